From an optimization exercise on the open Yosys and OpenROAD flow, aimed at small area, a short achievable clock period and few clock cycles; shortcuts taken in it are not production practice.
RTL that was checked went through simulation tests only; none was proved equivalent to the original.
The runs stand in the order in which they began. Some may have run side by side, so a run need not build on the results above it, and the first need not be the original design.
Not every run is shown, and edits may drop behaviour that the tests do not exercise.
Only the layout flow was run in runs 2 to 9, 11, 12, 19 to 22, 29 and 30; the RTL was not checked for function there.

==> design/flow/design.v <==
module Register_Unit (data_out, data_in, load, clk, rst);
  parameter 		word_size = 8;
  output [word_size-1: 0] 	data_out	;
  input 	[word_size-1: 0] 	data_in	;
  input 							load		;
  input 							clk, rst	;
  reg 	[word_size-1: 0]	data_out	;
  always @ (posedge clk or negedge rst)
    if (rst == 0) 
		data_out <= 0			; 
	 else if (load) 
		data_out <= data_in	;
endmodule 
module D_flop (data_out, data_in, load, clk, rst);
  output 		data_out;
  input 		data_in;
  input 		load;
  input 		clk, rst;
  reg 		data_out;
  always @ (posedge clk or negedge rst)
	if (rst == 0) 
		data_out <= 0			; 
	else if (load == 1)
		data_out <= data_in	;
endmodule 
module Address_Register (data_out, data_in, load, clk, rst);
  parameter word_size = 8;
  output [word_size-1: 0] 	data_out			;
  input 	[word_size-1: 0] 	data_in			;
  input 							load, clk, rst	;
  reg 	[word_size-1: 0]	data_out			;
  always @ (posedge clk or negedge rst)
   if (rst == 0) 
		data_out <= 0			; 
	else if (load) 
		data_out <= data_in	;
endmodule 
module Instruction_Register (data_out, data_in, load, clk, rst);
  parameter word_size = 8;
  output [word_size-1: 0] 	data_out		;
  input 	[word_size-1: 0] 	data_in		;
  input 							load			;
  input 							clk, rst		;
  reg 	[word_size-1: 0]	data_out		;
  always @ (posedge clk or negedge rst)
   if (rst == 0) 
		data_out <= 0			; 
	else if (load) 
		data_out <= data_in	; 
endmodule 
module Program_Counter (count, data_in, Load_PC, Inc_PC, clk, rst);
  parameter word_size = 8;
  output [word_size-1: 0] 	count					;
  input 	[word_size-1: 0] 	data_in				;
  input 							Load_PC, Inc_PC	;
  input 							clk, rst				;
  reg 	[word_size-1: 0]	count					;
  always @ (posedge clk or negedge rst)
    if (rst == 0) 
		count <= 0; 
	else if (Load_PC) 
		count <= data_in; 
	else if  (Inc_PC) 
		count <= count +1;
endmodule 
module Multiplexer_5ch (mux_out, data_a, data_b, data_c, data_d, data_e, sel);
  parameter word_size = 8;
  output [word_size-1: 0] 	mux_out											;
  input 	[word_size-1: 0] 	data_a, data_b, data_c, data_d, data_e	;
  input 	[2: 0] 				sel												;
  assign  mux_out = (sel == 0) 	? data_a: (sel == 1) 
? data_b : (sel == 2) 
? data_c: (sel == 3) 
? data_d : (sel == 4) 
? data_e : data_a; 
endmodule
module MultControl 
	(
		input Clock, rst, Reset, Q0, C0,           
		output Start, Add,sub, Shift, Halt			 
	);  
	reg [5:0] state;                					 
	parameter StartS=6'b000001, TestS=6'b000010, AddS=6'b000100, ShiftS=6'b001000, HaltS=6'b010000,subS=6'b100000	;
	always @(posedge Clock, negedge rst)
	if (rst==0)
		state <= HaltS		;
	else if (Reset==1) 
		state <= StartS		; 				 
	else 											 
	case (state)          
	StartS:  
			state <= TestS		;       		 
	TestS:   
		if (Q0 == 1 && C0 == 1) 
			state <= subS		;
		else if(Q0 == 1)
			state <= AddS		; 				 
		else 
			state <= ShiftS	; 				 
	AddS:  
			state <= ShiftS	;          	 
	subS:
			state <= ShiftS	;          	 
	ShiftS:   
		if (C0) 
			state <= HaltS		;  			 
		else 
			state <= TestS		; 				 
	HaltS:  
			state <= HaltS		; 				 
	endcase
	assign Start 	= state[0]	;       
	assign Add  	= state[2]	;       
	assign Shift 	= state[3]	;       
	assign Halt  	= state[4]	;       
	assign sub	 	= state[5] 	;
endmodule
module Eight_Bit_Multiplier_RISC 
	(
		input 				Clock										, 
		input 				rst											,
		input 				Reset										,		
		input  	[7:0] 		Multiplicand								,
		input  	[7:0] 		Multiplier									,        
		output 	[15:0] 		Product										,
		output 				mul_done										
	);
	reg 	[7:0]  	RegQ   												;       
	reg 	[16:0]	RegA												;       
	reg 	[16:0] 	RegM												;       
	reg 	[2:0] 	Count												;       
	wire 	C0, Start, Add, Shift, sub, sub_flag						;
	assign 	Product = {RegA[7:0],RegQ}									;		
	always @(posedge Clock)
	if (Start == 1) 
		Count <= 3'b00													;        
	else if (Shift == 1) 
		Count <= Count + 1												;  		 
	assign C0 			= Count[2] & Count[1] & Count[0]				;      	 
	always @(posedge Clock)
		if (Start == 1) 
				RegM <= {{8{Multiplicand[7]}},Multiplicand}				;
	always @(posedge Clock)
	if (Start == 1)  
			RegQ <= Multiplier											;      
	else if (Shift == 1) 
		RegQ <= {RegA[0],RegQ[7:1]}										;  	 
	always @(posedge Clock)
	if (Start == 1)
			RegA	<=	16'd0											;
	else if(sub == 1)
		RegA	<=	RegA - RegM											;		 
	else if (Add == 1)  
		RegA <= RegA + RegM												;    	 
	else if(Shift == 1)							 								 
		RegA	<= RegA >> 1											;
	MultControl Ctrl
	(
		 .Clock(Clock)													,
		 .rst(rst)														,
		 .Reset(Reset)													,
		 .Q0(RegQ[0])													,                             
		 .C0(C0)														, 
		 .Start(Start)													,
		 .Add(Add)														,
		 .sub(sub)														,
		 .Shift(Shift)													,
		 .Halt(mul_done)										
	);  
endmodule 
module Alu_RISC (alu_mul_done_flag,alu_overflow_flag,alu_zero_flag, alu_out,mul_LSB_byte,mul_MSB_byte, data_1, data_2, sel, mul_start, clk, rst);
  parameter word_size = 8;
  parameter op_size = 4;
  parameter NOP 	= 4'b0000							;
  parameter ADD 	= 4'b0001							;
  parameter SUB 	= 4'b0010							;
  parameter AND 	= 4'b0011							;
  parameter NOT 	= 4'b0100							;
  parameter RD  	= 4'b0101							;
  parameter WR		= 4'b0110							;
  parameter BR		= 4'b0111							;
  parameter BRZ 	= 4'b1000							;
  parameter BRO 	= 4'b1001							;
  parameter MUL 	= 4'b1010							;
  output 						alu_overflow_flag		;
  output 						alu_zero_flag			;
  output 						alu_mul_done_flag		;
  output 	[word_size-1: 0] 	alu_out					;
  output 	[word_size-1: 0] 	mul_LSB_byte			;
  output 	[word_size-1: 0] 	mul_MSB_byte			;
  input 	[word_size-1: 0] 	data_1, data_2			;
  input 	[op_size-1: 0] 		sel						;
  input     					mul_start				;
  input     					clk, rst				;
  reg 		[word_size-1: 0]	alu_out					;
  wire							Reset					;
  wire							mul_done				;
  wire          [(2*word_size)-1: 0]    		Product					;
  assign  alu_zero_flag = ~|alu_out;
 assign  alu_overflow_flag	=	(data_1[word_size - 1] & data_2[word_size - 1] & ~alu_out[word_size - 1])|(~data_1[word_size - 1] & ~data_2[word_size - 1] & alu_out[word_size - 1])	;
 assign alu_mul_done_flag	=	mul_done	;
	always @ (sel or data_1 or data_2) 
	begin  
		 case  (sel)
		  NOP:	alu_out = 0;
		  ADD:	alu_out = data_1 + data_2;   
		  SUB:	alu_out = data_2 - data_1;
		  AND:	alu_out = data_1 & data_2;
		  NOT:	alu_out = ~ data_2;	  
		  default: 	alu_out = 0	;
		endcase 
	end	 
	assign Reset	=	mul_start	;
	assign mul_LSB_byte	=	Product[7:0]	;
	assign mul_MSB_byte	=	Product[15:8]	;
	Eight_Bit_Multiplier_RISC MULTIPLIER
	(
		 .Clock(clk)													,
		 .rst(rst)														,
		 .Reset(Reset)													,
		 .Multiplicand(data_1)											,                             
		 .Multiplier(data_2)											, 
		 .Product(Product)												,
		 .mul_done(mul_done)														
	);  
endmodule
module Processing_Unit (instruction, Zflag,ovflag, mdflag,address, Bus_1, mem_word, Load_R0, Load_R1, Load_R2, 
  Load_R3, Load_PC, Inc_PC, Sel_Bus_1_Mux, Load_IR, Load_Add_R, Load_Reg_Y, Load_Reg_Z, Load_Reg_ov,Load_Reg_md,
  Start_mul, Sel_Bus_2_Mux, clk, rst);
  parameter word_size = 8;
  parameter op_size = 4;
  parameter Sel1_size = 3;
  parameter Sel2_size = 3;
  output [word_size-1: 0] 	instruction, address, Bus_1															;
  output 					mdflag																				;
  output 					ovflag																				;
  output 					Zflag																				;
  input [word_size-1: 0]  	mem_word																			;
  input 					Load_R0, Load_R1, Load_R2, Load_R3, Load_PC, Inc_PC									;
  input [Sel1_size-1: 0] 	Sel_Bus_1_Mux																		;
  input [Sel2_size-1: 0] 	Sel_Bus_2_Mux																		;
  input 					Load_IR, Load_Add_R, Load_Reg_Y, Load_Reg_Z	,Load_Reg_ov,Load_Reg_md				;
  input 					Start_mul																			;
  input 					clk, rst																			;
  wire						Load_R0, Load_R1, Load_R2, Load_R3													;
  wire [word_size-1: 0] 	Bus_2																				;
  wire [word_size-1: 0] 	R0_out, R1_out, R2_out, R3_out														;
  wire [word_size-1: 0] 	PC_count, Y_value, alu_out,mul_LSB_byte,mul_MSB_byte								;
  wire 						alu_zero_flag																		;
  wire 						alu_overflow_flag																	;
  wire 						alu_mul_done_flag																	;
  wire [op_size-1 : 0] 		opcode = instruction [word_size-1: word_size-op_size]								;
  Register_Unit 		R0 	(R0_out, Bus_2, Load_R0, clk, rst)													;
  Register_Unit 		R1 	(R1_out, Bus_2, Load_R1, clk, rst)													;
  Register_Unit 		R2 	(R2_out, Bus_2, Load_R2, clk, rst)													;
  Register_Unit 		R3 	(R3_out, Bus_2, Load_R3, clk, rst)													;
  Register_Unit 		Reg_Y (Y_value, Bus_2, Load_Reg_Y, clk, rst)											;
  D_flop 				Reg_md 	(mdflag, alu_mul_done_flag, Load_Reg_md, clk, rst)								;
  D_flop 				Reg_ov 	(ovflag, alu_overflow_flag, Load_Reg_ov, clk, rst)								;
  D_flop 				Reg_Z 	(Zflag, alu_zero_flag, Load_Reg_Z, clk, rst)									;
  Address_Register 		Add_R	(address, Bus_2, Load_Add_R, clk, rst)											;
  Instruction_Register	IR		(instruction, Bus_2, Load_IR, clk, rst)											;
  Program_Counter 		PC		(PC_count, Bus_2, Load_PC, Inc_PC, clk, rst)									;
  Multiplexer_5ch 		Mux_1 (Bus_1, R0_out, R1_out, R2_out, R3_out, PC_count, Sel_Bus_1_Mux)					;
  Multiplexer_5ch 		Mux_2	(Bus_2, alu_out, Bus_1, mem_word,mul_LSB_byte,mul_MSB_byte, Sel_Bus_2_Mux)		;
  Alu_RISC 				ALU	(alu_mul_done_flag,alu_overflow_flag,alu_zero_flag, alu_out,mul_LSB_byte,mul_MSB_byte, Y_value, Bus_1, opcode, Start_mul, clk, rst)			;
endmodule 
module Control_Unit (
  Load_R0, Load_R1, 
  Load_R2, Load_R3, 
  Load_PC, Inc_PC, 
  Sel_Bus_1_Mux, Sel_Bus_2_Mux,
  Load_IR, Load_Add_R, Load_Reg_Y, Load_Reg_Z, Load_Reg_ov,Load_Reg_md,
  Start_mul, write, instruction, zero,over_flow,mul_done, clk, rst);
  parameter word_size = 8, op_size = 4, state_size = 4;
  parameter src_size = 2, dest_size = 2, Sel1_size = 3, Sel2_size = 3;
  parameter S_idle = 0, S_fet1 = 1, S_fet2 = 2, S_dec = 3;
  parameter  S_ex1 = 4, S_rd1 = 5, S_rd2 = 6,S_ex2 = 12,mul_done_wait = 13,LD_MUL_MSB=14;  
  parameter S_wr1 = 7, S_wr2 = 8, S_br1 = 9, S_br2 = 10, S_halt = 11;  
  parameter NOP = 0, ADD = 1, SUB = 2, AND = 3, NOT = 4	,MUL = 10;
  parameter RD  = 5, WR =  6,  BR =  7, BRZ = 8,BRO = 9	;  
  parameter R0 = 0, R1 = 1, R2 = 2, R3 = 3;  
  output Load_R0, Load_R1, Load_R2, Load_R3;
  output Load_PC, Inc_PC;
  output [Sel1_size-1:0] Sel_Bus_1_Mux;
  output Load_IR, Load_Add_R;
  output Load_Reg_Y, Load_Reg_Z,Load_Reg_ov,Load_Reg_md;
  output [Sel2_size-1: 0] Sel_Bus_2_Mux;
  output Start_mul;
  output write;
  input [word_size-1: 0] instruction;
  input zero;
  input over_flow;
  input mul_done;
  input clk, rst;
  reg [state_size-1: 0] state, next_state;
  reg Load_R0, Load_R1, Load_R2, Load_R3, Load_PC, Inc_PC;
  reg Load_IR, Load_Add_R, Load_Reg_Y;
  reg Sel_ALU, Sel_Bus_1, Sel_Mem,Sel_mul_LSB,Sel_mul_MSB;
  reg Sel_R0, Sel_R1, Sel_R2, Sel_R3, Sel_PC;
  reg Load_Reg_Z, write,Load_Reg_ov,Load_Reg_md,Start_mul;
  reg err_flag;
  wire [op_size-1:0] opcode = instruction [word_size-1: word_size - op_size];
  wire [src_size-1: 0] src = instruction [src_size + dest_size -1: dest_size];
  wire [dest_size-1:0] dest = instruction [dest_size -1:0];
  assign  Sel_Bus_1_Mux[Sel1_size-1:0] = Sel_R0 ? 0:
				 Sel_R1 ? 1:
				 Sel_R2 ? 2:
				 Sel_R3 ? 3:
				 Sel_PC ? 4: 3'd0;   
  assign  Sel_Bus_2_Mux[Sel2_size-1:0] = Sel_ALU ? 0:
				 Sel_Bus_1 	 ? 1:
				 Sel_Mem 	 ? 2:
				 Sel_mul_LSB ? 3:
				 Sel_mul_MSB ? 4: 3'd0;
  always @ (posedge clk or negedge rst) begin: State_transitions
    if (rst == 0) state <= S_idle; else state <= next_state; end
  always @ (*) begin: Output_and_next_state 
    Sel_R0 = 0; 	Sel_R1 = 0;     	Sel_R2 = 0;    	Sel_R3 = 0;     	Sel_PC = 0;
    Load_R0 = 0; 	Load_R1 = 0; 	Load_R2 = 0; 	Load_R3 = 0;	Load_PC = 0;
    Load_IR = 0;	Load_Add_R = 0;	Load_Reg_Y = 0;	Load_Reg_Z = 0;Load_Reg_ov = 0;Load_Reg_md=0	;
    Inc_PC 		= 0			; 
    Sel_Bus_1 	= 0			; 
    Sel_ALU 	= 0			; 
    Sel_Mem 	= 0			; 
    Sel_mul_LSB = 0			; 
    Sel_mul_MSB = 0			; 
    write 		= 0			; 
    Start_mul 	= 0			; 
    err_flag 	= 0			;	 
    next_state 	= state		;
     case  (state)	
			S_idle:		
				next_state = S_fet1;      
			S_fet1:	  begin       	  	  	
						next_state = S_fet2; 
						Sel_PC = 1;
						Sel_Bus_1 = 1;
						Load_Add_R = 1; 
    				  end
			S_fet2:	  begin 		
							next_state = S_dec; 
							Sel_Mem = 1;
      	  	  		   Load_IR = 1; 
      	  	  		   Inc_PC = 1;
    				     end
      	S_dec:  	  case  (opcode) 
							  NOP: next_state = S_fet1;
							  ADD, SUB, AND: begin
													  next_state = S_ex1;
													  Sel_Bus_1 = 1;
													  Load_Reg_Y = 1;
													  case  (src)
															R0: 		Sel_R0 = 1; 
															R1: 		Sel_R1 = 1; 
															R2: 		Sel_R2 = 1;
															R3: 		Sel_R3 = 1; 
															default : 	err_flag = 1;
													  endcase   
													end  
							  NOT: begin
									 next_state = S_fet1;
									 Load_Reg_Z = 1;
									 Sel_Bus_1 = 1; 
									 Sel_ALU = 1; 
									 case  (src)
											R0: 		Sel_R0 = 1;			      
											R1: 		Sel_R1 = 1;
											R2: 		Sel_R2 = 1;			      
											R3: 		Sel_R3 = 1; 
											default : 	err_flag = 1;
									 endcase   
									 case  (dest)
											R0: 		Load_R0 = 1; 
											R1: 		Load_R1 = 1;			      
											R2: 		Load_R2 = 1;
											R3: 		Load_R3 = 1;			      
											default: 	err_flag = 1;
									 endcase   
									 end  
							RD: begin
									 next_state = S_rd1;
									 Sel_PC = 1; Sel_Bus_1 = 1; Load_Add_R = 1; 
								 end  
							WR: begin
									 next_state = S_wr1;
									 Sel_PC = 1; Sel_Bus_1 = 1; Load_Add_R = 1; 
								 end   
							BR: begin 
									next_state = S_br1;  
									Sel_PC = 1; Sel_Bus_1 = 1; Load_Add_R = 1; 
								 end   
							BRZ: if (zero == 1) 
										begin 
											next_state = S_br1; 
											Sel_PC = 1; Sel_Bus_1 = 1; Load_Add_R = 1; 
										end  
									else 
										begin  
											 next_state = S_fet1; 
											 Inc_PC = 1; 
										end
							BRO: if (over_flow == 1) 
										begin
											next_state = S_br1;  
											Sel_PC = 1; Sel_Bus_1 = 1; Load_Add_R = 1; 
										end  
									else  
										begin 
											 next_state = S_fet1; 
											 Inc_PC = 1; 
										end
							MUL: begin
									  next_state 	= S_ex2	;
									  Start_mul 	= 1		;
									  Sel_Bus_1 	= 1		;
									  Load_Reg_Y 	= 1		;
									  case  (src)
											R0: 		Sel_R0 = 1; 
											R1: 		Sel_R1 = 1; 
											R2: 		Sel_R2 = 1;
											R3: 		Sel_R3 = 1; 
											default : 	err_flag = 1;
									  endcase   
								end  
							default : 
										next_state = S_halt;
							endcase   
				S_ex1:		begin 
								  next_state = S_fet1;
								  Load_Reg_Z = 1;
								  Load_Reg_ov	=	1;	 
								  Sel_ALU = 1; 
									  case  (dest)
										 R0: begin Sel_R0 = 1; Load_R0 = 1; end
										 R1: begin Sel_R1 = 1; Load_R1 = 1; end
										 R2: begin Sel_R2 = 1; Load_R2 = 1; end
										 R3: begin Sel_R3 = 1; Load_R3 = 1; end
										 default : err_flag = 1; 
									  endcase  
								end 
				S_ex2:		begin 
								  next_state 	= mul_done_wait	;
								  Load_Reg_md 	= 1				;
									  case  (dest)
										 R0: Sel_R0 = 1; 
										 R1: Sel_R1 = 1; 
										 R2: Sel_R2 = 1; 
										 R3: Sel_R3 = 1; 
										 default : err_flag = 1; 
									  endcase  
								end 
				mul_done_wait:begin
								if(mul_done == 1) 
								begin
									next_state = LD_MUL_MSB			;
									Load_Reg_Z 	= 	1				;
									Load_Reg_ov	=	1				;
									Sel_mul_LSB = 	1				;
									  case  (src)
										 R0: Load_R0 = 1			; 
										 R1: Load_R1 = 1			; 
										 R2: Load_R2 = 1			; 
										 R3: Load_R3 = 1			; 
										 default : err_flag = 1		;	 
									  endcase 
								end 
							else
								begin
								  next_state 	= state				;
								  Load_Reg_md 	= 1					;
								  case  (dest)
										 R0: Sel_R0 = 1; 
										 R1: Sel_R1 = 1; 
										 R2: Sel_R2 = 1; 
										 R3: Sel_R3 = 1; 
										 default : err_flag = 1; 
									  endcase 
								end
								end
				LD_MUL_MSB:	begin
							next_state = S_fet1;
							Load_Reg_Z 	= 	1				;
							Load_Reg_ov	=	1				;
							Sel_mul_MSB = 	1				;
							case  (dest)
								 R0: Load_R0 = 1			; 
								 R1: Load_R1 = 1			; 
								 R2: Load_R2 = 1			; 
								 R3: Load_R3 = 1			; 
							 default : err_flag = 1		;	 
						  endcase 
						end 
    	      S_rd1:		begin 
								  next_state = S_rd2;
								  Sel_Mem = 1;
								  Load_Add_R = 1; 
								  Inc_PC = 1;
								end
    	      S_wr1: 		begin
								  next_state = S_wr2;
								  Sel_Mem = 1;
								  Load_Add_R = 1; 
								  Inc_PC = 1;
								end 
      		S_rd2:		begin 
								  next_state = S_fet1;
								  Sel_Mem = 1;
									  case  (dest) 
										 R0: 		Load_R0 = 1; 
										 R1: 		Load_R1 = 1; 
										 R2: 		Load_R2 = 1; 
										 R3: 		Load_R3 = 1; 
										 default : 	err_flag = 1;
									  endcase  
								end
    	      S_wr2:		begin 
								  next_state = S_fet1;
								  write = 1;
								  case  (src)
										 R0: 		Sel_R0 = 1;		 	    
										 R1: 		Sel_R1 = 1;		 	    
										 R2: 		Sel_R2 = 1; 		 	    
										 R3: 		Sel_R3 = 1;			    
										 default : 	err_flag = 1;
								  endcase  
								end
				S_br1:		begin next_state = S_br2; Sel_Mem = 1; Load_Add_R = 1; end
				S_br2:		begin next_state = S_fet1; Sel_Mem = 1; Load_PC = 1; end
				S_halt:  		next_state = S_halt;
				default:		next_state = S_idle;
     endcase    
  end
endmodule 
module RISC_SPM (clk, rst, mem_addr, mem_wdata, mem_we, mem_rdata);
  parameter word_size = 8;
  parameter Sel1_size = 3;
  parameter Sel2_size = 3;
  wire [Sel1_size-1: 0] Sel_Bus_1_Mux;
  wire [Sel2_size-1: 0] Sel_Bus_2_Mux;
  input clk, rst;
  output [word_size-1: 0] mem_addr;
  output [word_size-1: 0] mem_wdata;
  output                  mem_we;
  input  [word_size-1: 0] mem_rdata;
  wire zero,over_flow,mul_done;
  wire [word_size-1: 0] instruction, address, Bus_1, mem_word;
  wire Load_R0, Load_R1, Load_R2, Load_R3, Load_PC, Inc_PC, Load_IR;   
  wire Load_Add_R, Load_Reg_Y, Load_Reg_Z,Load_Reg_ov,Load_Reg_md;
  wire Start_mul;
  wire write;
  Processing_Unit M0_Processor (instruction,zero, over_flow,mul_done,address, Bus_1, mem_word, Load_R0, Load_R1,
    Load_R2, Load_R3, Load_PC, Inc_PC, Sel_Bus_1_Mux, Load_IR, Load_Add_R, Load_Reg_Y,
    Load_Reg_Z, Load_Reg_ov, Load_Reg_md, Start_mul, Sel_Bus_2_Mux, clk, rst);
  Control_Unit M1_Controller (Load_R0, Load_R1, Load_R2, Load_R3, Load_PC, Inc_PC, 
    Sel_Bus_1_Mux, Sel_Bus_2_Mux , Load_IR, Load_Add_R, Load_Reg_Y, Load_Reg_Z, Load_Reg_ov,Load_Reg_md,
    Start_mul, write, instruction, zero,over_flow,mul_done, clk, rst);
  assign mem_addr  = address;
  assign mem_wdata = Bus_1;
  assign mem_we    = write;
  assign mem_word  = mem_rdata;
endmodule
==> design/flow/run.sh <==
#!/bin/bash
# synth_recipe.tcl (not shown) runs the flow's synth.tcl, then flattens the netlist and writes it again
# the make line also repeats each setting of config.mk as NAME=value (left out here)
make -C /OpenROAD-flow-scripts/flow DESIGN_CONFIG=/design/flow/config.mk WORK_HOME=/design/flow/orfs CLKGATE_MAP_FILE= SYNTH_SCRIPT=/design/flow/synth_recipe.tcl finish
==> design/flow/config.mk <==
export PLATFORM = sky130hd
export DESIGN_NAME = RISC_SPM
export DESIGN_NICKNAME = RISC_SPM
export VERILOG_FILES = /design/flow/design.v
export SDC_FILE = /design/flow/constraint.sdc
export NUM_CORES = 4
export LEC_CHECK = 0
export CAP_MARGIN = 20
export CORE_MARGIN = 2
export CORE_UTILIZATION = 40
export SLEW_MARGIN = 20
==> design/flow/constraint.sdc <==
create_clock -name core_clock -period 6.0 [get_ports {clk}]
set_input_delay 1.2000 -clock core_clock [delete_from_list [all_inputs] [get_ports {clk}]]
set_output_delay 1.2000 -clock core_clock [all_outputs]
set_load 0.01 [all_outputs]
==> impl_metrics.env, run 1 <==
export IMPL_num_io_pins=27
export IMPL_cp_start_kind="register"
export IMPL_drc=0
export IMPL_crit_fanout=18
export IMPL_clk_pin_slew_ns=0.06
export IMPL_setup_tns_ns=0
export IMPL_first_global_vias=6843
export IMPL_overflow=0
export IMPL_grt_max_degree=64
export IMPL_start_util_pct=40.6
export IMPL_drtIter0Drc=667
export IMPL_globalplace_congestion=0.921
export IMPL_worst_ep_arrival_time_ns=5.53
export IMPL_cts_root_buf="clkbuf_16"
export IMPL_syn_inst=914
export IMPL_drt_pre_antenna_iters=5
export IMPL_end_kind="register"
export IMPL_synthArstFlopShare_pct=68.1
export IMPL_postCtsHoldBufs=0
export IMPL_numPortBuffers=26
export IMPL_tightest_slew_ns=1.04
export IMPL_grt_pass1_wl_um=38200
export IMPL_syn_cell_area_um2=8190
export IMPL_cts_buffer_depth=2
export IMPL_synth_warning_count=9
export IMPL_fin_crit_ns=5.22
export IMPL_fmax_mhz=191
export IMPL_post_cts_setup_buffers=0
export IMPL_fp_dieArea_um2=21600
export IMPL_seq_area_frac_synth_pct=34.3
export IMPL_fp_coreArea_um2=20200
export IMPL_dp_hpwl_um=17000
export IMPL_drv_cap=0
export IMPL_regMostFlops="M0_Processor.ALU.MULTIPLIER.RegA"
export IMPL_cts_resized=0
export IMPL_max_slew_margin_rel_pct=30.9
export IMPL_path_class="register to register"
export IMPL_antenna_found_initial=0
export IMPL_h_tree_depth=4
export IMPL_rsz0062_at_grt="false"
export IMPL_largest_reg_flops=17
export IMPL_wl_per_cell_um=19.9
export IMPL_ys_flop_type="dfrtp_1"
export IMPL_drive_above_1_share_pct=14.1
export IMPL_holdWs_ns=0.477
export IMPL_fin_skew_ns=0.0107
export IMPL_fin_nets=969
export IMPL_ys_types=87
export IMPL_period_share_pct=87.0
export IMPL_avgSynthCellArea_um2=8.96
export IMPL_slew_violations=0
export IMPL_die_h_um=147
export IMPL_worstSkewPairLatency_ns=0.42
export IMPL_worstHoldPathType="register to register"
export IMPL_synth_edff_count=16
export IMPL_syn2layout_area_growth_pct=12.4
export IMPL_finalHoldViolCount=0
export IMPL_cp_required_ns=6.31
export IMPL_syn_num_nets=971
export IMPL_numCtsBuffers=17
export IMPL_status="complete, no violations"
export IMPL_antenna_cells=0
export IMPL_ys_ff_latch=113
export IMPL_antenna_left=0
export IMPL_viasPerCell=5.93
export IMPL_die_w_um=147
export IMPL_vias=7081
export IMPL_post_place_ws_ns=0.873
export IMPL_cts_sinks=113
export IMPL_cts_tree="built"
export IMPL_layout_setup_ws_ns=0.777
export IMPL_finalSetupViolations=0
export IMPL_fillers=1970
export IMPL_seqCellArea_um2=2810
export IMPL_multi_input_area_um2=5000
export IMPL_postRouteWirelength_um=23800
export IMPL_num_rows=52
export IMPL_track_usage_pct=22.3
-- synth_stat cells (8+ instances only) --
cell type	count	area, µm²
nand3_1	23	115
and3_1	8	50.1
dfxtp_1	20	400
a21o_1	19	143
mux2i_1	12	120
nor2_1	89	334
o21bai_1	8	60.1
xnor2_1	11	96.3
a31oi_1	13	81.3
o21ai_0	51	255
edfxtp_1	16	480
dfrtp_1	76	1900
inv_1	41	154
mux2_2	61	687
nor3_1	26	130
a21oi_1	66	330
a221o_1	8	80.1
clkbuf_1	38	143
ha_1	44	551
nand2_1	58	218
a211oi_1	18	135
nand2b_1	16	100
nor2b_1	15	93.8
o22ai_1	10	62.6
-- worst paths after layout --
path	startpoint	depth (start not counted)	endpoint	slack, ns
min in group asynchronous	rst	1	M0_Processor.ALU.MULTIPLIER.Ctrl.state[1]$_DFFE_PN0P_	0.63
max	M1_Controller.state[2]$_DFFE_PN0N_	17	M0_Processor.PC.count[7]$_DFFE_PN0P_	0.78
max reg2reg	M1_Controller.state[2]$_DFFE_PN0N_	17	M0_Processor.PC.count[7]$_DFFE_PN0P_	0.78
min reg2reg	M0_Processor.Add_R.data_out[0]$_DFFE_PN0P_	2	M0_Processor.Add_R.data_out[0]$_DFFE_PN0P_	0.48
min	M0_Processor.Add_R.data_out[0]$_DFFE_PN0P_	2	M0_Processor.Add_R.data_out[0]$_DFFE_PN0P_	0.48
max in group asynchronous	rst	2	M0_Processor.R0.data_out[4]$_DFFE_PN0P_	4.34
-- cells by family after synthesis --
| logic type | Yosys count | synth area share, % |
|---|---|---|
| xor+xnor | 18 | 1.92 |
| flops | 113 | 34.3 |
| simple gates | 281 | 17.1 |
| fa+ha+maj | 47 | 7.45 |
| compound gates | 285 | 24.2 |
| mux | 76 | 10.4 |
| buf+inv | 94 | 4.69 |
-- worst max-delay path, stage by stage (launching register included) --
cell and delay (ns):
dfrtp_1 0.64, nor2b_1 0.26, a21boi_1 0.40, nand2_1 0.15, o2bb2ai_1 0.68, a21o_1 0.19
nor2_1 0.06, nor2_1 0.32, ha_1 0.30, nor2b_1 0.13, o21a_1 0.17, o31a_1 0.25
o41ai_1 0.31, xnor2_1 0.17, a22o_1 0.25, mux2i_1 0.19, o21ai_1 0.23, a221o_1 0.41
-- layout make-up --
class,count,share of cell area (%)
Multi-Input combinational cell,707,54.3
Sequential cell,113,30.5
Clock buffer,18,4.77
Tap cell,270,3.67
Timing Repair Buffer,32,3.29
Clock inverter,14,1.85
Inverter,41,1.67
-- metal layers --
metal | track usage [%] | share of wire (%) | vias up
met5 | 0 | 0 | -
li1 | - | - | 3389
met3 | 5.43 | 5.7 | 34
met1 | 32.4 | 48 | 3449
met4 | 5.67 | 1.7 | 0
met2 | 33.4 | 44 | 209
-- metrics by stage --
stage,instances,area (µm²),util (%)
2_1_floorplan,914,8190,-
3_3_place_gp,1163,8600,42.7
3_5_place_dp,1163,8600,42.7
4_1_cts,1195,9210,45.7
5_1_grt,1195,9210,45.7
6_report,1195,9210,45.7
-- cell usage in the layout (no fill, tap or decap), drive strengths merged, types with 6 or more instances in the layout --
cell type and count:
a21o 19, inv 48, nand3 23, mux2i 12, a21oi 69, buf 7
o211ai 10, o31ai 6, nand2 58, or2 6, clkdlybuf4s50 25, xnor2 11
o21bai 8, o22a 7, nand2b 17, nor3 27, and3 8, mux2 64
a211oi 21, o221ai 7, ha 44, xor2 7, edfxtp 16, o22ai 10
a221o 8, clkbuf 18, a221oi 6, a31oi 13, dfxtp 20, dfrtp 76
o21ai 53, nor3b 6, nor2b 15, nor2 89
Testbench counts, summed over its fixed seeds: cycles 69,472.
Power of run 1 is not shown: the default activity estimate is doubtful for this run.
==> run 2, diff against run 1 <==
==> design/flow/design.v (replaced) <==
module RISC_SPM (clk, rst, mem_addr, mem_wdata, mem_we, mem_rdata);
  input        clk, rst;
  output [7:0] mem_addr;
  output [7:0] mem_wdata;
  output       mem_we;
  input  [7:0] mem_rdata;
  localparam [3:0] S_FETCH = 4'd0, S_EXEC = 4'd1, S_RD2 = 4'd2, S_WR2 = 4'd3, S_BR2 = 4'd4,
                   S_M1 = 4'd5, S_M2 = 4'd6, S_M3 = 4'd7, S_MW = 4'd8, S_HALT = 4'd9;
  reg [7:0] R0, R1, R2, R3;    
  reg [7:0] IR;                
  reg [7:0] AR;                
  reg [7:0] T;                 
  reg       Z, V;
  reg [1:0] pr;                
  reg       qm1;               
  reg [3:0] st;
  wire [3:0] op = IR[7:4];
  wire [1:0] s  = IR[3:2];
  wire [1:0] d  = IR[1:0];
  reg [7:0] a, b;              
  always @* begin
    case (s) 2'd0: a = R0; 2'd1: a = R1; 2'd2: a = R2; default: a = R3; endcase
    case (d) 2'd0: b = R0; 2'd1: b = R1; 2'd2: b = R2; default: b = R3; endcase
  end
  wire exec = (st == S_EXEC);
  wire       is_sub = (op == 4'd2);
  wire [7:0] ax     = a ^ {8{is_sub}};
  wire [4:0] alo    = {1'b0, b[3:0]} + {1'b0, ax[3:0]} + {4'd0, is_sub};
  wire [3:0] ahi0   = b[7:4] + ax[7:4];
  wire [3:0] ahi1   = b[7:4] + ax[7:4] + 4'd1;
  wire [7:0] sum    = {alo[4] ? ahi1 : ahi0, alo[3:0]};
  reg  [7:0] r;
  always @* begin
    case (op[2:0])
      3'd3:    r = a & b;
      3'd4:    r = ~a;
      default: r = sum;
    endcase
  end
  wire alu_v = (a[7] & b[7] & ~r[7]) | (~a[7] & ~b[7] & r[7]);
  wire       same = (s == d);
  wire       one  = pr[0] ^ qm1;
  wire       two  = (pr[1] & ~pr[0] & ~qm1) | (~pr[1] & pr[0] & qm1);
  wire       neg  = pr[1];
  wire [9:0] mb   = two ? {b[7], b, 1'b0} : (one ? {b[7], b[7], b} : 10'd0);
  wire [9:0] my   = mb ^ {10{neg}};
  wire [9:0] mx   = {{2{T[7]}}, T};
  wire [5:0] mlo  = {1'b0, mx[4:0]} + {1'b0, my[4:0]} + {5'd0, neg};
  wire [4:0] mhi0 = mx[9:5] + my[9:5];
  wire [4:0] mhi1 = mx[9:5] + my[9:5] + 5'd1;
  wire [9:0] S    = {mlo[5] ? mhi1 : mhi0, mlo[4:0]};
  reg  [1:0] pnext;
  always @* begin
    if (!same) pnext = a[3:2];
    else case (st)
      S_M1:    pnext = a[5:4];
      S_M2:    pnext = a[7:6];
      default: pnext = a[3:2];
    endcase
  end
  wire is_alu  = (op == 4'd1) | (op == 4'd2) | (op == 4'd3) | (op == 4'd4);
  wire is_mul  = (op == 4'd10);
  wire is_mem  = (op == 4'd5) | (op == 4'd6);
  wire taken   = (op == 4'd7) | ((op == 4'd8) & Z) | ((op == 4'd9) & V);
  wire halt    = op[3] & (op[2] | (op[1] & op[0]));
  wire mul_it  = (exec & is_mul) | (st == S_M1) | (st == S_M2) | (st == S_M3);
  wire use_t   = (exec & (is_mem | taken)) | (st == S_RD2) | (st == S_WR2) | (st == S_BR2);
  assign mem_addr  = use_t ? T : AR;
  assign mem_wdata = a;
  assign mem_we    = (st == S_WR2);
  wire fetch = (st == S_FETCH) | (st == S_MW) |
               (exec & ~is_mul & ~is_mem & ~taken & ~halt);
  wire [3:0] nop   = mem_rdata[7:4];
  wire       nlong = (nop == 4'd5) | (nop == 4'd6) | (nop == 4'd7) | (nop == 4'd8) | (nop == 4'd9);
  wire [7:0] ar1   = AR + 8'd1;
  wire [7:0] ar2   = AR + 8'd2;
  reg       wen;
  reg [7:0] W;
  always @* begin
    wen = 1'b0;
    W   = r;
    if (exec & is_alu)      begin wen = 1'b1; W = r; end
    else if (st == S_RD2)   begin wen = 1'b1; W = mem_rdata; end
    else if (mul_it)        begin wen = ~same; W = {S[1:0], a[7:2]}; end
    else if (st == S_MW)    begin wen = 1'b1; W = T; end
  end
  wire [1:0] widx = mul_it ? s : d;
  wire [1:0] ns = mem_rdata[3:2];
  reg  [1:0] rn;
  always @* begin
    case (ns) 2'd0: rn = R0[1:0]; 2'd1: rn = R1[1:0]; 2'd2: rn = R2[1:0]; default: rn = R3[1:0]; endcase
    if (wen && widx == ns) rn = W[1:0];
  end
  always @(posedge clk or negedge rst) begin
    if (!rst) begin
      R0 <= 8'd0; R1 <= 8'd0; R2 <= 8'd0; R3 <= 8'd0;
      AR <= 8'd0; Z <= 1'b0; V <= 1'b0; st <= S_FETCH;
    end else begin
      if (wen) case (widx)
        2'd0: R0 <= W; 2'd1: R1 <= W; 2'd2: R2 <= W; default: R3 <= W;
      endcase
      if (exec & is_alu) begin
        Z <= (r == 8'd0);
        if (op != 4'd4) V <= alu_v;
      end else if (st == S_M3) begin
        Z <= 1'b1;
        V <= pr[1] & ((s == 2'd0) ? S[1] : R0[7]);
      end
      if (fetch) AR <= nlong ? ar2 : ar1;
      else if (st == S_BR2) AR <= mem_rdata;
      case (st)
        S_FETCH: st <= S_EXEC;
        S_EXEC:
          if (halt)         st <= S_HALT;
          else if (is_mul)  st <= S_M1;
          else if (is_mem | taken)
            st <= (op == 4'd5) ? S_RD2 : (op == 4'd6) ? S_WR2 : S_BR2;
        S_RD2:   st <= S_FETCH;
        S_WR2:   st <= S_FETCH;
        S_BR2:   st <= S_FETCH;
        S_M1:    st <= S_M2;
        S_M2:    st <= S_M3;
        S_M3:    st <= S_MW;
        S_MW:    st <= S_EXEC;
        S_HALT:  st <= S_HALT;
        default: st <= S_FETCH;
      endcase
    end
  end
  always @(posedge clk) begin
    if (fetch) begin
      IR  <= mem_rdata;
      T   <= nlong ? ar1 : 8'd0;
      pr  <= rn;
      qm1 <= 1'b0;
    end else if (mul_it) begin
      T   <= S[9:2];
      pr  <= pnext;
      qm1 <= pr[1];
    end else if (exec & (is_mem | taken)) begin
      T   <= mem_rdata;
    end
  end
endmodule
--- a/design/flow/config.mk
+++ b/design/flow/config.mk
@@ -7,2 +7,3 @@
 export LEC_CHECK = 0
+export ABC_AREA = 1
 export CAP_MARGIN = 20
==> impl_metrics.env, run 2 <==
export IMPL_worstSkewPairLatency_ns=0.34
export IMPL_reg2reg_to="T[7]$_DFFE_PP_"
export IMPL_period_share_pct=71.4
export IMPL_drt_pre_antenna_iters=5
export IMPL_syn2layout_area_growth_pct=14.0
export IMPL_die_w_um=119
export IMPL_yosys_top_cells_count="nand2_1, inv_1, nand3_1, nor2_1"
export IMPL_first_global_vias=5089
export IMPL_drive_above_1_share_pct=7.73
export IMPL_cts_sinks=65
export IMPL_slew_violations=0
export IMPL_worst_r2r_path_depth=16
export IMPL_die_h_um=119
export IMPL_num_io_pins=27
export IMPL_fin_crit_ns=4.28
export IMPL_postRouteWirelength_um=17100
export IMPL_seq_area_frac_synth_pct=32.2
export IMPL_cp_required_ns=4.80
export IMPL_post_cts_setup_buffers=0
export IMPL_numPortBuffers=26
export IMPL_syn_cell_area_um2=5310
export IMPL_synth_top_cell_by_area="dfrtp_1"
export IMPL_reg2reg_slack_ns=2.42
export IMPL_globalplace_congestion=0.925
export IMPL_antenna_left=0
export IMPL_cp_start_kind="register"
export IMPL_ys_flop_type="dfrtp_1"
export IMPL_grt_pass1_wl_um=27500
export IMPL_ys_ff_latch=65
export IMPL_fp_dieArea_um2=14200
export IMPL_hold_path_depth=2
export IMPL_drc=0
export IMPL_worst_ep_arrival_time_ns=3.08
export IMPL_cts_root_buf="clkbuf_16"
export IMPL_numCtsBuffers=9
export IMPL_ys_top_cells_by_area="dfrtp_1, nand2_1, edfxtp_1"
export IMPL_synth_edff_count=18
export IMPL_crit_fanout=9
export IMPL_cts_tree="built"
export IMPL_end_kind="primary output"
export IMPL_wl_per_cell_um=17.5
export IMPL_synthArstFlopShare_pct=70.8
export IMPL_vias=5413
export IMPL_finalSetupViolations=0
export IMPL_hold_path_startpoint="AR[5]$_DFFE_PN0P_"
export IMPL_synth_most_common_cell="nand2_1"
export IMPL_syn_inst=769
export IMPL_num_rows=42
export IMPL_hold_path_end="AR[5]$_DFFE_PN0P_"
export IMPL_finalHoldViolCount=0
export IMPL_clk_pin_slew_ns=0.06
export IMPL_avgSynthCellArea_um2=6.91
export IMPL_drtIter0Drc=588
export IMPL_antenna_found_initial=0
export IMPL_viasPerCell=5.53
export IMPL_ys_types=50
export IMPL_overflow=0
export IMPL_layout_common_cells="nand2_1, inv_1, nand3_1, nor2_1"
export IMPL_tightest_slew_ns=0.962
export IMPL_fin_skew_ns=0.00855
export IMPL_cts_resized=0
export IMPL_syn_num_nets=801
export IMPL_final_common_cell="nand2_1"
export IMPL_fmax_mhz=233
export IMPL_postCtsHoldBufs=0
export IMPL_fin_nets=829
export IMPL_rsz0062_at_grt="false"
export IMPL_max_slew_margin_rel_pct=35.7
export IMPL_r2r_start="IR[0]$_DFFE_PN_"
export IMPL_synth_top_area_share_pct=21.7
export IMPL_dp_hpwl_um=13100
export IMPL_path_class="register to primary output"
export IMPL_cts_buffer_depth=2
export IMPL_grt_max_degree=47
export IMPL_setup_tns_ns=0
export IMPL_fp_coreArea_um2=13100
export IMPL_antenna_cells=0
export IMPL_worstHoldPathType="register to register"
export IMPL_h_tree_depth=3
export IMPL_synth_warning_count=1
export IMPL_track_usage_pct=24.8
export IMPL_drv_cap=0
export IMPL_status="complete, no violations"
export IMPL_start_util_pct=40.6
[run 2: through the flow]
| stage | cells | worst slack (ns) | hold WS (ns) | utilization [%] | cell area, µm² |
|---|---|---|---|---|---|
| 6_report | 978 | 1.72 | 0.480 | 46.3 | 6060 |
| 5_1_grt | 978 | 1.62 | 0.522 | 46.3 | 6060 |
| 4_1_cts | 977 | 1.74 | 0.485 | 46.2 | 6050 |
| 3_5_place_dp | 961 | 2.12 | 0.473 | 43.9 | 5740 |
| 3_3_place_gp | 961 | 2.14 | 0.468 | 43.9 | 5740 |
| 2_1_floorplan | 769 | 3.09 | 0.448 | - | 5310 |
[run 2: area by class of cell]
cell class	count	area, µm²
Fill cell	1320	7030
Sequential cell	65	1710
Tap cell	176	220
Clock buffer	11	253
Inverter	88	330
Multi-Input combinational cell	605	3220
Clock inverter	5	53.8
Timing Repair Buffer	28	273
[run 2: worst max-delay path, stage by stage (launching register included)]
cell and delay (ns):
dfrtp_1 0.44, or2_1 0.31, nor2_2 0.30, inv_1 0.23
o211ai_1 0.37, buf_4 0.27, nor2_1 0.05, a21oi_1 0.19
clkdlybuf4s50_1 0.57
[run 2: cells by family (layout without fill, tap and decap cells)]
logic type	after synthesis	after routing	share of synthesized area, %
and+or+nand+nor	406	406	33.2
AOI/OAI and AO/OA	142	142	15.7
buffers and inverters	99	132	7.25
DFF	65	65	32.2
xor gates and xnor gates	34	34	5.75
adders and majority gates	22	22	5.75
muxes	1	1	0.188
[run 2: worst max-delay path by stage]
stage,endpoint,cells after the start,from
finish,mem_addr[2],8,st[0]$_DFFE_PN0P_
global route,mem_addr[2],8,st[0]$_DFFE_PN0P_
CTS,mem_addr[2],7,st[0]$_DFFE_PN0P_
detailed placement,mem_addr[2],7,st[0]$_DFFE_PN0P_
global placement,mem_addr[2],7,st[0]$_DFFE_PN0P_
floorplan,Z$_DFFE_PN0P_,20,IR[3]$_DFFE_PN_
[run 2: metal layers]
| layer | wire, µm | vias to the layer above | GRT usage, % |
|---|---|---|---|
| li1 | - | 2612 | - |
| met5 | 0 | - | 0 |
| met4 | 359 | 0 | 8.33 |
| met2 | 7760 | 192 | 39.2 |
| met3 | 924 | 24 | 2.63 |
| met1 | 8080 | 2585 | 35.3 |
Power of run 2 is left out: the tool's default activity adds up to more than one toggle a clock period on the data nets, which glitch-free logic cannot reach.
==> run 3, diff against run 2 <==
--- a/design/flow/config.mk
+++ b/design/flow/config.mk
@@ -7,3 +7,2 @@
 export LEC_CHECK = 0
-export ABC_AREA = 1
 export CAP_MARGIN = 20
==> impl_metrics.env, run 3 <==
export IMPL_status="complete, no violations"
export IMPL_post_cts_setup_buffers=0
export IMPL_crit_fanout=14
export IMPL_track_usage_pct=22.7
export IMPL_h_tree_depth=3
export IMPL_cts_root_buf="clkbuf_16"
export IMPL_drv_cap=0
export IMPL_ys_types=76
export IMPL_end_kind="primary output"
export IMPL_drt_pre_antenna_iters=5
export IMPL_fmax_mhz=231
export IMPL_synthArstFlopShare_pct=70.8
export IMPL_seq_area_frac_synth_pct=30.7
export IMPL_fp_dieArea_um2=14900
export IMPL_synth_edff_count=18
export IMPL_worstHoldPathType="register to register"
export IMPL_worstSkewPairLatency_ns=0.34
export IMPL_cts_resized=0
export IMPL_layout_common_cells="nor2_1, dfrtp_1, nand2_1, a21oi_1"
export IMPL_worst_ep_arrival_time_ns=3.13
export IMPL_yosys_top_cells_count="nor2_1, dfrtp_1, nand2_1, a21oi_1, o21ai_0"
export IMPL_finalHoldViolCount=0
export IMPL_syn_cell_area_um2=5570
export IMPL_slew_violations=0
export IMPL_syn_inst=593
export IMPL_num_rows=43
export IMPL_syn_num_nets=625
export IMPL_rsz0062_at_grt="false"
export IMPL_fillers=1328
export IMPL_finalSetupViolations=0
export IMPL_antenna_left=0
export IMPL_wl_per_cell_um=21.1
export IMPL_cts_buffer_depth=2
export IMPL_viasPerCell=6.30
export IMPL_max_slew_margin_rel_pct=44.7
export IMPL_fp_coreArea_um2=13700
export IMPL_grt_max_degree=47
export IMPL_overflow=0
export IMPL_final_common_cell="nor2_1"
export IMPL_synth_warning_count=1
export IMPL_tightest_slew_ns=0.824
export IMPL_dp_hpwl_um=12000
export IMPL_drtIter0Drc=613
export IMPL_numPortBuffers=26
export IMPL_synth_top_cell_by_area="dfrtp_1"
export IMPL_cts_tree="built"
export IMPL_fin_nets=621
export IMPL_startpoint="IR[4]$_DFFE_PN_"
export IMPL_drc=0
export IMPL_num_io_pins=27
export IMPL_grt_pass1_wl_um=26000
export IMPL_ys_top_cells_by_area="dfrtp_1, edfxtp_1, mux4_2"
export IMPL_r2r_start="IR[2]$_DFFE_PN_"
export IMPL_die_w_um=122
export IMPL_antenna_found_initial=0
export IMPL_setup_tns_ns=0
export IMPL_clk_pin_slew_ns=0.06
export IMPL_period_share_pct=72.1
export IMPL_globalplace_congestion=0.867
export IMPL_postCtsHoldBufs=0
export IMPL_syn2layout_area_growth_pct=11.9
export IMPL_hold_path_startpoint="R3[2]$_DFFE_PN0P_"
export IMPL_drive_above_1_share_pct=15.0
export IMPL_path_class="register to primary output"
export IMPL_fin_skew_ns=0.00645
export IMPL_vias=4876
export IMPL_ys_ff_latch=65
export IMPL_die_h_um=122
export IMPL_ys_flop_type="dfrtp_1"
export IMPL_avgSynthCellArea_um2=9.39
export IMPL_start_util_pct=40.6
export IMPL_synth_most_common_cell="nor2_1"
export IMPL_first_global_vias=4561
export IMPL_postRouteWirelength_um=16300
export IMPL_cp_required_ns=4.80
export IMPL_cp_start_kind="register"
export IMPL_cts_sinks=65
export IMPL_antenna_cells=0
export IMPL_numCtsBuffers=9
export IMPL_synth_top_area_share_pct=20.7
export IMPL_fin_crit_ns=4.33
run 3: changes by cell type after synthesis, moves of 12 or more:
| cell | before | now |
|---|---|---|
| inv_1 | 72 | 10 |
| clkbuf_1 | 2 | 23 |
| inv_2 | 15 | 0 |
| a21oi_1 | 26 | 39 |
| o21ai_1 | 25 | 0 |
| nand2_1 | 235 | 41 |
| xnor2_1 | 8 | 22 |
| mux4_2 | 0 | 18 |
| mux2_2 | 0 | 33 |
| nand3_1 | 72 | 15 |
| o21ai_0 | 46 | 34 |
run 3: cell type report:
class	count	area, µm²	share of cell area (%)
Tap cell	180	225	3.61
Multi-Input combinational cell	473	3640	58.4
Clock buffer	11	243	3.90
Clock inverter	5	86.3	1.39
Inverter	10	37.5	0.602
Timing Repair Buffer	30	288	4.62
Sequential cell	65	1710	27.5
run 3: final timing paths:
kind	endpoint	slack (ns)	cells after the start
min in group asynchronous	AR[2]$_DFFE_PN0P_	0.87	1
max	mem_addr[1]	1.67	6
min	R3[2]$_DFFE_PN0P_	0.51	2
max reg2reg	R1[5]$_DFFE_PN0P_	1.80	10
max in group asynchronous	R1[4]$_DFFE_PN0P_	4.68	1
min reg2reg	R3[2]$_DFFE_PN0P_	0.51	2
run 3: kinds of logic after synthesis:
group / after synthesis / synth area share, %
AOI/OAI and AO/OA: 169 / 20.9
and+or+nand+nor: 177 / 15.8
DFF: 65 / 30.7
muxes: 68 / 17.1
xor gates and xnor gates: 37 / 5.82
adders and majority gates: 22 / 5.48
buffers and inverters: 55 / 4.16
run 3: critical path, stage by stage (launching register included):
cell and delay [ns]:
edfxtp_1 0.66, mux2_2 0.40, a32oi_1 0.33, o21ai_0 0.13
nand3b_1 0.38, mux2_2 0.40, clkdlybuf4s50_1 0.48
run 3: routing by layer:
layer / part of all wire, % / vias to the layer above / track usage, %
li1: - / 2247 / -
met1: 45 / 2419 / 33.2
met2: 46 / 189 / 34.3
met3: 6.8 / 21 / 3.75
met4: 1.8 / 0 / 7.47
met5: 0 / - / 0
run 3: metrics by stage:
step	utilization [%]	instance area, µm²	hold slack (ns)	setup WS [ns]	std cells
2_1_floorplan	-	5570	0.460	2.66	593
3_3_place_gp	42.9	5890	0.478	1.94	758
3_5_place_dp	43.0	5890	0.496	1.80	758
4_1_cts	45.4	6220	0.514	1.73	774
5_1_grt	45.4	6230	0.541	1.52	774
6_report	45.4	6230	0.510	1.67	774
Power of run 3 is left out for the same reason.
==> run 4, diff against run 3 <==
==> design/flow/design.v (replaced) <==
module RISC_SPM (clk, rst, mem_addr, mem_wdata, mem_we, mem_rdata);
  input        clk, rst;
  output [7:0] mem_addr;
  output [7:0] mem_wdata;
  output       mem_we;
  input  [7:0] mem_rdata;
  localparam [3:0] S_FETCH = 4'd0, S_EXEC = 4'd1, S_RD2 = 4'd2, S_WR2 = 4'd3, S_BR2 = 4'd4,
                   S_M1 = 4'd5, S_M2 = 4'd6, S_M3 = 4'd7, S_MW = 4'd8, S_HALT = 4'd9;
  reg [7:0] R0, R1, R2, R3;    
  reg [3:0] op;                
  reg [3:0] so, sd;            
  reg       opnd;              
  reg [7:0] AR;                
  reg [7:0] T;                 
  reg       Z, V;
  reg [1:0] pr;                
  reg       qm1;               
  reg [3:0] st;
  wire [7:0] a = ({8{so[0]}} & R0) | ({8{so[1]}} & R1) | ({8{so[2]}} & R2) | ({8{so[3]}} & R3);
  wire [7:0] b = ({8{sd[0]}} & R0) | ({8{sd[1]}} & R1) | ({8{sd[2]}} & R2) | ({8{sd[3]}} & R3);
  wire exec = (st == S_EXEC);
  wire       is_sub = (op == 4'd2);
  wire       is_and = (op == 4'd3);
  wire       is_not = (op == 4'd4);
  wire [7:0] ax     = a ^ {8{is_sub}};
  wire [4:0] alo    = {1'b0, b[3:0]} + {1'b0, ax[3:0]} + {4'd0, is_sub};
  wire [3:0] ahi0   = b[7:4] + ax[7:4];
  wire [3:0] ahi1   = b[7:4] + ax[7:4] + 4'd1;
  wire [7:0] sum    = {alo[4] ? ahi1 : ahi0, alo[3:0]};
  wire [7:0] r      = is_and ? (a & b) : is_not ? ~a : sum;
  wire       alu_v  = (a[7] & b[7] & ~r[7]) | (~a[7] & ~b[7] & r[7]);
  wire [7:0] zc     = {b[6:0] | ax[6:0], is_sub};
  wire       zsum   = ((b ^ ax) == zc);
  wire       alu_z  = is_and ? ((a & b) == 8'd0) : is_not ? (a == 8'hFF) : zsum;
  wire       same = |(so & sd);
  wire       one  = pr[0] ^ qm1;
  wire       two  = (pr[1] & ~pr[0] & ~qm1) | (~pr[1] & pr[0] & qm1);
  wire       neg  = pr[1];
  wire [9:0] mb   = two ? {b[7], b, 1'b0} : (one ? {b[7], b[7], b} : 10'd0);
  wire [9:0] my   = mb ^ {10{neg}};
  wire [9:0] mx   = {{2{T[7]}}, T};
  wire [5:0] mlo  = {1'b0, mx[4:0]} + {1'b0, my[4:0]} + {5'd0, neg};
  wire [4:0] mhi0 = mx[9:5] + my[9:5];
  wire [4:0] mhi1 = mx[9:5] + my[9:5] + 5'd1;
  wire [9:0] S    = {mlo[5] ? mhi1 : mhi0, mlo[4:0]};
  reg  [1:0] pnext;
  always @* begin
    if (!same) pnext = a[3:2];
    else case (st)
      S_M1:    pnext = a[5:4];
      S_M2:    pnext = a[7:6];
      default: pnext = a[3:2];
    endcase
  end
  wire is_alu  = (op == 4'd1) | (op == 4'd2) | is_and | is_not;
  wire is_mul  = (op == 4'd10);
  wire halt    = op[3] & (op[2] | (op[1] & op[0]));
  wire mul_it  = (exec & is_mul) | (st == S_M1) | (st == S_M2) | (st == S_M3);
  assign mem_addr  = AR;
  assign mem_wdata = a;
  assign mem_we    = (st == S_WR2);
  wire fetch = (st == S_FETCH) | (st == S_MW) | (exec & ~is_mul & ~opnd & ~halt);
  wire alu_w  = exec & is_alu;
  wire z_next = alu_w ? alu_z : Z;
  wire v_next = (alu_w & ~is_not) ? alu_v : V;
  wire [3:0] nop    = mem_rdata[7:4];
  wire       nmul   = (nop == 4'd10);
  wire       nbrz   = (nop == 4'd8);
  wire       nbro   = (nop == 4'd9);
  wire       nopnd  = (nop == 4'd5) | (nop == 4'd6) | (nop == 4'd7) |
                      (nbrz & z_next) | (nbro & v_next);
  wire       nskip  = (nbrz | nbro) & ~nopnd;
  wire [7:0] ar1    = AR + 8'd1;
  wire [7:0] ar2    = AR + 8'd2;
  reg       wen;
  reg [7:0] W;
  always @* begin
    wen = 1'b0;
    W   = r;
    if (alu_w)              begin wen = 1'b1; W = r; end
    else if (st == S_RD2)   begin wen = 1'b1; W = mem_rdata; end
    else if (mul_it)        begin wen = ~same; W = {S[1:0], a[7:2]}; end
    else if (st == S_MW)    begin wen = 1'b1; W = T; end
  end
  wire [3:0] wsel = {4{wen}} & (mul_it ? so : sd);
  wire [1:0] ns = mem_rdata[3:2];
  reg  [1:0] rn;
  always @* begin
    case (ns) 2'd0: rn = R0[1:0]; 2'd1: rn = R1[1:0]; 2'd2: rn = R2[1:0]; default: rn = R3[1:0]; endcase
    if (wsel[ns]) rn = W[1:0];
  end
  always @(posedge clk or negedge rst) begin
    if (!rst) begin
      R0 <= 8'd0; R1 <= 8'd0; R2 <= 8'd0; R3 <= 8'd0;
      AR <= 8'd0; Z <= 1'b0; V <= 1'b0; st <= S_FETCH;
    end else begin
      if (wsel[0]) R0 <= W;
      if (wsel[1]) R1 <= W;
      if (wsel[2]) R2 <= W;
      if (wsel[3]) R3 <= W;
      if (alu_w) begin
        Z <= alu_z;
        if (!is_not) V <= alu_v;
      end else if (st == S_M3) begin
        Z <= 1'b1;
        V <= pr[1] & (so[0] ? S[1] : R0[7]);
      end
      if (fetch) AR <= nskip ? ar2 : ar1;
      else if ((exec & opnd) | (st == S_BR2)) AR <= mem_rdata;
      else if ((st == S_RD2) | (st == S_WR2)) AR <= T;
      case (st)
        S_FETCH: st <= S_EXEC;
        S_EXEC:
          if (halt)         st <= S_HALT;
          else if (is_mul)  st <= S_M1;
          else if (opnd)    st <= (op == 4'd5) ? S_RD2 : (op == 4'd6) ? S_WR2 : S_BR2;
        S_RD2:   st <= S_FETCH;
        S_WR2:   st <= S_FETCH;
        S_BR2:   st <= S_FETCH;
        S_M1:    st <= S_M2;
        S_M2:    st <= S_M3;
        S_M3:    st <= S_MW;
        S_MW:    st <= S_EXEC;
        S_HALT:  st <= S_HALT;
        default: st <= S_FETCH;
      endcase
    end
  end
  always @(posedge clk) begin
    if (fetch) begin
      op   <= nop;
      so   <= 4'b0001 << mem_rdata[3:2];
      sd   <= 4'b0001 << mem_rdata[1:0];
      opnd <= nopnd;
      T    <= nmul ? 8'd0 : ar2;
      pr   <= rn;
      qm1  <= 1'b0;
    end else if (mul_it) begin
      T    <= S[9:2];
      pr   <= pnext;
      qm1  <= pr[1];
    end
  end
endmodule
--- a/design/flow/config.mk
+++ b/design/flow/config.mk
@@ -7,2 +7,3 @@
 export LEC_CHECK = 0
+export ABC_AREA = 1
 export CAP_MARGIN = 20
==> impl_metrics.env, run 4 <==
export IMPL_cts_sinks=70
export IMPL_num_rows=44
export IMPL_setup_tns_ns=0
export IMPL_antenna_left=0
export IMPL_ys_types=56
export IMPL_cts_root_buf="clkbuf_16"
export IMPL_cts_buffer_depth=2
export IMPL_cp_required_ns=6.22
export IMPL_cp_start_kind="register"
export IMPL_fin_crit_ns=3.85
export IMPL_synth_edff_count=23
export IMPL_worstSkewPairLatency_ns=0.34
export IMPL_fp_dieArea_um2=15600
export IMPL_grt_pass1_wl_um=28300
export IMPL_num_io_pins=27
export IMPL_hold_path_startpoint="R2[6]$_DFFE_PN0P_"
export IMPL_track_usage_pct=22.7
export IMPL_wl_met1_um=8260
export IMPL_avgSynthCellArea_um2=7.00
export IMPL_drtIter0Drc=488
export IMPL_antenna_found_initial=0
export IMPL_worst_ep_arrival_time_ns=4.07
export IMPL_finalSetupViolations=0
export IMPL_seq_area_frac_synth_pct=31.8
export IMPL_ys_flop_type="dfrtp_1"
export IMPL_syn_num_nets=877
export IMPL_yosys_top_cells_count="nand2_1, inv_1, o21ai_0, nor2_1, dfrtp_1"
export IMPL_globalplace_congestion=0.927
export IMPL_cts_resized=0
export IMPL_cts_tree="built"
export IMPL_wl_per_cell_um=16.6
export IMPL_antenna_cells=0
export IMPL_numCtsBuffers=9
export IMPL_fmax_mhz=260
export IMPL_fin_skew_ns=0.00961
export IMPL_fillers=1480
export IMPL_dr_wl_met3_um=1080
export IMPL_r2r_start="so[0]$_SDFFCE_PP0N_"
export IMPL_tightest_slew_ns=0.831
export IMPL_start_util_pct=40.6
export IMPL_worstHoldPathType="register to register"
export IMPL_final_common_cell="nand2_1"
export IMPL_vias=5595
export IMPL_drive_above_1_share_pct=8.00
export IMPL_max_slew_margin_rel_pct=44.0
export IMPL_grt_max_degree=47
export IMPL_crit_fanout=11
export IMPL_postCtsHoldBufs=0
export IMPL_postRouteWirelength_um=17400
export IMPL_slew_violations=0
export IMPL_clk_pin_slew_ns=0.06
export IMPL_fp_coreArea_um2=14400
export IMPL_first_global_vias=5354
export IMPL_synth_warning_count=1
export IMPL_die_h_um=125
export IMPL_ys_ff_latch=70
export IMPL_synthArstFlopShare_pct=65.7
export IMPL_dp_hpwl_um=13400
export IMPL_startpoint="so[0]$_SDFFCE_PP0N_"
export IMPL_period_share_pct=64.1
export IMPL_syn_cell_area_um2=5860
export IMPL_fin_nets=897
export IMPL_met2_length_um=7570
export IMPL_viasPerCell=5.34
export IMPL_synth_top_area_share_pct=19.6
export IMPL_path_class="register to register"
export IMPL_drt_pre_antenna_iters=5
export IMPL_ys_top_cells_by_area="dfrtp_1, nand2_1, edfxtp_1"
export IMPL_layout_common_cells="nand2_1, inv_1, o21ai_0, nor2_1, dfrtp_1"
export IMPL_rsz0062_at_grt="false"
export IMPL_syn_inst=838
export IMPL_synth_top_cell_by_area="dfrtp_1"
export IMPL_end_kind="register"
export IMPL_drv_cap=0
export IMPL_overflow=0
export IMPL_numPortBuffers=26
export IMPL_top_layer="met4"
export IMPL_post_cts_setup_buffers=0
export IMPL_die_w_um=125
export IMPL_finalHoldViolCount=0
export IMPL_h_tree_depth=3
export IMPL_synth_most_common_cell="nand2_1"
export IMPL_status="complete, no violations"
export IMPL_syn2layout_area_growth_pct=11.5
export IMPL_final_util_pct=45.3
export IMPL_drc=0
-- run 4: cell types whose count changed after synthesis, moves of 13 or more --
cell / before / now
nand2_1: 41 / 235
inv_1: 10 / 108
o21ai_0: 34 / 91
mux2_2: 33 / 1
nand3_1: 15 / 34
mux4_2: 18 / 0
xnor2_1: 22 / 4
clkbuf_1: 23 / 8
xor2_1: 15 / 28
-- run 4: per-layer routing --
| layer | vias to the layer above | global-route usage [%] |
|---|---|---|
| li1 | 2804 | - |
| met1 | 2555 | 32.3 |
| met2 | 198 | 34.8 |
| met3 | 38 | 3.77 |
| met4 | 0 | 8.17 |
| met5 | - | 0 |
-- run 4: final timing paths --
path	to	slack (ns)	cells after the start
setup / recovery	AR[3]$_DFFE_PN0P_	2.15	24
hold / removal	R2[6]$_DFFE_PN0P_	0.49	2
setup reg to reg	AR[3]$_DFFE_PN0P_	2.15	24
hold reg to reg	R2[6]$_DFFE_PN0P_	0.49	2
max in group asynchronous	st[3]$_DFFE_PN0P_	4.60	2
min in group asynchronous	R1[0]$_DFFE_PN0P_	0.98	2
-- run 4: stage by stage --
| step | hold WS (ns) | instance area (µm²) | setup WS, ns | instances |
|---|---|---|---|---|
| 3_5_place_dp | 0.485 | 6240 | 2.16 | 1031 |
| 5_1_grt | 0.531 | 6540 | 1.71 | 1047 |
| 2_1_floorplan | 0.453 | 5860 | 2.77 | 838 |
| 4_1_cts | 0.501 | 6540 | 2.17 | 1047 |
| 3_3_place_gp | 0.470 | 6240 | 2.28 | 1031 |
| 6_report | 0.494 | 6540 | 2.15 | 1047 |
-- run 4: cell type report --
type	count	area [µm²]	area share (%)
clock inverters	6	42.5	0.651
flip-flops and latches	70	1860	28.5
repair buffers	30	285	4.37
well taps	184	230	3.52
clock buffers	10	250	3.83
inverters	119	447	6.84
multi-input cells	628	3420	52.3
-- run 4: worst max-delay path, cell delays in order, from the launching register on --
cell and delay (ns):
edfxtp_1 0.55, nand2_1 0.11, nand4_1 0.34, xor2_1 0.30, ha_1 0.20, inv_1 0.05, fa_1 0.44, inv_1 0.08
nand2_1 0.05, nor2_1 0.17, nand2_1 0.10, nand2_1 0.07, nand2_1 0.05, nand3_1 0.06, nand3_1 0.11, nand3_1 0.10
nand2_1 0.05, clkinv_1 0.04, nand2_1 0.07, nand2_2 0.17, nand3_2 0.27, nand2_1 0.14, nand3_1 0.08, nand2_1 0.07
o21ai_1 0.06
-- run 4: logic make-up after synthesis --
| group | count (synthesis) | synth area share, % |
|---|---|---|
| simple gates | 386 | 28.8 |
| flops | 70 | 31.8 |
| mux | 1 | 0.192 |
| compound gates | 180 | 17.9 |
| buf+inv | 140 | 9.93 |
| fa+ha+maj | 29 | 6.70 |
| xor+xnor | 32 | 4.78 |
Power of run 4 is left out for the same reason.
==> run 5, diff against run 4 <==
--- a/design/flow/config.mk
+++ b/design/flow/config.mk
@@ -7,3 +7,2 @@
 export LEC_CHECK = 0
-export ABC_AREA = 1
 export CAP_MARGIN = 20
==> impl_metrics.env, run 5 <==
export IMPL_multi_input_area_um2=3670
export IMPL_reg2reg_to="AR[7]$_DFFE_PN0P_"
export IMPL_overflow=0
export IMPL_layout_common_cells="nand2_1, dfrtp_1, a22oi_1, a21oi_1, nor2_1"
export IMPL_hold_path_end="R0[4]$_DFFE_PN0P_"
export IMPL_cts_root_buf="clkbuf_16"
export IMPL_numPortBuffers=26
export IMPL_num_io_pins=27
export IMPL_seqCellArea_um2=1860
export IMPL_grt_busiest_layer="met2"
export IMPL_synth_top_area_share_pct=19.6
export IMPL_fillers=1420
export IMPL_syn2layout_area_growth_pct=10.7
export IMPL_cts_resized=0
export IMPL_grtUsageMet1_pct=29.6
export IMPL_cts_buffer_depth=2
export IMPL_ys_types=79
export IMPL_worstSkewPairLatency_ns=0.35
export IMPL_ys_flop_type="dfrtp_1"
export IMPL_die_h_um=125
export IMPL_synthArstFlopShare_pct=65.7
export IMPL_worst_r2r_path_depth=15
export IMPL_fp_coreArea_um2=14400
export IMPL_worst_ep_arrival_time_ns=4.75
export IMPL_cts_tree="built"
export IMPL_hold_path_startpoint="R0[4]$_DFFE_PN0P_"
export IMPL_fin_crit_ns=4.50
export IMPL_worstHoldPathType="register to register"
export IMPL_synth_edff_count=23
export IMPL_syn_num_nets=671
export IMPL_drc=0
export IMPL_cts_sinks=70
export IMPL_met2_usage_pct=36.7
export IMPL_die_w_um=125
export IMPL_slew_violations=0
export IMPL_grt_max_degree=47
export IMPL_end_kind="register"
export IMPL_drive_above_1_share_pct=13.2
export IMPL_synth_top_cell_by_area="dfrtp_1"
export IMPL_tightest_slew_ns=0.942
export IMPL_postCtsHoldBufs=0
export IMPL_grt_pass1_wl_um=27800
export IMPL_post_cts_setup_buffers=0
export IMPL_rsz0062_at_grt="false"
export IMPL_vias=5144
export IMPL_setup_tns_ns=0
export IMPL_drt_pre_antenna_iters=5
export IMPL_start_util_pct=40.7
export IMPL_crit_fanout=16
export IMPL_viasPerCell=6.27
export IMPL_drv_cap=0
export IMPL_path_class="register to register"
export IMPL_status="complete, no violations"
export IMPL_reg2reg_slack_ns=1.50
export IMPL_postRouteWirelength_um=17400
export IMPL_track_usage_pct=22.5
export IMPL_fin_nets=671
export IMPL_antenna_left=0
export IMPL_max_slew_margin_rel_pct=36.7
export IMPL_dp_hpwl_um=12900
export IMPL_synth_most_common_cell="nand2_1"
export IMPL_clk_pin_slew_ns=0.06
export IMPL_antenna_found_initial=0
export IMPL_h_tree_depth=3
export IMPL_antenna_cells=0
export IMPL_first_global_vias=5071
export IMPL_globalplace_congestion=0.903
export IMPL_fp_dieArea_um2=15700
export IMPL_cp_required_ns=6.25
export IMPL_wl_per_cell_um=21.2
export IMPL_fin_skew_ns=0.00843
export IMPL_syn_cell_area_um2=5870
export IMPL_synth_warning_count=1
export IMPL_r2r_start="op[2]$_DFFE_PN_"
export IMPL_numCtsBuffers=9
export IMPL_holdWs_ns=0.541
export IMPL_ys_top_cells_by_area="dfrtp_1, edfxtp_1, mux2_2"
export IMPL_finalSetupViolations=0
export IMPL_final_common_cell="nand2_1"
export IMPL_seq_area_frac_synth_pct=31.7
export IMPL_ys_ff_latch=70
export IMPL_yosys_top_cells_count="nand2_1, dfrtp_1, a22oi_1, a21oi_1, nor2_1"
export IMPL_gr_usage_met3_pct=5.05
export IMPL_finalHoldViolCount=0
export IMPL_avgSynthCellArea_um2=9.29
export IMPL_num_rows=44
export IMPL_period_share_pct=74.9
export IMPL_drtIter0Drc=567
export IMPL_fmax_mhz=222
export IMPL_hold_path_depth=1
export IMPL_cp_start_kind="register"
export IMPL_syn_inst=632
==> run 5: cell types whose count changed after synthesis, moves of 11 or more <==
cell | before | now
mux2i_1 | 0 | 13
and2_1 | 1 | 12
nand2_2 | 12 | 0
nand2_1 | 235 | 64
xnor2_1 | 4 | 18
clkbuf_1 | 8 | 21
nand4_1 | 17 | 4
o21ai_0 | 91 | 20
nand3_1 | 34 | 13
mux2_2 | 1 | 35
nor2_1 | 61 | 36
a22oi_1 | 3 | 41
inv_1 | 108 | 26
==> run 5: cell type report <==
type / instances / share of cell area (%)
inverters: 29 / 1.67
clock inverters: 3 / 0.693
multi-input cells: 491 / 56.4
flip-flops and latches: 70 / 28.6
repair buffers: 31 / 4.54
clock buffers: 13 / 4.50
well taps: 184 / 3.54
==> run 5: critical path, cell delays in order, from the launching register on <==
cell	delay [ns]
edfxtp_1	0.61
nor4b_2	0.32
buf_4	0.25
xor2_1	0.21
ha_1	0.20
inv_1	0.05
fa_1	0.37
xor2_1	0.18
a2111oi_2	0.44
xnor3_1	0.37
o2111a_1	0.32
o31ai_2	0.34
a21oi_4	0.11
a21oi_2	0.26
a2111oi_0	0.14
a311oi_1	0.23
==> run 5: worst max path at each step <==
stage / to / start / cells past startpoint
after floorplan: AR[7]$_DFFE_PN0P_ / so[0]$_SDFFCE_PP0N_ / 16
after global placement: AR[7]$_DFFE_PN0P_ / op[3]$_DFFE_PN_ / 15
after detailed placement: AR[7]$_DFFE_PN0P_ / op[3]$_DFFE_PN_ / 15
after CTS: AR[7]$_DFFE_PN0P_ / op[3]$_DFFE_PN_ / 15
after global routing: AR[7]$_DFFE_PN0P_ / op[3]$_DFFE_PN_ / 15
final: AR[7]$_DFFE_PN0P_ / op[2]$_DFFE_PN_ / 15
==> run 5: through the flow <==
step | util [%] | setup WS [ns] | instances | area, µm²
finish | 45.1 | 1.50 | 821 | 6500
global route | 45.1 | 1.11 | 821 | 6500
CTS | 45.1 | 1.54 | 821 | 6500
detailed placement | 42.7 | 1.53 | 805 | 6160
global placement | 42.7 | 1.64 | 805 | 6160
floorplan | - | 2.04 | 632 | 5870
==> run 5: cell families after synthesis <==
family          Yosys count  synth area share [%]
compound gates          189                  22.8
xor+xnor                 41                  6.58
fa+ha+maj                29                  6.69
buf+inv                  71                  5.84
flops                    70                  31.7
mux                      52                  10.3
simple gates            180                  16.0
==> run 5: layer usage <==
metal / wire, µm / vias to the layer above / part of all wire, %
met5: 0 / - / 0
met4: 415 / 0 / 2.4
met3: 1270 / 41 / 7.3
met2: 8300 / 230 / 48
met1: 7460 / 2520 / 43
li1: - / 2353 / -
Power of run 5 is left out for the same reason.
==> run 6, diff against run 5 <==
--- a/design/flow/design.v
+++ b/design/flow/design.v
@@ -12,2 +12,3 @@
   reg       opnd;              
+  reg       chk;               
   reg [7:0] AR;                
@@ -64,3 +65,2 @@
   wire z_next = alu_w ? alu_z : Z;
-  wire v_next = (alu_w & ~is_not) ? alu_v : V;
   wire [3:0] nop    = mem_rdata[7:4];
@@ -69,5 +69,8 @@
   wire       nbro   = (nop == 4'd9);
+  wire       vlate  = alu_w & ~is_not;
   wire       nopnd  = (nop == 4'd5) | (nop == 4'd6) | (nop == 4'd7) |
-                      (nbrz & z_next) | (nbro & v_next);
+                      (nbrz & z_next) | (nbro & (V | vlate));
+  wire       nchk   = nbro & vlate;
   wire       nskip  = (nbrz | nbro) & ~nopnd;
+  wire       untake = chk & ~V;            
   wire [7:0] ar1    = AR + 8'd1;
@@ -108,2 +111,3 @@
       if (fetch) AR <= nskip ? ar2 : ar1;
+      else if (exec & opnd & untake) AR <= ar1;
       else if ((exec & opnd) | (st == S_BR2)) AR <= mem_rdata;
@@ -115,2 +119,3 @@
           else if (is_mul)  st <= S_M1;
+          else if (opnd & untake) st <= S_FETCH;
           else if (opnd)    st <= (op == 4'd5) ? S_RD2 : (op == 4'd6) ? S_WR2 : S_BR2;
@@ -134,2 +139,3 @@
       opnd <= nopnd;
+      chk  <= nchk;
       T    <= nmul ? 8'd0 : ar2;
--- a/design/flow/config.mk
+++ b/design/flow/config.mk
@@ -7,2 +7,3 @@
 export LEC_CHECK = 0
+export ABC_AREA = 1
 export CAP_MARGIN = 20
==> impl_metrics.env, run 6 <==
export IMPL_antenna_found_initial=0
export IMPL_seqCellArea_um2=1890
export IMPL_critPathBufInv=0
export IMPL_drive_above_1_share_pct=6.19
export IMPL_numPortBuffers=26
export IMPL_first_global_vias=5439
export IMPL_ys_types=47
export IMPL_setup_tns_ns=0
export IMPL_worstHoldPathType="register to register"
export IMPL_drv_cap=0
export IMPL_grt_max_degree=47
export IMPL_syn_inst=861
export IMPL_crit_fanout=11
export IMPL_globalplace_congestion=0.900
export IMPL_layout_common_cells="nand2_1, inv_1, o21ai_0, nor2_1, nand3_1"
export IMPL_synth_compound_area_share_pct=16.7
export IMPL_path_common_cell="o21ai_0"
export IMPL_multi_input_area_um2=3490
export IMPL_crit_path_max_incr_delay_ns=0.57
export IMPL_die_h_um=126
export IMPL_cts_tree="built"
export IMPL_post_cts_setup_buffers=0
export IMPL_synth_simple_gate_area_share_pct=30.6
export IMPL_cts_sinks=71
export IMPL_dp_hpwl_um=14100
export IMPL_postRouteWirelength_um=18500
export IMPL_viasPerCell=5.39
export IMPL_drt_pre_antenna_iters=5
export IMPL_ys_ff_latch=71
export IMPL_grt_pass1_wl_um=30200
export IMPL_antenna_left=0
export IMPL_synthArstFlopShare_pct=64.8
export IMPL_fin_skew_ns=0.00866
export IMPL_wl_per_cell_um=17.3
export IMPL_critPathSlowestCell="edfxtp_1"
export IMPL_worstSkewPairLatency_ns=0.34
export IMPL_cts_buffer_depth=2
export IMPL_post_place_ws_ns=2.30
export IMPL_top_layer="met4"
export IMPL_rsz0062_at_grt="false"
export IMPL_seq_area_frac_synth_pct=31.8
export IMPL_synth_edff_count=24
export IMPL_fmax_mhz=262
export IMPL_fin_nets=922
export IMPL_tightest_slew_ns=0.881
export IMPL_start_util_pct=40.9
export IMPL_numCtsBuffers=9
export IMPL_synth_top_cell_by_area="dfrtp_1"
export IMPL_fin_crit_ns=3.82
export IMPL_synth_warning_count=1
export IMPL_drc=0
export IMPL_die_w_um=126
export IMPL_postCtsHoldBufs=0
export IMPL_syn2layout_area_growth_pct=11.5
export IMPL_syn_num_nets=900
export IMPL_track_usage_pct=24.0
export IMPL_max_slew_margin_rel_pct=41.2
export IMPL_end_kind="register"
export IMPL_synth_top_area_share_pct=19.4
export IMPL_finalHoldViolCount=0
export IMPL_h_tree_depth=3
export IMPL_yosys_area_share_xor_xnor_pct=4.72
export IMPL_layout_setup_ws_ns=2.18
export IMPL_synth_adder_area_share_pct=6.61
export IMPL_final_util_pct=45.6
export IMPL_synth_most_common_cell="nand2_1"
export IMPL_status="complete, no violations"
export IMPL_synthMuxAreaShare_pct=0
export IMPL_fillers=1555
export IMPL_syn_cell_area_um2=5940
export IMPL_dr_wl_met3_um=1160
export IMPL_ys_top_cells_by_area="dfrtp_1, nand2_1, edfxtp_1"
export IMPL_cts_root_buf="clkbuf_16"
export IMPL_fp_dieArea_um2=15800
export IMPL_avgSynthCellArea_um2=6.90
export IMPL_num_rows=44
export IMPL_cts_resized=0
export IMPL_finalSetupViolations=0
export IMPL_fp_coreArea_um2=14500
export IMPL_vias=5774
export IMPL_period_share_pct=63.7
export IMPL_met2_length_um=8140
export IMPL_synth_top_family_by_area="simple AND/OR/NAND/NOR gates"
export IMPL_path_class="register to register"
export IMPL_num_io_pins=27
export IMPL_clk_pin_slew_ns=0.06
export IMPL_cp_required_ns=6.19
export IMPL_ys_flop_type="dfrtp_1"
export IMPL_final_common_cell="nand2_1"
export IMPL_worst_ep_arrival_time_ns=4.01
export IMPL_drtIter0Drc=574
export IMPL_cp_start_kind="register"
export IMPL_antenna_cells=0
export IMPL_yosys_top_cells_count="nand2_1, inv_1, o21ai_0, nor2_1, nand3_1"
export IMPL_overflow=0
export IMPL_cp_top_family="compound AO/OA/AOI/OAI gates"
export IMPL_crit_chain="nand2_1 > nand4_1 > xor2_1 > ha_1 > fa_1 > ha_1 > nand2_1 > o21ai_0 > o21ai_0 > o21ai_0 > o21ai_0 > o221ai_1 > o21ai_0 > o21ai_0"
export IMPL_slew_violations=0
export IMPL_wl_met1_um=8960
-- run 6: kinds of logic (layout without fill, tap and decap cells) --
kind of cell    after synthesis  in the layout
compound gates              174            174
xor+xnor                     32             32
fa+ha+maj                    29             29
buf+inv                     141            168
flops                        71             71
simple gates                414            414
-- run 6: worst reg2reg max path, cell delays in order, from the launching register on --
cell      delay [ns]
edfxtp_1        0.57
nand2_1         0.12
nand4_1         0.37
xor2_1          0.30
ha_1            0.24
fa_1            0.46
ha_1            0.29
nand2_1         0.06
o21ai_0         0.11
o21ai_0         0.18
o21ai_0         0.12
o21ai_0         0.23
o221ai_1        0.15
o21ai_0         0.27
o21ai_0         0.19
-- run 6: path summary, 6_finish.rpt --
path	slack, ns	endpoint	depth (start not counted)	startpoint
max	2.18	R3[5]$_DFFE_PN0P_	14	so[0]$_SDFFCE_PP0N_
min	0.49	R1[2]$_DFFE_PN0P_	2	R1[2]$_DFFE_PN0P_
max reg2reg	2.18	R3[5]$_DFFE_PN0P_	14	so[0]$_SDFFCE_PP0N_
min reg2reg	0.49	R1[2]$_DFFE_PN0P_	2	R1[2]$_DFFE_PN0P_
max in group asynchronous	4.60	Z$_DFFE_PN0P_	2	rst
min in group asynchronous	0.97	R3[0]$_DFFE_PN0P_	2	rst
-- run 6: final cells by class --
type | instances | area share, %
Clock buffer | 13 | 3.95
Sequential cell | 71 | 28.6
Tap cell | 184 | 3.48
Inverter | 124 | 7.03
Clock inverter | 3 | 0.246
Timing Repair Buffer | 28 | 4.08
Multi-Input combinational cell | 649 | 52.7
-- run 6: metrics by stage --
| step | hold slack, ns | area (µm²) | instances |
|---|---|---|---|
| 5_1_grt | 0.540 | 6620 | 1072 |
| 4_1_cts | 0.499 | 6620 | 1072 |
| 2_1_floorplan | 0.453 | 5940 | 861 |
| 3_3_place_gp | 0.482 | 6350 | 1056 |
| 3_5_place_dp | 0.484 | 6350 | 1056 |
| 6_report | 0.494 | 6620 | 1072 |
-- run 6: per-layer routing --
layer	global-route usage, %	vias to the layer above
li1	-	2881
met1	36.3	2666
met2	36.3	205
met3	3.70	22
met4	5.43	0
met5	0	-
Power of run 6 is left out for the same reason.
==> run 7, diff against run 6 <==
--- a/design/flow/config.mk
+++ b/design/flow/config.mk
@@ -11,2 +11,3 @@
 export CORE_UTILIZATION = 40
+export SETUP_SLACK_MARGIN = 2.3
 export SLEW_MARGIN = 20
==> impl_metrics.env, run 7 <==
export IMPL_status="complete, no violations"
export IMPL_worstHoldPathType="register to register"
export IMPL_finalHoldViolCount=0
export IMPL_seq_area_frac_synth_pct=31.8
export IMPL_fillers=1551
export IMPL_vias=5819
export IMPL_cp_required_ns=6.21
export IMPL_syn_num_nets=900
export IMPL_yosys_top_cells_count="nand2_1, inv_1, o21ai_0, nor2_1, nand3_1"
export IMPL_fmax_mhz=289
export IMPL_end_kind="register"
export IMPL_cts_buffer_depth=2
export IMPL_synth_edff_count=24
export IMPL_postRouteWirelength_um=18600
export IMPL_r2r_start="so[0]$_SDFFCE_PP0N_"
export IMPL_globalplace_congestion=0.900
export IMPL_hold_path_startpoint="R1[2]$_DFFE_PN0P_"
export IMPL_ys_ff_latch=71
export IMPL_ys_types=47
export IMPL_yosys_area_share_xor_xnor_pct=4.72
export IMPL_rsz0062_at_grt="true"
export IMPL_drive_above_1_share_pct=7.27
export IMPL_layout_common_cells="nand2_1, inv_1, o21ai_0, nor2_1, nand3_1"
export IMPL_worst_ep_arrival_time_ns=3.66
export IMPL_fp_coreArea_um2=14500
export IMPL_drtIter0Drc=565
export IMPL_wl_per_cell_um=17.3
export IMPL_cts_tree="built"
export IMPL_synth_simple_gate_area_share_pct=30.6
export IMPL_numPortBuffers=26
export IMPL_num_rows=44
export IMPL_antenna_found_initial=0
export IMPL_critPathSlowestCell="edfxtp_1"
export IMPL_fin_skew_ns=0.00805
export IMPL_h_tree_depth=3
export IMPL_clk_pin_slew_ns=0.06
export IMPL_antenna_cells=0
export IMPL_cts_sinks=71
export IMPL_ys_top_cells_by_area="dfrtp_1, nand2_1, edfxtp_1"
export IMPL_avgSynthCellArea_um2=6.90
export IMPL_setup_tns_ns=0
export IMPL_tightest_slew_ns=0.872
export IMPL_cp_start_kind="register"
export IMPL_synth_top_area_share_pct=19.4
export IMPL_synth_top_family_by_area="simple AND/OR/NAND/NOR gates"
export IMPL_synth_warning_count=1
export IMPL_synthArstFlopShare_pct=64.8
export IMPL_antenna_left=0
export IMPL_synth_most_common_cell="nand2_1"
export IMPL_seqCellArea_um2=1890
export IMPL_grt_max_degree=47
export IMPL_synth_adder_area_share_pct=6.61
export IMPL_crit_path_max_incr_delay_ns=0.57
export IMPL_numCtsBuffers=9
export IMPL_max_slew_margin_rel_pct=41.8
export IMPL_track_usage_pct=24.0
export IMPL_reg2reg_to="R1[5]$_DFFE_PN0P_"
export IMPL_worst_r2r_path_depth=13
export IMPL_drc=0
export IMPL_synth_compound_area_share_pct=16.7
export IMPL_fin_nets=928
export IMPL_fin_crit_ns=3.45
export IMPL_ys_flop_type="dfrtp_1"
export IMPL_syn2layout_area_growth_pct=12.5
export IMPL_die_w_um=126
export IMPL_syn_inst=861
export IMPL_die_h_um=126
export IMPL_crit_chain="nand2_1 > nand4_1 > xor2_2 > fa_1 > ha_1 > nand2_1 > o21ai_0 > o21ai_0 > o21ai_0 > o21ai_0 > o221ai_1 > o21ai_2 > o21ai_0"
export IMPL_reg2reg_slack_ns=2.55
export IMPL_drt_pre_antenna_iters=5
export IMPL_period_share_pct=57.6
export IMPL_worstSkewPairLatency_ns=0.34
export IMPL_finalSetupViolations=0
export IMPL_dp_hpwl_um=14100
export IMPL_grt_pass1_wl_um=30200
export IMPL_path_class="register to register"
export IMPL_first_global_vias=5439
export IMPL_viasPerCell=5.40
export IMPL_overflow=0
export IMPL_start_util_pct=40.9
export IMPL_multi_input_area_um2=3500
export IMPL_syn_cell_area_um2=5940
export IMPL_cts_root_buf="clkbuf_16"
export IMPL_num_io_pins=27
export IMPL_hold_path_end="R1[2]$_DFFE_PN0P_"
export IMPL_fp_dieArea_um2=15800
export IMPL_drv_cap=0
export IMPL_path_common_cell="o21ai_0"
export IMPL_crit_fanout=11
export IMPL_slew_violations=0
export IMPL_final_common_cell="nand2_1"
export IMPL_synth_top_cell_by_area="dfrtp_1"
export IMPL_synthMuxAreaShare_pct=0
export IMPL_hold_path_depth=2
run 7: cell families after synthesis:
group / Yosys count
simple gates: 414
compound gates: 174
buf+inv: 141
flops: 71
xor+xnor: 32
fa+ha+maj: 29
run 7: worst max-delay path by stage:
| stage | from | end | cells after the start |
|---|---|---|---|
| after floorplan | so[0]$_SDFFCE_PP0N_ | R0[5]$_DFFE_PN0P_ | 15 |
| after global placement | so[0]$_SDFFCE_PP0N_ | R3[5]$_DFFE_PN0P_ | 14 |
| after detailed placement | so[0]$_SDFFCE_PP0N_ | R1[5]$_DFFE_PN0P_ | 14 |
| after CTS | so[0]$_SDFFCE_PP0N_ | R2[5]$_DFFE_PN0P_ | 14 |
| after global routing | so[0]$_SDFFCE_PP0N_ | R3[5]$_DFFE_PN0P_ | 13 |
| final | so[0]$_SDFFCE_PP0N_ | R1[5]$_DFFE_PN0P_ | 13 |
run 7: metal layers:
| metal | vias to the layer above | track usage, % | share of wire, % |
|---|---|---|---|
| li1 | 2899 | - | - |
| met1 | 2688 | 36.3 | 48 |
| met2 | 208 | 36.3 | 44 |
| met3 | 24 | 3.70 | 6.3 |
| met4 | 0 | 5.43 | 1.7 |
| met5 | - | 0 | 0 |
run 7: critical path: cells and delay by family, from the launching register on:
kind,cells,cell delay (ns)
AND/OR/NAND/NOR,3,0.55
AO/OA/AOI/OAI,7,1.10
flip-flops,1,0.57
XOR/XNOR,1,0.30
adder cells (fa/ha/maj),2,0.79
run 7: area by class of cell:
type                            count  share of cell area (%)
Sequential cell                    71                    28.3
Tap cell                          184                    3.44
Clock inverter                      3                   0.243
Multi-Input combinational cell    649                    52.4
Inverter                          124                    6.96
Clock buffer                       13                    3.91
Timing Repair Buffer               34                    4.72
run 7: repair_timing:
item                       4_1_cts  5_1_grt
setup endpoints to repair        0       15
resized for setup                0        5
setup buffers                    0        6
hold buffers                     0        0
run 7: metrics by stage:
step | hold WS, ns | instance area [µm²] | utilization [%] | cells | setup WS, ns
3_3_place_gp | 0.482 | 6350 | 43.7 | 1056 | 2.36
2_1_floorplan | 0.453 | 5940 | - | 861 | 3.06
4_1_cts | 0.499 | 6620 | 45.6 | 1072 | 2.30
6_report | 0.494 | 6690 | 46.0 | 1078 | 2.55
3_5_place_dp | 0.484 | 6350 | 43.7 | 1056 | 2.30
5_1_grt | 0.540 | 6690 | 46.0 | 1078 | 2.32
Power of run 7 is left out for the same reason.
==> run 8, diff against run 7 <==
--- a/design/flow/config.mk
+++ b/design/flow/config.mk
@@ -11,3 +11,3 @@
 export CORE_UTILIZATION = 40
-export SETUP_SLACK_MARGIN = 2.3
+export SETUP_SLACK_MARGIN = 2.7
 export SLEW_MARGIN = 20
==> impl_metrics.env, run 8 <==
export IMPL_drive_above_1_share_pct=15.0
export IMPL_tightest_slew_ns=0.755
export IMPL_worstSkewPairLatency_ns=0.34
export IMPL_cts_root_buf="clkbuf_16"
export IMPL_critPathSlowestCell="clkdlybuf4s50_1"
export IMPL_ys_top_cells_by_area="dfrtp_1, nand2_1, edfxtp_1"
export IMPL_num_rows=44
export IMPL_grt_pass1_wl_um=30400
export IMPL_synth_compound_area_share_pct=16.7
export IMPL_numCtsBuffers=9
export IMPL_yosys_area_share_xor_xnor_pct=4.72
export IMPL_synth_top_family_by_area="simple AND/OR/NAND/NOR gates"
export IMPL_fin_crit_ns=3.25
export IMPL_hold_path_depth=2
export IMPL_ys_flop_type="dfrtp_1"
export IMPL_critPathBufInv=3
export IMPL_synth_top_area_share_pct=19.4
export IMPL_dp_hpwl_um=14100
export IMPL_fillers=1511
export IMPL_fp_dieArea_um2=15800
export IMPL_crit_chain="buf_4 > nand2_1 > nand2_1 > inv_1 > nand2_1 > clkdlybuf4s50_1"
export IMPL_overflow=0
export IMPL_start_util_pct=40.9
export IMPL_final_common_cell="nand2_1"
export IMPL_crit_path_max_incr_delay_ns=0.59
export IMPL_die_h_um=126
export IMPL_synth_adder_area_share_pct=6.61
export IMPL_cts_sinks=71
export IMPL_synthMuxAreaShare_pct=0
export IMPL_syn_cell_area_um2=5940
export IMPL_syn2layout_area_growth_pct=20.1
export IMPL_drc=0
export IMPL_antenna_cells=0
export IMPL_multi_input_area_um2=3720
export IMPL_ys_ff_latch=71
export IMPL_die_w_um=126
export IMPL_cp_top_family="buffers and inverters"
export IMPL_fmax_mhz=308
export IMPL_vias=6054
export IMPL_end_kind="primary output"
export IMPL_synthArstFlopShare_pct=64.8
export IMPL_wl_per_cell_um=17.3
export IMPL_syn_inst=861
export IMPL_startpoint="so[3]$_SDFFCE_PN0N_"
export IMPL_path_depth=6
export IMPL_layout_common_cells="nand2_1, inv_1, nor2_1, o21ai_0, nand3_1"
export IMPL_clk_pin_slew_ns=0.06
export IMPL_avgSynthCellArea_um2=6.90
export IMPL_drtIter0Drc=678
export IMPL_first_global_vias=5509
export IMPL_viasPerCell=5.45
export IMPL_fin_nets=960
export IMPL_seq_area_frac_synth_pct=31.8
export IMPL_slew_violations=0
export IMPL_worst_r2r_path_depth=15
export IMPL_track_usage_pct=24.3
export IMPL_postRouteWirelength_um=19200
export IMPL_setup_tns_ns=0
export IMPL_synth_top_cell_by_area="dfrtp_1"
export IMPL_synth_simple_gate_area_share_pct=30.6
export IMPL_period_share_pct=54.2
export IMPL_globalplace_congestion=0.900
export IMPL_reg2reg_slack_ns=2.77
export IMPL_rsz0062_at_grt="true"
export IMPL_cts_tree="built"
export IMPL_synth_warning_count=1
export IMPL_fp_coreArea_um2=14500
export IMPL_fin_skew_ns=0.00776
export IMPL_path_class="register to primary output"
export IMPL_reg2reg_to="R1[6]$_DFFE_PN0P_"
export IMPL_path_common_cell="nand2_1"
export IMPL_cp_required_ns=4.80
export IMPL_r2r_start="so[3]$_SDFFCE_PN0N_"
export IMPL_status="complete, no violations"
export IMPL_antenna_found_initial=0
export IMPL_drt_pre_antenna_iters=5
export IMPL_yosys_top_cells_count="nand2_1, inv_1, o21ai_0, nor2_1, nand3_1"
export IMPL_numPortBuffers=26
export IMPL_drv_cap=0
export IMPL_finalHoldViolCount=0
export IMPL_worst_ep_arrival_time_ns=2.05
export IMPL_synth_most_common_cell="nand2_1"
export IMPL_syn_num_nets=900
export IMPL_h_tree_depth=3
export IMPL_grt_max_degree=47
export IMPL_ys_types=47
export IMPL_worstSetupEndpoint="mem_wdata[7]"
export IMPL_finalSetupViolations=0
export IMPL_num_io_pins=27
export IMPL_cp_start_kind="register"
export IMPL_crit_fanout=8
export IMPL_max_slew_margin_rel_pct=49.4
export IMPL_worstHoldPathType="register to register"
export IMPL_cts_buffer_depth=2
export IMPL_antenna_left=0
export IMPL_seqCellArea_um2=1890
export IMPL_synth_edff_count=24
[run 8: cell count changes in the layout (fill, tap and decap cells not counted), sizes merged]
cell / delta
buf: +30
clkinv: -1
clkinvlp: +1
nand2: +1
nand3: +1
[run 8: metal layers]
layer / global-route usage, % / up-vias / part of all wire (%)
met3: 3.78 / 29 / 7.3
met4: 5.69 / 0 / 1.7
met2: 37.0 / 233 / 45
li1: - / 2966 / -
met5: 0 / - / 0
met1: 36.4 / 2826 / 46
[run 8: timing repair]
item | in CTS | in global routing
gates cloned | 0 | 2
pin swaps | 4 | 27
endpoints found under the setup margin | 20 | 33
hold buffers | 0 | 0
setup buffers | 14 | 22
gates resized for setup | 6 | 67
[run 8: layout make-up]
type                    count  area share, %
flip-flops and latches     71           26.5
clock buffers              13           3.66
repair buffers             64           7.68
well taps                 184           3.23
multi-input cells         651           52.1
clock inverters             3          0.228
inverters                 124           6.58
[run 8: logic make-up (layout without fill, tap and decap cells)]
logic type / after synthesis / in the layout
adder cells (fa/ha/maj): 29 / 29
flip-flops: 71 / 71
buffers and inverters: 141 / 204
AND/OR/NAND/NOR: 414 / 416
AO/OA/AOI/OAI: 174 / 174
XOR/XNOR: 32 / 32
[run 8: through the flow]
stage	util (%)	cells	setup WS [ns]	hold WS (ns)	instance area, µm²
2_1_floorplan	-	861	3.06	0.453	5940
6_report	49.1	1110	2.75	0.499	7140
3_5_place_dp	43.7	1056	2.30	0.484	6350
5_1_grt	49.1	1110	2.64	0.540	7140
4_1_cts	46.5	1086	2.70	0.499	6750
3_3_place_gp	43.7	1056	2.36	0.482	6350
[run 8: worst reg2reg max path, stage by stage, from the launching register on]
cell	delay, ns
edfxtp_1	0.52
nand2_1	0.11
nand4_1	0.21
xor2_2	0.26
ha_2	0.21
fa_2	0.54
ha_1	0.14
nand2_1	0.08
xnor2_2	0.15
o21ai_1	0.18
a21oi_2	0.09
nor2_2	0.14
a21oi_2	0.06
o21ai_2	0.26
nand3_1	0.12
nand2_1	0.09
[run 8: worst min path at each step]
stage | to | startpoint
CTS | R1[2]$_DFFE_PN0P_ | R1[2]$_DFFE_PN0P_
global route | V$_DFFE_PN0P_ | V$_DFFE_PN0P_
finish | R1[2]$_DFFE_PN0P_ | R1[2]$_DFFE_PN0P_
global placement | R1[2]$_DFFE_PN0P_ | R1[2]$_DFFE_PN0P_
floorplan | R1[2]$_DFFE_PN0P_ | R1[2]$_DFFE_PN0P_
detailed placement | R1[2]$_DFFE_PN0P_ | R1[2]$_DFFE_PN0P_
Power of run 8 is left out for the same reason.
==> run 9, diff against run 8 <==
--- a/design/flow/config.mk
+++ b/design/flow/config.mk
@@ -10,4 +10,4 @@
 export CORE_MARGIN = 2
-export CORE_UTILIZATION = 40
-export SETUP_SLACK_MARGIN = 2.7
+export CORE_UTILIZATION = 65
+export SETUP_SLACK_MARGIN = 2.3
 export SLEW_MARGIN = 20
==> impl_metrics.env, run 9 <==
export IMPL_ys_ff_latch=71
export IMPL_track_usage_pct=38.7
export IMPL_syn_inst=861
export IMPL_numPortBuffers=26
export IMPL_ys_top_cells_by_area="dfrtp_1, nand2_1, edfxtp_1"
export IMPL_setup_tns_ns=0
export IMPL_status="complete, no violations"
export IMPL_wl_per_cell_um=18.7
export IMPL_cts_root_buf="clkbuf_8"
export IMPL_period_share_pct=58.9
export IMPL_path_depth=13
export IMPL_ys_types=47
export IMPL_seq_area_frac_synth_pct=31.8
export IMPL_antenna_left=0
export IMPL_drt_pre_antenna_iters=6
export IMPL_fp_coreArea_um2=8810
export IMPL_overflow=0
export IMPL_multi_input_area_um2=3500
export IMPL_finalHoldViolCount=0
export IMPL_final_common_cell="nand2_1"
export IMPL_fin_skew_ns=0.0150
export IMPL_tightest_slew_ns=0.860
export IMPL_cts_buffer_depth=2
export IMPL_syn2layout_area_growth_pct=9.41
export IMPL_dp_hpwl_um=13900
export IMPL_numCtsBuffers=9
export IMPL_gr_usage_met3_pct=9.84
export IMPL_met2_usage_pct=60.2
export IMPL_synthArstFlopShare_pct=64.8
export IMPL_synth_warning_count=1
export IMPL_drc=0
export IMPL_drv_cap=0
export IMPL_viasPerCell=6.31
export IMPL_worstHoldPathType="register to register"
export IMPL_num_rows=34
export IMPL_synth_most_common_cell="nand2_1"
export IMPL_fmax_mhz=283
export IMPL_path_common_cell="o21ai_0"
export IMPL_syn_num_nets=900
export IMPL_fin_crit_ns=3.53
export IMPL_antenna_cells=0
export IMPL_die_h_um=99.6
export IMPL_postCtsHoldBufs=0
export IMPL_fp_dieArea_um2=9920
export IMPL_crit_fanout=10
export IMPL_die_w_um=99.6
export IMPL_drive_above_1_share_pct=7.38
export IMPL_fin_nets=928
export IMPL_ys_flop_type="dfrtp_1"
export IMPL_first_global_vias=6063
export IMPL_layout_common_cells="nand2_1, inv_1, o21ai_0, nor2_1, nand3_1"
export IMPL_crit_path_max_incr_delay_ns=0.62
export IMPL_vias=6320
export IMPL_cp_start_kind="register"
export IMPL_synth_top_area_share_pct=19.4
export IMPL_fillers=723
export IMPL_h_tree_depth=3
export IMPL_rsz0062_at_grt="false"
export IMPL_worstSkewPairLatency_ns=0.36
export IMPL_syn_cell_area_um2=5940
export IMPL_num_io_pins=27
export IMPL_grt_pass1_wl_um=30200
export IMPL_drtIter0Drc=875
export IMPL_grt_busiest_layer="met2"
export IMPL_worst_r2r_path_depth=13
export IMPL_slew_violations=0
export IMPL_synth_top_cell_by_area="dfrtp_1"
export IMPL_avgSynthCellArea_um2=6.90
export IMPL_critPathBufInv=0
export IMPL_crit_chain="nand2_1 > nand4_1 > xor2_1 > fa_1 > nand3_1 > nand2_1 > xor2_1 > o21ai_0 > o21ai_0 > o21ai_0 > o221ai_1 > nand3_1 > o21ai_0"
export IMPL_hold_path_depth=2
export IMPL_postRouteWirelength_um=18700
export IMPL_end_kind="register"
export IMPL_path_class="register to register"
export IMPL_cp_required_ns=6.22
export IMPL_start_util_pct=67.5
export IMPL_synth_edff_count=24
export IMPL_finalSetupViolations=0
export IMPL_clk_pin_slew_ns=0.08
export IMPL_critPathSlowestCell="edfxtp_1"
export IMPL_cts_sinks=71
export IMPL_grtUsageMet1_pct=52.9
export IMPL_seqCellArea_um2=1890
export IMPL_worst_ep_arrival_time_ns=3.76
export IMPL_antenna_found_initial=0
export IMPL_globalplace_congestion=0.962
export IMPL_yosys_top_cells_count="nand2_1, inv_1, o21ai_0, nor2_1, nand3_1"
export IMPL_cts_tree="built"
export IMPL_cp_top_family="compound AO/OA/AOI/OAI gates"
export IMPL_grt_max_degree=47
export IMPL_max_slew_margin_rel_pct=42.6
[run 9: cell count changes in the layout (fill, tap and decap cells not counted), moves of 6 or more]
cell       previous run  this run
buf_4                36         9
clkbuf_16            10         0
clkbuf_8              0        12
inv_1               107       114
inv_2                15         8
nor2_1               68        74
o21ai_0              67        82
o21ai_1              17         8
[run 9: worst reg2reg max path, delay by kind of cell, from the launching register on]
kind / cells / cell delay (ns)
xor gates and xnor gates: 2 / 0.48
and+or+nand+nor: 5 / 0.87
DFF: 1 / 0.62
adders and majority gates: 1 / 0.50
AOI/OAI and AO/OA: 5 / 0.95
[run 9: final timing paths]
| kind | startpoint | end | slack (ns) |
|---|---|---|---|
| max reg2reg | so[3]$_SDFFCE_PN0N_ | R1[4]$_DFFE_PN0P_ | 2.47 |
| min in group asynchronous | rst | R1[4]$_DFFE_PN0P_ | 0.86 |
| max | so[3]$_SDFFCE_PN0N_ | R1[4]$_DFFE_PN0P_ | 2.47 |
| min | V$_DFFE_PN0P_ | V$_DFFE_PN0P_ | 0.53 |
| min reg2reg | V$_DFFE_PN0P_ | V$_DFFE_PN0P_ | 0.53 |
| max in group asynchronous | rst | R1[5]$_DFFE_PN0P_ | 4.69 |
[run 9: kinds of logic after synthesis]
group,share of synthesized area [%]
simple gates,30.6
flops,31.8
buf+inv,9.47
compound gates,16.7
fa+ha+maj,6.61
xor+xnor,4.72
[run 9: metal layers]
metal  share of wire [%]  up-vias  wire length, µm
li1                    -     2895                -
met1                  40     2940             7430
met2                  45      414             8460
met3                  12       71             2230
met4                 3.2        0              590
met5                   0        -                0
[run 9: cell type report]
cell class | instances | share of cell area, %
clock buffers | 12 | 2.54
clock inverters | 4 | 0.423
inverters | 124 | 7.16
multi-input cells | 649 | 53.8
flip-flops and latches | 71 | 29.1
well taps | 108 | 2.08
repair buffers | 34 | 4.89
[run 9: timing repair]
action	4_1_cts	5_1_grt
endpoints found under the setup margin	0	11
buffers inserted	0	7
gates resized for setup	0	2
[run 9: stage by stage]
step | cells | setup WS, ns | instance area, µm² | hold WS, ns | util (%)
CTS | 995 | 2.46 | 6440 | 0.522 | 73.1
detailed placement | 979 | 2.48 | 6240 | 0.504 | 70.9
finish | 1002 | 2.47 | 6500 | 0.533 | 73.8
floorplan | 861 | 3.06 | 5940 | 0.453 | -
global route | 1002 | 2.31 | 6500 | 0.548 | 73.8
global placement | 979 | 2.49 | 6240 | 0.487 | 70.9
Power of run 9 is left out for the same reason.
==> run 10, diff against run 9 <==
--- a/design/flow/design.v
+++ b/design/flow/design.v
@@ -26,6 +26,19 @@
   wire [7:0] ax     = a ^ {8{is_sub}};
-  wire [4:0] alo    = {1'b0, b[3:0]} + {1'b0, ax[3:0]} + {4'd0, is_sub};
-  wire [3:0] ahi0   = b[7:4] + ax[7:4];
-  wire [3:0] ahi1   = b[7:4] + ax[7:4] + 4'd1;
-  wire [7:0] sum    = {alo[4] ? ahi1 : ahi0, alo[3:0]};
+  wire [7:0] ag     = b & ax;
+  wire [7:0] ap     = b ^ ax;
+  reg  [7:0] kg, kp, kg2, kp2;
+  integer    ki, ks;
+  always @* begin
+    kg = ag; kp = ap;
+    kg[0] = ag[0] | (ap[0] & is_sub);
+    for (ks = 1; ks < 8; ks = ks * 2) begin
+      kg2 = kg; kp2 = kp;
+      for (ki = ks; ki < 8; ki = ki + 1) begin
+        kg2[ki] = kg[ki] | (kp[ki] & kg[ki-ks]);
+        kp2[ki] = kp[ki] & kp[ki-ks];
+      end
+      kg = kg2; kp = kp2;
+    end
+  end
+  wire [7:0] sum    = ap ^ {kg[6:0], is_sub};
   wire [7:0] r      = is_and ? (a & b) : is_not ? ~a : sum;
@@ -42,6 +55,19 @@
   wire [9:0] mx   = {{2{T[7]}}, T};
-  wire [5:0] mlo  = {1'b0, mx[4:0]} + {1'b0, my[4:0]} + {5'd0, neg};
-  wire [4:0] mhi0 = mx[9:5] + my[9:5];
-  wire [4:0] mhi1 = mx[9:5] + my[9:5] + 5'd1;
-  wire [9:0] S    = {mlo[5] ? mhi1 : mhi0, mlo[4:0]};
+  wire [9:0] mg   = mx & my;
+  wire [9:0] mp   = mx ^ my;
+  reg  [9:0] qg, qp, qg2, qp2;
+  integer    qi, qs;
+  always @* begin
+    qg = mg; qp = mp;
+    qg[0] = mg[0] | (mp[0] & neg);
+    for (qs = 1; qs < 10; qs = qs * 2) begin
+      qg2 = qg; qp2 = qp;
+      for (qi = qs; qi < 10; qi = qi + 1) begin
+        qg2[qi] = qg[qi] | (qp[qi] & qg[qi-qs]);
+        qp2[qi] = qp[qi] & qp[qi-qs];
+      end
+      qg = qg2; qp = qp2;
+    end
+  end
+  wire [9:0] S    = mp ^ {qg[8:0], neg};
   reg  [1:0] pnext;
--- a/design/flow/config.mk
+++ b/design/flow/config.mk
@@ -10,4 +10,4 @@
 export CORE_MARGIN = 2
-export CORE_UTILIZATION = 65
-export SETUP_SLACK_MARGIN = 2.3
+export CORE_UTILIZATION = 40
+export SETUP_SLACK_MARGIN = 2.7
 export SLEW_MARGIN = 20
==> impl_metrics.env, run 10 <==
export IMPL_final_common_cell="nand2_1"
export IMPL_cp_top_family="buffers and inverters"
export IMPL_synth_top_cell_by_area="dfrtp_1"
export IMPL_synth_edff_count=24
export IMPL_ys_types=52
export IMPL_cp_start_kind="register"
export IMPL_h_tree_depth=3
export IMPL_fillers=1485
export IMPL_finalSetupViolations=0
export IMPL_first_global_vias=5472
export IMPL_viasPerCell=5.45
export IMPL_worstHoldPathType="register to register"
export IMPL_num_io_pins=27
export IMPL_die_h_um=126
export IMPL_syn_num_nets=886
export IMPL_cts_buffer_depth=2
export IMPL_overflow=0
export IMPL_syn_inst=851
export IMPL_avgSynthCellArea_um2=6.95
export IMPL_fin_skew_ns=0.00402
export IMPL_finalHoldViolCount=0
export IMPL_antenna_found_initial=0
export IMPL_crit_path_max_incr_delay_ns=0.56
export IMPL_critPathBufInv=4
export IMPL_drc=0
export IMPL_die_w_um=126
export IMPL_num_rows=44
export IMPL_vias=6010
export IMPL_track_usage_pct=24.3
export IMPL_status="complete, no violations"
export IMPL_layout_common_cells="nand2_1, inv_1, o21ai_0, nor2_1, dfrtp_1"
export IMPL_cts_root_buf="clkbuf_16"
export IMPL_postRouteWirelength_um=19100
export IMPL_syn2layout_area_growth_pct=17.9
export IMPL_yosys_top_cells_count="nand2_1, inv_1, o21ai_0, nor2_1, dfrtp_1"
export IMPL_drt_pre_antenna_iters=5
export IMPL_syn_cell_area_um2=5910
export IMPL_antenna_left=0
export IMPL_synth_most_common_cell="nand2_1"
export IMPL_dp_hpwl_um=14000
export IMPL_tightest_slew_ns=0.789
export IMPL_ys_ff_latch=71
export IMPL_path_class="register to primary output"
export IMPL_synthArstFlopShare_pct=64.8
export IMPL_grt_max_degree=47
export IMPL_grt_pass1_wl_um=30100
export IMPL_multi_input_area_um2=3600
export IMPL_fp_dieArea_um2=15800
export IMPL_cts_tree="built"
export IMPL_fin_crit_ns=3.18
export IMPL_antenna_cells=0
export IMPL_seqCellArea_um2=1890
export IMPL_crit_chain="buf_4 > inv_2 > o21ai_1 > nor2_4 > inv_1 > clkdlybuf4s50_1"
export IMPL_ys_top_cells_by_area="dfrtp_1, nand2_1, edfxtp_1"
export IMPL_rsz0062_at_grt="true"
export IMPL_globalplace_congestion=0.918
export IMPL_numCtsBuffers=9
export IMPL_start_util_pct=40.8
export IMPL_fmax_mhz=315
export IMPL_clk_pin_slew_ns=0.06
export IMPL_max_slew_margin_rel_pct=47.3
export IMPL_numPortBuffers=26
export IMPL_worst_ep_arrival_time_ns=1.98
export IMPL_synth_top_area_share_pct=19.5
export IMPL_period_share_pct=53.0
export IMPL_cp_required_ns=4.80
export IMPL_cts_sinks=71
export IMPL_wl_per_cell_um=17.3
export IMPL_ys_flop_type="dfrtp_1"
export IMPL_critPathSlowestCell="clkdlybuf4s50_1"
export IMPL_end_kind="primary output"
export IMPL_setup_tns_ns=0
export IMPL_synth_warning_count=1
export IMPL_crit_fanout=7
export IMPL_worstSkewPairLatency_ns=0.35
export IMPL_drv_cap=0
export IMPL_fp_coreArea_um2=14500
export IMPL_slew_violations=0
export IMPL_seq_area_frac_synth_pct=32.0
export IMPL_drtIter0Drc=551
export IMPL_drive_above_1_share_pct=14.3
export IMPL_fin_nets=949
==> run 10: changes by cell type in the layout (fill, tap and decap cells not counted), moves of 6 or more <==
cell       previous run  this run
o21ai_0              82        67
clkbuf_16             0         9
inv_1               114        82
nor2_1               74        58
nand2_2               3        12
buf_4                 9        38
a31oi_1               1         7
clkbuf_8             12         0
nand2_1             236       269
inv_2                 8        16
nand3_1              56        34
o22ai_1              17         9
o21ai_1               8        21
==> run 10: kinds of logic (layout without fill, tap and decap cells) <==
group | after synthesis | after routing | synth area share [%]
DFF | 71 | 71 | 32.0
AOI/OAI and AO/OA | 177 | 177 | 17.1
adders and majority gates | 25 | 25 | 5.55
and+or+nand+nor | 430 | 430 | 32.3
xor gates and xnor gates | 30 | 30 | 4.45
buffers and inverters | 118 | 186 | 8.64
==> run 10: path summary, 6_finish.rpt <==
kind	startpoint	end	slack [ns]	cells past startpoint
max	so[0]$_SDFFCE_PP0N_	mem_wdata[6]	2.82	6
max in group asynchronous	rst	st[1]$_DFFE_PN0P_	4.60	2
min reg2reg	R0[5]$_DFFE_PN0P_	R0[5]$_DFFE_PN0P_	0.48	2
min in group asynchronous	rst	R1[1]$_DFFE_PN0P_	0.97	2
min	R0[5]$_DFFE_PN0P_	R0[5]$_DFFE_PN0P_	0.48	2
max reg2reg	sd[2]$_SDFFCE_PN0N_	T[6]$_DFFE_PP_	2.88	17
==> run 10: tightest hold or removal path: cells and delay by family (launching register included) <==
kind / cells / cell delay, ns
simple gates: 2 / 0.10
flops: 1 / 0.34
==> run 10: through the flow <==
stage	hold slack (ns)	cell area [µm²]	utilization (%)	instances	setup slack, ns
5_1_grt	0.526	6970	48.1	1103	2.66
3_5_place_dp	0.469	6300	43.5	1048	2.37
2_1_floorplan	0.449	5910	-	851	2.86
3_3_place_gp	0.467	6300	43.5	1048	2.42
6_report	0.481	6970	48.1	1103	2.82
4_1_cts	0.485	6650	45.9	1070	2.64
==> run 10: routing by layer <==
layer,track usage (%),part of all wire [%],vias up
li1,-,-,2938
met1,36.4,46,2776
met2,35.4,44,273
met3,4.07,8.1,23
met4,8.24,1.7,0
met5,0,0,-
==> run 10: layout make-up <==
type | count | area share [%]
clock inverter | 6 | 1.01
clock buffer | 10 | 3.29
tap | 184 | 3.30
multi-input combinational | 662 | 51.6
sequential | 71 | 27.1
timing repair buffer | 67 | 7.97
inverter | 103 | 5.69
==> run 10: repair_timing <==
action	in CTS	in global routing
hold buffers	0	0
endpoints found under the setup margin	13	40
setup buffers	6	33
pin swaps	3	9
gates resized for setup	5	29
Testbench counts for the RTL of run 10, summed over its fixed seeds: cycles 26,597.
Power of run 10 is left out for the same reason.
==> run 11, diff against run 10 <==
--- a/design/flow/design.v
+++ b/design/flow/design.v
@@ -10,3 +10,5 @@
   reg [3:0] op;                
-  reg [3:0] so, sd;            
+  reg [1:0] sb, db;            
+  wire [3:0] so = 4'b0001 << sb;
+  wire [3:0] sd = 4'b0001 << db;
   reg       opnd;              
@@ -19,4 +21,7 @@
   reg [3:0] st;
-  wire [7:0] a = ({8{so[0]}} & R0) | ({8{so[1]}} & R1) | ({8{so[2]}} & R2) | ({8{so[3]}} & R3);
-  wire [7:0] b = ({8{sd[0]}} & R0) | ({8{sd[1]}} & R1) | ({8{sd[2]}} & R2) | ({8{sd[3]}} & R3);
+  reg [7:0] a, b;
+  always @* begin
+    case (sb) 2'd0: a = R0; 2'd1: a = R1; 2'd2: a = R2; default: a = R3; endcase
+    case (db) 2'd0: b = R0; 2'd1: b = R1; 2'd2: b = R2; default: b = R3; endcase
+  end
   wire exec = (st == S_EXEC);
@@ -122,9 +127,4 @@
     if (!rst) begin
-      R0 <= 8'd0; R1 <= 8'd0; R2 <= 8'd0; R3 <= 8'd0;
       AR <= 8'd0; Z <= 1'b0; V <= 1'b0; st <= S_FETCH;
     end else begin
-      if (wsel[0]) R0 <= W;
-      if (wsel[1]) R1 <= W;
-      if (wsel[2]) R2 <= W;
-      if (wsel[3]) R3 <= W;
       if (alu_w) begin
@@ -159,2 +159,10 @@
   end
+  wire [7:0] Wr  = W & {8{rst}};
+  wire [3:0] rwe = wsel | {4{~rst}};
+  always @(posedge clk) begin
+    if (rwe[0]) R0 <= Wr;
+    if (rwe[1]) R1 <= Wr;
+    if (rwe[2]) R2 <= Wr;
+    if (rwe[3]) R3 <= Wr;
+  end
   always @(posedge clk) begin
@@ -162,4 +170,4 @@
       op   <= nop;
-      so   <= 4'b0001 << mem_rdata[3:2];
-      sd   <= 4'b0001 << mem_rdata[1:0];
+      sb   <= mem_rdata[3:2];
+      db   <= mem_rdata[1:0];
       opnd <= nopnd;
==> impl_metrics.env, run 11 <==
export IMPL_status="complete, no violations"
export IMPL_ys_types=59
export IMPL_globalplace_congestion=0.964
export IMPL_ys_flop_type="edfxtp_1"
export IMPL_synthArstFlopShare_pct=20.9
export IMPL_synth_warning_count=1
export IMPL_num_rows=43
export IMPL_vias=5934
export IMPL_finalHoldViolCount=0
export IMPL_fillers=1326
export IMPL_final_common_cell="nand2_1"
export IMPL_syn_inst=764
export IMPL_die_w_um=123
export IMPL_layout_common_cells="nand2_1, inv_1, nor2_1, edfxtp_1"
export IMPL_h_tree_depth=3
export IMPL_numCtsBuffers=9
export IMPL_synth_top_cell_by_area="edfxtp_1"
export IMPL_cp_required_ns=6.11
export IMPL_path_class="register to register"
export IMPL_postRouteWirelength_um=19700
export IMPL_postCtsHoldBufs=0
export IMPL_tightest_slew_ns=1.03
export IMPL_synth_most_common_cell="nand2_1"
export IMPL_drtIter0Drc=636
export IMPL_worst_ep_arrival_time_ns=3.34
export IMPL_seq_area_frac_synth_pct=33.9
export IMPL_fin_nets=883
export IMPL_finalSetupViolations=0
export IMPL_multi_input_area_um2=3830
export IMPL_antenna_cells=0
export IMPL_ys_top_cells_by_area="edfxtp_1, nand2_1, dfrtp_1"
export IMPL_layout_setup_ws_ns=2.76
export IMPL_syn_cell_area_um2=5700
export IMPL_start_util_pct=41.0
export IMPL_cts_tree="built"
export IMPL_max_slew_margin_rel_pct=30.6
export IMPL_syn2layout_area_growth_pct=29.9
export IMPL_cts_sinks=67
export IMPL_ys_ff_latch=67
export IMPL_slew_violations=0
export IMPL_period_share_pct=53.9
export IMPL_seqCellArea_um2=1930
export IMPL_setup_tns_ns=0
export IMPL_startpoint="db[0]$_DFFE_PN_"
export IMPL_grtUsageMet1_pct=36.8
export IMPL_grt_busiest_layer="met2"
export IMPL_cts_root_buf="clkbuf_16"
export IMPL_numPortBuffers=26
export IMPL_viasPerCell=5.76
export IMPL_post_place_ws_ns=2.27
export IMPL_met2_usage_pct=38.3
export IMPL_drc=0
export IMPL_worstHoldPathType="register to register"
export IMPL_antenna_found_initial=0
export IMPL_fin_skew_ns=0.00786
export IMPL_rsz0062_at_grt="true"
export IMPL_grt_max_degree=29
export IMPL_hold_path_startpoint="V$_DFFE_PN0P_"
export IMPL_yosys_top_cells_count="nand2_1, inv_1, o21ai_0, nand3_1, nor2_1"
export IMPL_crit_fanout=8
export IMPL_fmax_mhz=309
export IMPL_drt_pre_antenna_iters=8
export IMPL_drv_cap=0
export IMPL_fp_coreArea_um2=13900
export IMPL_grt_pass1_wl_um=29300
export IMPL_antenna_left=0
export IMPL_cts_buffer_depth=2
export IMPL_r2r_start="db[0]$_DFFE_PN_"
export IMPL_dp_hpwl_um=14100
export IMPL_first_global_vias=5325
export IMPL_cp_start_kind="register"
export IMPL_avgSynthCellArea_um2=7.46
export IMPL_num_io_pins=27
export IMPL_wl_per_cell_um=19.2
export IMPL_gr_usage_met3_pct=5.07
export IMPL_end_kind="register"
export IMPL_drive_above_1_share_pct=24.3
export IMPL_worstSkewPairLatency_ns=0.35
export IMPL_overflow=0
export IMPL_reg2reg_slack_ns=2.76
export IMPL_clk_pin_slew_ns=0.06
export IMPL_track_usage_pct=25.7
export IMPL_fp_dieArea_um2=15200
export IMPL_die_h_um=123
export IMPL_fin_crit_ns=3.24
export IMPL_syn_num_nets=799
export IMPL_synth_edff_count=52
export IMPL_synth_top_area_share_pct=27.4
run 11: logic make-up (layout without fill, tap and decap cells):
kind of cell / Yosys count / count (layout) / share of synthesized area (%)
and+or+nand+nor: 360 / 363 / 29.6
buffers and inverters: 111 / 195 / 7.91
AOI/OAI and AO/OA: 169 / 169 / 17.9
adders and majority gates: 25 / 25 / 5.75
xor gates and xnor gates: 31 / 31 / 4.77
muxes: 1 / 1 / 0.176
DFF: 67 / 67 / 33.9
run 11: critical path, stage by stage (launching register included):
cell	delay [ns]
edfxtp_1	0.51
buf_6	0.18
buf_6	0.13
o21ai_4	0.17
nand3_4	0.11
nand2_8	0.11
o22ai_4	0.09
xor2_1	0.18
ha_1	0.34
nand2_2	0.09
nand2_2	0.06
a21oi_2	0.14
inv_1	0.06
nand2_1	0.07
inv_2	0.04
o21ai_2	0.12
nand2_1	0.09
nand2_2	0.08
nand2_2	0.06
a21oi_2	0.14
a21oi_1	0.07
o21ai_1	0.09
o21ai_1	0.07
run 11: worst paths after layout:
kind                                      to  cells after the start
min in group asynchronous  st[0]$_DFFE_PN0P_                      2
hold reg to reg                V$_DFFE_PN0P_                      2
hold / removal                 V$_DFFE_PN0P_                      2
max in group asynchronous  AR[7]$_DFFE_PN0P_                      2
setup reg to reg              T[6]$_DFFE_PP_                     22
setup / recovery              T[6]$_DFFE_PP_                     22
run 11: what timing repair did:
item | CTS | global route
gates cloned | 1 | 2
pin swaps | 6 | 45
setup endpoints to repair | 77 | 70
resized for setup | 23 | 109
setup buffers | 21 | 37
run 11: metal layers:
layer | wire length [µm] | vias to the layer above | part of all wire, %
met5 | 0 | - | 0
met4 | 282 | 0 | 1.4
met2 | 9080 | 285 | 46
met3 | 1640 | 21 | 8.3
met1 | 8740 | 2857 | 44
li1 | - | 2771 | -
run 11: cell type report:
class | instances | share of cell area, %
clock buffer | 10 | 3.09
tap | 180 | 3.04
sequential | 67 | 26.1
timing repair buffer | 85 | 10.4
multi-input combinational | 589 | 51.7
inverter | 96 | 5.05
clock inverter | 4 | 0.592
run 11: through the flow:
| stage | std cells | utilization, % | area, µm² | hold slack, ns |
|---|---|---|---|---|
| after CTS | 992 | 47.8 | 6640 | 0.531 |
| after global placement | 956 | 44.0 | 6110 | 0.497 |
| after detailed placement | 956 | 44.0 | 6110 | 0.498 |
| after global routing | 1031 | 53.3 | 7400 | 0.567 |
| after floorplan | 764 | - | 5700 | 0.476 |
| final | 1031 | 53.3 | 7400 | 0.525 |
Power of run 11 is left out for the same reason.
==> run 12, diff against run 11 <==
--- a/design/flow/config.mk
+++ b/design/flow/config.mk
@@ -11,2 +11,3 @@
 export CORE_UTILIZATION = 40
+export CTS_BUF_LIST = sky130_fd_sc_hd__clkbuf_4
 export SETUP_SLACK_MARGIN = 2.7
==> impl_metrics.env, run 12 <==
export IMPL_synthArstFlopShare_pct=20.9
export IMPL_avgSynthCellArea_um2=7.46
export IMPL_rsz0062_at_grt="true"
export IMPL_drive_above_1_share_pct=25.9
export IMPL_postRouteWirelength_um=19800
export IMPL_grt_pass1_wl_um=29300
export IMPL_worstSkewPairLatency_ns=0.49
export IMPL_grt_max_degree=29
export IMPL_hold_path_end="AR[5]$_DFFE_PN0P_"
export IMPL_overflow=0
export IMPL_syn_num_nets=799
export IMPL_worst_ep_arrival_time_ns=3.58
export IMPL_end_kind="register"
export IMPL_ys_top_cells_by_area="edfxtp_1, nand2_1, dfrtp_1"
export IMPL_path_depth=22
export IMPL_drc=0
export IMPL_vias=6010
export IMPL_final_common_cell="nand2_1"
export IMPL_finalSetupViolations=0
export IMPL_crit_fanout=6
export IMPL_ys_types=59
export IMPL_ys_ff_latch=67
export IMPL_seq_area_frac_synth_pct=33.9
export IMPL_fin_crit_ns=3.34
export IMPL_worstHoldPathType="register to register"
export IMPL_cts_sinks=67
export IMPL_syn_cell_area_um2=5700
export IMPL_finalHoldViolCount=0
export IMPL_dp_hpwl_um=14100
export IMPL_path_class="register to register"
export IMPL_r2r_start="sb[0]$_DFFE_PN_"
export IMPL_status="complete, no violations"
export IMPL_slew_violations=0
export IMPL_reg2reg_to="R0[6]$_DFFE_PP_"
export IMPL_critPathBufInv=4
export IMPL_synth_most_common_cell="nand2_1"
export IMPL_cts_root_buf="clkbuf_4"
export IMPL_start_util_pct=41.0
export IMPL_antenna_left=0
export IMPL_ys_flop_type="edfxtp_1"
export IMPL_cts_tree="built"
export IMPL_numCtsBuffers=9
export IMPL_synth_top_cell_by_area="edfxtp_1"
export IMPL_first_global_vias=5314
export IMPL_postCtsHoldBufs=0
export IMPL_synth_warning_count=1
export IMPL_cp_required_ns=6.24
export IMPL_fp_coreArea_um2=13900
export IMPL_globalplace_congestion=0.964
export IMPL_viasPerCell=5.78
export IMPL_wl_per_cell_um=19.1
export IMPL_fin_nets=890
export IMPL_worst_r2r_path_depth=22
export IMPL_syn_inst=764
export IMPL_drv_cap=0
export IMPL_antenna_found_initial=1
export IMPL_reg2reg_slack_ns=2.66
export IMPL_clk_pin_slew_ns=0.12
export IMPL_cts_buffer_depth=2
export IMPL_fillers=1350
export IMPL_num_rows=43
export IMPL_period_share_pct=55.7
export IMPL_hold_path_depth=2
export IMPL_setup_tns_ns=0
export IMPL_yosys_top_cells_count="nand2_1, inv_1, o21ai_0, nand3_1, nor2_1"
export IMPL_num_io_pins=27
export IMPL_die_h_um=123
export IMPL_path_common_cell="nand2_1"
export IMPL_hold_path_startpoint="AR[5]$_DFFE_PN0P_"
export IMPL_h_tree_depth=3
export IMPL_die_w_um=123
export IMPL_numPortBuffers=26
export IMPL_crit_path_max_incr_delay_ns=0.51
export IMPL_synth_top_area_share_pct=27.4
export IMPL_fmax_mhz=299
export IMPL_cp_top_family="simple AND/OR/NAND/NOR gates"
export IMPL_max_slew_margin_rel_pct=32.8
export IMPL_cp_start_kind="register"
export IMPL_critPathSlowestCell="edfxtp_1"
export IMPL_syn2layout_area_growth_pct=28.2
export IMPL_synth_edff_count=52
export IMPL_drt_pre_antenna_iters=6
export IMPL_layout_common_cells="nand2_1, inv_1, buf_4, nor2_1, edfxtp_1"
export IMPL_crit_chain="buf_6 > inv_4 > nor2_4 > buf_6 > nand2_2 > nand3_2 > o21ai_4 > inv_2 > nand2_4 > o21ai_4 > fa_2 > nand3_2 > nand2_2 > nand2_1 > nand2_1 > a21oi_2 > xor2_1 > o21ai_1 > nand3b_1 > nand2_1 > a21oi_2 > a211oi_4"
export IMPL_track_usage_pct=25.6
export IMPL_fp_dieArea_um2=15200
export IMPL_fin_skew_ns=0.0173
export IMPL_drtIter0Drc=754
export IMPL_tightest_slew_ns=1.00
-- run 12: cell counts after synthesis --
No cell type changed its count.
-- run 12: per-stage QoR --
| stage | instance area (µm²) | instances | worst slack (ns) | util [%] | hold slack [ns] |
|---|---|---|---|---|---|
| floorplan | 5700 | 764 | 2.74 | - | 0.476 |
| global placement | 6110 | 956 | 2.23 | 44.0 | 0.497 |
| detailed placement | 6110 | 956 | 2.27 | 44.0 | 0.498 |
| CTS | 6500 | 992 | 2.56 | 46.8 | 0.530 |
| global route | 7300 | 1039 | 2.47 | 52.6 | 0.578 |
| finish | 7300 | 1039 | 2.66 | 52.6 | 0.535 |
-- run 12: how the worst max path moves through the flow --
stage | start | to | slack, ns
final | sb[0]$_DFFE_PN_ | R0[6]$_DFFE_PP_ | 2.66
after global routing | db[0]$_DFFE_PN_ | T[6]$_DFFE_PP_ | 2.47
after CTS | pr[1]$_DFFE_PP_ | T[6]$_DFFE_PP_ | 2.56
after detailed placement | db[1]$_DFFE_PN_ | T[6]$_DFFE_PP_ | 2.27
after global placement | db[1]$_DFFE_PN_ | T[6]$_DFFE_PP_ | 2.23
after floorplan | pr[1]$_DFFE_PP_ | T[6]$_DFFE_PP_ | 2.74
-- run 12: worst min-delay path, stage by stage, from the launching register on --
cell and delay (ns):
dfrtp_1 0.39, nand2_1 0.06, nand2_1 0.06
-- run 12: metal layers --
layer	GRT usage, %	vias up	routed length (µm)
li1	-	2790	-
met1	36.7	2879	8590
met2	38.7	304	8990
met3	4.57	37	1730
met4	8.66	0	489
met5	0	-	0
-- run 12: timing repair --
action	in CTS	in global routing
cloned	1	2
endpoints found under the setup margin	77	72
pin swaps	8	52
gates resized for setup	33	109
setup buffers	21	44
-- run 12: cell type report --
class | instances | area [µm²] | share of cell area (%)
multi-input cells | 589 | 3870 | 53.0
flip-flops and latches | 67 | 1930 | 26.5
repair buffers | 92 | 782 | 10.7
inverters | 96 | 374 | 5.12
well taps | 180 | 225 | 3.08
clock buffers | 10 | 75.1 | 1.03
clock inverters | 4 | 43.8 | 0.600
diodes | 1 | 2.50 | 0.0343
-- run 12: cell families (layout without fill, tap and decap cells) --
group	after synthesis	count (layout)	synth area share, %
simple gates	360	363	29.6
compound gates	169	169	17.9
buf+inv	111	202	7.91
flops	67	67	33.9
xor+xnor	31	31	4.77
fa+ha+maj	25	25	5.75
mux	1	1	0.176
other cells	0	1	0
Power of run 12 is left out for the same reason.
==> run 13, diff against run 12 <==
--- a/design/flow/design.v
+++ b/design/flow/design.v
@@ -10,5 +10,3 @@
   reg [3:0] op;                
-  reg [1:0] sb, db;            
-  wire [3:0] so = 4'b0001 << sb;
-  wire [3:0] sd = 4'b0001 << db;
+  reg [3:0] so, sd;            
   reg       opnd;              
@@ -21,7 +19,4 @@
   reg [3:0] st;
-  reg [7:0] a, b;
-  always @* begin
-    case (sb) 2'd0: a = R0; 2'd1: a = R1; 2'd2: a = R2; default: a = R3; endcase
-    case (db) 2'd0: b = R0; 2'd1: b = R1; 2'd2: b = R2; default: b = R3; endcase
-  end
+  wire [7:0] a = ({8{so[0]}} & R0) | ({8{so[1]}} & R1) | ({8{so[2]}} & R2) | ({8{so[3]}} & R3);
+  wire [7:0] b = ({8{sd[0]}} & R0) | ({8{sd[1]}} & R1) | ({8{sd[2]}} & R2) | ({8{sd[3]}} & R3);
   wire exec = (st == S_EXEC);
@@ -170,4 +165,4 @@
       op   <= nop;
-      sb   <= mem_rdata[3:2];
-      db   <= mem_rdata[1:0];
+      so   <= 4'b0001 << mem_rdata[3:2];
+      sd   <= 4'b0001 << mem_rdata[1:0];
       opnd <= nopnd;
--- a/design/flow/config.mk
+++ b/design/flow/config.mk
@@ -11,3 +11,2 @@
 export CORE_UTILIZATION = 40
-export CTS_BUF_LIST = sky130_fd_sc_hd__clkbuf_4
 export SETUP_SLACK_MARGIN = 2.7
==> impl_metrics.env, run 13 <==
export IMPL_status="complete, no violations"
export IMPL_die_h_um=124
export IMPL_dp_hpwl_um=13700
export IMPL_tightest_slew_ns=0.848
export IMPL_syn2layout_area_growth_pct=16.0
export IMPL_vias=5586
export IMPL_crit_fanout=8
export IMPL_setup_tns_ns=0
export IMPL_startpoint="so[0]$_SDFFCE_PP0N_"
export IMPL_cts_root_buf="clkbuf_16"
export IMPL_period_share_pct=53.3
export IMPL_fp_coreArea_um2=14000
export IMPL_layout_common_cells="nand2_1, inv_1, nor2_1, edfxtp_1, o21ai_0"
export IMPL_synth_edff_count=56
export IMPL_postRouteWirelength_um=18000
export IMPL_seq_area_frac_synth_pct=35.5
export IMPL_wl_per_cell_um=17.5
export IMPL_max_slew_margin_rel_pct=43.2
export IMPL_grt_max_degree=33
export IMPL_grt_pass1_wl_um=28500
export IMPL_final_common_cell="nand2_1"
export IMPL_antenna_cells=0
export IMPL_drt_pre_antenna_iters=6
export IMPL_r2r_start="so[1]$_SDFFCE_PP0N_"
export IMPL_hold_path_startpoint="V$_DFFE_PN0P_"
export IMPL_worst_ep_arrival_time_ns=2.00
export IMPL_syn_num_nets=839
export IMPL_synth_top_cell_by_area="edfxtp_1"
export IMPL_first_global_vias=5249
export IMPL_syn_cell_area_um2=5790
export IMPL_finalSetupViolations=0
export IMPL_drc=0
export IMPL_slew_violations=0
export IMPL_fmax_mhz=313
export IMPL_avgSynthCellArea_um2=7.20
export IMPL_cp_required_ns=4.80
export IMPL_cts_tree="built"
export IMPL_synth_warning_count=1
export IMPL_postCtsHoldBufs=0
export IMPL_rsz0062_at_grt="true"
export IMPL_start_util_pct=41.4
export IMPL_fillers=1409
export IMPL_numCtsBuffers=9
export IMPL_fin_crit_ns=3.20
export IMPL_die_w_um=124
export IMPL_ys_flop_type="edfxtp_1"
export IMPL_worstSkewPairLatency_ns=0.34
export IMPL_track_usage_pct=23.3
export IMPL_h_tree_depth=3
export IMPL_cp_start_kind="register"
export IMPL_drtIter0Drc=563
export IMPL_viasPerCell=5.43
export IMPL_fp_dieArea_um2=15400
export IMPL_cts_buffer_depth=2
export IMPL_antenna_left=0
export IMPL_fin_nets=880
export IMPL_worstHoldPathType="register to register"
export IMPL_drive_above_1_share_pct=11.8
export IMPL_overflow=0
export IMPL_synth_top_area_share_pct=29.1
export IMPL_numPortBuffers=26
export IMPL_ys_top_cells_by_area="edfxtp_1, nand2_1, inv_1"
export IMPL_end_kind="primary output"
export IMPL_fin_skew_ns=0.00734
export IMPL_path_class="register to primary output"
export IMPL_ys_types=48
export IMPL_ys_ff_latch=71
export IMPL_globalplace_congestion=0.920
export IMPL_finalHoldViolCount=0
export IMPL_clk_pin_slew_ns=0.06
export IMPL_synthArstFlopShare_pct=19.7
export IMPL_antenna_found_initial=0
export IMPL_num_rows=43
export IMPL_drv_cap=0
export IMPL_cts_sinks=71
export IMPL_syn_inst=804
export IMPL_synth_most_common_cell="nand2_1"
export IMPL_yosys_top_cells_count="nand2_1, inv_1, nor2_1, o21ai_0, edfxtp_1"
export IMPL_num_io_pins=27
-- run 13: per-stage QoR --
stage | std cells | utilization, % | area, µm² | hold WS (ns) | setup WS, ns
6_report | 1028 | 48.0 | 6710 | 0.529 | 2.80
5_1_grt | 1028 | 48.0 | 6710 | 0.583 | 2.65
2_1_floorplan | 804 | - | 5790 | 0.475 | 3.10
3_3_place_gp | 999 | 44.3 | 6200 | 0.513 | 2.54
4_1_cts | 1013 | 46.6 | 6520 | 0.530 | 2.73
3_5_place_dp | 999 | 44.3 | 6200 | 0.513 | 2.55
-- run 13: logic make-up after synthesis --
group / Yosys count / share of synthesized area, %
AOI/OAI and AO/OA: 167 / 16.8
xor gates and xnor gates: 28 / 4.24
adders and majority gates: 25 / 5.66
buffers and inverters: 135 / 9.34
DFF: 71 / 35.5
and+or+nand+nor: 378 / 28.5
-- run 13: layout make-up --
cell class | instances | area [µm²] | area share [%]
multi-input combinational | 598 | 3290 | 49.0
sequential | 71 | 2050 | 30.6
inverter | 123 | 462 | 6.88
timing repair buffer | 42 | 378 | 5.63
clock buffer | 9 | 225 | 3.35
tap | 180 | 225 | 3.35
clock inverter | 5 | 85.1 | 1.27
-- run 13: final timing paths --
check                                          to  slack (ns)  cells past startpoint
max in group asynchronous       st[3]$_DFFE_PN0P_        4.21                      2
worst min-delay path                V$_DFFE_PN0P_        0.53                      2
worst max register to register    R0[2]$_DFFE_PP_        2.87                     12
worst max-delay path                 mem_wdata[7]        2.80                      6
worst min register to register      V$_DFFE_PN0P_        0.53                      2
min in group asynchronous       st[2]$_DFFE_PN0P_        1.21                      1
-- run 13: timing repair --
action / 4_1_cts / 5_1_grt
resized for setup: 1 / 24
pin swaps: 0 / 5
setup buffers: 0 / 15
setup endpoints to repair: 4 / 38
-- run 13: per-layer routing --
layer	wire length (µm)	part of all wire [%]	global-route usage, %
met5	0	0	0
met4	355	2.0	7.20
met3	1400	7.8	3.14
met2	8060	45	36.1
met1	8170	45	33.7
-- run 13: critical path, stage by stage, from the launching register on --
cell	delay [ns]
edfxtp_1	0.52
buf_4	0.20
nand2_2	0.05
nand2_2	0.08
nor2_4	0.21
inv_2	0.10
clkdlybuf4s50_1	0.49
Testbench counts for the RTL of run 13, summed over its fixed seeds: cycles 26,597.
Power of run 13 is left out for the same reason.
==> run 14, diff against run 13 <==
--- a/design/flow/config.mk
+++ b/design/flow/config.mk
@@ -11,3 +11,3 @@
 export CORE_UTILIZATION = 40
-export SETUP_SLACK_MARGIN = 2.7
+export SETUP_SLACK_MARGIN = 3.0
 export SLEW_MARGIN = 20
==> impl_metrics.env, run 14 <==
export IMPL_status="complete, no violations"
export IMPL_drtIter0Drc=581
export IMPL_fin_skew_ns=0.00768
export IMPL_tightest_slew_ns=0.841
export IMPL_ys_flop_type="edfxtp_1"
export IMPL_synth_top_cell_by_area="edfxtp_1"
export IMPL_seq_area_frac_synth_pct=35.5
export IMPL_numCtsBuffers=9
export IMPL_num_rows=43
export IMPL_grt_busiest_layer="met2"
export IMPL_die_h_um=124
export IMPL_worst_ep_arrival_time_ns=3.18
export IMPL_finalSetupViolations=0
export IMPL_worst_r2r_path_depth=17
export IMPL_clk_pin_slew_ns=0.06
export IMPL_fillers=1364
export IMPL_overflow=0
export IMPL_gr_usage_met3_pct=3.91
export IMPL_drv_cap=0
export IMPL_fin_crit_ns=3.03
export IMPL_cts_root_buf="clkbuf_16"
export IMPL_worstSkewPairLatency_ns=0.34
export IMPL_antenna_left=0
export IMPL_die_w_um=124
export IMPL_worstHoldPathType="register to register"
export IMPL_ys_ff_latch=71
export IMPL_max_slew_margin_rel_pct=43.6
export IMPL_drt_pre_antenna_iters=5
export IMPL_synth_top_area_share_pct=29.1
export IMPL_antenna_cells=0
export IMPL_numPortBuffers=26
export IMPL_grt_pass1_wl_um=29300
export IMPL_syn_cell_area_um2=5790
export IMPL_layout_common_cells="nand2_1, inv_1, nor2_1, edfxtp_1, o21ai_0"
export IMPL_ys_top_cells_by_area="edfxtp_1, nand2_1, inv_1"
export IMPL_cp_start_kind="register"
export IMPL_drc=0
export IMPL_cts_sinks=71
export IMPL_syn2layout_area_growth_pct=23.6
export IMPL_synth_warning_count=1
export IMPL_postRouteWirelength_um=19000
export IMPL_viasPerCell=5.50
export IMPL_antenna_found_initial=0
export IMPL_syn_inst=804
export IMPL_fp_coreArea_um2=14000
export IMPL_setup_tns_ns=0
export IMPL_crit_fanout=7
export IMPL_critPathSlowestCell="edfxtp_1"
export IMPL_num_io_pins=27
export IMPL_crit_chain="buf_6 > nand2_2 > nand4_1 > xor2_2 > buf_4 > ha_4 > a21oi_2 > nor2_1 > a211oi_1 > nand2_1 > nand2_2 > nand2_1 > nand2_1 > nand3_1 > nand2_1 > o21ai_1 > a21oi_2"
export IMPL_slew_violations=0
export IMPL_ys_types=48
export IMPL_wl_per_cell_um=18.0
export IMPL_avgSynthCellArea_um2=7.20
export IMPL_drive_above_1_share_pct=18.6
export IMPL_grtUsageMet1_pct=33.8
export IMPL_finalHoldViolCount=0
export IMPL_synth_edff_count=56
export IMPL_track_usage_pct=23.9
export IMPL_yosys_top_cells_count="nand2_1, inv_1, nor2_1, o21ai_0, edfxtp_1"
export IMPL_cts_tree="built"
export IMPL_fin_nets=907
export IMPL_final_common_cell="nand2_1"
export IMPL_rsz0062_at_grt="true"
export IMPL_start_util_pct=41.4
export IMPL_cts_buffer_depth=2
export IMPL_fp_dieArea_um2=15400
export IMPL_synthArstFlopShare_pct=19.7
export IMPL_met2_usage_pct=37.0
export IMPL_grt_max_degree=33
export IMPL_crit_path_max_incr_delay_ns=0.52
export IMPL_period_share_pct=50.5
export IMPL_end_kind="register"
export IMPL_cp_required_ns=6.15
export IMPL_dp_hpwl_um=13700
export IMPL_hold_path_depth=2
export IMPL_vias=5799
export IMPL_path_class="register to register"
export IMPL_syn_num_nets=839
export IMPL_path_common_cell="nand2_1"
export IMPL_h_tree_depth=3
export IMPL_postCtsHoldBufs=0
export IMPL_globalplace_congestion=0.920
export IMPL_first_global_vias=5447
export IMPL_synth_most_common_cell="nand2_1"
export IMPL_fmax_mhz=330
-- run 14: cell counts after synthesis --
Identical to the previous run, type by type.
-- run 14: cells by family after synthesis --
family,count (synthesis),share of synthesized area [%]
AO/OA/AOI/OAI,167,16.8
adder cells (fa/ha/maj),25,5.66
buffers and inverters,135,9.34
flip-flops,71,35.5
XOR/XNOR,28,4.24
AND/OR/NAND/NOR,378,28.5
-- run 14: worst paths after layout --
path	startpoint	end	slack (ns)
hold reg to reg	V$_DFFE_PN0P_	V$_DFFE_PN0P_	0.53
setup reg to reg	so[2]$_SDFFCE_PN0N_	R2[7]$_DFFE_PP_	2.97
max in group asynchronous	rst	st[3]$_DFFE_PN0P_	4.18
min in group asynchronous	rst	AR[6]$_DFFE_PN0P_	1.22
setup / recovery	so[2]$_SDFFCE_PN0N_	R2[7]$_DFFE_PP_	2.97
hold / removal	V$_DFFE_PN0P_	V$_DFFE_PN0P_	0.53
-- run 14: per-layer routing --
metal / share of wire [%] / routed length, µm / up-vias
li1: - / - / 2809
met1: 46 / 8790 / 2742
met2: 45 / 8570 / 220
met3: 6.5 / 1240 / 28
met4: 1.9 / 367 / 0
met5: 0 / 0 / -
-- run 14: final cells by class --
cell class                 count  area [µm²]  area share (%)
clock inverter                 5        85.1            1.19
inverter                     123         462            6.45
tap                          180         225            3.15
multi-input combinational    600        3540            49.5
sequential                    71        2050            28.7
clock buffer                   9         225            3.15
timing repair buffer          67         561            7.84
-- run 14: what timing repair did --
| item | CTS | global route |
|---|---|---|
| endpoints found under the hold margin | 0 | 0 |
| gates cloned | 0 | 2 |
| pin swaps | 8 | 18 |
| setup endpoints to repair | 43 | 47 |
| buffers inserted | 23 | 17 |
| resized for setup | 29 | 58 |
-- run 14: critical path, delay by kind of cell, from the launching register on --
kind | cells | cell delay, ns
adder cells (fa/ha/maj) | 1 | 0.24
AO/OA/AOI/OAI | 4 | 0.70
AND/OR/NAND/NOR | 9 | 0.80
flip-flops | 1 | 0.52
XOR/XNOR | 1 | 0.25
buffers and inverters | 2 | 0.34
-- run 14: stage by stage --
step	worst slack [ns]	hold WS, ns	instances	utilization [%]	area [µm²]
4_1_cts	3.00	0.530	1036	48.5	6780
5_1_grt	2.81	0.583	1055	51.1	7150
6_report	2.97	0.526	1055	51.1	7150
3_3_place_gp	2.54	0.513	999	44.3	6200
3_5_place_dp	2.55	0.513	999	44.3	6200
2_1_floorplan	3.10	0.475	804	-	5790
Power of run 14 is left out for the same reason.
==> run 15, diff against run 14 <==
==> design/flow/flow/run.sh (new file) <==
#!/bin/bash
# The standard layout, with the port buffers made of buf_2 cells instead of ORFS's default.
export BUFFER_PORTS_ARGS="-buffer_cell sky130_fd_sc_hd__buf_2"
bash standard.sh > standard.log 2>&1
==> design/flow/standard.sh (new file) <==
#!/bin/bash
# synth_recipe.tcl (not shown) runs the flow's synth.tcl, then flattens the netlist and writes it again
# the make line also repeats each setting of config.mk as NAME=value (left out here)
make -C /OpenROAD-flow-scripts/flow DESIGN_CONFIG=/design/flow/config.mk WORK_HOME=/design/flow/orfs CLKGATE_MAP_FILE= SYNTH_SCRIPT=/design/flow/synth_recipe.tcl "${@:-finish}"
--- a/design/flow/config.mk
+++ b/design/flow/config.mk
@@ -11,3 +11,3 @@
 export CORE_UTILIZATION = 40
-export SETUP_SLACK_MARGIN = 3.0
+export SETUP_SLACK_MARGIN = 2.7
 export SLEW_MARGIN = 20
removed: design/flow/run.sh
==> impl_metrics.env, run 15 <==
export IMPL_fp_coreArea_um2=14000
export IMPL_antenna_found_initial=0
export IMPL_synth_edff_count=56
export IMPL_dp_hpwl_um=14100
export IMPL_cp_start_kind="register"
export IMPL_gr_usage_met3_pct=4.38
export IMPL_seq_area_frac_synth_pct=35.5
export IMPL_end_kind="register"
export IMPL_setup_tns_ns=0
export IMPL_postRouteWirelength_um=18500
export IMPL_worstSkewPairLatency_ns=0.36
export IMPL_clk_pin_slew_ns=0.06
export IMPL_fmax_mhz=316
export IMPL_crit_path_max_incr_delay_ns=0.58
export IMPL_period_share_pct=52.8
export IMPL_crit_fanout=6
export IMPL_num_io_pins=27
export IMPL_viasPerCell=5.45
export IMPL_synth_top_cell_by_area="edfxtp_1"
export IMPL_numPortBuffers=26
export IMPL_cts_sinks=71
export IMPL_fin_skew_ns=0.0105
export IMPL_postCtsHoldBufs=0
export IMPL_track_usage_pct=23.8
export IMPL_syn_num_nets=839
export IMPL_worst_ep_arrival_time_ns=3.34
export IMPL_syn_cell_area_um2=5790
export IMPL_drc=0
export IMPL_cts_tree="built"
export IMPL_drt_pre_antenna_iters=5
export IMPL_cp_top_family="compound AO/OA/AOI/OAI gates"
export IMPL_fin_nets=886
export IMPL_final_common_cell="nand2_1"
export IMPL_synth_most_common_cell="nand2_1"
export IMPL_synthArstFlopShare_pct=19.7
export IMPL_holdWs_ns=0.508
export IMPL_grt_max_degree=33
export IMPL_critPathBufInv=2
export IMPL_path_class="register to register"
export IMPL_crit_chain="clkbuf_2 > nand2_1 > o21ai_2 > nor2_2 > inv_2 > nand2_2 > o21ai_2 > fa_1 > a21oi_1 > o21ai_0 > o21ai_0 > a211oi_1 > o22ai_1 > nor2_1"
export IMPL_worstHoldPathType="register to register"
export IMPL_tightest_slew_ns=1.00
export IMPL_antenna_cells=0
export IMPL_vias=5645
export IMPL_fin_crit_ns=3.17
export IMPL_drive_above_1_share_pct=15.5
export IMPL_met2_usage_pct=34.2
export IMPL_grtUsageMet1_pct=35.4
export IMPL_h_tree_depth=3
export IMPL_cts_buffer_depth=2
export IMPL_ys_top_cells_by_area="edfxtp_1, nand2_1, inv_1"
export IMPL_synth_top_area_share_pct=29.1
export IMPL_wl_per_cell_um=17.9
export IMPL_ys_types=48
export IMPL_ys_ff_latch=71
export IMPL_finalHoldViolCount=0
export IMPL_syn2layout_area_growth_pct=15.1
export IMPL_status="complete, no violations"
export IMPL_numCtsBuffers=9
export IMPL_grt_busiest_layer="met1"
export IMPL_finalSetupViolations=0
export IMPL_die_h_um=124
export IMPL_first_global_vias=5158
export IMPL_synth_warning_count=1
export IMPL_layout_common_cells="nand2_1, inv_1, nor2_1, o21ai_0, edfxtp_1"
export IMPL_cp_required_ns=6.17
export IMPL_max_slew_margin_rel_pct=32.8
export IMPL_drtIter0Drc=661
export IMPL_cts_root_buf="clkbuf_16"
export IMPL_rsz0062_at_grt="true"
export IMPL_critPathSlowestCell="fa_1"
export IMPL_slew_violations=0
export IMPL_ys_flop_type="edfxtp_1"
export IMPL_antenna_left=0
export IMPL_num_rows=43
export IMPL_avgSynthCellArea_um2=7.20
export IMPL_grt_pass1_wl_um=28900
export IMPL_fp_dieArea_um2=15400
export IMPL_drv_cap=0
export IMPL_syn_inst=804
export IMPL_globalplace_congestion=1.03
export IMPL_yosys_top_cells_count="nand2_1, inv_1, nor2_1, o21ai_0, edfxtp_1"
export IMPL_start_util_pct=41.4
export IMPL_die_w_um=124
export IMPL_overflow=0
==> run 15: cell count changes in the layout (fill, tap and decap cells not counted), moves of 5 or more <==
cell,delta
a21oi_1,+6
buf_2,+25
buf_4,-20
clkdlybuf4s50_1,-19
dlygate4sd2_1,-5
o21ai_0,+5
o21ai_2,-5
==> run 15: tightest hold or removal path, stage by stage, from the launching register on <==
cell,delay (ns)
dfrtp_1,0.34
nand3_1,0.07
nand2_1,0.07
==> run 15: what timing repair did <==
action / in CTS / in global routing
resized for setup: 2 / 16
pin swaps: 0 / 3
endpoints found under the setup margin: 9 / 30
cloned: 0 / 1
buffers inserted: 1 / 20
==> run 15: layout make-up <==
type,instances,area (µm²)
inverters,123,462
repair buffers,47,283
clock inverters,6,133
flip-flops and latches,71,2050
fillers,1458,7320
well taps,180,225
clock buffers,10,229
multi-input cells,599,3280
==> run 15: layer usage <==
| metal | part of all wire, % | vias up | routed length, µm |
|---|---|---|---|
| met3 | 7.0 | 39 | 1290 |
| met5 | 0 | - | 0 |
| li1 | - | 2769 | - |
| met4 | 3.2 | 0 | 594 |
| met1 | 47 | 2630 | 8650 |
| met2 | 43 | 207 | 7990 |
==> run 15: worst paths after layout <==
path / startpoint / endpoint / slack, ns / depth (start not counted)
max: so[3]$_SDFFCE_PN0N_ / R2[1]$_DFFE_PP_ / 2.83 / 14
min: V$_DFFE_PN0P_ / V$_DFFE_PN0P_ / 0.51 / 2
max reg2reg: so[3]$_SDFFCE_PN0N_ / R2[1]$_DFFE_PP_ / 2.83 / 14
min reg2reg: V$_DFFE_PN0P_ / V$_DFFE_PN0P_ / 0.51 / 2
max in group asynchronous: rst / V$_DFFE_PN0P_ / 4.78 / 1
min in group asynchronous: rst / AR[5]$_DFFE_PN0P_ / 0.84 / 1
==> run 15: kinds of logic after synthesis <==
group	count (synthesis)	synth area share [%]
buf+inv	135	9.34
fa+ha+maj	25	5.66
flops	71	35.5
xor+xnor	28	4.24
compound gates	167	16.8
simple gates	378	28.5
==> run 15: per-stage QoR <==
stage | instance area, µm² | setup WS, ns | utilization, % | cells
after floorplan | 5790 | 3.10 | - | 804
after global placement | 6060 | 2.46 | 43.4 | 998
after global routing | 6660 | 2.65 | 47.6 | 1036
after CTS | 6440 | 2.76 | 46.0 | 1015
final | 6660 | 2.83 | 47.6 | 1036
after detailed placement | 6060 | 2.50 | 43.4 | 998
Power of run 15 is left out for the same reason.
==> run 16, diff against run 15 <==
==> design/flow/run.sh (new file) <==
#!/bin/bash
# synth_recipe.tcl (not shown) runs the flow's synth.tcl, then flattens the netlist and writes it again
# the make line also repeats each setting of config.mk as NAME=value (left out here)
make -C /OpenROAD-flow-scripts/flow DESIGN_CONFIG=/design/flow/config.mk WORK_HOME=/design/flow/orfs CLKGATE_MAP_FILE= SYNTH_SCRIPT=/design/flow/synth_recipe.tcl finish
--- a/design/flow/config.mk
+++ b/design/flow/config.mk
@@ -11,2 +11,3 @@
 export CORE_UTILIZATION = 40
+export PLACE_DENSITY = 0.8
 export SETUP_SLACK_MARGIN = 2.7
removed: design/flow/flow/run.sh
removed: design/flow/standard.sh
==> impl_metrics.env, run 16 <==
export IMPL_viasPerCell=5.61
export IMPL_seq_area_frac_synth_pct=35.5
export IMPL_syn2layout_area_growth_pct=15.8
export IMPL_fp_dieArea_um2=15400
export IMPL_drt_pre_antenna_iters=8
export IMPL_final_common_cell="nand2_1"
export IMPL_holdWs_ns=0.521
export IMPL_synth_warning_count=1
export IMPL_finalHoldViolCount=0
export IMPL_grt_pass1_wl_um=27400
export IMPL_synth_edff_count=56
export IMPL_syn_inst=804
export IMPL_r2r_start="sd[1]$_SDFFCE_PP0N_"
export IMPL_crit_fanout=5
export IMPL_finalSetupViolations=0
export IMPL_fillers=1333
export IMPL_setup_tns_ns=0
export IMPL_synth_top_cell_by_area="edfxtp_1"
export IMPL_cp_start_kind="register"
export IMPL_yosys_top_cells_count="nand2_1, inv_1, nor2_1, o21ai_0, edfxtp_1"
export IMPL_h_tree_depth=3
export IMPL_path_class="register to register"
export IMPL_status="complete, no violations"
export IMPL_syn_num_nets=839
export IMPL_die_h_um=124
export IMPL_grt_max_degree=33
export IMPL_met2_usage_pct=34.1
export IMPL_hold_path_startpoint="V$_DFFE_PN0P_"
export IMPL_syn_cell_area_um2=5790
export IMPL_antenna_cells=0
export IMPL_cts_root_buf="clkbuf_16"
export IMPL_antenna_found_initial=0
export IMPL_globalplace_congestion=1.04
export IMPL_worst_ep_arrival_time_ns=3.34
export IMPL_synth_most_common_cell="nand2_1"
export IMPL_worstHoldPathType="register to register"
export IMPL_numPortBuffers=26
export IMPL_avgSynthCellArea_um2=7.20
export IMPL_period_share_pct=54.2
export IMPL_numCtsBuffers=9
export IMPL_drv_cap=0
export IMPL_postRouteWirelength_um=17300
export IMPL_fin_nets=887
export IMPL_grtUsageMet1_pct=30.2
export IMPL_drive_above_1_share_pct=12.1
export IMPL_cp_required_ns=6.09
export IMPL_end_kind="register"
export IMPL_worstSkewPairLatency_ns=0.34
export IMPL_track_usage_pct=22.0
export IMPL_max_slew_margin_rel_pct=32.9
export IMPL_postCtsHoldBufs=0
export IMPL_placed_cells=1002
export IMPL_num_rows=43
export IMPL_cts_tree="built"
export IMPL_fin_skew_ns=0.00813
export IMPL_cts_sinks=71
export IMPL_first_global_vias=5302
export IMPL_ys_flop_type="edfxtp_1"
export IMPL_layout_cells_non_filler=1037
export IMPL_layout_common_cells="nand2_1, inv_1, nor2_1, o21ai_0, edfxtp_1"
export IMPL_die_w_um=124
export IMPL_start_util_pct=41.4
export IMPL_ys_types=48
export IMPL_synth_top_area_share_pct=29.1
export IMPL_clk_pin_slew_ns=0.06
export IMPL_ys_top_cells_by_area="edfxtp_1, nand2_1, inv_1"
export IMPL_slew_violations=0
export IMPL_gr_usage_met3_pct=2.88
export IMPL_grt_busiest_layer="met2"
export IMPL_cts_buffer_depth=2
export IMPL_antenna_left=0
export IMPL_fmax_mhz=308
export IMPL_rsz0062_at_grt="true"
export IMPL_drc=0
export IMPL_drtIter0Drc=750
export IMPL_overflow=0
export IMPL_fin_crit_ns=3.25
export IMPL_fp_coreArea_um2=14000
export IMPL_synthArstFlopShare_pct=19.7
export IMPL_vias=5815
export IMPL_num_io_pins=27
export IMPL_tightest_slew_ns=0.999
export IMPL_wl_per_cell_um=16.7
export IMPL_dp_hpwl_um=12700
export IMPL_ys_ff_latch=71
export IMPL_startpoint="sd[1]$_SDFFCE_PP0N_"
-- run 16: kinds of logic after synthesis --
family	count (synthesis)	share of synthesized area, %
DFF	71	35.5
AOI/OAI and AO/OA	167	16.8
buffers and inverters	135	9.34
adders and majority gates	25	5.66
and+or+nand+nor	378	28.5
xor gates and xnor gates	28	4.24
-- run 16: metrics by stage --
step / util (%) / setup WS [ns] / instance area (µm²)
floorplan: - / 3.10 / 5790
global placement: 44.5 / 2.58 / 6220
detailed placement: 44.5 / 2.59 / 6220
CTS: 47.1 / 2.74 / 6590
global route: 47.9 / 2.57 / 6700
finish: 47.9 / 2.75 / 6700
-- run 16: worst max-delay path, stage by stage (launching register included) --
cell      delay (ns)
edfxtp_1        0.48
inv_2           0.11
o21ai_0         0.17
inv_1           0.07
nand2_2         0.16
inv_1           0.12
o22ai_1         0.17
xor2_1          0.14
fa_1            0.43
nand2_1         0.07
inv_1           0.04
o21ai_0         0.15
nand2_1         0.09
nand2_1         0.09
nand2_1         0.06
nand2_1         0.07
a21boi_0        0.13
o21ai_1         0.22
nand3_1         0.10
nand2_1         0.07
o22ai_1         0.06
-- run 16: area by class of cell --
class,count,area (µm²),area share (%)
multi-input cells,598,3230,48.2
flip-flops and latches,71,2050,30.6
inverters,123,462,6.89
repair buffers,49,433,6.46
clock buffers,9,225,3.36
well taps,180,225,3.36
clock inverters,7,78.8,1.18
-- run 16: worst paths after layout --
path,to,slack [ns],cells past startpoint
setup / recovery,T[6]$_DFFE_PP_,2.75,20
hold / removal,V$_DFFE_PN0P_,0.52,2
setup reg to reg,T[6]$_DFFE_PP_,2.75,20
hold reg to reg,V$_DFFE_PN0P_,0.52,2
max in group asynchronous,st[2]$_DFFE_PN0P_,4.56,2
min in group asynchronous,AR[4]$_DFFE_PN0P_,1.20,2
-- run 16: per-layer routing --
metal,vias to the layer above,part of all wire (%)
met5,-,0
met1,2619,42
met4,0,4.7
met2,352,45
met3,70,8.6
li1,2774,-
-- run 16: repair_timing --
item,CTS,global route
resized for setup,1,7
pin swaps,0,2
setup endpoints to repair,1,24
setup buffers,8,11
hold endpoints to repair,0,0
Power of run 16 is left out for the same reason.
==> run 17, diff against run 16 <==
--- a/design/flow/config.mk
+++ b/design/flow/config.mk
@@ -11,4 +11,4 @@
 export CORE_UTILIZATION = 40
-export PLACE_DENSITY = 0.8
 export SETUP_SLACK_MARGIN = 2.7
 export SLEW_MARGIN = 20
+export TNS_END_PERCENT = 20
==> impl_metrics.env, run 17 <==
export IMPL_end_kind="primary output"
export IMPL_period_share_pct=54.2
export IMPL_cts_buffer_depth=2
export IMPL_h_tree_depth=3
export IMPL_dp_hpwl_um=13700
export IMPL_cp_required_ns=4.80
export IMPL_final_cell_area_um2=6660
export IMPL_cts_tree="built"
export IMPL_crit_chain="inv_2 > o21ai_1 > nor2_2 > inv_1 > clkdlybuf4s50_1"
export IMPL_synth_edff_count=56
export IMPL_fin_skew_ns=0.00567
export IMPL_num_rows=43
export IMPL_max_slew_margin_rel_pct=41.9
export IMPL_syn2layout_area_growth_pct=15.1
export IMPL_antenna_found_initial=0
export IMPL_first_global_vias=5249
export IMPL_ys_top_cells_by_area="edfxtp_1, nand2_1, inv_1"
export IMPL_vias=5584
export IMPL_cts_sinks=71
export IMPL_yosys_top_cells_count="nand2_1, inv_1, nor2_1, o21ai_0, edfxtp_1"
export IMPL_finalSetupViolations=0
export IMPL_crit_fanout=8
export IMPL_drv_cap=0
export IMPL_ys_types=48
export IMPL_worstSkewPairLatency_ns=0.34
export IMPL_avgSynthCellArea_um2=7.20
export IMPL_grt_pass1_wl_um=28500
export IMPL_drt_pre_antenna_iters=5
export IMPL_setup_tns_ns=0
export IMPL_clk_pin_slew_ns=0.06
export IMPL_placed_area_um2=6200
export IMPL_finalHoldViolCount=0
export IMPL_slew_violations=0
export IMPL_worstHoldPathType="register to register"
export IMPL_worst_ep_arrival_time_ns=2.05
export IMPL_synth_top_cell_by_area="edfxtp_1"
export IMPL_viasPerCell=5.45
export IMPL_synth_top_area_share_pct=29.1
export IMPL_final_common_cell="nand2_1"
export IMPL_syn_num_nets=839
export IMPL_drc=0
export IMPL_rsz0062_at_grt="true"
export IMPL_drive_above_1_share_pct=11.2
export IMPL_cp_start_kind="register"
export IMPL_multi_input_area_um2=3260
export IMPL_synthArstFlopShare_pct=19.7
export IMPL_die_h_um=124
export IMPL_synth_most_common_cell="nand2_1"
export IMPL_ys_flop_type="edfxtp_1"
export IMPL_fp_dieArea_um2=15400
export IMPL_layout_common_cells="nand2_1, inv_1, nor2_1, edfxtp_1, o21ai_0"
export IMPL_numCtsBuffers=9
export IMPL_crit_path_max_incr_delay_ns=0.53
export IMPL_fin_nets=877
export IMPL_globalplace_congestion=0.920
export IMPL_fillers=1411
export IMPL_ys_ff_latch=71
export IMPL_antenna_left=0
export IMPL_antenna_cells=0
export IMPL_syn_cell_area_um2=5790
export IMPL_syn_inst=804
export IMPL_num_io_pins=27
export IMPL_fmax_mhz=308
export IMPL_seqCellArea_um2=2050
export IMPL_postRouteWirelength_um=18000
export IMPL_seq_area_frac_synth_pct=35.5
export IMPL_critPathSlowestCell="edfxtp_1"
export IMPL_tightest_slew_ns=0.868
export IMPL_status="complete, no violations"
export IMPL_die_w_um=124
export IMPL_fp_coreArea_um2=14000
export IMPL_synth_warning_count=1
export IMPL_grt_max_degree=33
export IMPL_drtIter0Drc=526
export IMPL_fin_crit_ns=3.25
export IMPL_track_usage_pct=23.3
export IMPL_overflow=0
export IMPL_numPortBuffers=26
export IMPL_cts_root_buf="clkbuf_16"
export IMPL_path_class="register to primary output"
export IMPL_start_util_pct=41.4
export IMPL_wl_per_cell_um=17.6
export IMPL_final_util_pct=47.6
[run 17: cell types whose count changed in the layout (fill, tap and decap cells not counted), sizes merged]
cell | before | now
buf | 23 | 13
inv | 124 | 121
clkinv | 2 | 4
clkinvlp | 3 | 1
bufinv | 1 | 2
[run 17: area by class of cell]
cell class                      count  area share [%]
Multi-Input combinational cell    598            48.9
Clock inverter                      5            1.28
Sequential cell                    71            30.8
Timing Repair Buffer               39            5.33
Clock buffer                        9            3.38
Inverter                          123            6.93
Tap cell                          180            3.38
[run 17: final timing paths]
path	start	endpoint	slack, ns	depth (start not counted)
hold reg to reg	V$_DFFE_PN0P_	V$_DFFE_PN0P_	0.53	2
max in group asynchronous	rst	st[3]$_DFFE_PN0P_	4.19	2
hold / removal	V$_DFFE_PN0P_	V$_DFFE_PN0P_	0.53	2
setup reg to reg	so[1]$_SDFFCE_PP0N_	R3[2]$_DFFE_PP_	2.85	12
min in group asynchronous	rst	AR[6]$_DFFE_PN0P_	1.21	1
setup / recovery	so[0]$_SDFFCE_PP0N_	mem_wdata[4]	2.75	5
[run 17: kinds of logic (layout without fill, tap and decap cells)]
group,Yosys count,in the layout,synth area share [%]
AND/OR/NAND/NOR,378,378,28.5
AO/OA/AOI/OAI,167,167,16.8
buffers and inverters,135,176,9.34
flip-flops,71,71,35.5
XOR/XNOR,28,28,4.24
adder cells (fa/ha/maj),25,25,5.66
[run 17: layer usage]
metal  routed length [µm]  vias up  GRT usage (%)
met5                    0        -              0
met4                  342        0           7.20
met3                 1300       27           3.14
met2                 8070      223           36.1
met1                 8300     2588           33.7
li1                     -     2746              -
[run 17: timing repair]
| item | CTS | global route |
|---|---|---|
| gates resized for setup | 1 | 18 |
| hold buffers | 0 | 0 |
| setup buffers | 0 | 12 |
| pin swaps | 0 | 5 |
| setup endpoints to repair | 4 | 38 |
[run 17: worst max-delay path: cells and delay by family (launching register included)]
kind	cells	cell delay, ns
compound gates	1	0.10
simple gates	1	0.26
buf+inv	3	0.82
flops	1	0.53
[run 17: metrics by stage]
stage,std cells,hold slack (ns),setup WS [ns]
after floorplan,804,0.475,3.10
after global placement,999,0.513,2.54
after detailed placement,999,0.513,2.55
after CTS,1013,0.530,2.73
after global routing,1025,0.583,2.64
final,1025,0.527,2.75
Power of run 17 is left out for the same reason.
==> run 18, diff against run 17 <==
--- a/design/flow/config.mk
+++ b/design/flow/config.mk
@@ -10,5 +10,4 @@
 export CORE_MARGIN = 2
-export CORE_UTILIZATION = 40
+export CORE_UTILIZATION = 50
 export SETUP_SLACK_MARGIN = 2.7
 export SLEW_MARGIN = 20
-export TNS_END_PERCENT = 20
==> impl_metrics.env, run 18 <==
export IMPL_globalplace_congestion=0.978
export IMPL_finalHoldViolCount=0
export IMPL_crit_fanout=8
export IMPL_grt_max_degree=33
export IMPL_syn_num_nets=839
export IMPL_track_usage_pct=29.6
export IMPL_finalSetupViolations=0
export IMPL_synth_top_cell_by_area="edfxtp_1"
export IMPL_antenna_found_initial=0
export IMPL_antenna_left=0
export IMPL_worst_ep_arrival_time_ns=2.03
export IMPL_fin_nets=885
export IMPL_first_global_vias=5197
export IMPL_ys_ff_latch=71
export IMPL_fp_dieArea_um2=12500
export IMPL_overflow=0
export IMPL_drv_cap=0
export IMPL_path_class="register to primary output"
export IMPL_seq_area_frac_synth_pct=35.5
export IMPL_antenna_cells=0
export IMPL_die_w_um=112
export IMPL_syn2layout_area_growth_pct=16.1
export IMPL_synthArstFlopShare_pct=19.7
export IMPL_syn_cell_area_um2=5790
export IMPL_ys_types=48
export IMPL_end_kind="primary output"
export IMPL_vias=5797
export IMPL_cts_root_buf="clkbuf_16"
export IMPL_synth_edff_count=56
export IMPL_cts_tree="built"
export IMPL_cp_start_kind="register"
export IMPL_worstHoldPathType="register to register"
export IMPL_status="complete, no violations"
export IMPL_postRouteWirelength_um=18800
export IMPL_fillers=1078
export IMPL_wl_per_cell_um=18.8
export IMPL_final_common_cell="nand2_1"
export IMPL_yosys_top_cells_count="nand2_1, inv_1, nor2_1, o21ai_0, edfxtp_1"
export IMPL_synth_most_common_cell="nand2_1"
export IMPL_drtIter0Drc=626
export IMPL_numPortBuffers=26
export IMPL_start_util_pct=50.9
export IMPL_fp_coreArea_um2=11400
export IMPL_num_rows=39
export IMPL_fin_skew_ns=0.0116
export IMPL_synth_top_area_share_pct=29.1
export IMPL_tightest_slew_ns=0.977
export IMPL_num_io_pins=27
export IMPL_cts_sinks=71
export IMPL_layout_common_cells="nand2_1, inv_1, nor2_1, edfxtp_1, o21ai_0"
export IMPL_drive_above_1_share_pct=12.9
export IMPL_dp_hpwl_um=14000
export IMPL_viasPerCell=5.81
export IMPL_max_slew_margin_rel_pct=34.2
export IMPL_rsz0062_at_grt="true"
export IMPL_reg2reg_slack_ns=2.91
export IMPL_drc=0
export IMPL_grt_pass1_wl_um=28600
export IMPL_ys_flop_type="edfxtp_1"
export IMPL_setup_tns_ns=0
export IMPL_avgSynthCellArea_um2=7.20
export IMPL_die_h_um=112
export IMPL_h_tree_depth=3
export IMPL_drt_pre_antenna_iters=6
export IMPL_synth_warning_count=1
export IMPL_syn_inst=804
export IMPL_postCtsHoldBufs=0
export IMPL_fin_crit_ns=3.23
export IMPL_ys_top_cells_by_area="edfxtp_1, nand2_1, inv_1"
export IMPL_worstSkewPairLatency_ns=0.34
export IMPL_period_share_pct=53.8
export IMPL_fmax_mhz=310
export IMPL_cp_required_ns=4.80
export IMPL_clk_pin_slew_ns=0.07
export IMPL_cts_buffer_depth=2
export IMPL_slew_violations=0
export IMPL_numCtsBuffers=9
export IMPL_final_util_pct=59.1
==> run 18: cell counts after synthesis <==
Identical to the previous run, type by type.
==> run 18: per-stage QoR <==
stage | area (µm²) | hold WS [ns] | setup WS [ns] | cells
after floorplan | 5790 | 0.475 | 3.10 | 804
after global placement | 6150 | 0.499 | 2.33 | 961
after detailed placement | 6140 | 0.503 | 2.51 | 961
after CTS | 6470 | 0.520 | 2.71 | 979
after global routing | 6720 | 0.545 | 2.58 | 998
final | 6720 | 0.521 | 2.77 | 998
==> run 18: repair_timing <==
action,CTS,global route
gates cloned,0,2
buffers inserted,2,17
gates resized for setup,4,26
pin swaps,1,7
setup endpoints to repair,13,45
==> run 18: final cells by class <==
| class | count | area, µm² | share of cell area [%] |
|---|---|---|---|
| well taps | 143 | 179 | 2.66 |
| clock inverters | 7 | 68.8 | 1.02 |
| repair buffers | 45 | 395 | 5.88 |
| flip-flops and latches | 71 | 2050 | 30.5 |
| multi-input cells | 600 | 3340 | 49.7 |
| clock buffers | 9 | 225 | 3.35 |
| inverters | 123 | 462 | 6.87 |
==> run 18: logic make-up (layout without fill, tap and decap cells) <==
logic type                 count (synthesis)  in the layout  share of synthesized area (%)
AOI/OAI and AO/OA                        167            167                           16.8
xor gates and xnor gates                  28             28                           4.24
adders and majority gates                 25             25                           5.66
buffers and inverters                    135            184                           9.34
DFF                                       71             71                           35.5
and+or+nand+nor                          378            380                           28.5
==> run 18: per-layer routing <==
metal | part of all wire, % | vias to the layer above | track usage (%) | wire, µm
met5 | 0 | - | 0 | 0
met4 | 3.4 | 0 | 12.0 | 646
met3 | 9.1 | 43 | 5.01 | 1700
met2 | 43 | 317 | 43.1 | 7980
met1 | 45 | 2672 | 43.9 | 8440
li1 | - | 2765 | - | -
==> run 18: worst max-delay path: stages (launching register included) <==
cell and delay (ns):
edfxtp_1 0.54, inv_2 0.14, o21ai_1 0.08, nor2_2 0.24, inv_1 0.17, clkdlybuf4s50_1 0.51
==> run 18: final timing paths <==
kind / end / cells past startpoint / from
worst max-delay path: mem_wdata[4] / 5 / so[0]$_SDFFCE_PP0N_
worst min-delay path: V$_DFFE_PN0P_ / 2 / V$_DFFE_PN0P_
worst max register to register: AR[5]$_DFFE_PN0P_ / 19 / so[0]$_SDFFCE_PP0N_
worst min register to register: V$_DFFE_PN0P_ / 2 / V$_DFFE_PN0P_
max in group asynchronous: V$_DFFE_PN0P_ / 1 / rst
min in group asynchronous: st[1]$_DFFE_PN0P_ / 1 / rst
Power of run 18 is left out for the same reason.
==> run 19, diff against run 18 <==
--- a/design/flow/design.v
+++ b/design/flow/design.v
@@ -103,12 +103,20 @@
   wire [7:0] ar2    = AR + 8'd2;
-  reg       wen;
-  reg [7:0] W;
-  always @* begin
-    wen = 1'b0;
-    W   = r;
-    if (alu_w)              begin wen = 1'b1; W = r; end
-    else if (st == S_RD2)   begin wen = 1'b1; W = mem_rdata; end
-    else if (mul_it)        begin wen = ~same; W = {S[1:0], a[7:2]}; end
-    else if (st == S_MW)    begin wen = 1'b1; W = T; end
-  end
+  wire       ar_f    = fetch & ~nskip;
+  wire       ar_s    = fetch & nskip;
+  wire       ar_u    = exec & opnd & untake;
+  wire       ar_m    = (exec & opnd & ~untake & ~halt & ~is_mul) | (st == S_BR2);
+  wire       ar_t    = (st == S_RD2) | (st == S_WR2);
+  wire       ar_h    = ~fetch & ~(exec & opnd & ~halt & ~is_mul) & ~(st == S_BR2) & ~ar_t;
+  wire [7:0] ar_next = ({8{ar_f | ar_u}} & ar1) | ({8{ar_s}} & ar2) | ({8{ar_m}} & mem_rdata) |
+                       ({8{ar_t}} & T) | ({8{ar_h}} & AR);
+  wire       sel_sum = alu_w & ~is_and & ~is_not;
+  wire       sel_and = alu_w & is_and;
+  wire       sel_not = alu_w & is_not;
+  wire       sel_rd  = (st == S_RD2);
+  wire       sel_mul = mul_it;
+  wire       sel_mw  = (st == S_MW);
+  wire       wen     = alu_w | sel_rd | (sel_mul & ~same) | sel_mw;
+  wire [7:0] Wo      = ({8{sel_and}} & a & b) | ({8{sel_not}} & ~a) | ({8{sel_rd}} & mem_rdata) |
+                       ({8{sel_mul}} & {S[1:0], a[7:2]}) | ({8{sel_mw}} & T);
+  wire [7:0] W       = ({8{sel_sum}} & sum) | Wo;
   wire [3:0] wsel = {4{wen}} & (mul_it ? so : sd);
@@ -131,6 +139,3 @@
       end
-      if (fetch) AR <= nskip ? ar2 : ar1;
-      else if (exec & opnd & untake) AR <= ar1;
-      else if ((exec & opnd) | (st == S_BR2)) AR <= mem_rdata;
-      else if ((st == S_RD2) | (st == S_WR2)) AR <= T;
+      AR <= ar_next;
       case (st)
@@ -154,3 +159,3 @@
   end
-  wire [7:0] Wr  = W & {8{rst}};
+  wire [7:0] Wr  = ({8{sel_sum & rst}} & sum) | (Wo & {8{rst}});
   wire [3:0] rwe = wsel | {4{~rst}};
--- a/design/flow/config.mk
+++ b/design/flow/config.mk
@@ -10,3 +10,3 @@
 export CORE_MARGIN = 2
-export CORE_UTILIZATION = 50
+export CORE_UTILIZATION = 40
 export SETUP_SLACK_MARGIN = 2.7
==> impl_metrics.env, run 19 <==
export IMPL_status="complete, no violations"
export IMPL_vias=5491
export IMPL_final_util_pct=47.4
export IMPL_syn_num_nets=801
export IMPL_antenna_left=0
export IMPL_ys_types=56
export IMPL_num_io_pins=27
export IMPL_critPathBufInv=3
export IMPL_syn_inst=766
export IMPL_fin_nets=848
export IMPL_path_class="register to primary output"
export IMPL_cts_root_buf="clkbuf_16"
export IMPL_worstSkewPairLatency_ns=0.35
export IMPL_grt_max_degree=24
export IMPL_fin_skew_ns=0.00609
export IMPL_finalSetupViolations=0
export IMPL_yosys_top_cells_count="nand2_1, inv_1, nor2_1, edfxtp_1, nand3_1"
export IMPL_drt_pre_antenna_iters=5
export IMPL_path_common_cell="nand2_1"
export IMPL_start_util_pct=41.1
export IMPL_num_rows=43
export IMPL_cp_top_family="buffers and inverters"
export IMPL_numPortBuffers=26
export IMPL_final_common_cell="nand2_1"
export IMPL_syn2layout_area_growth_pct=15.4
export IMPL_critPathSlowestCell="edfxtp_1"
export IMPL_seqCellArea_um2=2050
export IMPL_cp_required_ns=4.80
export IMPL_crit_chain="buf_4 > nand2_1 > nand2_1 > nor2_4 > inv_2 > clkdlybuf4s50_1"
export IMPL_antenna_found_initial=0
export IMPL_h_tree_depth=3
export IMPL_worst_ep_arrival_time_ns=2.03
export IMPL_fp_coreArea_um2=13900
export IMPL_die_w_um=124
export IMPL_hold_path_startpoint="Z$_DFFE_PN0P_"
export IMPL_seq_area_frac_synth_pct=35.9
export IMPL_r2r_start="sd[0]$_SDFFCE_PP0N_"
export IMPL_finalHoldViolCount=0
export IMPL_fmax_mhz=309
export IMPL_grt_pass1_wl_um=27100
export IMPL_ys_ff_latch=71
export IMPL_crit_fanout=6
export IMPL_max_slew_margin_rel_pct=62.6
export IMPL_synth_top_cell_by_area="edfxtp_1"
export IMPL_cts_buffer_depth=2
export IMPL_synth_top_area_share_pct=29.4
export IMPL_globalplace_congestion=1.00
export IMPL_drv_cap=0
export IMPL_cts_sinks=71
export IMPL_layout_common_cells="nand2_1, inv_1, nor2_1, edfxtp_1, nand3_1"
export IMPL_fillers=1364
export IMPL_track_usage_pct=24.2
export IMPL_syn_cell_area_um2=5720
export IMPL_placed_area_um2=6130
export IMPL_first_global_vias=5000
export IMPL_synth_warning_count=1
export IMPL_postRouteWirelength_um=17800
export IMPL_synth_edff_count=56
export IMPL_worstHoldPathType="register to register"
export IMPL_synth_most_common_cell="nand2_1"
export IMPL_period_share_pct=53.9
export IMPL_wl_per_cell_um=17.9
export IMPL_drtIter0Drc=578
export IMPL_final_cell_area_um2=6600
export IMPL_synthArstFlopShare_pct=19.7
export IMPL_dp_hpwl_um=13500
export IMPL_ys_top_cells_by_area="edfxtp_1, nand2_1, dfrtp_1"
export IMPL_antenna_cells=0
export IMPL_end_kind="primary output"
export IMPL_die_h_um=124
export IMPL_viasPerCell=5.50
export IMPL_slew_violations=0
export IMPL_startpoint="so[0]$_SDFFCE_PP0N_"
export IMPL_multi_input_area_um2=3200
export IMPL_drc=0
export IMPL_crit_path_max_incr_delay_ns=0.50
export IMPL_cts_tree="built"
export IMPL_avgSynthCellArea_um2=7.47
export IMPL_cp_start_kind="register"
export IMPL_numCtsBuffers=9
export IMPL_tightest_slew_ns=0.556
export IMPL_fp_dieArea_um2=15300
export IMPL_rsz0062_at_grt="true"
export IMPL_ys_flop_type="edfxtp_1"
export IMPL_drive_above_1_share_pct=12.8
export IMPL_fin_crit_ns=3.23
export IMPL_overflow=0
export IMPL_clk_pin_slew_ns=0.06
export IMPL_setup_tns_ns=0
-- run 19: cell types whose count changed in the layout (fill, tap and decap cells not counted), sizes merged, moves of 4 or more --
cell,change
a22oi,+4
xor2,+6
a21oi,-5
inv,-20
o21ai,-45
nand2,+23
nand4,-7
-- run 19: worst paths after layout --
| kind | to | slack (ns) | depth (start not counted) |
|---|---|---|---|
| max reg2reg | T[7]$_DFFE_PP_ | 2.89 | 16 |
| max | mem_wdata[7] | 2.77 | 6 |
| max in group asynchronous | V$_DFFE_PN0P_ | 4.51 | 2 |
| min reg2reg | Z$_DFFE_PN0P_ | 0.52 | 2 |
| min in group asynchronous | AR[4]$_DFF_PN0_ | 1.23 | 2 |
| min | Z$_DFFE_PN0P_ | 0.52 | 2 |
-- run 19: metrics by stage --
step / hold slack (ns) / cells / setup slack (ns)
detailed placement: 0.514 / 960 / 2.61
global route: 0.551 / 998 / 2.68
finish: 0.517 / 998 / 2.77
floorplan: 0.481 / 766 / 3.17
global placement: 0.498 / 960 / 2.62
CTS: 0.521 / 983 / 2.73
-- run 19: final cells by class --
cell class                 instances  area share (%)
tap                              180            3.41
clock inverter                     7           0.834
timing repair buffer              49            6.60
inverter                         105            6.12
sequential                        71            31.1
multi-input combinational        577            48.5
clock buffer                       9            3.41
-- run 19: cell families after synthesis --
logic type / count (synthesis) / synth area share, %
flip-flops: 71 / 35.9
AO/OA/AOI/OAI: 119 / 12.9
adder cells (fa/ha/maj): 25 / 5.73
AND/OR/NAND/NOR: 401 / 32.0
XOR/XNOR: 32 / 4.90
buffers and inverters: 118 / 8.60
-- run 19: per-layer routing --
layer	vias to the layer above	wire, µm	global-route usage (%)
met5	-	0	0
met4	0	492	9.66
met3	37	1210	3.30
met2	245	8050	37.3
met1	2592	8070	34.5
li1	2617	-	-
-- run 19: worst reg2reg max path, delay by kind of cell (launching register included) --
| kind | cells | cell delay, ns |
|---|---|---|
| flops | 1 | 0.48 |
| buf+inv | 2 | 0.45 |
| compound gates | 7 | 0.91 |
| simple gates | 4 | 0.31 |
| fa+ha+maj | 1 | 0.36 |
| xor+xnor | 2 | 0.33 |
-- run 19: repair_timing --
action,in CTS,in global routing
endpoints found under the setup margin,6,29
endpoints found under the hold margin,0,0
resized for setup,1,9
buffers inserted,7,15
hold buffers,0,0
gates cloned,0,0
pin swaps,1,1
Power of run 19 is left out for the same reason.
==> run 20, diff against run 19 <==
--- a/design/flow/design.v
+++ b/design/flow/design.v
@@ -16,4 +16,3 @@
   reg       Z, V;
-  reg [1:0] pr;                
-  reg       qm1;               
+  reg       bone, btwo, bneg;  
   reg [3:0] st;
@@ -43,4 +42,3 @@
   wire [7:0] sum    = ap ^ {kg[6:0], is_sub};
-  wire [7:0] r      = is_and ? (a & b) : is_not ? ~a : sum;
-  wire       alu_v  = (a[7] & b[7] & ~r[7]) | (~a[7] & ~b[7] & r[7]);
+  wire       alu_v  = ~is_and & ~(a[7] ^ b[7]) & (sum[7] ^ a[7]);
   wire [7:0] zc     = {b[6:0] | ax[6:0], is_sub};
@@ -49,5 +47,5 @@
   wire       same = |(so & sd);
-  wire       one  = pr[0] ^ qm1;
-  wire       two  = (pr[1] & ~pr[0] & ~qm1) | (~pr[1] & pr[0] & qm1);
-  wire       neg  = pr[1];
+  wire       one  = bone;
+  wire       two  = btwo;
+  wire       neg  = bneg;
   wire [9:0] mb   = two ? {b[7], b, 1'b0} : (one ? {b[7], b[7], b} : 10'd0);
@@ -137,3 +135,3 @@
         Z <= 1'b1;
-        V <= pr[1] & (so[0] ? S[1] : R0[7]);
+        V <= bneg & (so[0] ? S[1] : R0[7]);
       end
@@ -175,8 +173,10 @@
       T    <= nmul ? 8'd0 : ar2;
-      pr   <= rn;
-      qm1  <= 1'b0;
+      bone <= rn[0];
+      btwo <= rn[1] & ~rn[0];
+      bneg <= rn[1];
     end else if (mul_it) begin
       T    <= S[9:2];
-      pr   <= pnext;
-      qm1  <= pr[1];
+      bone <= pnext[0] ^ bneg;
+      btwo <= (pnext[1] & ~pnext[0] & ~bneg) | (~pnext[1] & pnext[0] & bneg);
+      bneg <= pnext[1];
     end
==> impl_metrics.env, run 20 <==
export IMPL_placed_area_um2=6100
export IMPL_vias=5251
export IMPL_start_util_pct=40.9
export IMPL_final_common_cell="nand2_1"
export IMPL_max_slew_margin_rel_pct=58.5
export IMPL_overflow=0
export IMPL_cp_top_family="buffers and inverters"
export IMPL_synth_edff_count=57
export IMPL_final_util_pct=47.3
export IMPL_ys_flop_type="edfxtp_1"
export IMPL_path_depth=5
export IMPL_numCtsBuffers=9
export IMPL_finalHoldViolCount=0
export IMPL_ys_types=56
export IMPL_fin_skew_ns=0.00616
export IMPL_num_rows=43
export IMPL_reg2reg_slack_ns=2.85
export IMPL_drtIter0Drc=545
export IMPL_dp_hpwl_um=13800
export IMPL_status="complete, no violations"
export IMPL_crit_fanout=9
export IMPL_drv_cap=0
export IMPL_worstHoldPathType="register to register"
export IMPL_yosys_top_cells_count="nand2_1, inv_1, nor2_1, edfxtp_1, xor2_1"
export IMPL_syn_cell_area_um2=5660
export IMPL_layout_common_cells="nand2_1, nor2_1, inv_1, edfxtp_1, xor2_1"
export IMPL_drc=0
export IMPL_cts_root_buf="clkbuf_16"
export IMPL_fp_coreArea_um2=13800
export IMPL_h_tree_depth=3
export IMPL_cts_sinks=71
export IMPL_grt_max_degree=24
export IMPL_crit_chain="inv_1 > o21ai_0 > nor2_2 > inv_1 > clkdlybuf4s50_1"
export IMPL_grt_pass1_wl_um=27400
export IMPL_antenna_left=0
export IMPL_postCtsHoldBufs=0
export IMPL_synth_top_cell_by_area="edfxtp_1"
export IMPL_synth_warning_count=1
export IMPL_globalplace_congestion=1.01
export IMPL_numPortBuffers=26
export IMPL_viasPerCell=5.41
export IMPL_cts_buffer_depth=2
export IMPL_final_cell_area_um2=6540
export IMPL_fmax_mhz=313
export IMPL_tightest_slew_ns=0.618
export IMPL_setup_tns_ns=0
export IMPL_cts_tree="built"
export IMPL_period_share_pct=53.3
export IMPL_synth_most_common_cell="nand2_1"
export IMPL_worstSetupEndpoint="mem_wdata[2]"
export IMPL_cp_required_ns=4.80
export IMPL_r2r_start="sd[3]$_SDFFCE_PN0N_"
export IMPL_fin_crit_ns=3.20
export IMPL_ys_top_cells_by_area="edfxtp_1, nand2_1, dfrtp_1"
export IMPL_die_h_um=123
export IMPL_critPathSlowestCell="clkdlybuf4s50_1"
export IMPL_syn_inst=745
export IMPL_antenna_found_initial=0
export IMPL_drive_above_1_share_pct=12.1
export IMPL_fin_nets=823
export IMPL_ys_ff_latch=71
export IMPL_wl_per_cell_um=18.3
export IMPL_worst_r2r_path_depth=18
export IMPL_slew_violations=0
export IMPL_synth_top_area_share_pct=30.2
export IMPL_antenna_cells=0
export IMPL_startpoint="so[2]$_SDFFCE_PN0N_"
export IMPL_fp_dieArea_um2=15100
export IMPL_reg2reg_to="T[6]$_DFFE_PP_"
export IMPL_drt_pre_antenna_iters=7
export IMPL_worstSkewPairLatency_ns=0.35
export IMPL_avgSynthCellArea_um2=7.60
export IMPL_postRouteWirelength_um=17700
export IMPL_worst_ep_arrival_time_ns=2.00
export IMPL_syn_num_nets=781
export IMPL_critPathBufInv=3
export IMPL_num_io_pins=27
export IMPL_path_common_cell="inv_1"
export IMPL_synthArstFlopShare_pct=19.7
export IMPL_end_kind="primary output"
export IMPL_finalSetupViolations=0
export IMPL_clk_pin_slew_ns=0.06
export IMPL_track_usage_pct=24.3
export IMPL_die_w_um=123
export IMPL_path_class="register to primary output"
export IMPL_cp_start_kind="register"
export IMPL_syn2layout_area_growth_pct=15.6
export IMPL_first_global_vias=4983
export IMPL_seq_area_frac_synth_pct=36.4
export IMPL_rsz0062_at_grt="true"
export IMPL_crit_path_max_incr_delay_ns=0.56
[run 20: changes by cell type in the layout (fill, tap and decap cells not counted), sizes merged, moves of 8 or more]
cell	delta
a21oi	-15
nand3	-13
inv	-13
buf	-8
nand2	-10
nand4	+9
[run 20: cell type report]
cell class              instances  area (µm²)
flip-flops and latches         71        2060
clock buffers                   9         225
well taps                     180         225
inverters                      96         365
repair buffers                 42         378
clock inverters                 6        86.3
multi-input cells             567        3200
fillers                      1370        7280
[run 20: what timing repair did]
action | in CTS | in global routing
setup endpoints to repair | 2 | 15
pin swaps | 0 | 2
resized for setup | 0 | 11
setup buffers | 2 | 13
[run 20: worst min-delay path by stage]
stage	end	start	slack, ns	cells past startpoint
2_1_floorplan	Z$_DFFE_PN0P_	Z$_DFFE_PN0P_	0.51	1
5_1_grt	Z$_DFFE_PN0P_	Z$_DFFE_PN0P_	0.56	1
6_report	Z$_DFFE_PN0P_	Z$_DFFE_PN0P_	0.54	1
3_3_place_gp	Z$_DFFE_PN0P_	Z$_DFFE_PN0P_	0.53	1
3_5_place_dp	Z$_DFFE_PN0P_	Z$_DFFE_PN0P_	0.54	1
4_1_cts	Z$_DFFE_PN0P_	Z$_DFFE_PN0P_	0.55	1
[run 20: cell families after synthesis]
kind of cell    count (synthesis)  share of synthesized area [%]
fa+ha+maj                      26                           6.01
compound gates                111                           12.6
xor+xnor                       38                           5.88
buf+inv                       107                           7.41
simple gates                  392                           31.7
flops                          71                           36.4
[run 20: routing by layer]
metal / share of wire [%] / up-vias / track usage, %
met5: 0 / - / 0
met4: 3.1 / 0 / 9.27
met3: 6.9 / 47 / 4.70
met2: 44 / 218 / 36.8
met1: 46 / 2439 / 34.2
li1: - / 2547 / -
[run 20: per-stage QoR]
step	cells	worst slack, ns	hold WS (ns)
final	971	2.80	0.545
after global routing	971	2.63	0.564
after floorplan	745	3.19	0.508
after global placement	941	2.69	0.525
after CTS	958	2.70	0.550
after detailed placement	941	2.67	0.537
Power of run 20 is left out for the same reason.
==> run 21, diff against run 20 <==
--- a/design/flow/config.mk
+++ b/design/flow/config.mk
@@ -11,2 +11,3 @@
 export CORE_UTILIZATION = 40
+export CTS_BUF_LIST = sky130_fd_sc_hd__clkbuf_8
 export SETUP_SLACK_MARGIN = 2.7
==> impl_metrics.env, run 21 <==
export IMPL_ys_ff_latch=71
export IMPL_cp_start_kind="register"
export IMPL_grt_pass1_wl_um=27200
export IMPL_path_class="register to primary output"
export IMPL_cts_sinks=71
export IMPL_seq_area_frac_synth_pct=36.4
export IMPL_fp_coreArea_um2=13800
export IMPL_synthArstFlopShare_pct=19.7
export IMPL_antenna_left=0
export IMPL_cp_required_ns=4.80
export IMPL_syn2layout_area_growth_pct=14.4
export IMPL_viasPerCell=5.38
export IMPL_end_kind="primary output"
export IMPL_crit_path_max_incr_delay_ns=0.50
export IMPL_crit_chain="clkbuf_2 > nand2_1 > nand2_1 > nor2_2 > inv_1 > clkdlybuf4s50_1"
export IMPL_avgSynthCellArea_um2=7.60
export IMPL_vias=5245
export IMPL_ys_top_cells_by_area="edfxtp_1, nand2_1, dfrtp_1"
export IMPL_rsz0062_at_grt="true"
export IMPL_cts_tree="built"
export IMPL_critPathBufInv=3
export IMPL_ys_types=56
export IMPL_synth_top_cell_by_area="edfxtp_1"
export IMPL_antenna_cells=0
export IMPL_fin_skew_ns=0.00946
export IMPL_finalSetupViolations=0
export IMPL_multi_input_area_um2=3210
export IMPL_crit_fanout=6
export IMPL_worst_ep_arrival_time_ns=2.05
export IMPL_period_share_pct=54.1
export IMPL_placed_cells=941
export IMPL_fillers=1389
export IMPL_wl_per_cell_um=18.2
export IMPL_drive_above_1_share_pct=12.6
export IMPL_grt_busiest_layer="met2"
export IMPL_gr_usage_met3_pct=5.40
export IMPL_postRouteWirelength_um=17700
export IMPL_globalplace_congestion=1.01
export IMPL_synth_warning_count=1
export IMPL_finalHoldViolCount=0
export IMPL_drc=0
export IMPL_layout_common_cells="nand2_1, nor2_1, inv_1, edfxtp_1, xor2_1"
export IMPL_fp_dieArea_um2=15100
export IMPL_fin_crit_ns=3.25
export IMPL_tightest_slew_ns=0.623
export IMPL_overflow=0
export IMPL_layout_cells_non_filler=975
export IMPL_numPortBuffers=26
export IMPL_yosys_top_cells_count="nand2_1, inv_1, nor2_1, edfxtp_1, xor2_1"
export IMPL_dp_hpwl_um=13800
export IMPL_cts_root_buf="clkbuf_8"
export IMPL_num_io_pins=27
export IMPL_ys_flop_type="edfxtp_1"
export IMPL_drtIter0Drc=502
export IMPL_grtUsageMet1_pct=33.6
export IMPL_grt_max_degree=24
export IMPL_syn_num_nets=781
export IMPL_cp_top_family="buffers and inverters"
export IMPL_status="complete, no violations"
export IMPL_synth_edff_count=57
export IMPL_path_common_cell="nand2_1"
export IMPL_max_slew_margin_rel_pct=58.2
export IMPL_setup_tns_ns=0
export IMPL_first_global_vias=4979
export IMPL_critPathSlowestCell="clkdlybuf4s50_1"
export IMPL_antenna_found_initial=0
export IMPL_cts_buffer_depth=2
export IMPL_postCtsHoldBufs=0
export IMPL_die_w_um=123
export IMPL_final_common_cell="nand2_1"
export IMPL_met2_usage_pct=36.0
export IMPL_seqCellArea_um2=2060
export IMPL_num_rows=43
export IMPL_clk_pin_slew_ns=0.08
export IMPL_synth_most_common_cell="nand2_1"
export IMPL_numCtsBuffers=9
export IMPL_start_util_pct=40.9
export IMPL_die_h_um=123
export IMPL_synth_top_area_share_pct=30.2
export IMPL_drv_cap=0
export IMPL_drt_pre_antenna_iters=7
export IMPL_worstSkewPairLatency_ns=0.38
export IMPL_fmax_mhz=308
export IMPL_h_tree_depth=3
export IMPL_worstHoldPathType="register to register"
export IMPL_slew_violations=0
export IMPL_track_usage_pct=24.1
export IMPL_syn_cell_area_um2=5660
export IMPL_syn_inst=745
export IMPL_fin_nets=827
==> run 21: layout make-up <==
cell class,count,area share (%)
Multi-Input combinational cell,567,49.5
Sequential cell,71,31.9
Timing Repair Buffer,46,6.22
Inverter,96,5.64
Tap cell,180,3.48
Clock buffer,9,1.91
Clock inverter,6,1.33
==> run 21: cells by family (layout without fill, tap and decap cells) <==
group           after synthesis  count (layout)  share of synthesized area [%]
compound gates              111             111                           12.6
xor+xnor                     38              38                           5.88
fa+ha+maj                    26              26                           6.01
buf+inv                     107             157                           7.41
flops                        71              71                           36.4
simple gates                392             392                           31.7
==> run 21: metal layers <==
metal  part of all wire, %  wire [µm]
met1                    45       8050
met2                    44       7710
met3                   7.7       1360
met4                   3.3        578
met5                     0          0
==> run 21: worst paths after layout <==
kind	start	to	slack (ns)	cells after the start
max	so[2]$_SDFFCE_PN0N_	mem_wdata[6]	2.75	6
min	Z$_DFFE_PN0P_	Z$_DFFE_PN0P_	0.55	1
max reg2reg	sd[0]$_SDFFCE_PP0N_	T[6]$_DFFE_PP_	2.85	17
min reg2reg	Z$_DFFE_PN0P_	Z$_DFFE_PN0P_	0.55	1
max in group asynchronous	rst	AR[6]$_DFF_PN0_	4.57	2
min in group asynchronous	rst	st[1]$_DFFE_PN0P_	1.17	2
==> run 21: through the flow <==
stage / worst slack, ns / util, % / instance area (µm²) / hold WS, ns
floorplan: 3.19 / - / 5660 / 0.508
detailed placement: 2.67 / 44.1 / 6100 / 0.537
global route: 2.62 / 46.8 / 6470 / 0.569
CTS: 2.72 / 45.8 / 6330 / 0.555
global placement: 2.69 / 44.1 / 6100 / 0.525
finish: 2.75 / 46.8 / 6470 / 0.549
==> run 21: timing repair <==
item,in CTS,in global routing
pin swaps,0,2
gates resized for setup,1,12
setup buffers,3,16
endpoints found under the setup margin,3,15
Power of run 21 is left out for the same reason.
==> run 22, diff against run 21 <==
--- a/design/flow/config.mk
+++ b/design/flow/config.mk
@@ -11,4 +11,3 @@
 export CORE_UTILIZATION = 40
-export CTS_BUF_LIST = sky130_fd_sc_hd__clkbuf_8
-export SETUP_SLACK_MARGIN = 2.7
+export SETUP_SLACK_MARGIN = 3.0
 export SLEW_MARGIN = 20
==> impl_metrics.env, run 22 <==
export IMPL_status="complete, no violations"
export IMPL_synth_top_area_share_pct=30.2
export IMPL_drc=0
export IMPL_max_slew_margin_rel_pct=56.9
export IMPL_numCtsBuffers=9
export IMPL_fmax_mhz=316
export IMPL_yosys_top_cells_count="nand2_1, inv_1, nor2_1, edfxtp_1, xor2_1"
export IMPL_die_h_um=123
export IMPL_seq_area_frac_synth_pct=36.4
export IMPL_crit_path_max_incr_delay_ns=0.47
export IMPL_num_rows=43
export IMPL_h_tree_depth=3
export IMPL_syn_inst=745
export IMPL_dp_hpwl_um=13800
export IMPL_setup_tns_ns=0
export IMPL_r2r_start="sd[2]$_SDFFCE_PN0N_"
export IMPL_worstHoldPathType="register to register"
export IMPL_worst_r2r_path_depth=18
export IMPL_overflow=0
export IMPL_ys_types=56
export IMPL_slew_violations=0
export IMPL_fin_skew_ns=0.00611
export IMPL_synth_top_cell_by_area="edfxtp_1"
export IMPL_rsz0062_at_grt="true"
export IMPL_worstSkewPairLatency_ns=0.35
export IMPL_final_util_pct=50.5
export IMPL_fin_nets=858
export IMPL_globalplace_congestion=1.01
export IMPL_path_class="register to register"
export IMPL_cp_required_ns=6.08
export IMPL_finalHoldViolCount=0
export IMPL_synth_edff_count=57
export IMPL_grt_pass1_wl_um=28500
export IMPL_drt_pre_antenna_iters=5
export IMPL_viasPerCell=5.43
export IMPL_track_usage_pct=25.2
export IMPL_antenna_found_initial=0
export IMPL_cts_sinks=71
export IMPL_period_share_pct=52.7
export IMPL_vias=5466
export IMPL_drive_above_1_share_pct=19.1
export IMPL_die_w_um=123
export IMPL_reg2reg_to="T[6]$_DFFE_PP_"
export IMPL_layout_common_cells="nand2_1, nor2_1, inv_1, edfxtp_1, buf_4"
export IMPL_ys_top_cells_by_area="edfxtp_1, nand2_1, dfrtp_1"
export IMPL_syn2layout_area_growth_pct=23.4
export IMPL_ys_ff_latch=71
export IMPL_ys_flop_type="edfxtp_1"
export IMPL_antenna_left=0
export IMPL_fp_dieArea_um2=15100
export IMPL_syn_num_nets=781
export IMPL_cts_root_buf="clkbuf_16"
export IMPL_synthArstFlopShare_pct=19.7
export IMPL_synth_warning_count=1
export IMPL_avgSynthCellArea_um2=7.60
export IMPL_cts_buffer_depth=2
export IMPL_startpoint="sd[2]$_SDFFCE_PN0N_"
export IMPL_fin_crit_ns=3.16
export IMPL_syn_cell_area_um2=5660
export IMPL_drtIter0Drc=578
export IMPL_num_io_pins=27
export IMPL_path_common_cell="nand2_1"
export IMPL_start_util_pct=40.9
export IMPL_numPortBuffers=26
export IMPL_end_kind="register"
export IMPL_worst_ep_arrival_time_ns=3.24
export IMPL_synth_most_common_cell="nand2_1"
export IMPL_antenna_cells=0
export IMPL_first_global_vias=5174
export IMPL_fp_coreArea_um2=13800
export IMPL_final_common_cell="nand2_1"
export IMPL_worstSetupEndpoint="T[6]$_DFFE_PP_"
export IMPL_grt_max_degree=24
export IMPL_postRouteWirelength_um=18800
export IMPL_drv_cap=0
export IMPL_critPathSlowestCell="edfxtp_1"
export IMPL_finalSetupViolations=0
export IMPL_cts_tree="built"
export IMPL_reg2reg_slack_ns=2.84
export IMPL_crit_chain="buf_6 > nand2_1 > nand4_1 > inv_2 > o22ai_2 > xor2_1 > ha_1 > nand2_1 > o21ai_2 > nand2_1 > nand2_1 > a21oi_2 > nor2_2 > nor2_1 > o21bai_1 > nand2_1 > nand2_1 > o22ai_1"
export IMPL_tightest_slew_ns=0.642
export IMPL_wl_per_cell_um=18.7
export IMPL_cp_start_kind="register"
export IMPL_postCtsHoldBufs=0
export IMPL_crit_fanout=5
export IMPL_clk_pin_slew_ns=0.06
-- run 22: cell counts after synthesis --
Identical to the previous run, type by type.
-- run 22: what timing repair did --
action                     in CTS  in global routing
setup buffers                  28                 22
pin swaps                       5                 21
setup endpoints to repair      30                 32
gates resized for setup        28                 42
-- run 22: cells by family after synthesis --
group | Yosys count | synth area share, %
xor+xnor | 38 | 5.88
simple gates | 392 | 31.7
compound gates | 111 | 12.6
fa+ha+maj | 26 | 6.01
flops | 71 | 36.4
buf+inv | 107 | 7.41
-- run 22: final cells by class --
cell class / count / area [µm²]
clock buffers: 9 / 225
clock inverters: 6 / 86.3
fillers: 1312 / 6850
inverters: 96 / 365
multi-input cells: 567 / 3390
flip-flops and latches: 71 / 2060
well taps: 180 / 225
repair buffers: 77 / 632
-- run 22: critical path, delay by kind of cell (launching register included) --
kind            cells  cell delay [ns]
flops               1             0.47
simple gates        9             0.93
compound gates      5             0.60
buf+inv             2             0.37
xor+xnor            1             0.15
fa+ha+maj           1             0.39
-- run 22: worst min path at each step --
| stage | from | to | slack (ns) | depth (start not counted) |
|---|---|---|---|---|
| finish | Z$_DFFE_PN0P_ | Z$_DFFE_PN0P_ | 0.54 | 1 |
| floorplan | Z$_DFFE_PN0P_ | Z$_DFFE_PN0P_ | 0.51 | 1 |
| global route | Z$_DFFE_PN0P_ | Z$_DFFE_PN0P_ | 0.56 | 1 |
| CTS | Z$_DFFE_PN0P_ | Z$_DFFE_PN0P_ | 0.55 | 1 |
| detailed placement | Z$_DFFE_PN0P_ | Z$_DFFE_PN0P_ | 0.54 | 1 |
| global placement | Z$_DFFE_PN0P_ | Z$_DFFE_PN0P_ | 0.53 | 1 |
-- run 22: per-stage QoR --
step / instances / instance area (µm²) / hold slack, ns / setup slack [ns]
3_5_place_dp: 941 / 6100 / 0.537 / 2.67
5_1_grt: 1006 / 6980 / 0.564 / 2.69
3_3_place_gp: 941 / 6100 / 0.525 / 2.69
6_report: 1006 / 6980 / 0.544 / 2.84
4_1_cts: 984 / 6630 / 0.550 / 2.89
2_1_floorplan: 745 / 5660 / 0.508 / 3.19
-- run 22: metal layers --
layer | vias to the layer above | GRT usage, % | routed length [µm]
met5 | - | 0 | 0
met3 | 35 | 4.34 | 1270
met1 | 2575 | 35.6 | 8450
met2 | 245 | 39.0 | 8630
li1 | 2611 | - | -
met4 | 0 | 8.76 | 445
Power of run 22 is left out for the same reason.
==> run 23, diff against run 22 <==
--- a/design/flow/design.v
+++ b/design/flow/design.v
@@ -16,3 +16,4 @@
   reg       Z, V;
-  reg       bone, btwo, bneg;  
+  reg [1:0] pr;                
+  reg       qm1;               
   reg [3:0] st;
@@ -42,2 +43,3 @@
   wire [7:0] sum    = ap ^ {kg[6:0], is_sub};
+  wire [7:0] r      = is_and ? (a & b) : is_not ? ~a : sum;
   wire       alu_v  = ~is_and & ~(a[7] ^ b[7]) & (sum[7] ^ a[7]);
@@ -47,5 +49,5 @@
   wire       same = |(so & sd);
-  wire       one  = bone;
-  wire       two  = btwo;
-  wire       neg  = bneg;
+  wire       one  = pr[0] ^ qm1;
+  wire       two  = (pr[1] & ~pr[0] & ~qm1) | (~pr[1] & pr[0] & qm1);
+  wire       neg  = pr[1];
   wire [9:0] mb   = two ? {b[7], b, 1'b0} : (one ? {b[7], b[7], b} : 10'd0);
@@ -135,3 +137,3 @@
         Z <= 1'b1;
-        V <= bneg & (so[0] ? S[1] : R0[7]);
+        V <= pr[1] & (so[0] ? S[1] : R0[7]);
       end
@@ -173,10 +175,8 @@
       T    <= nmul ? 8'd0 : ar2;
-      bone <= rn[0];
-      btwo <= rn[1] & ~rn[0];
-      bneg <= rn[1];
+      pr   <= rn;
+      qm1  <= 1'b0;
     end else if (mul_it) begin
       T    <= S[9:2];
-      bone <= pnext[0] ^ bneg;
-      btwo <= (pnext[1] & ~pnext[0] & ~bneg) | (~pnext[1] & pnext[0] & bneg);
-      bneg <= pnext[1];
+      pr   <= pnext;
+      qm1  <= pr[1];
     end
==> impl_metrics.env, run 23 <==
export IMPL_rsz0062_at_grt="true"
export IMPL_overflow=0
export IMPL_final_common_cell="nand2_1"
export IMPL_num_rows=42
export IMPL_fin_nets=837
export IMPL_path_class="register to primary output"
export IMPL_postRouteWirelength_um=17900
export IMPL_worstHoldPathType="register to register"
export IMPL_tightest_slew_ns=0.728
export IMPL_globalplace_congestion=0.946
export IMPL_die_h_um=121
export IMPL_syn_inst=736
export IMPL_synth_top_cell_by_area="edfxtp_1"
export IMPL_drive_above_1_share_pct=19.2
export IMPL_finalSetupViolations=0
export IMPL_layout_common_cells="nand2_1, inv_1, nor2_1, edfxtp_1, buf_4"
export IMPL_cts_buffer_depth=2
export IMPL_worstSkewPairLatency_ns=0.35
export IMPL_avgSynthCellArea_um2=7.50
export IMPL_antenna_left=0
export IMPL_yosys_top_cells_count="nand2_1, inv_1, nor2_1, edfxtp_1, xor2_1"
export IMPL_numCtsBuffers=9
export IMPL_num_io_pins=27
export IMPL_vias=5333
export IMPL_grt_max_degree=23
export IMPL_synth_warning_count=1
export IMPL_ys_types=50
export IMPL_wl_per_cell_um=18.2
export IMPL_track_usage_pct=25.3
export IMPL_ys_top_cells_by_area="edfxtp_1, nand2_1, inv_1"
export IMPL_crit_fanout=5
export IMPL_worst_ep_arrival_time_ns=1.84
export IMPL_cp_start_kind="register"
export IMPL_drtIter0Drc=531
export IMPL_die_w_um=121
export IMPL_finalHoldViolCount=0
export IMPL_grt_pass1_wl_um=27900
export IMPL_synth_most_common_cell="nand2_1"
export IMPL_drc=0
export IMPL_fp_coreArea_um2=13300
export IMPL_cts_tree="built"
export IMPL_seq_area_frac_synth_pct=37.2
export IMPL_cp_required_ns=4.80
export IMPL_startpoint="so[0]$_SDFFCE_PP0N_"
export IMPL_hold_path_startpoint="Z$_DFFE_PN0P_"
export IMPL_antenna_cells=0
export IMPL_syn_cell_area_um2=5520
export IMPL_synth_edff_count=56
export IMPL_viasPerCell=5.43
export IMPL_syn_num_nets=772
export IMPL_fin_skew_ns=0.00869
export IMPL_clk_pin_slew_ns=0.05
export IMPL_antenna_found_initial=0
export IMPL_ys_flop_type="edfxtp_1"
export IMPL_start_util_pct=41.3
export IMPL_numPortBuffers=26
export IMPL_h_tree_depth=3
export IMPL_period_share_pct=50.7
export IMPL_cts_sinks=71
export IMPL_first_global_vias=5251
export IMPL_synthArstFlopShare_pct=19.7
export IMPL_fin_crit_ns=3.04
export IMPL_dp_hpwl_um=13300
export IMPL_fp_dieArea_um2=14700
export IMPL_max_slew_margin_rel_pct=51.1
export IMPL_layout_setup_ws_ns=2.96
export IMPL_setup_tns_ns=0
export IMPL_slew_violations=0
export IMPL_syn2layout_area_growth_pct=24.1
export IMPL_r2r_start="so[1]$_SDFFCE_PP0N_"
export IMPL_cts_root_buf="clkbuf_16"
export IMPL_end_kind="primary output"
export IMPL_status="complete, no violations"
export IMPL_synth_top_area_share_pct=30.5
export IMPL_post_place_ws_ns=2.57
export IMPL_fmax_mhz=329
export IMPL_ys_ff_latch=71
export IMPL_drv_cap=0
export IMPL_drt_pre_antenna_iters=5
[run 23: path summary, 6_finish.rpt]
kind | endpoint | slack, ns | cells after the start
setup / recovery | mem_wdata[5] | 2.96 | 5
hold / removal | Z$_DFFE_PN0P_ | 0.55 | 3
setup reg to reg | AR[5]$_DFF_PN0_ | 3.00 | 20
hold reg to reg | Z$_DFFE_PN0P_ | 0.55 | 3
max in group asynchronous | AR[4]$_DFF_PN0_ | 4.53 | 2
min in group asynchronous | st[0]$_DFFE_PN0P_ | 1.21 | 2
[run 23: worst max-delay path, cell delays in order, from the launching register on]
cell and delay [ns]:
edfxtp_1 0.51, inv_4 0.11, o21ai_4 0.18, nor2_4 0.07, inv_2 0.07, clkdlybuf4s50_1 0.54
[run 23: what timing repair did]
| action | CTS | global route |
|---|---|---|
| setup buffers | 28 | 10 |
| resized for setup | 28 | 64 |
| hold buffers | 0 | 0 |
| pin swaps | 5 | 34 |
| setup endpoints to repair | 34 | 26 |
[run 23: layer usage]
metal | part of all wire (%) | up-vias | global-route usage, %
li1 | - | 2562 | -
met1 | 44 | 2525 | 34.6
met2 | 47 | 216 | 39.0
met3 | 7.3 | 30 | 5.36
met4 | 2.5 | 0 | 9.91
met5 | 0 | - | 0
[run 23: metrics by stage]
step	utilization [%]	cell area (µm²)	std cells	hold WS [ns]
4_1_cts	48.9	6530	972	0.557
3_5_place_dp	44.5	5940	928	0.542
6_report	51.3	6840	982	0.552
3_3_place_gp	44.5	5940	928	0.534
5_1_grt	51.3	6840	982	0.584
2_1_floorplan	-	5520	736	0.503
[run 23: cell families after synthesis]
| family | Yosys count | synth area share, % |
|---|---|---|
| adder cells (fa/ha/maj) | 26 | 6.17 |
| AO/OA/AOI/OAI | 118 | 13.4 |
| AND/OR/NAND/NOR | 357 | 28.4 |
| XOR/XNOR | 36 | 5.72 |
| buffers and inverters | 128 | 9.21 |
| flip-flops | 71 | 37.2 |
[run 23: final cells by class]
| cell class | count | area, µm² |
|---|---|---|
| clock inverters | 4 | 95.1 |
| inverters | 117 | 443 |
| repair buffers | 65 | 573 |
| clock buffers | 12 | 236 |
| flip-flops and latches | 71 | 2050 |
| well taps | 176 | 220 |
| fillers | 1311 | 6500 |
| multi-input cells | 537 | 3220 |
Testbench counts for the RTL of run 23, summed over its fixed seeds: cycles 26,597.
Power of run 23 is left out for the same reason.
==> run 24, diff against run 23 <==
--- a/design/flow/config.mk
+++ b/design/flow/config.mk
@@ -11,3 +11,4 @@
 export CORE_UTILIZATION = 40
-export SETUP_SLACK_MARGIN = 3.0
+export CTS_BUF_LIST = sky130_fd_sc_hd__clkbuf_8
+export SETUP_SLACK_MARGIN = 2.7
 export SLEW_MARGIN = 20
==> impl_metrics.env, run 24 <==
export IMPL_worst_r2r_path_depth=21
export IMPL_first_global_vias=5053
export IMPL_final_common_cell="nand2_1"
export IMPL_antenna_cells=0
export IMPL_rsz0062_at_grt="true"
export IMPL_syn_num_nets=772
export IMPL_finalHoldViolCount=0
export IMPL_hold_path_depth=2
export IMPL_path_class="register to primary output"
export IMPL_slew_violations=0
export IMPL_final_util_pct=48.3
export IMPL_synth_top_area_share_pct=30.5
export IMPL_hold_path_end="qm1$_SDFFE_PN0N_"
export IMPL_clk_pin_slew_ns=0.07
export IMPL_ys_top_cells_by_area="edfxtp_1, nand2_1, inv_1"
export IMPL_antenna_left=0
export IMPL_fp_dieArea_um2=14700
export IMPL_tightest_slew_ns=0.660
export IMPL_syn2layout_area_growth_pct=16.8
export IMPL_avgSynthCellArea_um2=7.50
export IMPL_track_usage_pct=24.3
export IMPL_die_w_um=121
export IMPL_postRouteWirelength_um=17200
export IMPL_end_kind="primary output"
export IMPL_ys_types=50
export IMPL_fin_crit_ns=3.25
export IMPL_synth_top_cell_by_area="edfxtp_1"
export IMPL_globalplace_congestion=0.946
export IMPL_syn_cell_area_um2=5520
export IMPL_ys_flop_type="edfxtp_1"
export IMPL_num_rows=42
export IMPL_multi_input_area_um2=3040
export IMPL_cts_root_buf="clkbuf_8"
export IMPL_drt_pre_antenna_iters=5
export IMPL_seq_area_frac_synth_pct=37.2
export IMPL_vias=5217
export IMPL_synth_warning_count=1
export IMPL_wl_per_cell_um=17.7
export IMPL_worstHoldPathType="register to register"
export IMPL_grt_pass1_wl_um=27000
export IMPL_reg2reg_slack_ns=2.87
export IMPL_fmax_mhz=307
export IMPL_synth_most_common_cell="nand2_1"
export IMPL_setup_tns_ns=0
export IMPL_cts_sinks=71
export IMPL_drive_above_1_share_pct=13.2
export IMPL_viasPerCell=5.38
export IMPL_numPortBuffers=26
export IMPL_synth_edff_count=56
export IMPL_cts_buffer_depth=2
export IMPL_cts_tree="built"
export IMPL_finalSetupViolations=0
export IMPL_cp_required_ns=4.80
export IMPL_ys_ff_latch=71
export IMPL_fillers=1332
export IMPL_fin_nets=824
export IMPL_num_io_pins=27
export IMPL_worst_ep_arrival_time_ns=2.05
export IMPL_numCtsBuffers=9
export IMPL_start_util_pct=41.3
export IMPL_drtIter0Drc=530
export IMPL_status="complete, no violations"
export IMPL_worstSkewPairLatency_ns=0.38
export IMPL_fp_coreArea_um2=13300
export IMPL_h_tree_depth=3
export IMPL_startpoint="so[1]$_SDFFCE_PP0N_"
export IMPL_seqCellArea_um2=2050
export IMPL_placed_cells=928
export IMPL_overflow=0
export IMPL_fin_skew_ns=0.00958
export IMPL_die_h_um=121
export IMPL_syn_inst=736
export IMPL_hold_path_startpoint="qm1$_SDFFE_PN0N_"
export IMPL_dp_hpwl_um=13300
export IMPL_crit_fanout=5
export IMPL_layout_common_cells="nand2_1, inv_1, nor2_1, edfxtp_1, xor2_1"
export IMPL_antenna_found_initial=0
export IMPL_layout_cells_non_filler=969
export IMPL_yosys_top_cells_count="nand2_1, inv_1, nor2_1, edfxtp_1, xor2_1"
export IMPL_period_share_pct=54.2
export IMPL_cp_start_kind="register"
export IMPL_drc=0
export IMPL_synthArstFlopShare_pct=19.7
export IMPL_reg2reg_to="AR[5]$_DFF_PN0_"
export IMPL_drv_cap=0
export IMPL_r2r_start="so[3]$_SDFFCE_PN0N_"
export IMPL_grt_max_degree=23
export IMPL_max_slew_margin_rel_pct=55.7
export IMPL_holdWs_ns=0.557
[run 24: worst max-delay path, stage by stage, from the launching register on]
cell             delay (ns)
edfxtp_1               0.53
inv_2                  0.12
o22ai_1                0.21
inv_1                  0.08
nand2_2                0.16
clkdlybuf4s50_1        0.57
[run 24: metrics by stage]
step / setup WS [ns] / instance area [µm²]
2_1_floorplan: 3.03 / 5520
5_1_grt: 2.62 / 6440
3_5_place_dp: 2.57 / 5940
6_report: 2.75 / 6440
3_3_place_gp: 2.72 / 5940
4_1_cts: 2.70 / 6220
[run 24: layout make-up]
| type | count | area share (%) |
|---|---|---|
| Clock buffer | 9 | 1.92 |
| Clock inverter | 7 | 1.65 |
| Inverter | 117 | 6.83 |
| Multi-Input combinational cell | 537 | 47.2 |
| Sequential cell | 71 | 31.8 |
| Tap cell | 176 | 3.42 |
| Timing Repair Buffer | 52 | 7.11 |
[run 24: worst max path at each step]
stage               depth (start not counted)  slack (ns)              end
finish                                      5        2.75     mem_wdata[2]
global route                               21        2.62  AR[5]$_DFF_PN0_
CTS                                         5        2.70     mem_wdata[3]
detailed placement                         15        2.57   T[6]$_DFFE_PP_
global placement                           15        2.72   T[6]$_DFFE_PP_
floorplan                                  16        3.03   T[6]$_DFFE_PP_
[run 24: logic make-up (layout without fill, tap and decap cells)]
| kind of cell | Yosys count | after routing | share of synthesized area (%) |
|---|---|---|---|
| DFF | 71 | 71 | 37.2 |
| AOI/OAI and AO/OA | 118 | 118 | 13.4 |
| buffers and inverters | 128 | 185 | 9.21 |
| adders and majority gates | 26 | 26 | 6.17 |
| xor gates and xnor gates | 36 | 36 | 5.72 |
| and+or+nand+nor | 357 | 357 | 28.4 |
[run 24: per-layer routing]
layer / wire length [µm] / global-route usage [%]
met5: 0 / 0
met4: 492 / 9.84
met3: 1270 / 3.76
met2: 7810 / 38.2
met1: 7600 / 33.6
[run 24: what timing repair did]
action                     4_1_cts  5_1_grt
hold buffers                     0        0
setup endpoints to repair        7       27
pin swaps                        0        4
resized for setup                5       22
setup buffers                    5       20
Power of run 24 is left out for the same reason.
==> run 25, diff against run 24 <==
--- a/design/flow/config.mk
+++ b/design/flow/config.mk
@@ -11,3 +11,2 @@
 export CORE_UTILIZATION = 40
-export CTS_BUF_LIST = sky130_fd_sc_hd__clkbuf_8
 export SETUP_SLACK_MARGIN = 2.7
==> impl_metrics.env, run 25 <==
export IMPL_synth_top_cell_by_area="edfxtp_1"
export IMPL_syn2layout_area_growth_pct=18.0
export IMPL_dp_hpwl_um=13300
export IMPL_num_io_pins=27
export IMPL_drc=0
export IMPL_cts_root_buf="clkbuf_16"
export IMPL_finalSetupViolations=0
export IMPL_syn_num_nets=772
export IMPL_drive_above_1_share_pct=12.5
export IMPL_finalHoldViolCount=0
export IMPL_slew_violations=0
export IMPL_synth_edff_count=56
export IMPL_crit_path_max_incr_delay_ns=0.58
export IMPL_numPortBuffers=26
export IMPL_antenna_cells=0
export IMPL_postRouteWirelength_um=17100
export IMPL_wl_per_cell_um=17.7
export IMPL_crit_fanout=8
export IMPL_syn_cell_area_um2=5520
export IMPL_avgSynthCellArea_um2=7.50
export IMPL_fin_skew_ns=0.00880
export IMPL_cp_required_ns=4.80
export IMPL_grt_pass1_wl_um=27200
export IMPL_final_common_cell="nand2_1"
export IMPL_track_usage_pct=24.6
export IMPL_h_tree_depth=3
export IMPL_ys_ff_latch=71
export IMPL_fmax_mhz=314
export IMPL_fp_coreArea_um2=13300
export IMPL_first_global_vias=5089
export IMPL_grt_max_degree=23
export IMPL_max_slew_margin_rel_pct=54.0
export IMPL_die_w_um=121
export IMPL_num_rows=42
export IMPL_period_share_pct=53.1
export IMPL_tightest_slew_ns=0.685
export IMPL_antenna_left=0
export IMPL_rsz0062_at_grt="false"
export IMPL_fin_crit_ns=3.19
export IMPL_seq_area_frac_synth_pct=37.2
export IMPL_fp_dieArea_um2=14700
export IMPL_cts_buffer_depth=2
export IMPL_path_class="register to primary output"
export IMPL_layout_common_cells="nand2_1, inv_1, nor2_1, edfxtp_1, xor2_1"
export IMPL_overflow=0
export IMPL_critPathBufInv=3
export IMPL_cp_top_family="buffers and inverters"
export IMPL_viasPerCell=5.39
export IMPL_fin_nets=820
export IMPL_end_kind="primary output"
export IMPL_drt_pre_antenna_iters=5
export IMPL_antenna_found_initial=0
export IMPL_final_util_pct=48.8
export IMPL_worst_ep_arrival_time_ns=1.99
export IMPL_globalplace_congestion=0.946
export IMPL_fillers=1324
export IMPL_drv_cap=0
export IMPL_clk_pin_slew_ns=0.05
export IMPL_worstSkewPairLatency_ns=0.35
export IMPL_synth_warning_count=1
export IMPL_cts_tree="built"
export IMPL_vias=5203
export IMPL_syn_inst=736
export IMPL_synth_most_common_cell="nand2_1"
export IMPL_yosys_top_cells_count="nand2_1, inv_1, nor2_1, edfxtp_1, xor2_1"
export IMPL_synth_top_area_share_pct=30.5
export IMPL_multi_input_area_um2=3040
export IMPL_start_util_pct=41.3
export IMPL_status="complete, no violations"
export IMPL_ys_flop_type="edfxtp_1"
export IMPL_critPathSlowestCell="edfxtp_1"
export IMPL_crit_chain="inv_1 > o21ai_2 > nor2_4 > inv_2 > clkdlybuf4s50_1"
export IMPL_cts_sinks=71
export IMPL_setup_tns_ns=0
export IMPL_cp_start_kind="register"
export IMPL_ys_types=50
export IMPL_numCtsBuffers=9
export IMPL_reg2reg_slack_ns=2.95
export IMPL_worstHoldPathType="register to register"
export IMPL_synthArstFlopShare_pct=19.7
export IMPL_drtIter0Drc=561
export IMPL_ys_top_cells_by_area="edfxtp_1, nand2_1, inv_1"
export IMPL_die_h_um=121
export IMPL_seqCellArea_um2=2050
run 25: cell types whose count changed in the layout (fill, tap and decap cells not counted), sizes merged:
cell and delta:
buf -4, clkbuf +3, clkdlybuf4s50 +1, dlymetal6s2s -1
inv -3
run 25: area by class of cell:
class                   count  area share, %
multi-input cells         537           46.7
clock buffers              12           3.63
flip-flops and latches     71           31.5
inverters                 117           6.76
well taps                 176           3.38
clock inverters             4           1.46
repair buffers             48           6.53
run 25: path summary, 6_finish.rpt:
kind	from	endpoint	cells past startpoint
max	so[2]$_SDFFCE_PN0N_	mem_wdata[4]	5
min in group asynchronous	rst	st[0]$_DFFE_PN0P_	2
max in group asynchronous	rst	AR[6]$_DFF_PN0_	2
max reg2reg	sd[0]$_SDFFCE_PP0N_	T[6]$_DFFE_PP_	16
min	Z$_DFFE_PN0P_	Z$_DFFE_PN0P_	3
min reg2reg	Z$_DFFE_PN0P_	Z$_DFFE_PN0P_	3
run 25: cells by family after synthesis:
group,synth area share (%)
simple gates,28.4
buf+inv,9.21
compound gates,13.4
flops,37.2
xor+xnor,5.72
fa+ha+maj,6.17
run 25: repair_timing:
| item | in CTS | in global routing |
|---|---|---|
| gates resized for setup | 5 | 22 |
| hold buffers | 0 | 0 |
| setup buffers | 2 | 19 |
| pin swaps | 0 | 3 |
| setup endpoints to repair | 5 | 22 |
run 25: worst reg2reg max path, stage by stage, from the launching register on:
cell      delay [ns]
edfxtp_1        0.54
nand2_1         0.11
nand4_1         0.17
inv_1           0.18
o22ai_1         0.10
xor2_1          0.18
fa_1            0.42
nor2_1          0.17
o21ai_0         0.09
nand2_1         0.08
nand2_1         0.07
nand2_1         0.06
nand2_1         0.06
a21boi_1        0.19
o21ai_1         0.10
a21oi_1         0.15
o22ai_1         0.09
run 25: layer usage:
metal	routed length [µm]	part of all wire, %	vias to the layer above	GRT usage (%)
met5	0	0	-	0
met3	1210	7.1	31	4.51
met1	7650	45	2418	33.8
met4	445	2.6	0	9.99
met2	7810	46	219	38.0
li1	-	-	2535	-
run 25: through the flow:
stage / area, µm² / hold slack [ns] / cells / worst slack, ns
floorplan: 5520 / 0.503 / 736 / 3.03
global placement: 5940 / 0.534 / 928 / 2.72
detailed placement: 5940 / 0.542 / 928 / 2.57
CTS: 6290 / 0.557 / 946 / 2.71
global route: 6510 / 0.569 / 965 / 2.68
finish: 6510 / 0.553 / 965 / 2.81
Power of run 25 is left out for the same reason.
==> run 26, diff against run 25 <==
--- a/design/flow/config.mk
+++ b/design/flow/config.mk
@@ -11,2 +11,3 @@
 export CORE_UTILIZATION = 40
+export GPL_ROUTABILITY_DRIVEN = 0
 export SETUP_SLACK_MARGIN = 2.7
==> impl_metrics.env, run 26 <==
export IMPL_status="complete, no violations"
export IMPL_worst_ep_arrival_time_ns=2.02
export IMPL_numPortBuffers=26
export IMPL_fp_coreArea_um2=13300
export IMPL_cts_buffer_depth=2
export IMPL_synth_edff_count=56
export IMPL_synth_most_common_cell="nand2_1"
export IMPL_overflow=0
export IMPL_postCtsHoldBufs=0
export IMPL_syn_cell_area_um2=5520
export IMPL_fin_skew_ns=0.00919
export IMPL_synth_top_area_share_pct=30.5
export IMPL_wl_met1_um=7310
export IMPL_track_usage_pct=23.2
export IMPL_rsz0062_at_grt="true"
export IMPL_h_tree_depth=3
export IMPL_period_share_pct=53.6
export IMPL_drive_above_1_share_pct=12.8
export IMPL_fmax_mhz=311
export IMPL_num_io_pins=27
export IMPL_cts_tree="built"
export IMPL_postRouteWirelength_um=16400
export IMPL_clk_pin_slew_ns=0.06
export IMPL_grt_pass1_wl_um=26100
export IMPL_vias=5211
export IMPL_finalHoldViolCount=0
export IMPL_fin_nets=820
export IMPL_synth_warning_count=1
export IMPL_layout_common_cells="nand2_1, inv_1, nor2_1, edfxtp_1, xor2_1"
export IMPL_cts_sinks=71
export IMPL_worstHoldPathType="register to register"
export IMPL_drv_cap=0
export IMPL_final_common_cell="nand2_1"
export IMPL_antenna_found_initial=0
export IMPL_ys_flop_type="edfxtp_1"
export IMPL_viasPerCell=5.40
export IMPL_worstSkewPairLatency_ns=0.35
export IMPL_fin_crit_ns=3.22
export IMPL_seq_area_frac_synth_pct=37.2
export IMPL_num_rows=42
export IMPL_drtIter0Drc=501
export IMPL_die_h_um=121
export IMPL_avgSynthCellArea_um2=7.50
export IMPL_dr_wl_met3_um=1240
export IMPL_syn_num_nets=772
export IMPL_syn2layout_area_growth_pct=17.9
export IMPL_fp_dieArea_um2=14700
export IMPL_cts_root_buf="clkbuf_16"
export IMPL_tightest_slew_ns=0.748
export IMPL_ys_ff_latch=71
export IMPL_crit_fanout=4
export IMPL_synthArstFlopShare_pct=19.7
export IMPL_drt_pre_antenna_iters=5
export IMPL_slew_violations=0
export IMPL_ys_top_cells_by_area="edfxtp_1, nand2_1, inv_1"
export IMPL_grt_max_degree=23
export IMPL_met2_length_um=7380
export IMPL_ys_types=50
export IMPL_syn_inst=736
export IMPL_drc=0
export IMPL_dp_hpwl_um=12800
export IMPL_antenna_cells=0
export IMPL_yosys_top_cells_count="nand2_1, inv_1, nor2_1, edfxtp_1, xor2_1"
export IMPL_first_global_vias=5009
export IMPL_cp_start_kind="register"
export IMPL_wl_per_cell_um=17.0
export IMPL_finalSetupViolations=0
export IMPL_path_class="register to primary output"
export IMPL_max_slew_margin_rel_pct=49.8
export IMPL_die_w_um=121
export IMPL_antenna_left=0
export IMPL_start_util_pct=41.3
export IMPL_synth_top_cell_by_area="edfxtp_1"
export IMPL_setup_tns_ns=0
export IMPL_top_layer="met4"
export IMPL_numCtsBuffers=9
export IMPL_cp_required_ns=4.80
export IMPL_end_kind="primary output"
run 26: path summary, 6_finish.rpt:
path,start,to,slack [ns],cells past startpoint
worst max-delay path,so[1]$_SDFFCE_PP0N_,mem_wdata[3],2.78,7
worst min-delay path,V$_DFFE_PN0P_,V$_DFFE_PN0P_,0.57,2
worst max register to register,pr[1]$_DFFE_PP_,T[6]$_DFFE_PP_,2.81,15
worst min register to register,V$_DFFE_PN0P_,V$_DFFE_PN0P_,0.57,2
max in group asynchronous,rst,AR[6]$_DFF_PN0_,4.54,2
min in group asynchronous,rst,st[0]$_DFFE_PN0P_,1.21,2
run 26: through the flow:
| step | setup WS [ns] | utilization (%) | std cells | instance area (µm²) | hold WS (ns) |
|---|---|---|---|---|---|
| after floorplan | 3.03 | - | 736 | 5520 | 0.503 |
| after global placement | 2.78 | 44.5 | 928 | 5940 | 0.535 |
| after detailed placement | 2.61 | 44.5 | 928 | 5940 | 0.544 |
| after CTS | 2.70 | 47.0 | 945 | 6270 | 0.562 |
| after global routing | 2.57 | 48.7 | 965 | 6510 | 0.588 |
| final | 2.78 | 48.7 | 965 | 6510 | 0.568 |
run 26: logic make-up after synthesis:
family	Yosys count	share of synthesized area (%)
compound gates	118	13.4
xor+xnor	36	5.72
buf+inv	128	9.21
fa+ha+maj	26	6.17
flops	71	37.2
simple gates	357	28.4
run 26: worst max-delay path, cell delays in order, from the launching register on:
cell and delay, ns:
edfxtp_1 0.49, buf_4 0.19, nand2_1 0.05, o21ai_1 0.07
nor2_2 0.17, buf_4 0.15, inv_2 0.06, clkdlybuf4s50_1 0.48
run 26: what timing repair did:
action / 4_1_cts / 5_1_grt
pin swaps: 0 / 6
endpoints found under the hold margin: 0 / 0
setup endpoints to repair: 4 / 26
setup buffers: 1 / 20
resized for setup: 4 / 16
run 26: layout make-up:
| cell class | instances | area [µm²] |
|---|---|---|
| Clock inverter | 7 | 93.8 |
| Multi-Input combinational cell | 537 | 3040 |
| Inverter | 117 | 443 |
| Tap cell | 176 | 220 |
| Clock buffer | 9 | 225 |
| Sequential cell | 71 | 2050 |
| Timing Repair Buffer | 48 | 432 |
| Fill cell | 1341 | 6840 |
run 26: metal layers:
layer  vias up  GRT usage, %
met5         -             0
met4         0          8.62
met3        39          5.03
met2       224          35.4
met1      2428          32.4
li1       2520             -
Power of run 26 is left out for the same reason.
==> run 27, diff against run 26 <==
--- a/design/flow/config.mk
+++ b/design/flow/config.mk
@@ -11,4 +11,3 @@
 export CORE_UTILIZATION = 40
-export GPL_ROUTABILITY_DRIVEN = 0
-export SETUP_SLACK_MARGIN = 2.7
+export SETUP_SLACK_MARGIN = 2.6
 export SLEW_MARGIN = 20
==> impl_metrics.env, run 27 <==
export IMPL_status="complete, no violations"
export IMPL_fin_skew_ns=0.00831
export IMPL_die_w_um=121
export IMPL_fp_coreArea_um2=13300
export IMPL_dp_hpwl_um=13300
export IMPL_reg2reg_slack_ns=2.82
export IMPL_avgSynthCellArea_um2=7.50
export IMPL_die_h_um=121
export IMPL_synth_most_common_cell="nand2_1"
export IMPL_path_class="register to primary output"
export IMPL_drc=0
export IMPL_fp_dieArea_um2=14700
export IMPL_gr_usage_met3_pct=4.51
export IMPL_ys_flop_type="edfxtp_1"
export IMPL_max_slew_margin_rel_pct=53.8
export IMPL_fin_crit_ns=3.36
export IMPL_hold_path_depth=3
export IMPL_synthArstFlopShare_pct=19.7
export IMPL_synth_top_area_share_pct=30.5
export IMPL_setup_tns_ns=0
export IMPL_first_global_vias=5083
export IMPL_start_util_pct=41.3
export IMPL_cts_root_buf="clkbuf_16"
export IMPL_globalplace_congestion=0.946
export IMPL_crit_chain="inv_1 > o22ai_1 > inv_1 > nand2_2 > clkdlybuf4s50_1"
export IMPL_cp_start_kind="register"
export IMPL_grtUsageMet1_pct=33.8
export IMPL_critPathBufInv=3
export IMPL_finalHoldViolCount=0
export IMPL_vias=5179
export IMPL_critPathSlowestCell="clkdlybuf4s50_1"
export IMPL_drt_pre_antenna_iters=6
export IMPL_synth_warning_count=1
export IMPL_r2r_start="sd[0]$_SDFFCE_PP0N_"
export IMPL_cp_top_family="buffers and inverters"
export IMPL_antenna_cells=0
export IMPL_post_place_ws_ns=2.57
export IMPL_grt_max_degree=23
export IMPL_grt_pass1_wl_um=27100
export IMPL_tightest_slew_ns=0.689
export IMPL_ys_types=50
export IMPL_path_common_cell="inv_1"
export IMPL_hold_path_startpoint="Z$_DFFE_PN0P_"
export IMPL_syn_inst=736
export IMPL_synth_top_cell_by_area="edfxtp_1"
export IMPL_cts_buffer_depth=2
export IMPL_worstSkewPairLatency_ns=0.36
export IMPL_drive_above_1_share_pct=11.1
export IMPL_end_kind="primary output"
export IMPL_clk_pin_slew_ns=0.06
export IMPL_slew_violations=0
export IMPL_postCtsHoldBufs=0
export IMPL_final_util_pct=48.1
export IMPL_antenna_left=0
export IMPL_syn2layout_area_growth_pct=16.3
export IMPL_period_share_pct=56.0
export IMPL_grt_busiest_layer="met2"
export IMPL_numPortBuffers=26
export IMPL_postRouteWirelength_um=17100
export IMPL_yosys_top_cells_count="nand2_1, inv_1, nor2_1, edfxtp_1, xor2_1"
export IMPL_antenna_found_initial=0
export IMPL_holdWs_ns=0.553
export IMPL_cp_required_ns=4.80
export IMPL_rsz0062_at_grt="true"
export IMPL_synth_edff_count=56
export IMPL_hold_path_end="Z$_DFFE_PN0P_"
export IMPL_worstHoldPathType="register to register"
export IMPL_met2_usage_pct=37.9
export IMPL_drv_cap=0
export IMPL_worst_ep_arrival_time_ns=2.16
export IMPL_wl_per_cell_um=17.8
export IMPL_layout_common_cells="nand2_1, inv_1, nor2_1, edfxtp_1, xor2_1"
export IMPL_final_common_cell="nand2_1"
export IMPL_track_usage_pct=24.5
export IMPL_syn_num_nets=772
export IMPL_worst_r2r_path_depth=16
export IMPL_layout_setup_ws_ns=2.64
export IMPL_num_io_pins=27
export IMPL_cts_sinks=71
export IMPL_viasPerCell=5.40
export IMPL_fin_nets=814
export IMPL_fmax_mhz=297
export IMPL_reg2reg_to="T[6]$_DFFE_PP_"
export IMPL_numCtsBuffers=9
export IMPL_num_rows=42
export IMPL_crit_fanout=6
export IMPL_seq_area_frac_synth_pct=37.2
export IMPL_h_tree_depth=3
export IMPL_cts_tree="built"
export IMPL_finalSetupViolations=0
export IMPL_ys_top_cells_by_area="edfxtp_1, nand2_1, inv_1"
export IMPL_crit_path_max_incr_delay_ns=0.56
export IMPL_ys_ff_latch=71
export IMPL_overflow=0
export IMPL_drtIter0Drc=535
export IMPL_syn_cell_area_um2=5520
run 27: layer usage:
layer | vias to the layer above | wire, µm
met2 | 200 | 7730
met3 | 39 | 1180
li1 | 2513 | -
met4 | 0 | 518
met1 | 2427 | 7650
met5 | - | 0
run 27: timing repair:
item,in CTS,in global routing
gates cloned,0,0
buffers inserted,0,15
endpoints found under the setup margin,2,19
pin swaps,0,0
gates resized for setup,2,11
run 27: logic make-up after synthesis:
logic type	after synthesis	synth area share [%]
and+or+nand+nor	357	28.4
buffers and inverters	128	9.21
adders and majority gates	26	6.17
AOI/OAI and AO/OA	118	13.4
xor gates and xnor gates	36	5.72
DFF	71	37.2
run 27: area by class of cell:
cell class | count | area, µm²
fillers | 1331 | 6930
multi-input cells | 537 | 2990
flip-flops and latches | 71 | 2050
inverters | 117 | 443
repair buffers | 42 | 380
clock buffers | 12 | 236
well taps | 176 | 220
clock inverters | 4 | 95.1
run 27: how the worst max path moves through the flow:
stage / startpoint / to / cells after the start
after floorplan: pr[1]$_DFFE_PP_ / T[6]$_DFFE_PP_ / 16
after global placement: pr[1]$_DFFE_PP_ / T[6]$_DFFE_PP_ / 15
after detailed placement: pr[1]$_DFFE_PP_ / T[6]$_DFFE_PP_ / 15
after CTS: so[0]$_SDFFCE_PP0N_ / mem_wdata[1] / 5
after global routing: so[2]$_SDFFCE_PN0N_ / mem_wdata[4] / 5
final: so[1]$_SDFFCE_PP0N_ / mem_wdata[2] / 5
run 27: per-stage QoR:
step | instance area, µm² | std cells
finish | 6410 | 959
floorplan | 5520 | 736
CTS | 6270 | 944
detailed placement | 5940 | 928
global placement | 5940 | 928
global route | 6410 | 959
run 27: worst reg2reg max path, stage by stage (launching register included):
cell and delay, ns:
edfxtp_1 0.54, nand2_1 0.11, nand4_1 0.22, inv_1 0.18, o22ai_1 0.11, xor2_1 0.19
fa_1 0.42, nor2_1 0.16, o21ai_0 0.09, nand2_1 0.08, nand2_1 0.07, nand2_1 0.06
nand2_1 0.06, a21boi_0 0.26, o21ai_1 0.12, a21oi_1 0.15, o22ai_1 0.10
Power of run 27 is left out for the same reason.
==> run 28, diff against run 27 <==
--- a/design/flow/config.mk
+++ b/design/flow/config.mk
@@ -11,3 +11,3 @@
 export CORE_UTILIZATION = 40
-export SETUP_SLACK_MARGIN = 2.6
+export SETUP_SLACK_MARGIN = 2.8
 export SLEW_MARGIN = 20
==> impl_metrics.env, run 28 <==
export IMPL_placed_area_um2=5940
export IMPL_reg2reg_to="R0[6]$_DFFE_PP_"
export IMPL_grt_max_degree=23
export IMPL_cts_sinks=71
export IMPL_synthArstFlopShare_pct=19.7
export IMPL_overflow=0
export IMPL_synth_top_area_share_pct=30.5
export IMPL_crit_fanout=5
export IMPL_synth_warning_count=1
export IMPL_path_class="register to primary output"
export IMPL_numCtsBuffers=9
export IMPL_final_cell_area_um2=6630
export IMPL_cts_root_buf="clkbuf_16"
export IMPL_setup_tns_ns=0
export IMPL_ys_flop_type="edfxtp_1"
export IMPL_postRouteWirelength_um=17600
export IMPL_globalplace_congestion=0.946
export IMPL_hold_path_end="Z$_DFFE_PN0P_"
export IMPL_clk_pin_slew_ns=0.06
export IMPL_antenna_found_initial=0
export IMPL_rsz0062_at_grt="true"
export IMPL_r2r_start="so[2]$_SDFFCE_PN0N_"
export IMPL_slew_violations=0
export IMPL_drv_cap=0
export IMPL_ys_top_cells_by_area="edfxtp_1, nand2_1, inv_1"
export IMPL_worst_ep_arrival_time_ns=2.00
export IMPL_hold_path_startpoint="Z$_DFFE_PN0P_"
export IMPL_finalSetupViolations=0
export IMPL_period_share_pct=53.3
export IMPL_reg2reg_slack_ns=2.97
export IMPL_cts_tree="built"
export IMPL_yosys_top_cells_count="nand2_1, inv_1, nor2_1, edfxtp_1, xor2_1"
export IMPL_end_kind="primary output"
export IMPL_fp_dieArea_um2=14700
export IMPL_synth_edff_count=56
export IMPL_ys_types=50
export IMPL_synth_most_common_cell="nand2_1"
export IMPL_worstSkewPairLatency_ns=0.36
export IMPL_antenna_left=0
export IMPL_die_w_um=121
export IMPL_syn_inst=736
export IMPL_syn2layout_area_growth_pct=20.3
export IMPL_vias=5237
export IMPL_numPortBuffers=26
export IMPL_start_util_pct=41.3
export IMPL_finalHoldViolCount=0
export IMPL_num_io_pins=27
export IMPL_fin_skew_ns=0.00679
export IMPL_h_tree_depth=3
export IMPL_dp_hpwl_um=13300
export IMPL_num_rows=42
export IMPL_wl_per_cell_um=18.1
export IMPL_grt_pass1_wl_um=27500
export IMPL_max_slew_margin_rel_pct=54.1
export IMPL_cts_buffer_depth=2
export IMPL_syn_num_nets=772
export IMPL_worstHoldPathType="register to register"
export IMPL_drive_above_1_share_pct=15.1
export IMPL_worst_r2r_path_depth=13
export IMPL_die_h_um=121
export IMPL_hold_path_depth=3
export IMPL_drtIter0Drc=558
export IMPL_syn_cell_area_um2=5520
export IMPL_avgSynthCellArea_um2=7.50
export IMPL_status="complete, no violations"
export IMPL_viasPerCell=5.39
export IMPL_ys_ff_latch=71
export IMPL_antenna_cells=0
export IMPL_cp_start_kind="register"
export IMPL_seq_area_frac_synth_pct=37.2
export IMPL_layout_common_cells="nand2_1, inv_1, nor2_1, edfxtp_1, xor2_1"
export IMPL_fp_coreArea_um2=13300
export IMPL_tightest_slew_ns=0.684
export IMPL_drt_pre_antenna_iters=7
export IMPL_synth_top_cell_by_area="edfxtp_1"
export IMPL_track_usage_pct=24.9
export IMPL_final_common_cell="nand2_1"
export IMPL_fin_crit_ns=3.20
export IMPL_first_global_vias=5141
export IMPL_fin_nets=827
export IMPL_cp_required_ns=4.80
export IMPL_fmax_mhz=313
export IMPL_drc=0
export IMPL_postCtsHoldBufs=0
[run 28: repair_timing]
action	in CTS	in global routing
pin swaps	0	10
gates cloned	0	0
endpoints found under the setup margin	19	28
buffers inserted	18	10
gates resized for setup	9	40
[run 28: layer usage]
layer / share of wire (%) / track usage (%) / vias up
li1: - / - / 2539
met1: 44 / 34.3 / 2438
met2: 45 / 38.4 / 227
met3: 8.3 / 5.69 / 33
met4: 2.4 / 8.55 / 0
met5: 0 / 0 / -
[run 28: through the flow]
| stage | instances | worst slack [ns] | util (%) | hold WS, ns |
|---|---|---|---|---|
| 2_1_floorplan | 736 | 3.03 | - | 0.503 |
| 3_3_place_gp | 928 | 2.72 | 44.5 | 0.534 |
| 3_5_place_dp | 928 | 2.57 | 44.5 | 0.542 |
| 4_1_cts | 962 | 2.76 | 48.1 | 0.557 |
| 5_1_grt | 972 | 2.71 | 49.7 | 0.569 |
| 6_report | 972 | 2.80 | 49.7 | 0.551 |
[run 28: cell type report]
class	instances	area, µm²
multi-input cells	537	3090
inverters	117	443
fillers	1303	6710
repair buffers	55	495
well taps	176	220
clock inverters	4	95.1
flip-flops and latches	71	2050
clock buffers	12	236
[run 28: cells by family after synthesis]
group	Yosys count	share of synthesized area, %
simple gates	357	28.4
flops	71	37.2
compound gates	118	13.4
fa+ha+maj	26	6.17
xor+xnor	36	5.72
buf+inv	128	9.21
[run 28: worst max path at each step]
stage,cells past startpoint,endpoint,startpoint
floorplan,16,T[6]$_DFFE_PP_,pr[1]$_DFFE_PP_
global placement,15,T[6]$_DFFE_PP_,pr[1]$_DFFE_PP_
detailed placement,15,T[6]$_DFFE_PP_,pr[1]$_DFFE_PP_
CTS,5,mem_wdata[3],so[0]$_SDFFCE_PP0N_
global route,16,T[7]$_DFFE_PP_,sd[1]$_SDFFCE_PP0N_
finish,5,mem_wdata[4],so[1]$_SDFFCE_PP0N_
[run 28: critical path: stages, from the launching register on]
cell and delay [ns]:
edfxtp_1 0.52, inv_2 0.13, o21ai_1 0.24, nor2_4 0.10, inv_2 0.10, clkdlybuf4s50_1 0.54
Power of run 28 is left out for the same reason.
==> run 29, diff against run 28 <==
--- a/design/flow/design.v
+++ b/design/flow/design.v
@@ -86,3 +86,3 @@
   assign mem_addr  = AR;
-  assign mem_wdata = a;
+  assign mem_wdata = T;               
   assign mem_we    = (st == S_WR2);
@@ -107,6 +107,8 @@
   wire       ar_m    = (exec & opnd & ~untake & ~halt & ~is_mul) | (st == S_BR2);
-  wire       ar_t    = (st == S_RD2) | (st == S_WR2);
-  wire       ar_h    = ~fetch & ~(exec & opnd & ~halt & ~is_mul) & ~(st == S_BR2) & ~ar_t;
+  wire       ar_t    = (st == S_RD2);
+  wire       ar_w    = (st == S_WR2);
+  wire       ar_h    = ~fetch & ~(exec & opnd & ~halt & ~is_mul) & ~(st == S_BR2) & ~ar_t & ~ar_w;
   wire [7:0] ar_next = ({8{ar_f | ar_u}} & ar1) | ({8{ar_s}} & ar2) | ({8{ar_m}} & mem_rdata) |
-                       ({8{ar_t}} & T) | ({8{ar_h}} & AR);
+                       ({8{ar_t}} & T) | ({8{ar_w}} & {so, sd}) |
+                       ({8{ar_h}} & AR);
   wire       sel_sum = alu_w & ~is_and & ~is_not;
@@ -181,2 +183,5 @@
       qm1  <= pr[1];
+    end else if (exec & (op == 4'd6)) begin
+      T    <= a;
+      {so, sd} <= T;
     end
--- a/design/flow/config.mk
+++ b/design/flow/config.mk
@@ -11,3 +11,3 @@
 export CORE_UTILIZATION = 40
-export SETUP_SLACK_MARGIN = 2.8
+export SETUP_SLACK_MARGIN = 2.7
 export SLEW_MARGIN = 20
==> impl_metrics.env, run 29 <==
export IMPL_grt_pass1_wl_um=30300
export IMPL_crit_fanout=6
export IMPL_synth_simple_gate_area_share_pct=30.0
export IMPL_final_common_cell="nand2_1"
export IMPL_worst_ep_arrival_time_ns=3.27
export IMPL_fp_dieArea_um2=15300
export IMPL_drc=0
export IMPL_drv_cap=0
export IMPL_grtUsageMet1_pct=36.4
export IMPL_syn2layout_area_growth_pct=18.1
export IMPL_drt_pre_antenna_iters=6
export IMPL_drive_above_1_share_pct=14.0
export IMPL_synthMuxAreaShare_pct=0
export IMPL_fp_coreArea_um2=13900
export IMPL_grt_max_degree=21
export IMPL_first_global_vias=5340
export IMPL_worst_r2r_path_depth=16
export IMPL_setup_tns_ns=0
export IMPL_slew_violations=0
export IMPL_synth_compound_area_share_pct=14.3
export IMPL_vias=5745
export IMPL_die_h_um=124
export IMPL_hold_path_startpoint="qm1$_SDFFE_PN0N_"
export IMPL_numCtsBuffers=9
export IMPL_dp_hpwl_um=15300
export IMPL_hold_path_depth=2
export IMPL_globalplace_congestion=1.01
export IMPL_rsz0062_at_grt="false"
export IMPL_finalSetupViolations=0
export IMPL_drtIter0Drc=687
export IMPL_reg2reg_slack_ns=2.82
export IMPL_fin_skew_ns=0.00983
export IMPL_status="complete, no violations"
export IMPL_ys_ff_latch=71
export IMPL_cts_buffer_depth=2
export IMPL_h_tree_depth=3
export IMPL_wl_per_cell_um=20.1
export IMPL_antenna_cells=0
export IMPL_grt_busiest_layer="met2"
export IMPL_synth_edff_count=56
export IMPL_r2r_start="sd[3]$_DFFE_PP_"
export IMPL_antenna_found_initial=0
export IMPL_layout_setup_ws_ns=2.82
export IMPL_numPortBuffers=26
export IMPL_track_usage_pct=27.2
export IMPL_met2_usage_pct=43.1
export IMPL_final_util_pct=48.6
export IMPL_fillers=1344
export IMPL_synth_adder_area_share_pct=5.93
export IMPL_seq_area_frac_synth_pct=35.8
export IMPL_path_class="register to register"
export IMPL_fmax_mhz=315
export IMPL_hold_path_end="qm1$_SDFFE_PN0N_"
export IMPL_synth_top_family_by_area="simple AND/OR/NAND/NOR gates"
export IMPL_syn_cell_area_um2=5730
export IMPL_period_share_pct=53.0
export IMPL_cts_tree="built"
export IMPL_placed_area_um2=6140
export IMPL_post_place_ws_ns=2.60
export IMPL_layout_common_cells="nand2_1, inv_1, nor2_1, edfxtp_1, xor2_1"
export IMPL_postRouteWirelength_um=20200
export IMPL_ys_types=52
export IMPL_synth_warning_count=1
export IMPL_ys_flop_type="edfxtp_1"
export IMPL_synth_most_common_cell="nand2_1"
export IMPL_tightest_slew_ns=0.858
export IMPL_postCtsHoldBufs=0
export IMPL_clk_pin_slew_ns=0.06
export IMPL_worstHoldPathType="register to register"
export IMPL_reg2reg_to="T[5]$_DFFE_PP_"
export IMPL_cts_sinks=71
export IMPL_num_rows=43
export IMPL_avgSynthCellArea_um2=7.44
export IMPL_overflow=0
export IMPL_die_w_um=124
export IMPL_final_cell_area_um2=6770
export IMPL_synth_top_cell_by_area="edfxtp_1"
export IMPL_finalHoldViolCount=0
export IMPL_gr_usage_met3_pct=5.49
export IMPL_fin_crit_ns=3.18
export IMPL_yosys_top_cells_count="nand2_1, inv_1, nor2_1, edfxtp_1, xor2_1"
export IMPL_end_kind="register"
export IMPL_cts_root_buf="clkbuf_16"
export IMPL_viasPerCell=5.71
export IMPL_fin_nets=857
export IMPL_cp_start_kind="register"
export IMPL_worstSkewPairLatency_ns=0.36
export IMPL_num_io_pins=27
export IMPL_syn_num_nets=807
export IMPL_synthArstFlopShare_pct=19.7
export IMPL_cp_required_ns=6.09
export IMPL_antenna_left=0
export IMPL_yosys_area_share_xor_xnor_pct=5.65
export IMPL_synth_top_area_share_pct=29.3
export IMPL_ys_top_cells_by_area="edfxtp_1, nand2_1, dfrtp_1"
export IMPL_max_slew_margin_rel_pct=42.8
export IMPL_start_util_pct=41.2
export IMPL_syn_inst=771
[run 29: how the worst max path moves through the flow]
stage	slack [ns]	cells past startpoint	end	startpoint
after floorplan	3.18	17	T[6]$_DFFE_PP_	pr[1]$_DFFE_PP_
after global placement	2.68	16	T[6]$_DFFE_PP_	pr[1]$_DFFE_PP_
after detailed placement	2.60	12	AR[3]$_DFF_PN0_	mem_rdata[7]
after CTS	2.71	14	R3[7]$_DFFE_PP_	so[0]$_DFFE_PP_
after global routing	2.60	19	T[6]$_DFFE_PP_	sd[1]$_DFFE_PP_
final	2.82	16	T[5]$_DFFE_PP_	sd[3]$_DFFE_PP_
[run 29: per-stage QoR]
| stage | hold slack (ns) | cells |
|---|---|---|
| after CTS | 0.501 | 980 |
| after floorplan | 0.450 | 771 |
| after global routing | 0.543 | 1006 |
| after detailed placement | 0.484 | 962 |
| after global placement | 0.475 | 962 |
| final | 0.510 | 1006 |
[run 29: timing repair]
action                                  4_1_cts  5_1_grt
setup buffers                                 2       26
resized for setup                             2       26
pin swaps                                     0        8
endpoints found under the setup margin        2       28
[run 29: metal layers]
metal  routed length, µm  part of all wire [%]  vias up
met5                   0                     0        -
met4                 881                   4.4        0
met3                1840                   9.1       62
met2                9240                    46      325
met1                8290                    41     2681
li1                    -                     -     2677
[run 29: logic make-up (layout without fill, tap and decap cells)]
| logic type | Yosys count | in the layout |
|---|---|---|
| AOI/OAI and AO/OA | 131 | 131 |
| and+or+nand+nor | 386 | 386 |
| buffers and inverters | 120 | 175 |
| xor gates and xnor gates | 37 | 37 |
| DFF | 71 | 71 |
| adders and majority gates | 26 | 26 |
[run 29: final cells by class]
class / count / area [µm²] / share of cell area [%]
flip-flops and latches: 71 / 2050 / 30.3
clock buffers: 9 / 225 / 3.33
well taps: 180 / 225 / 3.33
clock inverters: 7 / 103 / 1.52
multi-input cells: 580 / 3300 / 48.7
repair buffers: 55 / 470 / 6.95
inverters: 104 / 398 / 5.88
[run 29: critical path: stages, from the launching register on]
cell	delay, ns
edfxtp_1	0.52
buf_4	0.22
nand2_1	0.05
nand2_1	0.05
a21oi_1	0.11
nand2_1	0.15
inv_1	0.17
o22ai_1	0.11
xor2_1	0.18
ha_1	0.38
buf_4	0.16
a211oi_2	0.26
o21ai_2	0.11
nand2_1	0.10
nand2_1	0.07
o21ai_0	0.16
o211ai_1	0.12
Power of run 29 is left out for the same reason.
==> run 30, diff against run 29 <==
--- a/design/flow/config.mk
+++ b/design/flow/config.mk
@@ -11,3 +11,3 @@
 export CORE_UTILIZATION = 40
-export SETUP_SLACK_MARGIN = 2.7
+export SETUP_SLACK_MARGIN = 2.9
 export SLEW_MARGIN = 20
==> impl_metrics.env, run 30 <==
export IMPL_antenna_found_initial=0
export IMPL_critPathSlowestCell="edfxtp_1"
export IMPL_antenna_cells=0
export IMPL_path_common_cell="nand2_1"
export IMPL_grt_max_degree=21
export IMPL_grt_pass1_wl_um=30800
export IMPL_cts_buffer_depth=2
export IMPL_globalplace_congestion=1.01
export IMPL_syn2layout_area_growth_pct=24.9
export IMPL_wl_per_cell_um=20.0
export IMPL_synth_edff_count=56
export IMPL_status="complete, no violations"
export IMPL_syn_num_nets=807
export IMPL_num_io_pins=27
export IMPL_viasPerCell=5.70
export IMPL_worst_ep_arrival_time_ns=3.15
export IMPL_synthArstFlopShare_pct=19.7
export IMPL_layout_common_cells="nand2_1, inv_1, nor2_1, edfxtp_1, buf_4"
export IMPL_synth_top_area_share_pct=29.3
export IMPL_crit_path_max_incr_delay_ns=0.55
export IMPL_fp_dieArea_um2=15300
export IMPL_slew_violations=0
export IMPL_crit_chain="nand2_1 > nand2_2 > a21oi_2 > nand2_2 > inv_4 > o22ai_4 > xor2_2 > ha_4 > a21oi_2 > o21ai_1 > nand2_1 > nand2_1 > a21oi_2 > nor2_1 > o21ai_1 > nand2_1 > xor2_1 > nand2_1 > nand3_1"
export IMPL_finalHoldViolCount=0
export IMPL_reg2reg_slack_ns=2.95
export IMPL_antenna_left=0
export IMPL_drive_above_1_share_pct=19.9
export IMPL_path_class="register to register"
export IMPL_seq_area_frac_synth_pct=35.8
export IMPL_end_kind="register"
export IMPL_die_h_um=124
export IMPL_drv_cap=0
export IMPL_setup_tns_ns=0
export IMPL_postCtsHoldBufs=0
export IMPL_syn_cell_area_um2=5730
export IMPL_ys_ff_latch=71
export IMPL_synth_top_cell_by_area="edfxtp_1"
export IMPL_h_tree_depth=3
export IMPL_vias=5867
export IMPL_dp_hpwl_um=15300
export IMPL_tightest_slew_ns=0.627
export IMPL_fmax_mhz=328
export IMPL_start_util_pct=41.2
export IMPL_clk_pin_slew_ns=0.07
export IMPL_cts_root_buf="clkbuf_16"
export IMPL_crit_fanout=7
export IMPL_rsz0062_at_grt="true"
export IMPL_overflow=0
export IMPL_numCtsBuffers=9
export IMPL_synth_warning_count=1
export IMPL_fin_crit_ns=3.05
export IMPL_ys_flop_type="edfxtp_1"
export IMPL_postRouteWirelength_um=20600
export IMPL_syn_inst=771
export IMPL_synth_most_common_cell="nand2_1"
export IMPL_num_rows=43
export IMPL_period_share_pct=50.8
export IMPL_drc=0
export IMPL_cts_tree="built"
export IMPL_fp_coreArea_um2=13900
export IMPL_numPortBuffers=26
export IMPL_fin_nets=880
export IMPL_worstHoldPathType="register to register"
export IMPL_ys_top_cells_by_area="edfxtp_1, nand2_1, dfrtp_1"
export IMPL_avgSynthCellArea_um2=7.44
export IMPL_worstSkewPairLatency_ns=0.36
export IMPL_track_usage_pct=27.6
export IMPL_finalSetupViolations=0
export IMPL_final_common_cell="nand2_1"
export IMPL_die_w_um=124
export IMPL_first_global_vias=5430
export IMPL_drt_pre_antenna_iters=6
export IMPL_yosys_top_cells_count="nand2_1, inv_1, nor2_1, edfxtp_1, xor2_1"
export IMPL_cp_start_kind="register"
export IMPL_ys_types=52
export IMPL_cp_required_ns=6.10
export IMPL_fin_skew_ns=0.00752
export IMPL_cts_sinks=71
export IMPL_drtIter0Drc=556
export IMPL_max_slew_margin_rel_pct=58.1
-- run 30: cell counts after synthesis --
No cell type changed its count.
-- run 30: cells by family after synthesis --
family / Yosys count / synth area share (%)
XOR/XNOR: 37 / 5.65
AO/OA/AOI/OAI: 131 / 14.3
flip-flops: 71 / 35.8
AND/OR/NAND/NOR: 386 / 30.0
buffers and inverters: 120 / 8.36
adder cells (fa/ha/maj): 26 / 5.94
-- run 30: timing repair --
item,in CTS,in global routing
pin swaps,3,31
gates resized for setup,9,63
setup buffers,17,34
endpoints found under the setup margin,18,41
-- run 30: stage by stage --
step                cells  utilization (%)  hold slack (ns)  instance area, µm²  setup slack (ns)
finish               1029             51.4            0.505                7160              2.95
CTS                   995             47.5            0.501                6620              2.88
global placement      962             44.1            0.475                6140              2.68
global route         1029             51.4            0.541                7160              2.68
detailed placement    962             44.1            0.484                6140              2.60
floorplan             771                -            0.450                5730              3.18
-- run 30: routing by layer --
layer	share of wire (%)	wire length [µm]	global-route usage [%]
met1	42	8580	36.8
met2	46	9520	43.6
met4	4.3	893	11.4
met3	7.6	1570	5.63
met5	0	0	0
-- run 30: worst paths after layout --
check,startpoint,cells past startpoint,to
worst max-delay path,sd[0]$_DFFE_PP_,19,T[6]$_DFFE_PP_
worst min-delay path,qm1$_SDFFE_PN0N_,2,qm1$_SDFFE_PN0N_
worst max register to register,sd[0]$_DFFE_PP_,19,T[6]$_DFFE_PP_
worst min register to register,qm1$_SDFFE_PN0N_,2,qm1$_SDFFE_PN0N_
max in group asynchronous,rst,2,AR[7]$_DFF_PN0_
min in group asynchronous,rst,2,st[1]$_DFFE_PN0P_
-- run 30: layout make-up --
cell class	count	area (µm²)
clock buffers	9	225
clock inverters	7	103
fillers	1301	6780
inverters	104	398
multi-input cells	580	3490
flip-flops and latches	71	2050
well taps	180	225
repair buffers	78	669
-- run 30: critical path, delay by kind of cell, from the launching register on --
kind	cells	cell delay, ns
xor+xnor	2	0.38
buf+inv	1	0.10
flops	1	0.55
fa+ha+maj	1	0.24
compound gates	6	0.71
simple gates	9	0.79
Power of run 30 is left out for the same reason.
==> run 31, diff against run 30 <==
--- a/design/flow/design.v
+++ b/design/flow/design.v
@@ -86,3 +86,3 @@
   assign mem_addr  = AR;
-  assign mem_wdata = T;               
+  assign mem_wdata = a;
   assign mem_we    = (st == S_WR2);
@@ -107,8 +107,6 @@
   wire       ar_m    = (exec & opnd & ~untake & ~halt & ~is_mul) | (st == S_BR2);
-  wire       ar_t    = (st == S_RD2);
-  wire       ar_w    = (st == S_WR2);
-  wire       ar_h    = ~fetch & ~(exec & opnd & ~halt & ~is_mul) & ~(st == S_BR2) & ~ar_t & ~ar_w;
+  wire       ar_t    = (st == S_RD2) | (st == S_WR2);
+  wire       ar_h    = ~fetch & ~(exec & opnd & ~halt & ~is_mul) & ~(st == S_BR2) & ~ar_t;
   wire [7:0] ar_next = ({8{ar_f | ar_u}} & ar1) | ({8{ar_s}} & ar2) | ({8{ar_m}} & mem_rdata) |
-                       ({8{ar_t}} & T) | ({8{ar_w}} & {so, sd}) |
-                       ({8{ar_h}} & AR);
+                       ({8{ar_t}} & T) | ({8{ar_h}} & AR);
   wire       sel_sum = alu_w & ~is_and & ~is_not;
@@ -183,5 +181,2 @@
       qm1  <= pr[1];
-    end else if (exec & (op == 4'd6)) begin
-      T    <= a;
-      {so, sd} <= T;
     end
--- a/design/flow/config.mk
+++ b/design/flow/config.mk
@@ -10,4 +10,4 @@
 export CORE_MARGIN = 2
-export CORE_UTILIZATION = 40
-export SETUP_SLACK_MARGIN = 2.9
+export CORE_UTILIZATION = 48
+export SETUP_SLACK_MARGIN = 2.7
 export SLEW_MARGIN = 20
==> impl_metrics.env, run 31 <==
export IMPL_fin_crit_ns=3.31
export IMPL_period_share_pct=55.2
export IMPL_ys_types=50
export IMPL_antenna_left=0
export IMPL_end_kind="primary output"
export IMPL_synth_warning_count=1
export IMPL_drt_pre_antenna_iters=9
export IMPL_track_usage_pct=27.8
export IMPL_cts_root_buf="clkbuf_16"
export IMPL_crit_fanout=8
export IMPL_worstSkewPairLatency_ns=0.35
export IMPL_syn_inst=736
export IMPL_numPortBuffers=26
export IMPL_fin_nets=824
export IMPL_path_class="register to primary output"
export IMPL_setup_tns_ns=0
export IMPL_grt_pass1_wl_um=26500
export IMPL_max_slew_margin_rel_pct=47.0
export IMPL_final_common_cell="nand2_1"
export IMPL_synthArstFlopShare_pct=19.7
export IMPL_rsz0062_at_grt="true"
export IMPL_status="complete, no violations"
export IMPL_start_util_pct=48.7
export IMPL_syn2layout_area_growth_pct=16.6
export IMPL_num_rows=39
export IMPL_fillers=1122
export IMPL_cp_required_ns=4.80
export IMPL_ys_top_cells_by_area="edfxtp_1, nand2_1, inv_1"
export IMPL_fmax_mhz=302
export IMPL_postRouteWirelength_um=17100
export IMPL_wl_per_cell_um=18.2
export IMPL_path_common_cell="nand2_1"
export IMPL_cp_start_kind="register"
export IMPL_layout_common_cells="nand2_1, inv_1, nor2_1, edfxtp_1, xor2_1"
export IMPL_synth_top_cell_by_area="edfxtp_1"
export IMPL_globalplace_congestion=0.956
export IMPL_numCtsBuffers=9
export IMPL_dp_hpwl_um=13100
export IMPL_die_w_um=111
export IMPL_syn_cell_area_um2=5520
export IMPL_ys_ff_latch=71
export IMPL_drv_cap=0
export IMPL_drive_above_1_share_pct=13.1
export IMPL_first_global_vias=4898
export IMPL_syn_num_nets=772
export IMPL_drc=0
export IMPL_antenna_cells=0
export IMPL_num_io_pins=27
export IMPL_crit_chain="buf_4 > nand2_1 > nand2_1 > inv_1 > nand2_1 > clkdlybuf4s50_1"
export IMPL_viasPerCell=5.61
export IMPL_grt_max_degree=23
export IMPL_seq_area_frac_synth_pct=37.2
export IMPL_clk_pin_slew_ns=0.06
export IMPL_worst_ep_arrival_time_ns=2.11
export IMPL_overflow=0
export IMPL_avgSynthCellArea_um2=7.50
export IMPL_worstHoldPathType="register to register"
export IMPL_drtIter0Drc=460
export IMPL_fp_coreArea_um2=11300
export IMPL_cts_buffer_depth=2
export IMPL_cts_tree="built"
export IMPL_synth_most_common_cell="nand2_1"
export IMPL_fin_skew_ns=0.00643
export IMPL_tightest_slew_ns=0.789
export IMPL_synth_top_area_share_pct=30.5
export IMPL_crit_path_max_incr_delay_ns=0.62
export IMPL_cts_sinks=71
export IMPL_ys_flop_type="edfxtp_1"
export IMPL_die_h_um=111
export IMPL_synth_edff_count=56
export IMPL_yosys_top_cells_count="nand2_1, inv_1, nor2_1, edfxtp_1, xor2_1"
export IMPL_critPathSlowestCell="edfxtp_1"
export IMPL_finalSetupViolations=0
export IMPL_slew_violations=0
export IMPL_fp_dieArea_um2=12400
export IMPL_antenna_found_initial=0
export IMPL_vias=5254
export IMPL_h_tree_depth=3
export IMPL_finalHoldViolCount=0
[run 31: changes by cell type after synthesis, sizes merged, moves of 3 or more]
| cell | delta |
|---|---|
| o21ai | -4 |
| a21oi | -11 |
| a22oi | +6 |
| o2111ai | -3 |
| inv | +13 |
| o211ai | +6 |
| nand2 | -18 |
| nand3 | -6 |
| nand3b | -3 |
| clkbuf | -3 |
| or2 | -3 |
| o221ai | -8 |
[run 31: cells by family after synthesis]
kind of cell             after synthesis  share of synthesized area, %
AND/OR/NAND/NOR                      357                          28.4
buffers and inverters                128                          9.21
AO/OA/AOI/OAI                        118                          13.4
flip-flops                            71                          37.2
XOR/XNOR                              36                          5.72
adder cells (fa/ha/maj)               26                          6.17
[run 31: timing repair]
| item | in CTS | in global routing |
|---|---|---|
| hold buffers | 0 | 0 |
| hold endpoints to repair | 0 | 0 |
| pin swaps | 0 | 4 |
| resized for setup | 4 | 17 |
| gates cloned | 0 | 0 |
| setup buffers | 2 | 23 |
| setup endpoints to repair | 6 | 27 |
[run 31: final cells by class]
type | count | area, µm² | share of cell area, %
flip-flops and latches | 71 | 2050 | 31.9
clock inverters | 7 | 55.1 | 0.856
well taps | 143 | 179 | 2.78
multi-input cells | 537 | 3020 | 47.0
clock buffers | 9 | 225 | 3.50
inverters | 117 | 443 | 6.89
repair buffers | 52 | 453 | 7.04
[run 31: stage by stage]
step	hold slack, ns	std cells	setup slack [ns]	cell area, µm²	util, %
finish	0.562	936	2.69	6430	56.8
global route	0.594	936	2.65	6430	56.8
CTS	0.553	913	2.71	6200	54.8
detailed placement	0.541	895	2.68	5890	52.1
global placement	0.537	895	2.76	5890	52.1
floorplan	0.503	736	3.03	5520	-
[run 31: worst max-delay path: cells and delay by family, from the launching register on]
family	cells	cell delay (ns)
buffers and inverters	3	0.82
DFF	1	0.62
and+or+nand+nor	3	0.32
[run 31: final timing paths]
kind | startpoint | to | slack (ns) | cells past startpoint
min in group asynchronous | rst | st[1]$_DFFE_PN0P_ | 1.21 | 2
hold reg to reg | V$_DFFE_PN0P_ | V$_DFFE_PN0P_ | 0.56 | 2
setup reg to reg | sd[0]$_SDFFCE_PP0N_ | T[5]$_DFFE_PP_ | 2.92 | 17
hold / removal | V$_DFFE_PN0P_ | V$_DFFE_PN0P_ | 0.56 | 2
max in group asynchronous | rst | AR[5]$_DFF_PN0_ | 4.54 | 2
setup / recovery | so[2]$_SDFFCE_PN0N_ | mem_wdata[7] | 2.69 | 6
[run 31: routing by layer]
metal / part of all wire, % / vias up / wire [µm] / GRT usage, %
met5: 0 / - / 0 / 0
met4: 2.1 / 0 / 359 / 8.97
met3: 7.2 / 31 / 1230 / 3.94
met2: 44 / 200 / 7500 / 42.1
met1: 47 / 2498 / 7970 / 41.1
li1: - / 2525 / - / -
Testbench counts for the RTL of run 31, summed over its fixed seeds: cycles 26,597.
Power of run 31 is left out for the same reason.
==> run 32, diff against run 31 <==
--- a/design/flow/config.mk
+++ b/design/flow/config.mk
@@ -10,3 +10,3 @@
 export CORE_MARGIN = 2
-export CORE_UTILIZATION = 48
+export CORE_UTILIZATION = 55
 export SETUP_SLACK_MARGIN = 2.7
==> impl_metrics.env, run 32 <==
export IMPL_synth_top_cell_by_area="edfxtp_1"
export IMPL_antenna_left=0
export IMPL_num_rows=36
export IMPL_drt_pre_antenna_iters=6
export IMPL_cts_root_buf="clkbuf_8"
export IMPL_crit_fanout=8
export IMPL_finalHoldViolCount=0
export IMPL_tightest_slew_ns=0.713
export IMPL_max_slew_margin_rel_pct=52.2
export IMPL_grt_max_degree=23
export IMPL_dp_hpwl_um=12600
export IMPL_cts_tree="built"
export IMPL_final_common_cell="nand2_1"
export IMPL_ys_ff_latch=71
export IMPL_synth_top_area_share_pct=30.5
export IMPL_drtIter0Drc=524
export IMPL_ys_flop_type="edfxtp_1"
export IMPL_hold_path_startpoint="Z$_DFFE_PN0P_"
export IMPL_synth_compound_area_share_pct=13.4
export IMPL_viasPerCell=5.72
export IMPL_start_util_pct=56.4
export IMPL_worst_ep_arrival_time_ns=2.07
export IMPL_startpoint="so[2]$_SDFFCE_PN0N_"
export IMPL_ys_top_cells_by_area="edfxtp_1, nand2_1, inv_1"
export IMPL_track_usage_pct=30.7
export IMPL_globalplace_congestion=0.964
export IMPL_synth_top_family_by_area="simple AND/OR/NAND/NOR gates"
export IMPL_worstSkewPairLatency_ns=0.37
export IMPL_fp_coreArea_um2=9770
export IMPL_synth_edff_count=56
export IMPL_layout_setup_ws_ns=2.73
export IMPL_fp_dieArea_um2=10800
export IMPL_fmax_mhz=306
export IMPL_yosys_area_share_xor_xnor_pct=5.72
export IMPL_syn_num_nets=772
export IMPL_first_global_vias=4948
export IMPL_drive_above_1_share_pct=11.7
export IMPL_post_place_ws_ns=2.57
export IMPL_cp_start_kind="register"
export IMPL_grt_busiest_layer="met2"
export IMPL_fin_crit_ns=3.27
export IMPL_wl_per_cell_um=17.8
export IMPL_synth_simple_gate_area_share_pct=28.4
export IMPL_numCtsBuffers=9
export IMPL_clk_pin_slew_ns=0.08
export IMPL_cp_required_ns=4.80
export IMPL_drv_cap=0
export IMPL_overflow=0
export IMPL_grtUsageMet1_pct=45.0
export IMPL_cts_sinks=71
export IMPL_worst_r2r_path_depth=16
export IMPL_vias=5247
export IMPL_status="complete, no violations"
export IMPL_slew_violations=0
export IMPL_met2_usage_pct=47.3
export IMPL_numPortBuffers=26
export IMPL_syn_inst=736
export IMPL_path_class="register to primary output"
export IMPL_syn_cell_area_um2=5520
export IMPL_drc=0
export IMPL_avgSynthCellArea_um2=7.50
export IMPL_rsz0062_at_grt="true"
export IMPL_cts_buffer_depth=2
export IMPL_period_share_pct=54.6
export IMPL_antenna_cells=0
export IMPL_fin_skew_ns=0.00877
export IMPL_synthArstFlopShare_pct=19.7
export IMPL_hold_path_depth=3
export IMPL_synthMuxAreaShare_pct=0
export IMPL_finalSetupViolations=0
export IMPL_syn2layout_area_growth_pct=13.6
export IMPL_die_h_um=104
export IMPL_worstHoldPathType="register to register"
export IMPL_seq_area_frac_synth_pct=37.2
export IMPL_ys_types=50
export IMPL_antenna_found_initial=0
export IMPL_synth_adder_area_share_pct=6.17
export IMPL_end_kind="primary output"
export IMPL_yosys_top_cells_count="nand2_1, inv_1, nor2_1, edfxtp_1, xor2_1"
export IMPL_postCtsHoldBufs=0
export IMPL_num_io_pins=27
export IMPL_synth_most_common_cell="nand2_1"
export IMPL_layout_common_cells="nand2_1, inv_1, nor2_1, edfxtp_1, xor2_1"
export IMPL_h_tree_depth=3
export IMPL_grt_pass1_wl_um=25900
export IMPL_gr_usage_met3_pct=2.63
export IMPL_r2r_start="sd[2]$_SDFFCE_PN0N_"
export IMPL_synth_warning_count=1
export IMPL_die_w_um=104
export IMPL_setup_tns_ns=0
export IMPL_fin_nets=816
export IMPL_postRouteWirelength_um=16400
-- run 32: cell counts after synthesis --
Identical to the previous run, type by type.
-- run 32: cell type report --
class | instances | area, µm²
Clock buffer | 10 | 128
Clock inverter | 6 | 85.1
Fill cell | 913 | 3510
Inverter | 117 | 440
Multi-Input combinational cell | 537 | 3000
Sequential cell | 71 | 2050
Tap cell | 133 | 166
Timing Repair Buffer | 44 | 395
-- run 32: what timing repair did --
action	in CTS	in global routing
setup buffers	0	17
gates resized for setup	5	12
pin swaps	0	2
gates cloned	0	0
setup endpoints to repair	4	22
-- run 32: metrics by stage --
step / hold WS (ns) / util, % / area [µm²] / cells
final: 0.561 / 64.1 / 6260 / 918
after global routing: 0.588 / 64.1 / 6260 / 918
after CTS: 0.560 / 62.5 / 6110 / 901
after detailed placement: 0.539 / 60.2 / 5880 / 885
after global placement: 0.535 / 60.2 / 5880 / 885
after floorplan: 0.503 / - / 5520 / 736
-- run 32: routing by layer --
metal / vias up / routed length (µm)
li1: 2511 / -
met1: 2459 / 7270
met2: 244 / 7260
met3: 33 / 1470
met4: 0 / 364
met5: - / 0
-- run 32: cell families (layout without fill, tap and decap cells) --
kind of cell / count (synthesis) / after routing
simple gates: 357 / 357
buf+inv: 128 / 177
compound gates: 118 / 118
flops: 71 / 71
xor+xnor: 36 / 36
fa+ha+maj: 26 / 26
-- run 32: final timing paths --
| kind | end | slack (ns) |
|---|---|---|
| min in group asynchronous | st[2]$_DFFE_PN0P_ | 1.19 |
| worst max register to register | T[6]$_DFFE_PP_ | 2.83 |
| worst min-delay path | Z$_DFFE_PN0P_ | 0.56 |
| max in group asynchronous | AR[4]$_DFF_PN0_ | 4.56 |
| worst max-delay path | mem_wdata[0] | 2.73 |
| worst min register to register | Z$_DFFE_PN0P_ | 0.56 |
-- run 32: critical path: stages (launching register included) --
cell and delay [ns]:
edfxtp_1 0.58, buf_4 0.22, nand2_1 0.07, nand4_2 0.26
clkdlybuf4s50_1 0.58
Power of run 32 is left out for the same reason.
==> run 33, diff against run 32 <==
--- a/design/flow/config.mk
+++ b/design/flow/config.mk
@@ -10,3 +10,3 @@
 export CORE_MARGIN = 2
-export CORE_UTILIZATION = 55
+export CORE_UTILIZATION = 62
 export SETUP_SLACK_MARGIN = 2.7
==> impl_metrics.env, run 33 <==
export IMPL_ys_top_cells_by_area="edfxtp_1, nand2_1, inv_1"
export IMPL_syn_inst=736
export IMPL_synth_warning_count=1
export IMPL_layout_cells_non_filler=895
export IMPL_cts_tree="built"
export IMPL_cp_top_family="buffers and inverters"
export IMPL_grt_max_degree=23
export IMPL_synth_most_common_cell="nand2_1"
export IMPL_syn2layout_area_growth_pct=14.3
export IMPL_drv_cap=0
export IMPL_cp_required_ns=4.80
export IMPL_vias=5473
export IMPL_drtIter0Drc=584
export IMPL_start_util_pct=63.6
export IMPL_hold_path_depth=2
export IMPL_worst_ep_arrival_time_ns=2.06
export IMPL_viasPerCell=6.12
export IMPL_cts_root_buf="clkbuf_8"
export IMPL_fin_nets=818
export IMPL_tightest_slew_ns=0.741
export IMPL_path_depth=6
export IMPL_end_kind="primary output"
export IMPL_crit_path_max_incr_delay_ns=0.53
export IMPL_worst_r2r_path_depth=21
export IMPL_critPathSlowestCell="edfxtp_1"
export IMPL_antenna_left=0
export IMPL_ys_flop_type="edfxtp_1"
export IMPL_max_slew_margin_rel_pct=50.2
export IMPL_synth_edff_count=56
export IMPL_drive_above_1_share_pct=13.9
export IMPL_num_rows=34
export IMPL_fp_coreArea_um2=8680
export IMPL_cts_buffer_depth=2
export IMPL_ys_types=50
export IMPL_period_share_pct=54.4
export IMPL_h_tree_depth=3
export IMPL_drc=0
export IMPL_dp_hpwl_um=12900
export IMPL_drt_pre_antenna_iters=6
export IMPL_clk_pin_slew_ns=0.08
export IMPL_yosys_top_cells_count="nand2_1, inv_1, nor2_1, edfxtp_1, xor2_1"
export IMPL_status="complete, no violations"
export IMPL_finalHoldViolCount=0
export IMPL_postRouteWirelength_um=17200
export IMPL_cts_sinks=71
export IMPL_numPortBuffers=26
export IMPL_rsz0062_at_grt="true"
export IMPL_globalplace_congestion=1.09
export IMPL_grt_pass1_wl_um=26800
export IMPL_crit_fanout=5
export IMPL_avgSynthCellArea_um2=7.50
export IMPL_fmax_mhz=306
export IMPL_ys_ff_latch=71
export IMPL_numCtsBuffers=9
export IMPL_fp_dieArea_um2=9670
export IMPL_syn_num_nets=772
export IMPL_fin_crit_ns=3.26
export IMPL_path_class="register to primary output"
export IMPL_syn_cell_area_um2=5520
export IMPL_synth_top_area_share_pct=30.5
export IMPL_slew_violations=0
export IMPL_cp_start_kind="register"
export IMPL_overflow=0
export IMPL_finalSetupViolations=0
export IMPL_track_usage_pct=35.7
export IMPL_die_h_um=98.3
export IMPL_layout_common_cells="nand2_1, inv_1, nor2_1, edfxtp_1"
export IMPL_antenna_cells=0
export IMPL_seq_area_frac_synth_pct=37.2
export IMPL_setup_tns_ns=0
export IMPL_first_global_vias=5141
export IMPL_final_common_cell="nand2_1"
export IMPL_worstSkewPairLatency_ns=0.36
export IMPL_antenna_found_initial=0
export IMPL_wl_per_cell_um=19.2
export IMPL_num_io_pins=27
export IMPL_crit_chain="buf_4 > nand2_1 > o21ai_1 > nor2_2 > inv_2 > clkdlybuf4s50_1"
export IMPL_fin_skew_ns=0.00882
export IMPL_critPathBufInv=3
export IMPL_die_w_um=98.3
export IMPL_synth_top_cell_by_area="edfxtp_1"
export IMPL_worstHoldPathType="register to register"
export IMPL_placed_cells=860
export IMPL_synthArstFlopShare_pct=19.7
[run 33: cell counts after synthesis]
No cell type changed its count.
[run 33: layout make-up]
type | count | area, µm²
tap | 108 | 135
sequential | 71 | 2050
timing repair buffer | 46 | 410
fill | 677 | 2370
inverter | 117 | 443
multi-input combinational | 537 | 3070
clock inverter | 6 | 68.8
clock buffer | 10 | 128
[run 33: cell families (layout without fill, tap and decap cells)]
group | Yosys count | after routing | synth area share, %
buffers and inverters | 128 | 179 | 9.21
XOR/XNOR | 36 | 36 | 5.72
AO/OA/AOI/OAI | 118 | 118 | 13.4
AND/OR/NAND/NOR | 357 | 357 | 28.4
adder cells (fa/ha/maj) | 26 | 26 | 6.17
flip-flops | 71 | 71 | 37.2
[run 33: worst paths after layout]
| check | start | slack (ns) | endpoint |
|---|---|---|---|
| max in group asynchronous | rst | 4.54 | AR[0]$_DFF_PN0_ |
| worst min-delay path | V$_DFFE_PN0P_ | 0.57 | V$_DFFE_PN0P_ |
| min in group asynchronous | rst | 1.21 | st[1]$_DFFE_PN0P_ |
| worst max register to register | so[1]$_SDFFCE_PP0N_ | 2.79 | AR[2]$_DFF_PN0_ |
| worst max-delay path | so[1]$_SDFFCE_PP0N_ | 2.74 | mem_wdata[3] |
| worst min register to register | V$_DFFE_PN0P_ | 0.57 | V$_DFFE_PN0P_ |
[run 33: per-stage QoR]
step | hold WS [ns] | setup slack, ns | instance area [µm²] | util (%)
5_1_grt | 0.592 | 2.62 | 6310 | 72.7
6_report | 0.571 | 2.74 | 6310 | 72.7
2_1_floorplan | 0.503 | 3.03 | 5520 | -
3_3_place_gp | 0.537 | 2.73 | 5850 | 67.4
3_5_place_dp | 0.532 | 2.60 | 5850 | 67.4
4_1_cts | 0.559 | 2.65 | 6060 | 69.8
[run 33: worst reg2reg max path: cells and delay by family, from the launching register on]
family	cells	cell delay [ns]
buffers and inverters	1	0.20
DFF	1	0.53
adders and majority gates	1	0.33
xor gates and xnor gates	2	0.37
and+or+nand+nor	16	1.66
AOI/OAI and AO/OA	1	0.06
[run 33: routing by layer]
| metal | up-vias | GRT usage (%) | part of all wire [%] |
|---|---|---|---|
| met3 | 59 | 7.44 | 12 |
| li1 | 2506 | - | - |
| met1 | 2520 | 51.4 | 40 |
| met4 | 0 | 11.8 | 3.0 |
| met2 | 388 | 54.1 | 45 |
| met5 | - | 0 | 0 |
[run 33: timing repair]
item,CTS,global route
resized for setup,3,30
pin swaps,0,5
hold buffers,0,0
buffers inserted,0,19
endpoints found under the setup margin,3,21
Power of run 33 is left out for the same reason.

static timing again, ports no longer ideal:
The flow's constraints put no driver on any port. The routed layouts listed below were extracted and timed again, unchanged, in two steps. Step 1 assumes that a clkbuf_16 drives the clock port and a buf_2 every other input. Step 2, shift: input delay + t, output delay - t, t = (earliest + latest rising clock arrival at the registers) / 2. This alone moves slack from input paths to output paths. a / b / c = ideal / step 1 / step 2; a / b = the first two.
| run | shift t [ns] | setup slack, ns | worst register clock-pin slew, ns |
|---|---|---|---|
| run 1 | 0.465 | 0.777 / 0.777 / 0.777 | 0.06 / 0.06 |
| run 2 | 0.384 | 1.717 / 1.673 / 2.057 | 0.06 / 0.06 |
| run 3 | 0.376 | 1.673 / 1.633 / 1.800 | 0.06 / 0.06 |
| run 4 | 0.378 | 2.153 / 2.153 / 2.153 | 0.06 / 0.06 |
| run 5 | 0.385 | 1.505 / 1.505 / 1.505 | 0.06 / 0.06 |
| run 6 | 0.374 | 2.180 / 2.180 / 2.180 | 0.06 / 0.06 |
| run 7 | 0.373 | 2.545 / 2.545 / 2.545 | 0.06 / 0.06 |
| run 8 | 0.374 | 2.749 / 2.714 / 2.497 | 0.06 / 0.06 |
| run 9 | 0.385 | 2.466 / 2.466 / 2.394 | 0.09 / 0.09 |
| run 10 | 0.384 | 2.822 / 2.781 / 2.660 | 0.06 / 0.06 |
| run 11 | 0.394 | 2.765 / 2.765 / 2.592 | 0.06 / 0.06 |
| run 12 | 0.514 | 2.656 / 2.656 / 2.550 | 0.12 / 0.12 |
| run 13 | 0.381 | 2.801 / 2.759 / 2.614 | 0.06 / 0.06 |
| run 14 | 0.380 | 2.970 / 2.970 / 2.764 | 0.06 / 0.06 |
| run 15 | 0.393 | 2.831 / 2.831 / 2.831 | 0.06 / 0.06 |
| run 16 | 0.377 | 2.750 / 2.732 / 2.464 | 0.06 / 0.06 |
| run 17 | 0.381 | 2.748 / 2.707 / 2.644 | 0.06 / 0.06 |
| run 18 | 0.381 | 2.771 / 2.728 / 2.629 | 0.07 / 0.07 |
| run 19 | 0.388 | 2.769 / 2.728 / 2.714 | 0.06 / 0.06 |
| run 20 | 0.388 | 2.801 / 2.757 / 2.810 | 0.06 / 0.06 |
| run 21 | 0.410 | 2.754 / 2.719 / 2.809 | 0.08 / 0.08 |
| run 22 | 0.390 | 2.836 / 2.836 / 2.824 | 0.06 / 0.06 |
| run 23 | 0.390 | 2.961 / 2.919 / 2.759 | 0.06 / 0.06 |
| run 24 | 0.411 | 2.746 / 2.711 / 2.795 | 0.08 / 0.08 |
| run 25 | 0.392 | 2.812 / 2.770 / 2.779 | 0.06 / 0.06 |
| run 26 | 0.388 | 2.783 / 2.742 / 2.702 | 0.06 / 0.06 |
| run 27 | 0.393 | 2.638 / 2.596 / 2.785 | 0.06 / 0.06 |
| run 28 | 0.396 | 2.802 / 2.759 / 2.784 | 0.06 / 0.06 |
| run 29 | 0.394 | 2.821 / 2.821 / 2.612 | 0.07 / 0.07 |
| run 30 | 0.396 | 2.951 / 2.951 / 2.725 | 0.07 / 0.07 |
| run 31 | 0.383 | 2.691 / 2.652 / 2.806 | 0.06 / 0.06 |
| run 32 | 0.402 | 2.727 / 2.691 / 2.666 | 0.08 / 0.08 |
| run 33 | 0.385 | 2.737 / 2.702 / 2.652 | 0.09 / 0.09 |
After both steps every run listed still meets setup and hold. The setup slack of run 16, which loses most, moves by -0.018 ns with the drivers and by -0.286 ns with both steps.
